From an optimization exercise on the open Yosys and OpenROAD flow, aimed at small area, a short achievable clock period and few clock cycles; shortcuts taken in it are not production practice. At most, simulation tests tie the RTL to the original design; equivalence was not proved. Order is by start time. A run may have started before the one above it ended, and the first run may already hold edits. Some runs may be left out. An edit can pass the tests and still lose a function that they never use. Only the layout flow was run in runs 1 to 4, 6, 7 and 9; the RTL was not checked for function there. No activity file was given, so power comes from the tool's default toggle rates.

**flow/run.sh**
```bash
#!/bin/bash
# synth_recipe.tcl (not shown) runs the flow's synth.tcl, then flattens the netlist and writes it again
# the make line also repeats each setting of config.mk as NAME=value (left out here)
make -C /OpenROAD-flow-scripts/flow DESIGN_CONFIG=/design/flow/config.mk WORK_HOME=/design/flow/orfs CLKGATE_MAP_FILE= SYNTH_SCRIPT=/design/flow/synth_recipe.tcl finish
```
**flow/config.mk**
```make
export PLATFORM = sky130hd
export DESIGN_NAME = ARM_SingleCycle_CPU
export DESIGN_NICKNAME = ARM_SingleCycle_CPU
export VERILOG_FILES = /design/flow/design.v
export SDC_FILE = /design/flow/constraint.sdc
export NUM_CORES = 4
export LEC_CHECK = 0
export CAP_MARGIN = 20
export CORE_MARGIN = 2
export CORE_UTILIZATION = 40
export PLACE_DENSITY = 0.6
export SLEW_MARGIN = 20
```
**flow/constraint.sdc**
```tcl
create_clock -name core_clock -period 14.0 [get_ports {i_CLK}]
set_input_delay 2.8000 -clock core_clock [delete_from_list [all_inputs] [get_ports {i_CLK}]]
set_output_delay 2.8000 -clock core_clock [all_outputs]
set_load 0.01 [all_outputs]
```
**flow/design.v**
```verilog
module	ARM_SingleCycle_DataPath
	#(parameter	BusWidth = 32)
	(input logic	i_CLK, i_RESET,
	input logic[1:0]				i_Reg_Src, i_Imm_Src,
	input logic						i_PC_Src, i_ALU_Src, 
	input logic						i_Mem_ToReg,
	input logic						i_Reg_Write,
	input logic[1:0]				i_ALU_Control,
	output logic[3:0]				o_ALU_Flags,
	input logic[23:0]				i_Instr,
	output logic[(BusWidth - 1):0]	o_PC, o_ALU_Result,
	output logic[(BusWidth - 1):0]	o_Write_Data,
	input logic[(BusWidth - 1):0]	i_Read_Data);
	logic[(BusWidth - 1):0]			s_PC_in;
	logic[(BusWidth - 1):0]			s_PC;
	logic[(BusWidth - 1):0]			s_PC_Plus4, s_PC_Plus8;
	logic[3:0]						s_Reg1_Address, s_Reg2_Address;
	logic[(BusWidth - 1):0]			s_Reg1_Data, s_Reg2_Data;
	logic[(BusWidth - 1):0]			s_ExtendedData;
	logic[6:0]						s_Shamt;
	logic[(BusWidth - 1):0]			s_Shifted_Data;
	logic[(BusWidth - 1):0]			s_ALU_Src2;
	logic[(BusWidth - 1):0]			s_ALU_Result;
	logic[(BusWidth - 1):0]			s_Result;
	ARM_Mux2				PC_Source
		(s_PC_Plus4, s_Result,
		i_PC_Src,
		s_PC_in);
	ARM_ProgramCounter		ProgramCounter
		(i_CLK, i_RESET,
		s_PC_in,
		s_PC);
	assign o_PC = s_PC;
	ARM_Adder				NextInstruction_Adder
		(s_PC,  32'd4,
		s_PC_Plus4);
	ARM_Adder				PC_Plus8_Adder
		( 32'd4, s_PC_Plus4,
		s_PC_Plus8);
	ARM_Mux2	Reg1_Source
		(i_Instr[19:16], 4'd15,
		i_Reg_Src[0],
		s_Reg1_Address[3:0]);
	ARM_Mux2	Reg2_Source
		(i_Instr[3:0], i_Instr[15:12],
		i_Reg_Src[1],
		s_Reg2_Address[3:0]);
	ARM_RegisterFile		RegisterFile
		(i_CLK, i_RESET,
		i_Reg_Write,
		s_Reg1_Address, s_Reg2_Address,
		 i_Instr[15:12],
		s_PC_Plus8,
		s_Result,
		s_Reg1_Data, s_Reg2_Data);
	ARM_ExtensionUnit		ExtensionUnit
		(i_Instr[23:0],
		i_Imm_Src,
		s_ExtendedData);
	ARM_Mux2				ALU_Src2_Mux
		(s_Reg2_Data, s_ExtendedData,
		i_ALU_Src,
		s_ALU_Src2);
	ARM_ALU					ALU
		(s_Reg1_Data, s_ALU_Src2,
		i_ALU_Control,
		s_ALU_Result,
		o_ALU_Flags);
	assign o_ALU_Result = s_ALU_Result;
	assign o_Write_Data = s_Reg2_Data;
	ARM_Mux2				Result_Source
		(s_ALU_Result, i_Read_Data,
		i_Mem_ToReg,
		s_Result);
endmodule
module	ARM_ProgramCounter
	#(parameter	AddressBusWidth	= 32)
	(input logic							i_CLK, i_RESET,
	input logic[(AddressBusWidth - 1):0]	i_Address,
	output logic[(AddressBusWidth - 1):0]	o_Address);
	always_ff	@(posedge i_CLK, posedge i_RESET)
	begin
		if (i_RESET)		o_Address <= 'd0;
		else				o_Address <= i_Address;
	end
endmodule
module	ARM_Adder
	#(parameter BusWidth = 32)
	(input logic[(BusWidth - 1):0]	i_Adder_Src1, i_Adder_Src2,
	output logic[(BusWidth - 1):0]	o_Adder_Result);
	assign o_Adder_Result = i_Adder_Src1 + i_Adder_Src2;
endmodule
module	ARM_RegisterFile
	#(parameter	BusWidth			= 32,
				RegisterFileSize	= 15)
	(input logic					i_CLK, i_RESET,
	input logic						i_Write_Enable,
	input logic[3:0]				i_Address_ToRead1, i_Address_ToRead2,
	input logic[3:0]				i_Address_ToWrite,
	input logic[(BusWidth - 1):0]	i_R15,
	input logic[(BusWidth - 1):0]	i_Write_Data,
	output logic[(BusWidth - 1):0]	o_Read_Data1, o_Read_Data2);
	int								i;
	logic[(BusWidth - 1):0]			RegisterFile[(RegisterFileSize - 1):0];
	always_ff	@(posedge i_CLK, posedge i_RESET)
	begin
		if (i_RESET)
		begin
			for (i = 0; i < 15; i = i + 1)		RegisterFile[i] <= 32'd0;
		end
		else if (i_Write_Enable)				RegisterFile[i_Address_ToWrite] <= i_Write_Data;
	end
	assign o_Read_Data1 = (i_Address_ToRead1 == 4'd15) ?	i_R15 : RegisterFile[i_Address_ToRead1];
	assign o_Read_Data2 = (i_Address_ToRead2 == 4'd15) ?	i_R15 : RegisterFile[i_Address_ToRead2];
endmodule
module	ARM_ExtensionUnit
	#(parameter	BusWidth			= 32,
				ExtendableDataWidth	= 24)
	(input logic[(ExtendableDataWidth - 1):0]	i_Data,
	input logic[1:0]							i_ExtensionControl,
	output logic[(BusWidth - 1):0]				o_Extension);
	typedef enum logic[1:0] {IMM_DATA_PROCESSING, IMM_MEM, IMM_BRANCH}	ExtensionType;
	always_comb
	begin
		case (i_ExtensionControl)
			IMM_DATA_PROCESSING:	o_Extension = {24'b0, i_Data[7:0]};
			IMM_MEM:				o_Extension = {20'b0, i_Data[11:0]};
			IMM_BRANCH:				o_Extension = {{6{i_Data[23]}}, i_Data[23:0], 2'b00};
			default:	o_Extension = 32'bx;
		endcase
	end
endmodule
module ARM_Shift
	#(parameter	BusWidth	= 32)
	(input logic[(BusWidth - 1):0]	i_Data,
	input logic[6:0]				i_Shamt,
	output logic[(BusWidth - 1):0]	o_Shifted_Data);
	int		l_Shamt;
	typedef enum logic[1:0]	{LSL, LSR, ASR, ROR}	t_ShiftType;
	logic[1:0]						s_ShiftType;
	assign s_ShiftType = i_Shamt[1:0];
	always_comb
	begin
		case (s_ShiftType)
			LSL:	o_Shifted_Data = (i_Data << i_Shamt[6:2]);
			LSR:	o_Shifted_Data = (i_Data >> i_Shamt[6:2]);
			ASR:	o_Shifted_Data = (i_Data >>> i_Shamt[6:2]);
			ROR:
			begin
				case(i_Shamt[6:2])
					4'd0:	o_Shifted_Data = i_Data;
					4'd1:
					begin
						o_Shifted_Data[((BusWidth - 1) - 1):0] = i_Data >> 1;
						o_Shifted_Data[(BusWidth - 1)] = i_Data[0];
					end
					4'd2:
					begin
						o_Shifted_Data[((BusWidth - 1) - 2):0] = i_Data >> 2;
						o_Shifted_Data[(BusWidth - 1):((BusWidth - 1) - 1)] = i_Data[1:0];
					end
					4'd3:
					begin
						o_Shifted_Data[((BusWidth - 1) - 3):0] = i_Data >> 3;
						o_Shifted_Data[(BusWidth - 1):((BusWidth - 1) - 2)] = i_Data[2:0];
					end
					4'd4:
					begin
						o_Shifted_Data[((BusWidth - 1) - 4):0] = i_Data >> 4;
						o_Shifted_Data[(BusWidth - 1):((BusWidth - 1) - 3)] = i_Data[3:0];
					end
					4'd5:
					begin
						o_Shifted_Data[((BusWidth - 1) - 5):0] = i_Data >> 5;
						o_Shifted_Data[(BusWidth - 1):((BusWidth - 1) - 4)] = i_Data[4:0];
					end
					4'd6:
					begin
						o_Shifted_Data[((BusWidth - 1) - 6):0] = i_Data >> 6;
						o_Shifted_Data[(BusWidth - 1):((BusWidth - 1) - 5)] = i_Data[5:0];
					end
					4'd7:
					begin
						o_Shifted_Data[((BusWidth - 1) - 7):0] = i_Data >> 7;
						o_Shifted_Data[(BusWidth - 1):((BusWidth - 1) - 6)] = i_Data[6:0];
					end
					4'd8:
					begin
						o_Shifted_Data[((BusWidth - 1) - 8):0] = i_Data >> 8;
						o_Shifted_Data[(BusWidth - 1):((BusWidth - 1) - 7)] = i_Data[7:0];
					end
					4'd9:
					begin
						o_Shifted_Data[((BusWidth - 1) - 9):0] = i_Data >> 9;
						o_Shifted_Data[(BusWidth - 1):((BusWidth - 1) - 8)] = i_Data[8:0];
					end
					4'd10:
					begin
						o_Shifted_Data[((BusWidth - 1) - 10):0] = i_Data >> 10;
						o_Shifted_Data[(BusWidth - 1):((BusWidth - 1) - 9)] = i_Data[9:0];
					end
					4'd11:
					begin
						o_Shifted_Data[((BusWidth - 1) - 11):0] = i_Data >> 11;
						o_Shifted_Data[(BusWidth - 1):((BusWidth - 1) - 10)] = i_Data[10:0];
					end
					4'd12:
					begin
						o_Shifted_Data[((BusWidth - 1) - 12):0] = i_Data >> 12;
						o_Shifted_Data[(BusWidth - 1):((BusWidth - 1) - 11)] = i_Data[11:0];
					end
					4'd13:
					begin
						o_Shifted_Data[((BusWidth - 1) - 13):0] = i_Data >> 13;
						o_Shifted_Data[(BusWidth - 1):((BusWidth - 1) - 12)] = i_Data[12:0];
					end
					4'd14:
					begin
						o_Shifted_Data[((BusWidth - 1) - 14):0] = i_Data >> 14;
						o_Shifted_Data[(BusWidth - 1):((BusWidth - 1) - 13)] = i_Data[13:0];
					end
					4'd15:
					begin
						o_Shifted_Data[((BusWidth - 1) - 15):0] = i_Data >> 15;
						o_Shifted_Data[(BusWidth - 1):((BusWidth - 1) - 14)] = i_Data[14:0];
					end
				endcase
			end
		endcase
	end
endmodule
module	ARM_ALU
	#(parameter	BusWidth	= 32)
	(input logic[(BusWidth - 1):0]	i_ALU_Src1, i_ALU_Src2,
	input logic[1:0]				i_ALU_Control,
	output logic[(BusWidth - 1):0]	o_ALU_Result,
	output logic[3:0]				o_ALU_Flags);
	logic[(BusWidth - 1):0]			s_ALU_Result;
	logic							s_Flag_Negative, s_Flag_Zero;
	logic							s_Flag_Carry, s_Flag_Overflow;
	logic[BusWidth:0]				s_Sum_Ext;
	logic							s_Sum_Carry;
	assign s_Sum_Ext = {1'b0, i_ALU_Src1} + {1'b0, i_ALU_Src2};
	assign s_Sum_Carry = s_Sum_Ext[BusWidth];
	typedef enum logic[1:0] {ADD, SUB, AND, ORR}	ALU_Operation;
	always_comb
	begin
		case (i_ALU_Control[1:0])
			ADD:	s_ALU_Result = i_ALU_Src1 + i_ALU_Src2;
			SUB:	s_ALU_Result = i_ALU_Src1 - i_ALU_Src2;
			AND:	s_ALU_Result = i_ALU_Src1 & i_ALU_Src2;
			ORR:	s_ALU_Result = i_ALU_Src1 | i_ALU_Src2;
			default:	s_ALU_Result = 32'b0;
		endcase
	end
	always_comb
	begin
		s_Flag_Negative = (s_ALU_Result[BusWidth - 1] == 1'b1) ?	1'b1 : 1'b0;
		s_Flag_Zero = (s_ALU_Result == 0) ?							1'b1 : 1'b0;
		case (i_ALU_Control[1:0])
			ADD:
			begin
				s_Flag_Carry = s_Sum_Carry;
				s_Flag_Overflow =	((~i_ALU_Src1[BusWidth - 1] & ~i_ALU_Src2[BusWidth - 1] & s_ALU_Result[BusWidth - 1]) |
									(i_ALU_Src1[BusWidth - 1] & i_ALU_Src2[BusWidth - 1] & ~s_ALU_Result[BusWidth - 1]));
			end
			SUB:
			begin
				s_Flag_Carry = (i_ALU_Src1 >= i_ALU_Src2) ?					1'b1 : 1'b0;
				s_Flag_Overflow =	((i_ALU_Src1[BusWidth - 1] & ~i_ALU_Src2[BusWidth - 1] & ~s_ALU_Result[BusWidth - 1]) |
									(~i_ALU_Src1[BusWidth - 1] & i_ALU_Src2[BusWidth - 1] & s_ALU_Result[BusWidth - 1]));
			end
			default:
			begin
				s_Flag_Carry = 1'bx;
				s_Flag_Overflow = 1'bx;
			end
		endcase
	end
	assign o_ALU_Result =	s_ALU_Result;
	assign o_ALU_Flags =	{s_Flag_Negative, s_Flag_Zero,
							s_Flag_Carry, s_Flag_Overflow};
endmodule
module ARM_Mux2
	#(parameter	BusWidth	= 32)
	(input logic[(BusWidth - 1):0]	i_Mux_Src0, i_Mux_Src1,
	input logic						i_Mux_Src_Select,
	output logic[(BusWidth - 1):0]	o_Mux_out);
	assign o_Mux_out = (i_Mux_Src_Select) ?	i_Mux_Src1 : i_Mux_Src0;
endmodule
module ARM_SyngleCycle_Controller
	(input logic		i_CLK, i_RESET,
	input logic[3:0]	i_ALU_Flags,
	output logic[1:0]	o_Reg_Src, o_Imm_Src,
	output logic		o_PC_Src, o_ALU_Src,
	output logic		o_Mem_ToReg,
	output logic		o_Reg_Write, o_Mem_Write,
	output logic[1:0]	o_ALU_Control,
	input logic[15:0]	i_Instr);
	logic[3:0]			s_Cond;
	logic[1:0]			s_Flag_Write;
	logic				s_PC_Src;
	logic				s_Reg_Write, s_Mem_Write;
	logic				s_No_Write;
	logic[1:0]			s_Op;
	logic[5:0]			s_Funct;
	logic[3:0]			s_Rd;
	assign s_Cond	= i_Instr[15:12];
	assign s_Op		= i_Instr[11:10];
	assign s_Funct	= i_Instr[9:4];
	assign s_Rd		= i_Instr[3:0];
	ARM_SyngleCycle_Decoder				Decoder
		(s_Op,
		s_Funct,
		s_Rd,
		s_Flag_Write,
		s_PC_Src,
		s_Reg_Write, s_Mem_Write,
		s_No_Write,
		o_Mem_ToReg,
		o_ALU_Src,
		o_Reg_Src, o_Imm_Src,
		o_ALU_Control);
	ARM_SyngleCycle_ConditionalLogic	ConditionalLogic
		(i_CLK, i_RESET,
		s_Cond,
		i_ALU_Flags,
		s_Flag_Write,
		s_PC_Src,
		s_Reg_Write, s_Mem_Write,
		s_No_Write,
		o_PC_Src,
		o_Reg_Write, o_Mem_Write);
endmodule
module	ARM_SyngleCycle_Decoder
	(input logic[1:0]	i_Op,
	input logic[5:0]	i_Funct,
	input logic[3:0]	i_Rd,
	output logic[1:0]	o_Flag_Write,
	output logic		o_PC_Src,
	output logic		o_Reg_Write, o_Mem_Write,
	output logic		o_No_Write,
	output logic		o_Mem_ToReg,
	output logic		o_ALU_Src,
	output logic[1:0]	o_Reg_Src, o_Imm_Src,
	output logic[1:0]	o_ALU_Control);
	logic				s_ALU_Operation;
	logic				s_Branch;
	ARM_SyngleCycle_ALU_Decoder		ALU_Decoder
		(i_Funct[4:0],
		s_ALU_Operation,
		o_ALU_Control, o_Flag_Write,
		o_No_Write);
	ARM_SyngleCycle_Main_Decoder	Main_Decoder
		(i_Op, {i_Funct[5], i_Funct[0]},
		o_Reg_Src, o_Imm_Src,
		o_ALU_Src,
		o_Reg_Write, o_Mem_Write,
		o_Mem_ToReg,
		s_ALU_Operation,
		s_Branch);
	ARM_SyngleCycle_PC_Logic		PC_Logic
		(i_Rd,
		s_Branch, o_Reg_Write,
		o_PC_Src);
endmodule
module	ARM_SyngleCycle_ALU_Decoder
	(input logic[4:0]	i_Funct,
	input logic			i_ALU_Operation,
	output logic[1:0]	o_ALU_Control, o_Flag_Write,
	output logic		o_No_Write);
	typedef enum logic[3:0]	{ADD = 4'b0100,
							SUB = 4'b0010,
							AND = 4'b0000,
							ORR = 4'b1100,
							CMP = 4'b1010}	InstructionType;
	always_comb
	begin
		if (i_ALU_Operation)
		begin
			o_ALU_Control		= 2'bxx;
			o_No_Write			= 1'bx;
			o_Flag_Write		= 2'b00;
			case (i_Funct[4:1])
				ADD:
				begin
					o_ALU_Control		= 2'b00;
					o_No_Write			= 1'b0;
					if (i_Funct[0])		o_Flag_Write	= 2'b11;
				end
				SUB:
				begin
					o_ALU_Control		= 2'b01;
					o_No_Write			= 1'b0;
					if (i_Funct[0])		o_Flag_Write	= 2'b11;
				end
				AND:
				begin
					o_ALU_Control		= 2'b10;
					o_No_Write			= 1'b0;
					if (i_Funct[0])		o_Flag_Write	= 2'b10;
				end
				ORR:
				begin
					o_ALU_Control		= 2'b11;
					o_No_Write			= 1'b0;
					if (i_Funct[0])		o_Flag_Write	= 2'b10;
				end
				CMP:
				begin
					o_ALU_Control		= 2'b01;
					o_No_Write			= 1'b1;
					if (i_Funct[0])		o_Flag_Write	= 2'b11;
				end
				default:
				begin
					o_ALU_Control		= 2'bxx;
					o_No_Write			= 1'bx;
					o_Flag_Write		= 2'bxx;
				end
			endcase
		end
		else
		begin
			o_ALU_Control	= 2'b0;
			o_Flag_Write	= 2'b0;
			o_No_Write		= 1'b0;
		end
	end
endmodule
module	ARM_SyngleCycle_Main_Decoder
	(input logic[1:0]	i_Op, i_Funct,
	output logic[1:0]	o_Reg_Src, o_Imm_Src,
	output logic		o_ALU_Src,
	output logic		o_Reg_Write, o_Mem_Write,
	output logic		o_Mem_ToReg,
	output logic		o_ALU_Operation,
	output logic		o_Branch);
	typedef enum logic[1:0] {DATA_PROCESSING,
							MEM_CONTROL,
							BRANCH}	InstructionType;
	always_comb
	begin
		case (i_Op)
			DATA_PROCESSING:
			begin
				if (i_Funct[1])
				begin
					o_Branch		= 1'b0;
					o_Mem_ToReg		= 1'b0;
					o_Mem_Write		= 1'b0;
					o_ALU_Src		= 1'b1;
					o_Imm_Src		= 2'b00;
					o_Reg_Write		= 1'b1;
					o_Reg_Src		= 2'bx0;
					o_ALU_Operation	= 1'b1;
				end
				else
				begin
					o_Branch		= 1'b0;
					o_Mem_ToReg		= 1'b0;
					o_Mem_Write		= 1'b0;
					o_ALU_Src		= 1'b0;
					o_Imm_Src		= 2'bxx;
					o_Reg_Write		= 1'b1;
					o_Reg_Src		= 2'b00;
					o_ALU_Operation	= 1'b1;
				end
			end
			MEM_CONTROL:
			begin
				if (i_Funct[0])
				begin
					o_Branch		= 1'b0;
					o_Mem_ToReg		= 1'b1;
					o_Mem_Write		= 1'b0;
					o_ALU_Src		= 1'b1;
					o_Imm_Src		= 2'b01;
					o_Reg_Write		= 1'b1;
					o_Reg_Src		= 2'bx0;
					o_ALU_Operation	= 1'b0;
				end
				else
				begin
					o_Branch		= 1'b0;
					o_Mem_ToReg		= 1'bx;
					o_Mem_Write		= 1'b1;
					o_ALU_Src		= 1'b1;
					o_Imm_Src		= 2'b01;
					o_Reg_Write		= 1'b0;
					o_Reg_Src		= 2'b10;
					o_ALU_Operation	= 1'b0;
				end
			end
			BRANCH:
			begin
				o_Branch		= 1'b1;
				o_Mem_ToReg		= 1'b0;
				o_Mem_Write		= 1'b0;
				o_ALU_Src		= 1'b1;
				o_Imm_Src		= 2'b10;
				o_Reg_Write		= 1'b0;
				o_Reg_Src		= 2'bx1;
				o_ALU_Operation	= 1'b0;
			end
			default:
			begin
				o_Branch		= 1'bx;
				o_Mem_ToReg		= 1'bx;
				o_Mem_Write		= 1'bx;
				o_ALU_Src		= 1'bx;
				o_Imm_Src		= 2'bxx;
				o_Reg_Write		= 1'bx;
				o_Reg_Src		= 2'bxx;
				o_ALU_Operation	= 1'bx;
			end
		endcase
	end
endmodule
module	ARM_SyngleCycle_PC_Logic
	(input logic[3:0]	i_Rd,
	input logic			i_Branch, i_Reg_Write,
	output logic		o_PC_Src);
	assign o_PC_Src = (((i_Rd == 4'd15) & i_Reg_Write) | i_Branch) ?	1'b1 : 1'b0;
endmodule
module	ARM_SyngleCycle_ConditionalLogic
	(input logic		i_CLK, i_RESET,
	input logic[3:0]	i_Cond,
	input logic[3:0]	i_ALU_Flags,
	input logic[1:0]	i_Flag_Write,
	input logic			i_PC_Src,
	input logic			i_Reg_Write, i_Mem_Write,
	input logic			i_No_Write,
	output logic		o_PC_Src,
	output logic		o_Reg_Write, o_Mem_Write);
	logic[1:0]			s_Flags_NZ, s_Flags_CV;
	logic				s_Cond_Executed;
	logic[1:0]			s_Flag_Write;
	assign s_Flag_Write = (s_Cond_Executed) ?	i_Flag_Write : 2'b00;
	always_ff	@(posedge i_CLK, posedge i_RESET)
	begin
		if (i_RESET)
		begin
			s_Flags_NZ <= 2'b00;
			s_Flags_CV <= 2'b00;
		end
		else
		begin
			if (s_Flag_Write[1])	s_Flags_NZ <= i_ALU_Flags[3:2];
			if (s_Flag_Write[0])	s_Flags_CV <= i_ALU_Flags[1:0];
		end
	end
	ARM_SyngleCycle_ConditionCheck	ConditionCheck
		(i_Cond,
		s_Flags_NZ,
		s_Flags_CV,
		s_Cond_Executed);
	always_comb
	begin
		if (s_Cond_Executed)
		begin
			o_PC_Src = i_PC_Src;
			o_Mem_Write = i_Mem_Write;
			if (~i_No_Write)	o_Reg_Write = i_Reg_Write;
			else					o_Reg_Write = 1'b0;
		end
		else
		begin
			o_PC_Src = 1'b0;
			o_Mem_Write = 1'b0;
			o_Reg_Write = 1'b0;
		end
	end
endmodule
module	ARM_SyngleCycle_ConditionCheck
	(input logic[3:0]	i_Cond,
	input logic[1:0]	i_Flags_NZ,
	input logic[1:0]	i_Flags_CV,
	output logic		o_Cond_Executed);
	typedef enum logic[3:0]	{EQ, NE, CS, LO,
							MI, PL, VS, VC,
							HI,	LS, GE, LT,
							GT, LE, AL}	ConditionTyoe;
	always_comb
	begin
		case (i_Cond)
			EQ:	if (i_Flags_NZ[0])		o_Cond_Executed = 1'b1;
				else					o_Cond_Executed = 1'b0;
			NE:	if (i_Flags_NZ[0] == 0)	o_Cond_Executed = 1'b1;
				else					o_Cond_Executed = 1'b0;
			CS:	if (i_Flags_CV[1])		o_Cond_Executed = 1'b1;
				else					o_Cond_Executed = 1'b0;
			LO:	if (i_Flags_CV[1] == 0)	o_Cond_Executed = 1'b1;
				else					o_Cond_Executed = 1'b0;
			MI:	if (i_Flags_NZ[1])		o_Cond_Executed = 1'b1;
				else					o_Cond_Executed = 1'b0;
			PL:	if (i_Flags_NZ[1] == 0)	o_Cond_Executed = 1'b1;
				else					o_Cond_Executed = 1'b0;
			VS:	if (i_Flags_CV[0])		o_Cond_Executed = 1'b1;
				else					o_Cond_Executed = 1'b0;
			VC:	if (i_Flags_CV[0] == 0)	o_Cond_Executed = 1'b1;
				else					o_Cond_Executed = 1'b0;
			HI:	if ((i_Flags_NZ[0] == 0) & (i_Flags_CV[1]))	o_Cond_Executed = 1'b1;
				else										o_Cond_Executed = 1'b0;
			LS:	if ((i_Flags_NZ[0]) | (i_Flags_CV[1] == 0))	o_Cond_Executed = 1'b1;
				else										o_Cond_Executed = 1'b0;
			GE:	if (~((i_Flags_NZ[1]) ^ (i_Flags_CV[0])))	o_Cond_Executed = 1'b1;
				else										o_Cond_Executed = 1'b0;
			LT:	if (((i_Flags_NZ[1]) ^ (i_Flags_CV[0])))	o_Cond_Executed = 1'b1;
				else										o_Cond_Executed = 1'b0;
			GT:	if ((~i_Flags_NZ[0]) & (~((i_Flags_NZ[1]) ^ (i_Flags_CV[0]))))	o_Cond_Executed = 1'b1;
				else															o_Cond_Executed = 1'b0;
			LE:	if ((i_Flags_NZ[0]) | (((i_Flags_NZ[1]) ^ (i_Flags_CV[0]))))	o_Cond_Executed = 1'b1;
				else															o_Cond_Executed = 1'b0;
			AL:	o_Cond_Executed = 1'b1;
			default:	o_Cond_Executed = 1'bx;
		endcase
	end
endmodule
module ARM_SingleCycle_CPU
	#(parameter	BusWidth	= 32)
	(input logic		i_CLK, i_RESET,
	input logic[(BusWidth - 1):0]	i_Instr,
	output logic[(BusWidth - 1):0]	o_PC,
	output logic[(BusWidth - 1):0]	o_Data_Address,
	output logic					o_Mem_Write,
	output logic[(BusWidth - 1):0]	o_Write_Data,
	input logic[(BusWidth - 1):0]	i_Read_Data);
	logic[3:0]			s_ALU_Flags;
	logic[1:0]			s_Reg_Src, s_Imm_Src;
	logic				s_PC_Src, s_ALU_Src;
	logic[1:0]			s_ALU_Control;
	logic				s_Mem_ToReg;
	logic				s_Reg_Write; 
	ARM_SingleCycle_DataPath	Datapath
		(i_CLK, i_RESET,
		s_Reg_Src, s_Imm_Src,
		s_PC_Src, s_ALU_Src,
		s_Mem_ToReg,
		s_Reg_Write,
		s_ALU_Control,
		s_ALU_Flags,
		i_Instr[23:0],
		o_PC, o_Data_Address,
		o_Write_Data,
		i_Read_Data);
	ARM_SyngleCycle_Controller	Controller
		(i_CLK, i_RESET,
		s_ALU_Flags,
		s_Reg_Src, s_Imm_Src,
		s_PC_Src, s_ALU_Src,
		s_Mem_ToReg,
		s_Reg_Write, o_Mem_Write,
		s_ALU_Control,
		{i_Instr[31:20], i_Instr[15:12]});
endmodule
```
==> qor.csv, run 1 <==
metric,value,unit
antenna violations before repair,6,
largest net degree at the start of global routing,81,
DP HPWL,103000,um
CP Capture Type,output pin,
Detail Route Antenna Nets,0,
# nets final,4052,
final period utilization,95.3,%
WS Path Type,input pin to output pin,
hold-fix buffers at CTS,0,
effective utilization at floorplan,40.5,%
Wirelength per Cell,30.9,um
worst skew pair latency,0.66,ns
Yosys cell types,89,
Final setup viols,0,
DRT Pass-1 Iters,8,
Clock Path Buffers,3,
Leak,0.0160,uW
synth-to-layout area growth,15.4,%
vias in the first global route,31400,
CP Data Required Time,11.20,ns
YS warnings,14,
Max-cap violations,0,
clk_skew,0.0302,ns
internal reg-to-reg setup slack,5.50,ns
Final Routed Wirelength,153000,um
Slew HR,20.0,%
Synth async-reset ratio,100,%
Final min period,13.35,ns
I/O Buffers,162,
CP Max Fanout,18,
Die Span X,287,um
"Slew Viols, Final",0,
Main synth FF type,dfrtp_1,
die height,287,um
Syn Area/Cell,8.33,um^2
RSZ-0062 raised after global routing,no,
status,"complete, no violations",
synthesized area,0.0321,mm^2
post-route setup TNS,0,ns
Setup Buffers After CTS,0,
H-tree depth,2,
first-pass GRT wire length,221000,um
f_max,74.9,MHz
Root Buffer,clkbuf_16,
Worst Max-Slew Pin Slew,1.20,ns
TritonCTS Buffers,56,
"commonest non-fill, non-tap cell in the layout",nand2_1,
Hold WC Path Type,register to register,
drt drc,0,
layout cells sized above 1,8.01,%
Core Region,0.0793,mm^2
critical path arrival,10.55,ns
Iter 0 DRT Violations,5220,
"EDFF count, synth",0,
full die area,0.0826,mm^2
"Reg clk slew, reported paths",0.06,ns
final hold violation count,0,
most frequent cells in the layout,"nand2_1, o21ai_0, dfrtp_1",
grt total ovfl,0,
Mapped Cells,3857,
Area after DPL,0.0351,mm^2
gpl congestion,0.990,
pwr dens,194,mW/mm^2
vias per cell,6.65,
GR Util All Layers,36.3,%
VDD IR max,101,uV
# resized after CTS,0,
row count,103,
post-route design area,0.0371,mm^2
post-synthesis register bit count,516,
I/O Pins,163,
Critical Path Start Type,input pin,
via count,33000,
Layout fillers,7792,
sequential-to-total area share from yosys stat,40.2,%
CTS tree,built,
clock sinks,516,
==> registers in the layout, indices dropped and copies added, names as in the netlist <==
| name | count |
|---|---|
| Controller.ConditionalLogic.s_Flags_CV | 2 |
| Datapath.RegisterFile.RegisterFile | 480 |
| Controller.ConditionalLogic.s_Flags_NZ | 2 |
| Datapath.ProgramCounter.o_Address | 32 |
==> stage by stage <==
step           cells  utilization, %  hold WS (ns)  total power, uW  setup slack, ns
2_1_floorplan   3857               -         0.469             4180             3.55
3_3_place_gp    4869            44.3         0.489             5480             1.02
3_5_place_dp    4869            44.3         0.497             5500            0.998
4_1_cts         4970            46.8         0.511             7090            0.961
5_1_grt         4971            46.8         0.532             7550            0.340
6_report        4972            46.8         0.507             7190            0.653
==> metal layers <==
layer | vias up | share of wire [%] | global-route usage (%)
met5 | - | 0.0065 | 0.174
met4 | 2 | 6.2 | 18.4
met3 | 587 | 12 | 10.0
met2 | 2260 | 42 | 53.8
met1 | 16000 | 40 | 48.5
li1 | 14200 | - | -
==> worst max-delay path, cell delays in order <==
cell and delay [ns]:
clkdlybuf4s50_1 0.46, inv_1 0.12, ha_1 0.60, a31oi_1 0.49, nor2_4 0.88, buf_4 0.39
a222oi_1 0.12, and3_1 0.20, nand4_1 0.18, o221ai_1 0.22, o21a_1 0.26, ha_1 0.52
nand2_1 0.11, o21ai_0 0.66, o21ai_0 0.22, a21oi_1 0.43, a21o_1 0.18, a21oi_1 0.09
o311ai_0 0.53, a221oi_1 0.16, a21oi_1 0.31, clkdlybuf4s50_1 0.60
==> synthesized netlist by cell type (all sizes together) (31+ instances only) <==
| cell | instances | share of area (%) |
|---|---|---|
| a22oi | 304 | 7.1 |
| xnor2 | 41 | 1.1 |
| nand3 | 104 | 1.6 |
| o21ai | 559 | 8.7 |
| a21o | 58 | 1.4 |
| inv | 133 | 1.6 |
| mux2i | 52 | 1.6 |
| nor3 | 45 | 0.75 |
| a21oi | 179 | 2.8 |
| nand4 | 87 | 1.7 |
| dfrtp | 516 | 40 |
| clkbuf | 284 | 3.3 |
| o21a | 31 | 0.72 |
| buf | 35 | 0.51 |
| nand2 | 607 | 7.1 |
| nor2 | 184 | 2.1 |
| a222oi | 67 | 2.1 |
| o22ai | 43 | 0.84 |
| ha | 107 | 4.2 |
==> logic make-up (layout without fill, tap and decap cells) <==
group	count (synthesis)	in the layout	share of synthesized area [%]
adders and majority gates	109	109	4.29
and+or+nand+nor	1180	1180	16.6
buffers and inverters	452	515	5.38
xor gates and xnor gates	65	65	1.77
AOI/OAI and AO/OA	1482	1482	30.1
other	0	2	0
DFF	516	516	40.2
muxes	53	53	1.65
==> where the power goes <==
part / switching [uW] / internal [uW] / leakage (uW)
registers: 679 / 2110 / 0.00665
clock network: 662 / 926 / 0.000949
logic: 1790 / 1020 / 0.00840
==> worst paths after layout <==
| path | from | end | depth (start not counted) |
|---|---|---|---|
| min | Datapath.RegisterFile.RegisterFile[6][3]$_DFFE_PP0P_ | Datapath.RegisterFile.RegisterFile[6][3]$_DFFE_PP0P_ | 2 |
| max in group asynchronous | i_RESET | Datapath.RegisterFile.RegisterFile[10][28]$_DFFE_PP0P_ | 4 |
| max reg2reg | Datapath.ProgramCounter.o_Address[6]$_DFF_PP0_ | Datapath.RegisterFile.RegisterFile[10][25]$_DFFE_PP0P_ | 22 |
| min reg2reg | Datapath.RegisterFile.RegisterFile[6][3]$_DFFE_PP0P_ | Datapath.RegisterFile.RegisterFile[6][3]$_DFFE_PP0P_ | 2 |
| max | i_Instr[27] | o_Data_Address[30] | 22 |
| min in group asynchronous | i_RESET | Datapath.RegisterFile.RegisterFile[7][7]$_DFFE_PP0P_ | 2 |
==> area by class of cell <==
cell class	instances	area, um^2	share of cell area (%)
antenna	2	5.00	0.0135
clock buffer	79	1600	4.31
clock inverter	22	329	0.887
inverter	133	503	1.36
multi-input combinational	2889	17900	48.2
sequential	516	12900	34.8
tap	1050	1310	3.54
timing repair buffer	281	2540	6.86
==> run 2: changes to the inputs <==
==> flow/design.v (replaced) <==
module	ARM_RegisterFile
	(input logic		i_CLK, i_RESET,
	input logic			i_Write_Enable,
	input logic[3:0]	i_Address_ToWrite,
	input logic[31:0]	i_Write_Data,
	input logic[3:0]	i_Address_ToRead1,
	input logic			i_Read1_PC,
	input logic[3:0]	i_Address_ToRead2,
	input logic[31:0]	i_R15,
	output logic[31:0]	o_Read_Data1, o_Read_Data2);
	logic[31:0]			s_Regs[14:0];
	logic[14:0]			s_Valid;
	logic[14:0]			s_Write;
	logic[15:0]			s_Sel1, s_Sel2;
	always_comb
	begin
		for (int i = 0; i < 15; i++)
			s_Write[i] = i_Write_Enable & (i_Address_ToWrite == i);
	end
	always_ff	@(posedge i_CLK, posedge i_RESET)
	begin
		if (i_RESET)	s_Valid <= 15'd0;
		else			s_Valid <= s_Valid | s_Write;
	end
	always_ff	@(posedge i_CLK)
	begin
		for (int i = 0; i < 15; i++)
			if (s_Write[i])	s_Regs[i] <= i_Write_Data;
	end
	always_comb
	begin
		for (int i = 0; i < 15; i++)
		begin
			s_Sel1[i] = ~i_Read1_PC & (i_Address_ToRead1 == i) & s_Valid[i];
			s_Sel2[i] = (i_Address_ToRead2 == i) & s_Valid[i];
		end
		s_Sel1[15] = i_Read1_PC | (i_Address_ToRead1 == 4'd15);
		s_Sel2[15] = (i_Address_ToRead2 == 4'd15);
		o_Read_Data1 = {32{s_Sel1[15]}} & i_R15;
		o_Read_Data2 = {32{s_Sel2[15]}} & i_R15;
		for (int i = 0; i < 15; i++)
		begin
			o_Read_Data1 = o_Read_Data1 | ({32{s_Sel1[i]}} & s_Regs[i]);
			o_Read_Data2 = o_Read_Data2 | ({32{s_Sel2[i]}} & s_Regs[i]);
		end
	end
endmodule
module	ARM_ConditionCheck
	(input logic[3:0]	i_Cond,
	input logic			i_N, i_Z, i_C, i_V,
	output logic		o_Pass);
	logic		s_Base;
	always_comb
	begin
		case (i_Cond[3:1])
			3'b000:		s_Base = i_Z;
			3'b001:		s_Base = i_C;
			3'b010:		s_Base = i_N;
			3'b011:		s_Base = i_V;
			3'b100:		s_Base = i_C & ~i_Z;
			3'b101:		s_Base = i_N == i_V;
			3'b110:		s_Base = ~i_Z & (i_N == i_V);
			default:	s_Base = 1'b1;
		endcase
	end
	assign o_Pass = (i_Cond == 4'b1110) | (s_Base ^ i_Cond[0]);
endmodule
module ARM_SingleCycle_CPU
	#(parameter	BusWidth	= 32)
	(input logic		i_CLK, i_RESET,
	input logic[(BusWidth - 1):0]	i_Instr,
	output logic[(BusWidth - 1):0]	o_PC,
	output logic[(BusWidth - 1):0]	o_Data_Address,
	output logic					o_Mem_Write,
	output logic[(BusWidth - 1):0]	o_Write_Data,
	input logic[(BusWidth - 1):0]	i_Read_Data);
	logic[3:0]	s_Cond, s_Cmd, s_Rn, s_Rd, s_Rm;
	logic[1:0]	s_Op;
	logic		s_I, s_S;
	assign s_Cond	= i_Instr[31:28];
	assign s_Op		= i_Instr[27:26];
	assign s_I		= i_Instr[25];
	assign s_Cmd	= i_Instr[24:21];
	assign s_S		= i_Instr[20];
	assign s_Rn		= i_Instr[19:16];
	assign s_Rd		= i_Instr[15:12];
	assign s_Rm		= i_Instr[3:0];
	logic		s_DP, s_Mem, s_Branch, s_Load;
	assign s_DP		= ~s_Op[1] & ~s_Op[0];
	assign s_Mem	= ~s_Op[1] &  s_Op[0];
	assign s_Branch	=  s_Op[1];
	assign s_Load	= s_Mem & s_S;
	logic		s_Sub, s_Logic, s_Cmp;
	assign s_Sub	= s_DP & s_Cmd[1];
	assign s_Logic	= s_DP & ~s_Cmd[1] & (s_Cmd[3] == s_Cmd[2]);
	assign s_Cmp	= s_Cmd[3] & s_Cmd[1];
	logic[31:0]	s_PC;
	logic		s_N, s_Z, s_C, s_V;
	logic[31:0]	s_PC_Plus4, s_PC_Plus8;
	assign s_PC_Plus4 = s_PC + 32'd4;
	assign s_PC_Plus8 = s_PC + 32'd8;
	logic		s_Cond_Pass;
	ARM_ConditionCheck	ConditionCheck
		(s_Cond, s_N, s_Z, s_C, s_V, s_Cond_Pass);
	logic[31:0]	s_RD1, s_RD2, s_Result;
	logic		s_Reg_Write;
	logic[3:0]	s_RA2;
	assign s_RA2 = s_Op[0] ? s_Rd : s_Rm;
	ARM_RegisterFile	RegisterFile
		(i_CLK, i_RESET,
		s_Reg_Write, s_Rd, s_Result,
		s_Rn, s_Branch, s_RA2,
		s_PC_Plus8,
		s_RD1, s_RD2);
	logic[31:0]	s_B, s_B_X;
	always_comb
	begin
		case (s_Op)
			2'b00:		s_B = s_I ? {24'b0, i_Instr[7:0]} : s_RD2;
			2'b01:		s_B = {20'b0, i_Instr[11:0]};
			default:	s_B = {{6{i_Instr[23]}}, i_Instr[23:0], 2'b00};
		endcase
	end
	assign s_B_X = s_B ^ {32{s_Sub}};
	logic[32:0]	s_Sum;
	assign s_Sum = {1'b0, s_RD1} + {1'b0, s_B_X} + {32'b0, s_Sub};
	logic[31:0]	s_ALU;
	assign s_ALU = s_Logic ? (s_Cmd[3] ? (s_RD1 | s_B) : (s_RD1 & s_B)) : s_Sum[31:0];
	assign s_Result = s_Load ? i_Read_Data : s_ALU;
	logic		s_Flag_N, s_Flag_Z, s_Flag_C, s_Flag_V;
	assign s_Flag_N = s_ALU[31];
	assign s_Flag_Z = ~|s_ALU;
	assign s_Flag_C = s_Sum[32];
	assign s_Flag_V = (s_RD1[31] == s_B_X[31]) & (s_Sum[31] != s_RD1[31]);
	logic		s_Flag_Write;
	assign s_Flag_Write = s_Cond_Pass & s_DP & s_S;
	always_ff	@(posedge i_CLK, posedge i_RESET)
	begin
		if (i_RESET)
		begin
			s_N <= 1'b0;
			s_Z <= 1'b0;
			s_C <= 1'b0;
			s_V <= 1'b0;
		end
		else if (s_Flag_Write)
		begin
			s_N <= s_Flag_N;
			s_Z <= s_Flag_Z;
			if (~s_Logic)
			begin
				s_C <= s_Flag_C;
				s_V <= s_Flag_V;
			end
		end
	end
	logic		s_Writes_Rd, s_PC_Src;
	assign s_Writes_Rd	= (s_DP & ~s_Cmp) | s_Load;
	assign s_Reg_Write	= s_Cond_Pass & s_Writes_Rd;
	assign s_PC_Src		= s_Cond_Pass & (s_Branch | ((s_DP | s_Load) & (s_Rd == 4'd15)));
	always_ff	@(posedge i_CLK, posedge i_RESET)
	begin
		if (i_RESET)	s_PC <= 32'd0;
		else			s_PC <= s_PC_Src ? s_Result : s_PC_Plus4;
	end
	assign o_PC				= s_PC;
	assign o_Data_Address	= s_Sum[31:0];
	assign o_Mem_Write		= s_Cond_Pass & s_Mem & ~s_S;
	assign o_Write_Data		= s_RD2;
endmodule
==> run 2 against run 1 <==
Compared with the run above:
- critical path type unchanged
- largest cell class is now flip-flops and latches
- clock-buffer cell count is 17 lower
- flip-flop and latch count increased by 15
- combinational power is 27% lower
==> qor.csv, run 2 <==
metric,value,unit
full die area,0.0731,mm^2
grt total ovfl,0,
RR Startpoint,RegisterFile.s_Valid[2]$_DFF_PP0_,
synthesized area,0.0284,mm^2
post-synth top area cell,edfxtp_1,
"Reg clk slew, reported paths",0.06,ns
die height,270,um
RSZ-0062 raised after global routing,no,
Final Routed Wirelength,149000,um
worst setup margin,0.701,ns
Max-cap violations,0,
largest net degree at the start of global routing,54,
Buf/Inv on CP,3,
WS Path Type,input pin to output pin,
final period utilization,95.0,%
DP HPWL,101000,um
status,"complete, no violations",
final hold violation count,0,
Synth Area in Compound Gates,22.1,%
DR WL met3,22600,um
post-route design area,0.0334,mm^2
Main synth FF type,edfxtp_1,
"commonest non-fill, non-tap cell in the layout",edfxtp_1,
CTS tree,built,
Syn Area/Cell,11.7,um^2
critical path's top delay family,compound AO/OA/AOI/OAI gates,
"EDFF count, synth",480,
mux cell area share after synthesis,1.12,%
TritonCTS Buffers,55,
H-tree depth,2,
effective utilization at floorplan,40.4,%
top-count cell post-synth,edfxtp_1,
critical path startpoint,i_Instr[3],
Wirelength per Cell,41.7,um
f_max,75.2,MHz
# resized after CTS,0,
Detail Route Antenna Nets,0,
Commonest cells post-synth,"edfxtp_1, a22oi_1, nand2_1, clkbuf_1, nor2_1",
Slew HR,16.0,%
Hold Startpoint,s_C$_DFFE_PP0P_,
Final min period,13.30,ns
Setup WS pre-CTS,1.09,ns
WL met2,62500,um
Top reg by flops,RegisterFile.s_Regs,
top post-synthesis cells by area,"edfxtp_1, a22oi_1, dfrtp_1",
Hold WC Path Type,register to register,
row count,97,
pwr dens,172,mW/mm^2
vias in the first global route,24700,
Core Region,0.0701,mm^2
Root Buffer,clkbuf_16,
# nets final,2694,
critical path arrival,10.50,ns
via count,26100,
Mapped Cells,2431,
layout cells sized above 1,12.4,%
gpl congestion,1.04,
Setup Buffers After CTS,0,
GR Util All Layers,39.6,%
Iter 0 DRT Violations,4472,
CP Max Fanout,17,
max reg flops,480,
Area after DPL,0.0316,mm^2
area of the multi-input gates,0.0120,mm^2
Worst Max-Slew Pin Slew,1.26,ns
DRT Pass-1 Iters,9,
post-synthesis register bit count,531,
synth-to-layout area growth,17.8,%
I/O Pins,163,
Highest Signal Layer,met5,
Critical Path Start Type,input pin,
most frequent cells in the layout,"edfxtp_1, a22oi_1, nand2_1",
first-pass GRT wire length,201000,um
Yosys cell types,100,
Layout fillers,6362,
Die Span X,270,um
wl on met1,54700,um
drt drc,0,
"Slew Viols, Final",0,
CP Cell Sequence,clkdlybuf4s50_1 > nor3b_1 > o221a_1 > a222oi_1 > o2111ai_1 > or3_1 > a22oi_1 > xnor2_1 > ha_1 > and4_1 > nand2_1 > or2_2 > o41ai_1 > o21ai_0 > buf_4 > o211ai_1 > a211oi_1 > o21ai_0 > a21oi_1 > xnor2_1 > clkdlybuf4s50_1,
I/O Buffers,162,
vias per cell,7.28,
Synth async-reset ratio,9.60,%
CP Data Required Time,11.20,ns
Clock Path Buffers,3,
clk_skew,0.0566,ns
largest family of logic cells by synthesized area,compound AO/OA/AOI/OAI gates,
CP max-delay cell,o221a_1,
"slowest stage delay, CP",1.11,ns
Final setup viols,0,
antenna violations before repair,5,
hold-fix buffers at CTS,0,
YS warnings,4,
CP Capture Type,output pin,
post-route setup TNS,0,ns
biggest regs,"RegisterFile.s_Regs x480, s_PC x32, RegisterFile.s_Valid x15",
simple-gate share of the synthesized area,12.6,%
adder-cell share of the synthesized area,2.09,%
register area,0.0157,mm^2
share of the synthesized area in the top cell type,50.8,%
VDD IR max,108,uV
sequential-to-total area share from yosys stat,55.3,%
clock sinks,531,
Leak,0.0112,uW
worst skew pair latency,0.65,ns
Synth Area in XOR/XNOR,3.58,%
[run 2: cell types whose count changed after synthesis, moves of 67 or more]
cell,change
edfxtp_1,+480
dfrtp_1,-465
o21ai_0,-457
nand2_1,-423
clkbuf_1,-141
inv_1,-99
a21oi_1,-94
ha_1,-74
a22oi_1,-68
nor2_1,-67
[run 2: logic make-up (layout without fill, tap and decap cells)]
kind of cell | Yosys count | count (layout)
AOI/OAI and AO/OA | 822 | 822
xor gates and xnor gates | 116 | 116
adders and majority gates | 50 | 50
buffers and inverters | 218 | 428
DFF | 531 | 531
muxes | 28 | 28
other | 0 | 6
and+or+nand+nor | 666 | 666
[run 2: final cells by class]
| type | instances | share of cell area, % |
|---|---|---|
| diodes | 6 | 0.0449 |
| clock buffers | 62 | 4.20 |
| clock inverters | 42 | 1.10 |
| inverters | 34 | 0.382 |
| multi-input cells | 1682 | 35.9 |
| flip-flops and latches | 531 | 47.0 |
| well taps | 940 | 3.52 |
| repair buffers | 290 | 7.85 |
[run 2: tightest hold or removal path, delay by kind of cell, from the launching register on]
kind / cells / cell delay, ns
and+or+nand+nor: 1 / 0.05
DFF: 1 / 0.36
AOI/OAI and AO/OA: 1 / 0.06
[run 2: report_power, final]
part           switching [uW]  internal, uW
combinational            1350           686
sequential                213          2060
clock                     667           787
[run 2: worst paths after layout]
check                                                     to  slack (ns)  cells after the start
min reg2reg                                  s_C$_DFFE_PP0P_        0.51                      2
min                                          s_C$_DFFE_PP0P_        0.51                      2
max                                       o_Data_Address[30]        0.70                     21
min in group asynchronous                 s_PC[15]$_DFF_PP0_        2.74                      3
max in group asynchronous  RegisterFile.s_Valid[2]$_DFF_PP0_       10.61                      3
max reg2reg                                  s_Z$_DFFE_PP0P_        6.13                     24
[run 2: through the flow]
| step | instances | utilization, % | hold slack, ns | power (uW) |
|---|---|---|---|---|
| finish | 3587 | 47.6 | 0.514 | 5760 |
| global route | 3581 | 47.6 | 0.557 | 5900 |
| floorplan | 2431 | - | 0.467 | 3140 |
| CTS | 3581 | 47.6 | 0.521 | 5670 |
| detailed placement | 3477 | 45.1 | 0.507 | 4240 |
| global placement | 3476 | 45.0 | 0.507 | 4220 |
[run 2: per-layer routing]
layer | track usage, % | vias up
li1 | - | 10200
met1 | 51.1 | 12800
met2 | 58.0 | 2487
met3 | 14.6 | 554
met4 | 20.7 | 4
met5 | 0 | -
==> run 3: changes to the inputs <==
--- a/flow/config.mk
+++ b/flow/config.mk
@@ -9,4 +9,5 @@
 export CORE_MARGIN = 2
 export CORE_UTILIZATION = 40
 export PLACE_DENSITY = 0.6
+export SETUP_SLACK_MARGIN = 5
 export SLEW_MARGIN = 20
==> run 3 against run 2 <==
Compared with the run above:
- sequential share of layout area is 5.7 points lower
- design area is 14% higher
- flip-flop and latch count stayed put
- clock skew is 0.025 ns lower
- sequential power hardly changed
- combinational power is 23% higher
- global-route usage is 2.2 points higher
- power is 9.7% higher
- wire length is 5.8% higher
- worst hold slack better by 0.0072 ns
- critical path type unchanged
- still clean
- non-clock buffer count is 243 higher
==> qor.csv, run 3 <==
metric,value,unit
status,"complete, no violations",
# nets final,2943,
Net Sw Power,2400,uW
Syn Area/Cell,11.7,um^2
Slew HR,25.4,%
post-route setup TNS,0,ns
Synth async-reset ratio,9.60,%
critical path startpoint,i_Instr[26],
Clock power frac,24.9,%
hold worst-path end,s_C$_DFFE_PP0P_,
pwr dens,166,mW/mm^2
Comb power frac,39.3,%
layout cells sized above 1,29.5,%
DRT Pass-1 Iters,12,
synth-to-layout area growth,34.2,%
Core Region,0.0701,mm^2
Die Span X,270,um
worst setup margin,3.46,ns
reg2reg end,s_Z$_DFFE_PP0P_,
sequential-to-total area share from yosys stat,55.3,%
full die area,0.0731,mm^2
Main synth FF type,edfxtp_1,
share of the synthesized area in the top cell type,50.8,%
Hold Path Stages,2,
post-synth top area cell,edfxtp_1,
Clock Path Buffers,3,
"EDFF count, synth",480,
Leak,0.0134,uW
most frequent cells in the layout,"edfxtp_1, buf_4, a22oi_1",
Root Buffer,clkbuf_16,
Reg power frac,35.7,%
Net Sw Frac,38.0,%
first-pass GRT wire length,213000,um
top-count cell post-synth,edfxtp_1,
TritonCTS Buffers,55,
critical path's top delay family,compound AO/OA/AOI/OAI gates,
top post-synthesis cells by area,"edfxtp_1, a22oi_1, dfrtp_1",
via count,28500,
Critical Path Start Type,input pin,
Buf/Inv on CP,4,
Max-cap violations,0,
YS warnings,4,
Final setup viols,0,
CP Capture Type,output pin,
Wirelength per Cell,41.2,um
vias in the first global route,27100,
I/O Buffers,162,
VDD IR max,102,uV
I/O Pins,163,
drt drc,0,
f_max,94.9,MHz
"most used cell, CP",xnor2_2,
Setup WS pre-CTS,1.35,ns
"Reg clk slew, reported paths",0.06,ns
"Slew Viols, Final",0,
"slowest stage delay, CP",0.45,ns
H-tree depth,2,
RR Startpoint,s_PC[4]$_DFF_PP0_,
CP Data Required Time,11.20,ns
RSZ-0062 raised after global routing,yes,
vias per cell,7.41,
Detail Route Antenna Nets,0,
internal reg-to-reg setup slack,6.36,ns
largest net degree at the start of global routing,52,
Hold Startpoint,s_C$_DFFE_PP0P_,
Yosys cell types,100,
DP HPWL,95900,um
row count,97,
Iter 0 DRT Violations,5258,
Hold WC Path Type,register to register,
CP max-delay cell,o32ai_4,
biggest regs,"RegisterFile.s_Regs x480, s_PC x32, RegisterFile.s_Valid x15",
clk_skew,0.0314,ns
antenna violations before repair,16,
max reg flops,480,
effective utilization at floorplan,40.4,%
WS Path Type,input pin to output pin,
die height,270,um
final period utilization,75.3,%
synthesized area,0.0284,mm^2
CP Cell Sequence,buf_16 > buf_12 > and3b_2 > o221a_4 > a22o_1 > a221oi_2 > nand4_1 > a22oi_2 > xnor2_2 > ha_4 > nor2b_4 > o31a_1 > o32ai_4 > o41ai_4 > o21ai_2 > o211ai_1 > buf_4 > a211o_1 > a21oi_2 > xnor2_2 > buf_2,
final hold violation count,0,
CTS tree,built,
Worst Max-Slew Pin Slew,1.12,ns
CP Max Fanout,7,
clock sinks,531,
post-synthesis register bit count,531,
Final min period,10.54,ns
GR Util All Layers,41.8,%
Commonest cells post-synth,"edfxtp_1, a22oi_1, nand2_1, clkbuf_1, nor2_1",
Mapped Cells,2431,
worst skew pair latency,0.66,ns
hold-fix buffers at CTS,0,
grt total ovfl,0,
Top reg by flops,RegisterFile.s_Regs,
gpl congestion,1.04,
Final Routed Wirelength,158000,um
worst r2r path cells,24,
critical path arrival,7.74,ns
Internal,3920,uW
"commonest non-fill, non-tap cell in the layout",edfxtp_1,
run 3: power by group through the flow:
stage | Sequential (uW) | Clock [uW] | Combinational, uW
floorplan | 2190 | 0 | 999
global placement | 2270 | 0 | 1950
detailed placement | 2270 | 0 | 1970
CTS | 2240 | 1570 | 2220
global route | 2260 | 1640 | 2540
finish | 2260 | 1570 | 2490
run 3: metal layers:
layer  part of all wire [%]  track usage, %  routed length, um
met1                     34            49.8              53600
met2                     40            59.7              63900
met3                     16            19.4              25600
met4                    9.3            28.7              14700
met5                   0.19            1.84                301
run 3: cell families (layout without fill, tap and decap cells):
family | count (synthesis) | after routing | share of synthesized area (%)
AO/OA/AOI/OAI | 822 | 827 | 22.1
AND/OR/NAND/NOR | 666 | 667 | 12.6
flip-flops | 531 | 531 | 55.3
buffers and inverters | 218 | 671 | 3.14
XOR/XNOR | 116 | 116 | 3.58
adder cells (fa/ha/maj) | 50 | 50 | 2.09
multiplexers | 28 | 28 | 1.12
other | 0 | 12 | 0
run 3: timing repair:
action / CTS / global route
pin swaps: 131 / 89
gates resized for setup: 546 / 109
gates cloned: 15 / 1
buffers inserted: 194 / 47
setup endpoints to repair: 195 / 32
run 3: worst max path at each step:
stage                                     to  slack [ns]  cells past startpoint
after floorplan           o_Data_Address[30]        3.92                     25
after global placement    o_Data_Address[30]        1.34                     21
after detailed placement  o_Data_Address[30]        1.35                     21
after CTS                 o_Data_Address[30]        3.75                     24
after global routing      o_Data_Address[30]        3.51                     24
final                     o_Data_Address[28]        3.46                     21
run 3: layout make-up:
cell class | instances | area, um^2
Clock buffer | 73 | 1470
Multi-Input combinational cell | 1688 | 13900
Antenna cell | 12 | 30.0
Fill cell | 5916 | 32100
Inverter | 34 | 131
Clock inverter | 31 | 439
Tap cell | 940 | 1180
Sequential cell | 531 | 15700
Timing Repair Buffer | 533 | 5220
run 3: tightest hold or removal path, stage by stage (launching register included):
cell and delay (ns):
dfrtp_1 0.37, nand2_1 0.05, o21ai_0 0.06
run 3: stage by stage:
stage	power, uW	instances	hold slack, ns	util (%)	instance area, um^2
floorplan	3190	2431	0.467	-	28800
global placement	4220	3469	0.515	45.2	31700
detailed placement	4240	3469	0.515	45.2	31700
CTS	6040	3782	0.527	53.0	37200
global route	6440	3830	0.555	54.2	38000
finish	6320	3842	0.521	54.3	38100
==> run 4: changes to the inputs <==
--- a/flow/config.mk
+++ b/flow/config.mk
@@ -5,6 +5,7 @@
 export SDC_FILE = /design/flow/constraint.sdc
 export NUM_CORES = 4
 export LEC_CHECK = 0
+export ABC_CLOCK_PERIOD_IN_PS = 4000
 export CAP_MARGIN = 20
 export CORE_MARGIN = 2
 export CORE_UTILIZATION = 40
==> run 4 against run 3 <==
Compared with the run above:
- final cell count stayed put
- global-route usage stayed put
- largest cell class unchanged
- sequential power hardly changed
- fmax stayed put
- first-iteration DRC count stayed put
- clock power hardly changed
==> qor.csv, run 4 <==
metric,value,unit
status,"complete, no violations",
TritonCTS Buffers,55,
Worst Max-Slew Pin Slew,1.12,ns
Syn Area/Cell,11.7,um^2
Final min period,10.54,ns
Max-cap violations,0,
Final Routed Wirelength,158000,um
internal reg-to-reg setup slack,6.36,ns
Main synth FF type,edfxtp_1,
critical path arrival,7.74,ns
most frequent cells in the layout,"edfxtp_1, buf_4, a22oi_1",
grt total ovfl,0,
effective utilization at floorplan,40.4,%
top-count cell post-synth,edfxtp_1,
Buf/Inv on CP,4,
Comb power frac,39.3,%
I/O Pins,163,
vias in the first global route,27100,
Detail Route Antenna Nets,0,
Synth async-reset ratio,9.60,%
row count,97,
post-route setup TNS,0,ns
CP Data Required Time,11.20,ns
Net Sw Frac,38.0,%
drt drc,0,
via count,28500,
CP Capture Type,output pin,
vias per cell,7.41,
Core Region,0.0701,mm^2
die height,270,um
YS warnings,4,
post-synthesis register bit count,531,
CP Max Fanout,7,
full die area,0.0731,mm^2
Iter 0 DRT Violations,5258,
antenna violations before repair,16,
"commonest non-fill, non-tap cell in the layout",edfxtp_1,
"Slew Viols, Final",0,
DRT Pass-1 Iters,12,
"Reg clk slew, reported paths",0.06,ns
Slew HR,25.4,%
worst setup margin,3.46,ns
hold worst-path end,s_C$_DFFE_PP0P_,
first-pass GRT wire length,213000,um
"slowest stage delay, CP",0.45,ns
max reg flops,480,
Reg power frac,35.7,%
DP HPWL,95900,um
largest net degree at the start of global routing,52,
Top reg by flops,RegisterFile.s_Regs,
share of the synthesized area in the top cell type,50.8,%
final hold violation count,0,
biggest regs,"RegisterFile.s_Regs x480, s_PC x32, RegisterFile.s_Valid x15",
Setup WS pre-CTS,1.35,ns
Wirelength per Cell,41.2,um
Final setup viols,0,
CP max-delay cell,o32ai_4,
Clock power frac,24.9,%
RSZ-0062 raised after global routing,yes,
gpl congestion,1.04,
critical path's top delay family,compound AO/OA/AOI/OAI gates,
post-synth top area cell,edfxtp_1,
"EDFF count, synth",480,
Hold Path Stages,2,
reg2reg end,s_Z$_DFFE_PP0P_,
Inst Count DP,3469,
Net Sw Power,2400,uW
clk_skew,0.0314,ns
GR Util All Layers,41.8,%
Hold WC Path Type,register to register,
CTS tree,built,
Crit path depth,21,
Hold Startpoint,s_C$_DFFE_PP0P_,
Die Span X,270,um
worst r2r path cells,24,
layout cells sized above 1,29.5,%
Yosys cell types,100,
top post-synthesis cells by area,"edfxtp_1, a22oi_1, dfrtp_1",
WS Path Type,input pin to output pin,
hold-fix buffers at CTS,0,
# nets final,2943,
VDD IR max,102,uV
Root Buffer,clkbuf_16,
synthesized area,0.0284,mm^2
synth-to-layout area growth,34.2,%
H-tree depth,2,
CP Cell Sequence,buf_16 > buf_12 > and3b_2 > o221a_4 > a22o_1 > a221oi_2 > nand4_1 > a22oi_2 > xnor2_2 > ha_4 > nor2b_4 > o31a_1 > o32ai_4 > o41ai_4 > o21ai_2 > o211ai_1 > buf_4 > a211o_1 > a21oi_2 > xnor2_2 > buf_2,
fin cells,3842,
Internal,3920,uW
Clock Path Buffers,3,
worst skew pair latency,0.66,ns
Leak,0.0134,uW
sequential-to-total area share from yosys stat,55.3,%
Commonest cells post-synth,"edfxtp_1, a22oi_1, nand2_1, clkbuf_1, nor2_1",
pwr dens,166,mW/mm^2
final period utilization,75.3,%
"most used cell, CP",xnor2_2,
RR Startpoint,s_PC[4]$_DFF_PP0_,
f_max,94.9,MHz
Critical Path Start Type,input pin,
Mapped Cells,2431,
I/O Buffers,162,
clock sinks,531,
[run 4: repair_timing]
action,CTS,global route
gates resized for setup,546,109
buffers inserted,194,47
pin swaps,131,89
gates cloned,15,1
endpoints found under the setup margin,195,32
hold endpoints to repair,0,0
[run 4: worst min-delay path, delay by kind of cell (launching register included)]
family	cells	cell delay [ns]
simple gates	1	0.05
flops	1	0.37
compound gates	1	0.06
[run 4: final cells by class]
| cell class | instances | area, um^2 |
|---|---|---|
| tap | 940 | 1180 |
| timing repair buffer | 533 | 5220 |
| clock buffer | 73 | 1470 |
| inverter | 34 | 131 |
| antenna | 12 | 30.0 |
| sequential | 531 | 15700 |
| clock inverter | 31 | 439 |
| multi-input combinational | 1688 | 13900 |
| fill | 5916 | 32100 |
[run 4: metrics by stage]
stage	total power [uW]	cell area (um^2)	util, %	hold slack, ns
after global routing	6440	38000	54.2	0.555
after CTS	6040	37200	53.0	0.527
after global placement	4220	31700	45.2	0.515
final	6320	38100	54.3	0.521
after floorplan	3190	28800	-	0.467
after detailed placement	4240	31700	45.2	0.515
[run 4: metal layers]
layer | wire [um] | global-route usage, % | up-vias
met3 | 25600 | 19.4 | 900
met2 | 63900 | 59.7 | 2941
li1 | - | - | 10800
met4 | 14700 | 28.7 | 14
met1 | 53600 | 49.8 | 13800
met5 | 301 | 1.84 | -
[run 4: logic make-up after synthesis]
kind of cell | count (synthesis) | synth area share (%)
compound gates | 822 | 22.1
mux | 28 | 1.12
fa+ha+maj | 50 | 2.09
flops | 531 | 55.3
buf+inv | 218 | 3.14
xor+xnor | 116 | 3.58
simple gates | 666 | 12.6
[run 4: power by group through the flow]
stage,combinational (uW),clock (uW),sequential (uW)
final,2490,1570,2260
after detailed placement,1970,0,2270
after global placement,1950,0,2270
after global routing,2540,1640,2260
after CTS,2220,1570,2240
after floorplan,999,0,2190
[run 4: worst max-delay path by stage]
stage,startpoint,to,slack (ns)
finish,i_Instr[26],o_Data_Address[28],3.46
global placement,i_Instr[13],o_Data_Address[30],1.34
floorplan,i_Instr[26],o_Data_Address[30],3.92
global route,i_Instr[26],o_Data_Address[30],3.51
CTS,i_Instr[26],o_Data_Address[30],3.75
detailed placement,i_Instr[0],o_Data_Address[30],1.35
==> run 5: changes to the inputs <==
--- a/flow/design.v
+++ b/flow/design.v
@@ -117,11 +117,14 @@
 	begin
 		case (s_Op)
 			2'b00:		s_B = s_I ? {24'b0, i_Instr[7:0]} : s_RD2;
-			2'b01:		s_B = {20'b0, i_Instr[11:0]};
 			default:	s_B = {{6{i_Instr[23]}}, i_Instr[23:0], 2'b00};
 		endcase
 	end
 	assign s_B_X = s_B ^ {32{s_Sub}};
+	logic[12:0]	s_Addr_Lo;
+	logic[19:0]	s_Addr_Hi;
+	assign s_Addr_Lo = {1'b0, s_RD1[11:0]} + {1'b0, i_Instr[11:0]};
+	assign s_Addr_Hi = s_RD1[31:12] + {19'b0, s_Addr_Lo[12]};
 	logic[32:0]	s_Sum;
 	assign s_Sum = {1'b0, s_RD1} + {1'b0, s_B_X} + {32'b0, s_Sub};
 	logic[31:0]	s_ALU;
@@ -164,7 +167,7 @@
 		else			s_PC <= s_PC_Src ? s_Result : s_PC_Plus4;
 	end
 	assign o_PC				= s_PC;
-	assign o_Data_Address	= s_Sum[31:0];
+	assign o_Data_Address	= {s_Addr_Hi, s_Addr_Lo[11:0]};
 	assign o_Mem_Write		= s_Cond_Pass & s_Mem & ~s_S;
 	assign o_Write_Data		= s_RD2;
 endmodule
--- a/flow/config.mk
+++ b/flow/config.mk
@@ -5,7 +5,6 @@
 export SDC_FILE = /design/flow/constraint.sdc
 export NUM_CORES = 4
 export LEC_CHECK = 0
-export ABC_CLOCK_PERIOD_IN_PS = 4000
 export CAP_MARGIN = 20
 export CORE_MARGIN = 2
 export CORE_UTILIZATION = 40
==> run 5 against run 4 <==
Compared with the run above:
- critical path depth up 7
- clock power down about 10%
- synthesized area up 1.9%
- wire length down 11%
- global-route usage down 5.0 points
- design area down 6.7%
- fmax up 2.9%
- sequential power about the same
- first-iteration DRC count down 2.5%
- register-to-register slack better by 0.05 ns
- highest routed layer unchanged
==> qor.csv, run 5 <==
metric,value,unit
worst r2r path cells,24,
I/O Buffers,162,
top post-synthesis cells by area,"edfxtp_1, a22oi_1, dfrtp_1",
top-count cell post-synth,edfxtp_1,
Commonest cells post-synth,"edfxtp_1, nand2_1, a22oi_1, clkbuf_1, nor2_1",
internal reg-to-reg setup slack,6.41,ns
die height,273,um
post-synthesis register bit count,531,
Iter 0 DRT Violations,5128,
Die Span X,273,um
most frequent cells in the layout,"edfxtp_1, nand2_1, a22oi_1",
final hold violation count,0,
max reg flops,480,
hold_ws,0.528,ns
antenna violations before repair,5,
post-synth top area cell,edfxtp_1,
CP Max Fanout,6,
vias per cell,7.20,
Slew HR,20.4,%
Main synth FF type,edfxtp_1,
CTS tree,built,
f_max,97.7,MHz
full die area,0.0744,mm^2
VDD IR max,93.3,uV
Final Routed Wirelength,141000,um
gpl congestion,0.993,
Core Region,0.0715,mm^2
Yosys cell types,90,
Wirelength per Cell,37.4,um
GR Util All Layers,36.8,%
via count,27200,
"EDFF count, synth",480,
row count,98,
grt total ovfl,0,
layout cells sized above 1,19.8,%
worst skew pair latency,0.63,ns
first-pass GRT wire length,195000,um
YS warnings,4,
Leak,0.0126,uW
# nets final,2891,
"Reg clk slew, reported paths",0.07,ns
Top reg by flops,RegisterFile.s_Regs,
sequential-to-total area share from yosys stat,54.3,%
TritonCTS Buffers,53,
I/O Pins,163,
synth-to-layout area growth,23.0,%
"commonest non-fill, non-tap cell in the layout",edfxtp_1,
biggest regs,"RegisterFile.s_Regs x480, s_PC x32, RegisterFile.s_Valid x15",
Hold WC Path Type,register to register,
Mapped Cells,2548,
Final min period,10.24,ns
drt drc,0,
critical path startpoint,i_Instr[18],
Max-cap violations,0,
Root Buffer,clkbuf_16,
Clock Path Buffers,3,
pwr dens,170,mW/mm^2
Worst setup endpoint,o_Data_Address[27],
largest net degree at the start of global routing,55,
effective utilization at floorplan,40.4,%
H-tree depth,2,
Detail Route Antenna Nets,0,
WS Path Type,input pin to output pin,
"Slew Viols, Final",0,
clock sinks,531,
final period utilization,73.1,%
total power,6040,uW
post-route setup TNS,0,ns
clk_skew,0.0165,ns
Hold Startpoint,s_C$_DFFE_PP0P_,
vias in the first global route,25800,
critical path arrival,7.44,ns
Final setup viols,0,
Critical Path Start Type,input pin,
Layout fillers,6228,
status,"complete, no violations",
reg2reg end,s_Z$_DFFE_PP0P_,
Synth async-reset ratio,9.60,%
RR Startpoint,s_PC[3]$_DFF_PP0_,
CP Data Required Time,11.20,ns
DRT Pass-1 Iters,11,
DP HPWL,89200,um
synthesized area,0.0289,mm^2
CP Capture Type,output pin,
share of the synthesized area in the top cell type,49.9,%
Syn Area/Cell,11.3,um^2
Worst Max-Slew Pin Slew,1.19,ns
RSZ-0062 raised after global routing,yes,
==> run 5: cell count changes after synthesis, moves of 12 or more <==
| cell | delta |
|---|---|
| a222oi_1 | +27 |
| a22oi_1 | -27 |
| and2_1 | +14 |
| and4_1 | -22 |
| clkbuf_1 | +14 |
| ha_1 | +14 |
| nand2_1 | +41 |
| nand3_1 | +18 |
| nor2_1 | +30 |
| nor3_1 | +15 |
| or2_2 | +12 |
| xor2_1 | +21 |
==> run 5: layout make-up <==
cell class	instances	area, um^2	share of cell area, %
Antenna cell	1	2.50	0.00704
Clock buffer	68	1430	4.03
Clock inverter	31	260	0.732
Inverter	31	119	0.334
Multi-Input combinational cell	1796	13400	37.7
Sequential cell	531	15700	44.2
Tap cell	950	1190	3.34
Timing Repair Buffer	363	3440	9.68
==> run 5: kinds of logic after synthesis <==
kind of cell	count (synthesis)	share of synthesized area, %
mux	38	1.49
simple gates	753	13.4
flops	531	54.3
buf+inv	221	2.96
xor+xnor	137	4.15
fa+ha+maj	61	2.59
compound gates	807	21.1
==> run 5: timing repair <==
action                     in CTS  in global routing
cloned                          3                  2
hold buffers                    0                  0
setup endpoints to repair     372                257
pin swaps                      50                 43
gates resized for setup       272                 91
buffers inserted               69                 34
==> run 5: critical path: stages <==
cell and delay, ns:
buf_12 0.12, nor2b_4 0.13, and4_1 0.19, a2111o_1 0.45
nor4_4 0.32, nand2_2 0.16, ha_4 0.21, fa_2 0.37
a21oi_4 0.19, nor2_4 0.06, nor2_2 0.16, o21bai_1 0.11
a21oi_2 0.17, o21bai_1 0.11, a21oi_2 0.21, o21bai_1 0.12
a21oi_2 0.16, nor2b_1 0.07, o21ai_1 0.15, nand2b_1 0.11
ha_4 0.18, and2_4 0.14, and2_4 0.17, nand2_4 0.08
nor3b_4 0.06, buf_4 0.15, xnor2_2 0.12, buf_2 0.17
==> run 5: how the worst min path moves through the flow <==
stage / slack [ns] / cells after the start / end
floorplan: 0.46 / 1 / RegisterFile.s_Valid[8]$_DFF_PP0_
global placement: 0.51 / 2 / s_C$_DFFE_PP0P_
finish: 0.53 / 2 / s_C$_DFFE_PP0P_
global route: 0.56 / 2 / s_Z$_DFFE_PP0P_
detailed placement: 0.51 / 2 / s_C$_DFFE_PP0P_
CTS: 0.53 / 2 / s_C$_DFFE_PP0P_
==> run 5: metrics by stage <==
| step | area (um^2) | setup WS (ns) | std cells | utilization (%) |
|---|---|---|---|---|
| 6_report | 35500 | 3.76 | 3771 | 49.7 |
| 5_1_grt | 35500 | 3.50 | 3770 | 49.7 |
| 4_1_cts | 34800 | 3.95 | 3732 | 48.7 |
| 3_5_place_dp | 32000 | 1.64 | 3561 | 44.8 |
| 3_3_place_gp | 32000 | 1.73 | 3561 | 44.8 |
| 2_1_floorplan | 29200 | 4.35 | 2548 | - |
==> run 5: power by group <==
group / switching [uW] / total [uW] / internal (uW)
registers: 197 / 2290 / 2090
logic: 1500 / 2340 / 845
clock network: 638 / 1410 / 767
==> run 5: per-layer routing <==
metal	vias to the layer above	GRT usage [%]	wire length [um]
met5	-	0	34
met4	6	20.7	10700
met3	730	13.3	21400
met1	13100	46.2	49800
li1	10700	-	-
met2	2689	54.9	59100
Testbench counts for the RTL of run 5, summed over its fixed seeds: cycles 76,800.
==> run 6: changes to the inputs <==
--- a/flow/design.v
+++ b/flow/design.v
@@ -44,6 +44,64 @@
 			o_Read_Data2 = o_Read_Data2 | ({32{s_Sel2[i]}} & s_Regs[i]);
 		end
 	end
+endmodule
+module	ARM_PrefixAdder
+	#(parameter	Width	= 32)
+	(input logic[(Width - 1):0]		i_A, i_B,
+	input logic						i_Cin,
+	output logic[(Width - 1):0]		o_Sum,
+	output logic					o_Cout);
+	localparam	Levels = $clog2(Width + 1);
+	logic[Width:0]		s_G[Levels:0];
+	logic[Width:0]		s_P[Levels:0];
+	logic[(Width - 1):0]	s_X;
+	assign s_X = i_A ^ i_B;
+	assign s_G[0] = {i_A & i_B, i_Cin};
+	assign s_P[0] = {s_X, 1'b0};
+	genvar	l, k;
+	generate
+		for (l = 0; l < Levels; l++)
+		begin : level
+			for (k = 0; k <= Width; k++)
+			begin : bit_k
+				if (k >= (1 << l))
+				begin
+					assign s_G[l + 1][k] = s_G[l][k] | (s_P[l][k] & s_G[l][k - (1 << l)]);
+					assign s_P[l + 1][k] = s_P[l][k] & s_P[l][k - (1 << l)];
+				end
+				else
+				begin
+					assign s_G[l + 1][k] = s_G[l][k];
+					assign s_P[l + 1][k] = s_P[l][k];
+				end
+			end
+		end
+	endgenerate
+	assign o_Sum	= s_X ^ s_G[Levels][(Width - 1):0];
+	assign o_Cout	= s_G[Levels][Width];
+endmodule
+module	ARM_PrefixIncrementer
+	#(parameter	Width	= 20)
+	(input logic[(Width - 1):0]		i_A,
+	input logic						i_Inc,
+	output logic[(Width - 1):0]		o_Sum);
+	localparam	Levels = $clog2(Width);
+	logic[(Width - 1):0]	s_P[Levels:0];
+	assign s_P[0] = {i_A[(Width - 2):0], 1'b1};
+	genvar	l, k;
+	generate
+		for (l = 0; l < Levels; l++)
+		begin : level
+			for (k = 0; k < Width; k++)
+			begin : bit_k
+				if (k >= (1 << l))
+					assign s_P[l + 1][k] = s_P[l][k] & s_P[l][k - (1 << l)];
+				else
+					assign s_P[l + 1][k] = s_P[l][k];
+			end
+		end
+	endgenerate
+	assign o_Sum = i_A ^ ({Width{i_Inc}} & s_P[Levels]);
 endmodule
 module	ARM_ConditionCheck
 	(input logic[3:0]	i_Cond,
@@ -121,19 +179,29 @@
 		endcase
 	end
 	assign s_B_X = s_B ^ {32{s_Sub}};
-	logic[12:0]	s_Addr_Lo;
+	logic[11:0]	s_Addr_Lo;
+	logic		s_Addr_C;
 	logic[19:0]	s_Addr_Hi;
-	assign s_Addr_Lo = {1'b0, s_RD1[11:0]} + {1'b0, i_Instr[11:0]};
-	assign s_Addr_Hi = s_RD1[31:12] + {19'b0, s_Addr_Lo[12]};
-	logic[32:0]	s_Sum;
-	assign s_Sum = {1'b0, s_RD1} + {1'b0, s_B_X} + {32'b0, s_Sub};
+	ARM_PrefixAdder	#(12)	Address_Adder
+		(s_RD1[11:0], i_Instr[11:0], 1'b0,
+		s_Addr_Lo, s_Addr_C);
+	ARM_PrefixIncrementer	#(20)	Address_Incrementer
+		(s_RD1[31:12], s_Addr_C,
+		s_Addr_Hi);
+	logic[31:0]	s_Sum;
+	logic		s_Carry;
+	ARM_PrefixAdder	#(32)	ALU_Adder
+		(s_RD1, s_B_X, s_Sub,
+		s_Sum, s_Carry);
 	logic[31:0]	s_ALU;
-	assign s_ALU = s_Logic ? (s_Cmd[3] ? (s_RD1 | s_B) : (s_RD1 & s_B)) : s_Sum[31:0];
+	assign s_ALU = s_Logic ? (s_Cmd[3] ? (s_RD1 | s_B) : (s_RD1 & s_B)) : s_Sum;
 	assign s_Result = s_Load ? i_Read_Data : s_ALU;
 	logic		s_Flag_N, s_Flag_Z, s_Flag_C, s_Flag_V;
 	assign s_Flag_N = s_ALU[31];
-	assign s_Flag_Z = ~|s_ALU;
-	assign s_Flag_C = s_Sum[32];
+	logic[31:0]	s_Zero_Bits;
+	assign s_Zero_Bits = (s_RD1 ^ s_B_X) ^ {s_RD1[30:0] | s_B_X[30:0], s_Sub};
+	assign s_Flag_Z = s_Logic ? ~|(s_Cmd[3] ? (s_RD1 | s_B) : (s_RD1 & s_B)) : ~|s_Zero_Bits;
+	assign s_Flag_C = s_Carry;
 	assign s_Flag_V = (s_RD1[31] == s_B_X[31]) & (s_Sum[31] != s_RD1[31]);
 	logic		s_Flag_Write;
 	assign s_Flag_Write = s_Cond_Pass & s_DP & s_S;
@@ -167,7 +235,7 @@
 		else			s_PC <= s_PC_Src ? s_Result : s_PC_Plus4;
 	end
 	assign o_PC				= s_PC;
-	assign o_Data_Address	= {s_Addr_Hi, s_Addr_Lo[11:0]};
+	assign o_Data_Address	= {s_Addr_Hi, s_Addr_Lo};
 	assign o_Mem_Write		= s_Cond_Pass & s_Mem & ~s_S;
 	assign o_Write_Data		= s_RD2;
 endmodule
--- a/flow/config.mk
+++ b/flow/config.mk
@@ -8,6 +8,8 @@
 export CAP_MARGIN = 20
 export CORE_MARGIN = 2
 export CORE_UTILIZATION = 40
+export CTS_BUF_LIST = sky130_fd_sc_hd__clkbuf_8
 export PLACE_DENSITY = 0.6
 export SETUP_SLACK_MARGIN = 5
 export SLEW_MARGIN = 20
+export SYNTH_HIERARCHICAL = 1
==> run 6 against run 5 <==
Compared with the run above:
- the layout now fails its checks (max-capacitance violations, max-slew violations)
- synthesized cell count increased by 31%
- sequential share of layout area is 4.0 points lower
- first-iteration DRC count up 7.0%
- non-clock buffer count increased by 32
- power is 7.8% higher
- via count increased by 15%
- clock-buffer cell count is 29 higher
- core utilization fell by 1.1 points
- wire length rose by 8.1%
- global-route usage fell by 1.7 points
- worst setup slack better by 0.63 ns
- final cell count grew 25%
- largest cell class unchanged
==> qor.csv, run 6 <==
metric,value,unit
status,"complete, but fails checks",
Layout Check Fails,"max-capacitance violations, max-slew violations",
antenna violations before repair,5,
hold_ws,0.504,ns
H-tree depth,3,
sequential-to-total area share from yosys stat,48.4,%
hold-fix buffers at CTS,0,
drt drc,0,
Syn Area/Cell,9.70,um^2
critical path arrival,6.81,ns
DRT Pass-1 Iters,9,
RR Startpoint,s_PC[5]$_DFF_PP0_,
CTS tree,built,
Root Buffer,clkbuf_8,
Commonest cells post-synth,"edfxtp_1, inv_1, nand3_1, nor3_1, clkbuf_1",
Yosys cell types,102,
Clock Path Buffers,3,
"commonest non-fill, non-tap cell in the layout",edfxtp_1,
largest net degree at the start of global routing,60,
grt total ovfl,0,
CP max-delay cell,or4_4,
TritonCTS Buffers,90,
Buf/Inv on CP,7,
WS Path Type,input pin to output pin,
clk_skew,0.0373,ns
share of the synthesized area in the top cell type,44.4,%
Worst Max-Slew Pin Slew,1.64,ns
DP HPWL,94600,um
Critical Path Start Type,input pin,
Slew HR,-9.31,%
Hold Startpoint,RegisterFile.s_Valid[4]$_DFF_PP0_,
critical path's top delay family,compound AO/OA/AOI/OAI gates,
final core occ,48.6,%
final period utilization,68.6,%
Net Sw Power,2630,uW
biggest regs,"RegisterFile.s_Regs x480, s_PC x32, RegisterFile.s_Valid x15",
post-synthesis register bit count,531,
Reg power frac,34.3,%
critical path startpoint,i_Instr[18],
Max-cap violations,2,
Internal,3880,uW
worst skew pair latency,0.73,ns
vias in the first global route,28900,
CP Max Fanout,7,
vias per cell,6.64,
Hold WC Path Type,register to register,
first-pass GRT wire length,208000,um
layout cells sized above 1,15.7,%
GR Util All Layers,35.1,%
Final min period,9.61,ns
Comb power frac,43.2,%
CP Data Required Time,11.20,ns
fin cells,4709,
Net Sw Frac,40.4,%
Final Routed Wirelength,153000,um
"slowest stage delay, CP",0.59,ns
Main synth FF type,edfxtp_1,
Core Region,0.0804,mm^2
Synth async-reset ratio,9.60,%
VDD IR max,71.9,uV
Detail Route Antenna Nets,0,
# nets final,3720,
Clock power frac,22.4,%
synthesized area,0.0324,mm^2
most frequent cells in the layout,"edfxtp_1, inv_1, nand3_1",
Wirelength per Cell,32.4,um
f_max,104,MHz
row count,104,
top-count cell post-synth,edfxtp_1,
via count,31300,
I/O Pins,163,
pwr dens,167,mW/mm^2
CP Capture Type,output pin,
clock sinks,531,
Final setup viols,0,
post-route setup TNS,0,ns
effective utilization at floorplan,40.3,%
top post-synthesis cells by area,"edfxtp_1, nand3_1, inv_1",
Iter 0 DRT Violations,5488,
Leak,0.0152,uW
full die area,0.0834,mm^2
post-synth top area cell,edfxtp_1,
"EDFF count, synth",480,
die height,289,um
final hold violation count,0,
Inst Count DP,4419,
YS warnings,18,
RSZ-0062 raised after global routing,yes,
"Reg clk slew, reported paths",0.06,ns
total power,6510,uW
Mapped Cells,3343,
Top reg by flops,RegisterFile.s_Regs,
max reg flops,480,
"Slew Viols, Final",44,
Die Span X,289,um
CP Cell Sequence,buf_12 > nor3b_4 > bufbuf_16 > buf_4 > a32oi_1 > nand3_1 > or4_4 > ha_4 > a21o_1 > nor2b_1 > o31a_1 > o21ai_2 > o21ai_2 > a221o_2 > nand4_4 > nor4_4 > buf_6 > buf_4 > buf_6 > xor2_1 > buf_2,
I/O Buffers,162,
gpl congestion,0.962,
synth-to-layout area growth,20.5,%
[run 6: metrics by stage]
stage          worst slack, ns  instance area (um^2)
2_1_floorplan             5.01                 32600
3_3_place_gp              2.46                 35500
3_5_place_dp              2.42                 35500
4_1_cts                   4.35                 38500
5_1_grt                   4.29                 39100
6_report                  4.39                 39100
[run 6: cell type report]
type	count	area, um^2
Antenna cell	4	10.0
Clock buffer	97	1340
Clock inverter	67	490
Fill cell	7540	41300
Inverter	425	1600
Multi-Input combinational cell	2130	14800
Sequential cell	531	15700
Tap cell	1060	1330
Timing Repair Buffer	395	3830
[run 6: power groups by stage]
stage / clock network (uW) / registers, uW / logic [uW]
after floorplan: 0 / 2230 / 1410
after global placement: 0 / 2260 / 2570
after detailed placement: 0 / 2260 / 2580
after CTS: 1450 / 2230 / 2660
after global routing: 1520 / 2250 / 2900
final: 1460 / 2230 / 2810
[run 6: metal layers]
layer,up-vias,GRT usage (%),part of all wire (%)
met2,2762,50.2,41
met4,4,22.7,8.3
li1,12900,-,-
met5,-,0,0.015
met3,734,11.3,15
met1,14900,45.6,36
[run 6: kinds of logic (layout without fill, tap and decap cells)]
kind of cell | after synthesis | in the layout | synth area share (%)
AO/OA/AOI/OAI | 512 | 512 | 12.2
XOR/XNOR | 174 | 174 | 4.70
adder cells (fa/ha/maj) | 110 | 110 | 4.07
buffers and inverters | 685 | 984 | 8.29
flip-flops | 531 | 531 | 48.4
multiplexers | 35 | 35 | 1.15
other | 1 | 6 | 0.0116
AND/OR/NAND/NOR | 1295 | 1297 | 21.2
[run 6: Yosys stat by module, one instance, submodules excluded, a selection]
module / area [um^2] / cells inside / flip-flops and latches
ARM_SingleCycle_CPU: 5600 / 783 / 36
ARM_RegisterFile: 23800 / 2158 / 495
ARM_ConditionCheck: 85.1 / 11 / 0
[run 6: timing repair]
item	in CTS	in global routing
gates resized for setup	211	89
gates cloned	10	4
pin swaps	52	36
setup buffers	83	25
setup endpoints to repair	220	112
[run 6: final timing paths]
path                       slack [ns]  cells after the start                           endpoint
setup / recovery                 4.39                     21                 o_Data_Address[23]
hold / removal                   0.50                      1  RegisterFile.s_Valid[4]$_DFF_PP0_
setup reg to reg                 6.90                     22                 s_PC[31]$_DFF_PP0_
hold reg to reg                  0.50                      1  RegisterFile.s_Valid[4]$_DFF_PP0_
max in group asynchronous       10.70                      2                 s_PC[20]$_DFF_PP0_
min in group asynchronous        2.71                      2                    s_Z$_DFFE_PP0P_
[run 6: worst register-to-register path, delay by kind of cell, from the launching register on]
| family | cells | cell delay [ns] |
|---|---|---|
| AND/OR/NAND/NOR | 10 | 3.42 |
| AO/OA/AOI/OAI | 7 | 1.38 |
| adder cells (fa/ha/maj) | 1 | 0.59 |
| XOR/XNOR | 2 | 0.55 |
| flip-flops | 1 | 0.50 |
| multiplexers | 1 | 0.25 |
| buffers and inverters | 1 | 0.23 |
==> run 7: changes to the inputs <==
--- a/flow/config.mk
+++ b/flow/config.mk
@@ -12,4 +12,3 @@
 export PLACE_DENSITY = 0.6
 export SETUP_SLACK_MARGIN = 5
 export SLEW_MARGIN = 20
-export SYNTH_HIERARCHICAL = 1
==> run 7 against run 6 <==
Compared with the run above:
- largest power group unchanged
- wire length rose by 15%
- clock-buffer cell count fell by 4
- sequential share of layout area up 1.2 points
- now clean on timing, DRC and antenna
- worst setup slack got worse by 0.13 ns
- combinational power is 3% higher
- critical endpoint is now o_Data_Address[22]
- highest routed layer unchanged
==> qor.csv, run 7 <==
metric,value,unit
status,"complete, no violations",
max reg flops,480,
Clock Path Buffers,3,
mux cell area share after synthesis,1.13,%
I/O Buffers,162,
total power,6600,uW
I/O Pins,163,
"Slew Viols, Final",0,
Die Span X,281,um
Critical Path Start Type,input pin,
# nets final,3218,
clock sinks,531,
die height,281,um
Iter 0 DRT Violations,5447,
post-synthesis register bit count,531,
pwr dens,174,mW/mm^2
antenna violations before repair,18,
top-count cell post-synth,edfxtp_1,
Commonest cells post-synth,"edfxtp_1, a22oi_1, nand2_1, clkbuf_1, nor2_1",
"Reg clk slew, reported paths",0.07,ns
row count,101,
YS warnings,12,
Area after DPL,0.0342,mm^2
internal reg-to-reg setup slack,5.61,ns
post-synth top area cell,edfxtp_1,
RR Startpoint,s_PC[3]$_DFF_PP0_,
via count,30100,
worst r2r path cells,22,
CP max-delay cell,a2111oi_2,
Max-cap violations,0,
Wirelength per Cell,42.1,um
GR Util All Layers,43.6,%
Main synth FF type,edfxtp_1,
CP Max Fanout,10,
largest family of logic cells by synthesized area,compound AO/OA/AOI/OAI gates,
effective utilization at floorplan,40.5,%
Final setup viols,0,
post-route design area,0.0379,mm^2
Synth Area in XOR/XNOR,4.61,%
Top reg by flops,RegisterFile.s_Regs,
Slew HR,20.3,%
full die area,0.0792,mm^2
reg2reg end,RegisterFile.s_Regs[7][30]$_DFFE_PP_,
CTS tree,built,
synth-to-layout area growth,23.3,%
share of the synthesized area in the top cell type,46.8,%
Synth async-reset ratio,9.60,%
Hold Path Stages,2,
hold worst-path end,s_V$_DFFE_PP0P_,
RSZ-0062 raised after global routing,yes,
most frequent cells in the layout,"edfxtp_1, a22oi_1, buf_4",
vias in the first global route,28800,
worst skew pair latency,0.74,ns
Mapped Cells,2780,
"EDFF count, synth",480,
layout cells sized above 1,21.2,%
H-tree depth,3,
Worst Max-Slew Pin Slew,1.19,ns
final hold violation count,0,
Root Buffer,clkbuf_8,
sequential-to-total area share from yosys stat,51.0,%
"commonest non-fill, non-tap cell in the layout",edfxtp_1,
Final Routed Wirelength,176000,um
simple-gate share of the synthesized area,13.5,%
WS Path Type,input pin to output pin,
grt total ovfl,0,
synthesized area,0.0308,mm^2
critical path arrival,6.94,ns
Hold Startpoint,s_V$_DFFE_PP0P_,
f_max,103,MHz
Hold WC Path Type,register to register,
DP HPWL,118000,um
Detail Route Antenna Nets,0,
adder-cell share of the synthesized area,4.02,%
Layout fillers,6828,
clk_skew,0.0408,ns
top post-synthesis cells by area,"edfxtp_1, a22oi_1, dfrtp_1",
Inst Count DP,3903,
Yosys cell types,102,
Synth Area in Compound Gates,21.8,%
gpl congestion,1.06,
CP Cell Sequence,buf_12 > nor3b_4 > buf_6 > and2_4 > buf_12 > buf_4 > a22oi_1 > nand4_1 > a2111oi_2 > buf_4 > inv_2 > ha_4 > or2_2 > a21oi_1 > nand4bb_4 > nor4_4 > buf_4 > buf_4 > buf_6 > buf_6 > buf_6 > nand3_2 > xnor2_1 > buf_2,
final period utilization,69.6,%
Core Region,0.0761,mm^2
drt drc,0,
DRT Pass-1 Iters,10,
Syn Area/Cell,11.1,um^2
"slowest stage delay, CP",0.41,ns
Leak,0.0135,uW
CP Data Required Time,11.20,ns
first-pass GRT wire length,236000,um
Final min period,9.74,ns
post-route setup TNS,0,ns
fin cells,4182,
CP Capture Type,output pin,
biggest regs,"RegisterFile.s_Regs x480, s_PC x32, RegisterFile.s_Valid x15",
TritonCTS Buffers,88,
vias per cell,7.20,
largest net degree at the start of global routing,57,
VDD IR max,82.1,uV
[run 7: cell count changes in the layout (fill, tap and decap cells not counted), sizes merged, moves of 37 or more]
cell | before | now
nor3 | 277 | 44
nand3 | 415 | 53
a2111oi | 98 | 18
a22oi | 0 | 205
a222oi | 0 | 44
a22o | 1 | 67
inv | 452 | 108
nand2 | 130 | 167
a21oi | 71 | 124
nand4 | 142 | 57
o21ai | 70 | 114
[run 7: final cells by class]
class | count | area [um^2] | area share (%)
diodes | 8 | 20.0 | 0.0528
clock inverters | 68 | 464 | 1.22
inverters | 86 | 323 | 0.851
multi-input cells | 1953 | 15100 | 39.7
clock buffers | 93 | 1280 | 3.37
repair buffers | 413 | 3800 | 10.0
flip-flops and latches | 531 | 15700 | 41.3
well taps | 1030 | 1290 | 3.40
[run 7: how the worst max path moves through the flow]
stage	startpoint	endpoint	slack, ns	cells past startpoint
after floorplan	i_Instr[19]	o_Data_Address[31]	4.70	23
after CTS	i_Instr[19]	o_Data_Address[31]	4.17	24
final	i_Instr[18]	o_Data_Address[22]	4.26	24
after detailed placement	i_Instr[16]	o_Data_Address[29]	2.24	21
after global placement	i_Instr[16]	o_Data_Address[29]	2.28	21
after global routing	i_Instr[19]	o_Data_Address[31]	4.17	26
[run 7: logic make-up (layout without fill, tap and decap cells)]
kind of cell | Yosys count | count (layout)
multiplexers | 31 | 31
flip-flops | 531 | 531
XOR/XNOR | 162 | 162
buffers and inverters | 297 | 660
adder cells (fa/ha/maj) | 103 | 103
AO/OA/AOI/OAI | 901 | 901
AND/OR/NAND/NOR | 755 | 756
other | 0 | 8
[run 7: through the flow]
step / setup WS, ns / utilization, % / hold WS [ns]
final: 4.26 / 49.9 / 0.550
after floorplan: 4.70 / - / 0.460
after CTS: 4.17 / 49.3 / 0.550
after detailed placement: 2.24 / 45.0 / 0.531
after global placement: 2.28 / 44.9 / 0.504
after global routing: 4.17 / 49.9 / 0.615
[run 7: metal layers]
metal  up-vias  wire (um)  part of all wire (%)  global-route usage, %
met4        16      17000                   9.7                   33.3
met1     14700      60000                    34                   51.6
met2      2903      72800                    41                   63.7
met3       879      26100                    15                   17.3
li1      11700          -                     -                      -
met5         -        205                  0.12                      0
[run 7: what timing repair did]
item                                    in CTS  in global routing
hold buffers                                 0                  0
pin swaps                                   57                 39
endpoints found under the setup margin     466                248
gates cloned                                 4                  0
setup buffers                               87                 19
resized for setup                          332                 70
hold endpoints to repair                     0                  0
[run 7: power breakdown]
group          leakage (uW)  switching (uW)  internal (uW)  total, uW
clock              0.000983             687            730       1420
sequential          0.00493             201           2090       2290
combinational       0.00757            1910            981       2890
[run 7: critical path, delay by kind of cell]
family	cells	cell delay [ns]
compound gates	3	0.95
buf+inv	12	1.72
fa+ha+maj	1	0.23
xor+xnor	1	0.11
simple gates	7	1.08
==> run 8: changes to the inputs <==
==> flow/design.v: back to that of run 5 <==
==> run 8 against run 7 <==
Compared with the run above:
- design area is 7.5% lower
- via count shrank 10%
- sequential power about the same
- synthesized area shrank 6.1%
- clock skew decreased by 0.013 ns
- register-to-register slack better by 0.50 ns
- power down 10%
- critical path depth up 4
- global-route usage is 6.8 points lower
- worst hold slack got worse by 0.020 ns
- first-iteration DRC count shrank 4.2%
- largest cell class unchanged
- highest routed layer unchanged
==> qor.csv, run 8 <==
metric,value,unit
first-pass GRT wire length,194000,um
grt total ovfl,0,
Main synth FF type,edfxtp_1,
Root Buffer,clkbuf_8,
max reg flops,480,
pwr dens,169,mW/mm^2
"Reg clk slew, reported paths",0.06,ns
post-route setup TNS,0,ns
Clock Path Buffers,3,
Slew HR,21.4,%
die height,273,um
Die Span X,273,um
Iter 0 DRT Violations,5217,
"Slew Viols, Final",0,
Buf/Inv on CP,3,
Final min period,10.21,ns
H-tree depth,3,
synth-to-layout area growth,21.5,%
Final Routed Wirelength,140000,um
Top reg by flops,RegisterFile.s_Regs,
final hold violation count,0,
GR Util All Layers,36.8,%
DRT Pass-1 Iters,15,
Syn Area/Cell,11.3,um^2
row count,98,
layout cells sized above 1,19.8,%
CTS tree,built,
total power,5940,uW
"most used cell, CP",a21oi_2,
VDD IR max,92.5,uV
"commonest non-fill, non-tap cell in the layout",edfxtp_1,
WS Path Type,input pin to output pin,
critical path arrival,7.41,ns
Area after DPL,0.0320,mm^2
post-synthesis register bit count,531,
synthesized area,0.0289,mm^2
Hold WC Path Type,register to register,
drt drc,0,
share of the synthesized area in the top cell type,49.9,%
post-route design area,0.0351,mm^2
gpl congestion,0.993,
TritonCTS Buffers,86,
Synth async-reset ratio,9.60,%
effective utilization at floorplan,40.4,%
Core Region,0.0715,mm^2
I/O Pins,163,
"slowest stage delay, CP",0.41,ns
Yosys cell types,90,
Commonest cells post-synth,"edfxtp_1, nand2_1, a22oi_1, clkbuf_1, nor2_1",
full die area,0.0744,mm^2
biggest regs,"RegisterFile.s_Regs x480, s_PC x32, RegisterFile.s_Valid x15",
Layout fillers,6295,
clock sinks,531,
vias per cell,7.13,
post-synth top area cell,edfxtp_1,
internal reg-to-reg setup slack,6.11,ns
Hold Startpoint,s_C$_DFFE_PP0P_,
top-count cell post-synth,edfxtp_1,
CP Capture Type,output pin,
vias in the first global route,25900,
CP Data Required Time,11.20,ns
status,"complete, no violations",
Max-cap violations,0,
"EDFF count, synth",480,
hold_ws,0.530,ns
top post-synthesis cells by area,"edfxtp_1, a22oi_1, dfrtp_1",
reg2reg end,s_Z$_DFFE_PP0P_,
worst r2r path cells,24,
RR Startpoint,s_PC[3]$_DFF_PP0_,
clk_skew,0.0279,ns
Detail Route Antenna Nets,0,
Crit path depth,28,
Leak,0.0125,uW
CP max-delay cell,a2111o_1,
Worst Max-Slew Pin Slew,1.17,ns
f_max,97.9,MHz
hold worst-path end,s_C$_DFFE_PP0P_,
worst skew pair latency,0.72,ns
via count,27100,
RSZ-0062 raised after global routing,yes,
# nets final,2892,
Hold Path Stages,2,
Mapped Cells,2548,
largest net degree at the start of global routing,55,
Final setup viols,0,
critical path's top delay family,simple AND/OR/NAND/NOR gates,
I/O Buffers,162,
final period utilization,72.9,%
Critical Path Start Type,input pin,
Wirelength per Cell,36.9,um
DP HPWL,89200,um
sequential-to-total area share from yosys stat,54.3,%
most frequent cells in the layout,"edfxtp_1, nand2_1, a22oi_1",
antenna violations before repair,7,
CP Max Fanout,8,
YS warnings,4,
[run 8: logic make-up after synthesis]
group                      count (synthesis)  synth area share (%)
and+or+nand+nor                          753                  13.4
buffers and inverters                    221                  2.96
DFF                                      531                  54.3
adders and majority gates                 61                  2.59
xor gates and xnor gates                 137                  4.15
muxes                                     38                  1.49
AOI/OAI and AO/OA                        807                  21.1
[run 8: routing by layer]
| layer | part of all wire [%] | up-vias | GRT usage, % |
|---|---|---|---|
| li1 | - | 10700 | - |
| met1 | 35 | 13000 | 45.7 |
| met2 | 42 | 2657 | 54.5 |
| met3 | 16 | 713 | 14.2 |
| met4 | 7.3 | 6 | 21.3 |
| met5 | 0.020 | - | 0 |
[run 8: how the worst max path moves through the flow]
stage,start,to,slack [ns]
3_3_place_gp,i_Instr[27],o_Data_Address[30],1.73
5_1_grt,i_Instr[16],o_Data_Address[31],3.42
2_1_floorplan,i_Instr[16],o_Data_Address[29],4.35
3_5_place_dp,i_Instr[27],o_Data_Address[30],1.64
6_report,i_Instr[16],o_Data_Address[27],3.79
4_1_cts,i_Instr[19],o_Data_Address[27],3.92
[run 8: what timing repair did]
action / in CTS / in global routing
pin swaps: 44 / 39
hold buffers: 0 / 0
resized for setup: 285 / 59
cloned: 3 / 0
buffers inserted: 48 / 25
endpoints found under the setup margin: 340 / 210
[run 8: through the flow]
step                util [%]  worst slack, ns  cells
global placement        44.8             1.73   3561
CTS                     48.5             3.92   3768
global route            49.1             3.42   3798
detailed placement      44.8             1.64   3561
finish                  49.1             3.79   3800
floorplan                  -             4.35   2548
[run 8: final cells by class]
| type | instances | area (um^2) | area share [%] |
|---|---|---|---|
| Sequential cell | 531 | 15700 | 44.7 |
| Clock buffer | 92 | 1270 | 3.61 |
| Inverter | 31 | 116 | 0.332 |
| Tap cell | 950 | 1190 | 3.39 |
| Multi-Input combinational cell | 1796 | 13300 | 37.8 |
| Clock inverter | 64 | 442 | 1.26 |
| Timing Repair Buffer | 331 | 3120 | 8.89 |
| Antenna cell | 5 | 12.5 | 0.0356 |
[run 8: worst reg2reg max path: stages (launching register included)]
cell	delay, ns
dfrtp_1	0.76
ha_1	0.41
and4_1	0.35
nand2_1	0.12
nor2_1	0.16
xor2_1	0.54
a222oi_1	0.24
and4_1	0.19
nand2_1	0.37
nand2_1	0.17
xor2_1	0.17
o21ai_0	0.20
ha_1	0.34
a21oi_1	0.23
o21ai_0	0.10
a32oi_1	0.34
nand3_1	0.26
xnor2_2	0.35
o22ai_1	0.16
or3b_2	0.50
nor4b_2	0.45
or4b_1	0.49
nor4b_2	0.48
nand4b_1	0.21
o41ai_2	0.22
[run 8: power breakdown]
group | total (uW) | internal (uW) | switching [uW]
clock | 1370 | 707 | 663
combinational | 2280 | 805 | 1480
sequential | 2290 | 2090 | 195
total | 5940 | 3600 | 2330
Testbench counts for the RTL of run 8, summed over its fixed seeds: cycles 76,800.
==> run 9: changes to the inputs <==
--- a/flow/design.v
+++ b/flow/design.v
@@ -117,14 +117,11 @@
 	begin
 		case (s_Op)
 			2'b00:		s_B = s_I ? {24'b0, i_Instr[7:0]} : s_RD2;
+			2'b01:		s_B = {20'b0, i_Instr[11:0]};
 			default:	s_B = {{6{i_Instr[23]}}, i_Instr[23:0], 2'b00};
 		endcase
 	end
 	assign s_B_X = s_B ^ {32{s_Sub}};
-	logic[12:0]	s_Addr_Lo;
-	logic[19:0]	s_Addr_Hi;
-	assign s_Addr_Lo = {1'b0, s_RD1[11:0]} + {1'b0, i_Instr[11:0]};
-	assign s_Addr_Hi = s_RD1[31:12] + {19'b0, s_Addr_Lo[12]};
 	logic[32:0]	s_Sum;
 	assign s_Sum = {1'b0, s_RD1} + {1'b0, s_B_X} + {32'b0, s_Sub};
 	logic[31:0]	s_ALU;
@@ -167,7 +164,7 @@
 		else			s_PC <= s_PC_Src ? s_Result : s_PC_Plus4;
 	end
 	assign o_PC				= s_PC;
-	assign o_Data_Address	= {s_Addr_Hi, s_Addr_Lo[11:0]};
+	assign o_Data_Address	= s_Sum[31:0];
 	assign o_Mem_Write		= s_Cond_Pass & s_Mem & ~s_S;
 	assign o_Write_Data		= s_RD2;
 endmodule
--- a/flow/config.mk
+++ b/flow/config.mk
@@ -5,6 +5,7 @@
 export SDC_FILE = /design/flow/constraint.sdc
 export NUM_CORES = 4
 export LEC_CHECK = 0
+export ABC_AREA = 1
 export CAP_MARGIN = 20
 export CORE_MARGIN = 2
 export CORE_UTILIZATION = 40
==> run 9 against run 8 <==
Compared with the run above:
- combinational power up 18%
- critical path type unchanged
- final cell count increased by 29%
- critical path depth fell by 4
- largest power group is now combinational logic
- clock skew is 0.036 ns higher
- clock power about the same
- synthesized cell count up 33%
==> qor.csv, run 9 <==
metric,value,unit
Die Span X,277,um
hold-fix buffers at CTS,0,
layout cells sized above 1,25.5,%
post-route setup TNS,0,ns
row count,99,
total power,6290,uW
post-synthesis register bit count,531,
RSZ-0062 raised after global routing,yes,
# nets final,3981,
I/O Pins,163,
most frequent cells in the layout,"nand2_1, edfxtp_1, inv_1",
Layout fillers,6514,
share of the synthesized area in the top cell type,48.5,%
drt drc,0,
CP Max Fanout,8,
TritonCTS Buffers,88,
pwr dens,159,mW/mm^2
die height,277,um
"Slew Viols, Final",0,
Leak,0.0159,uW
vias per cell,6.19,
f_max,104,MHz
DRT Pass-1 Iters,7,
register area,0.0157,mm^2
area of the multi-input gates,0.0143,mm^2
final hold violation count,0,
Critical Path Start Type,input pin,
post-route design area,0.0396,mm^2
full die area,0.0765,mm^2
Clock Path Buffers,3,
Top reg by flops,RegisterFile.s_Regs,
DP HPWL,98000,um
Mapped Cells,3377,
Core Region,0.0732,mm^2
Commonest cells post-synth,"nand2_1, edfxtp_1, inv_1, nor2_1",
Slew HR,18.5,%
max reg flops,480,
grt total ovfl,0,
Hold WC Path Type,register to register,
Syn Area/Cell,8.80,um^2
H-tree depth,3,
sequential-to-total area share from yosys stat,52.8,%
critical path arrival,6.78,ns
VDD IR max,71.2,uV
Worst Max-Slew Pin Slew,1.22,ns
Iter 0 DRT Violations,5167,
status,"complete, no violations",
gpl congestion,1.06,
CP Capture Type,output pin,
"EDFF count, synth",480,
"Reg clk slew, reported paths",0.06,ns
Final min period,9.58,ns
worst setup margin,4.42,ns
antenna violations before repair,5,
clk_skew,0.0635,ns
I/O Buffers,162,
Yosys cell types,72,
top post-synthesis cells by area,"edfxtp_1, nand2_1, inv_1",
final core occ,54.0,%
"commonest non-fill, non-tap cell in the layout",nand2_1,
effective utilization at floorplan,40.6,%
Max-cap violations,0,
top-count cell post-synth,nand2_1,
Main synth FF type,edfxtp_1,
clock sinks,531,
YS warnings,4,
Final Routed Wirelength,156000,um
final period utilization,68.5,%
biggest regs,"RegisterFile.s_Regs x480, s_PC x32, RegisterFile.s_Valid x15",
Wirelength per Cell,31.8,um
post-synth top area cell,edfxtp_1,
vias in the first global route,27900,
GR Util All Layers,39.5,%
WS Path Type,input pin to output pin,
worst skew pair latency,0.73,ns
first-pass GRT wire length,212000,um
Final setup viols,0,
CTS tree,built,
Synth async-reset ratio,9.60,%
synthesized area,0.0297,mm^2
synth-to-layout area growth,33.2,%
Setup WS pre-CTS,2.12,ns
CP Data Required Time,11.20,ns
Root Buffer,clkbuf_8,
Area after DPL,0.0327,mm^2
Detail Route Antenna Nets,0,
largest net degree at the start of global routing,63,
via count,30400,
## run 9: changes by cell type in the layout (fill, tap and decap cells not counted), sizes merged, moves of 49 or more
cell	change
o21ai	+89
xnor2	-49
buf	+200
nor2	+156
nand3	+111
a222oi	-90
a22oi	-205
inv	+348
a22o	-53
nand2	+813
o22ai	+77
## run 9: cell families after synthesis
| group | share of synthesized area (%) |
|---|---|
| simple gates | 24.1 |
| xor+xnor | 2.82 |
| flops | 52.8 |
| buf+inv | 7.02 |
| fa+ha+maj | 1.46 |
| compound gates | 11.8 |
## run 9: worst paths after layout
path                              startpoint                                 to  slack (ns)  cells past startpoint
max                              i_Instr[17]                 o_Data_Address[28]        4.42                     24
min                          s_Z$_DFFE_PP0P_                    s_Z$_DFFE_PP0P_        0.54                      2
max reg2reg                s_PC[3]$_DFF_PP0_                 s_PC[30]$_DFF_PP0_        6.59                     41
min reg2reg                  s_Z$_DFFE_PP0P_                    s_Z$_DFFE_PP0P_        0.54                      2
max in group asynchronous            i_RESET  RegisterFile.s_Valid[6]$_DFF_PP0_       10.71                      3
min in group asynchronous            i_RESET                    s_Z$_DFFE_PP0P_        2.61                      3
## run 9: area by class of cell
type / instances / area share, %
Antenna cell: 5 / 0.0316
Tap cell: 959 / 3.03
Multi-Input combinational cell: 2346 / 36.2
Sequential cell: 531 / 39.7
Inverter: 386 / 4.44
Timing Repair inverter: 3 / 0.0696
Clock inverter: 59 / 1.01
Clock buffer: 92 / 3.20
Timing Repair Buffer: 525 / 12.4
## run 9: worst max-delay path, stage by stage
cell	delay (ns)
buf_2	0.17
inv_4	0.10
nand2_2	0.11
inv_1	0.12
nand3_4	0.17
buf_4	0.14
buf_4	0.28
o22ai_1	0.12
nor4_1	0.59
nand2_1	0.27
ha_4	0.38
inv_1	0.10
o31ai_2	0.24
buf_4	0.17
nand3_2	0.08
nand3_2	0.09
inv_2	0.04
o21ai_2	0.13
inv_2	0.05
buf_6	0.12
o21ai_4	0.15
xor2_2	0.17
inv_1	0.05
buf_2	0.13
## run 9: per-layer routing
metal,GRT usage (%),wire [um]
met1,49.9,55200
met5,0,122
met3,13.9,24300
met2,56.5,62800
met4,27.4,13600
## run 9: stage by stage
step / hold WS, ns / cells
2_1_floorplan: 0.440 / 3377
3_3_place_gp: 0.487 / 4461
3_5_place_dp: 0.484 / 4461
4_1_cts: 0.528 / 4824
5_1_grt: 0.599 / 4903
6_report: 0.537 / 4906
## run 9: repair_timing
item	4_1_cts	5_1_grt
gates cloned	6	2
setup buffers	206	75
pin swaps	130	129
gates resized for setup	622	232
endpoints found under the setup margin	70	31
## run 9: power breakdown
group	internal, uW	total, uW	leakage [uW]	switching (uW)
clock network	699	1360	0.000947	662
logic	989	2690	0.0101	1700
registers	2080	2240	0.00489	162
==> run 10: changes to the inputs <==
--- a/flow/design.v
+++ b/flow/design.v
@@ -117,11 +117,14 @@
 	begin
 		case (s_Op)
 			2'b00:		s_B = s_I ? {24'b0, i_Instr[7:0]} : s_RD2;
-			2'b01:		s_B = {20'b0, i_Instr[11:0]};
 			default:	s_B = {{6{i_Instr[23]}}, i_Instr[23:0], 2'b00};
 		endcase
 	end
 	assign s_B_X = s_B ^ {32{s_Sub}};
+	logic[12:0]	s_Addr_Lo;
+	logic[19:0]	s_Addr_Hi;
+	assign s_Addr_Lo = {1'b0, s_RD1[11:0]} + {1'b0, i_Instr[11:0]};
+	assign s_Addr_Hi = s_RD1[31:12] + {19'b0, s_Addr_Lo[12]};
 	logic[32:0]	s_Sum;
 	assign s_Sum = {1'b0, s_RD1} + {1'b0, s_B_X} + {32'b0, s_Sub};
 	logic[31:0]	s_ALU;
@@ -164,7 +167,7 @@
 		else			s_PC <= s_PC_Src ? s_Result : s_PC_Plus4;
 	end
 	assign o_PC				= s_PC;
-	assign o_Data_Address	= s_Sum[31:0];
+	assign o_Data_Address	= {s_Addr_Hi, s_Addr_Lo[11:0]};
 	assign o_Mem_Write		= s_Cond_Pass & s_Mem & ~s_S;
 	assign o_Write_Data		= s_RD2;
 endmodule
==> flow/flow/run.sh (new file) <==
#!/bin/bash
set -euo pipefail
export BUFFER_PORTS_ARGS="-buffer_cell sky130_fd_sc_hd__buf_1"
bash standard.sh > standard_flow.log 2>&1
==> flow/standard.sh (new file) <==
#!/bin/bash
# synth_recipe.tcl (not shown) runs the flow's synth.tcl, then flattens the netlist and writes it again
# the make line also repeats each setting of config.mk as NAME=value (left out here)
make -C /OpenROAD-flow-scripts/flow DESIGN_CONFIG=/design/flow/config.mk WORK_HOME=/design/flow/orfs CLKGATE_MAP_FILE= SYNTH_SCRIPT=/design/flow/synth_recipe.tcl "${@:-finish}"
--- a/flow/config.mk
+++ b/flow/config.mk
@@ -5,7 +5,6 @@
 export SDC_FILE = /design/flow/constraint.sdc
 export NUM_CORES = 4
 export LEC_CHECK = 0
-export ABC_AREA = 1
 export CAP_MARGIN = 20
 export CORE_MARGIN = 2
 export CORE_UTILIZATION = 40
removed: flow/run.sh
==> run 10 against run 9 <==
Compared with the run above:
- still clean
- sequential power about the same
- synthesized cell count shrank 25%
- combinational power decreased by 7%
- fmax is 8.8% lower
- clock power barely moved
- clock-buffer cell count down 2
- synthesized area fell by 2.7%
- critical path depth rose by 30
- largest power group unchanged
==> qor.csv, run 10 <==
metric,value,unit
biggest regs,"RegisterFile.s_Regs x480, s_PC x32, RegisterFile.s_Valid x15",
grt total ovfl,0,
Final setup viols,0,
via count,27800,
Clock Path Buffers,3,
Die Span X,273,um
Syn Area/Cell,11.3,um^2
Iter 0 DRT Violations,5186,
top post-synthesis cells by area,"edfxtp_1, a22oi_1, dfrtp_1",
first-pass GRT wire length,198000,um
area of the multi-input gates,0.0135,mm^2
sequential-to-total area share from yosys stat,54.3,%
Final min period,10.51,ns
Yosys cell types,90,
vias in the first global route,26500,
full die area,0.0744,mm^2
# nets final,2963,
final hold violation count,0,
met2 Use GR,55.0,%
"EDFF count, synth",480,
simple-gate share of the synthesized area,13.4,%
clock sinks,531,
share of the synthesized area in the top cell type,49.9,%
final period utilization,75.1,%
reg2reg end,s_Z$_DFFE_PP0P_,
"Reg clk slew, reported paths",0.06,ns
antenna violations before repair,9,
Worst Max-Slew Pin Slew,1.24,ns
Hold Startpoint,s_C$_DFFE_PP0P_,
row count,98,
Core Region,0.0715,mm^2
RSZ-0062 raised after global routing,yes,
"Slew Viols, Final",0,
H-tree depth,3,
Main synth FF type,edfxtp_1,
Root Buffer,clkbuf_8,
Commonest cells post-synth,"edfxtp_1, nand2_1, a22oi_1, clkbuf_1, nor2_1",
GR Util All Layers,37.6,%
TritonCTS Buffers,86,
post-route setup TNS,0,ns
f_max,95.2,MHz
Slew HR,16.4,%
synthesized area,0.0289,mm^2
DP HPWL,88900,um
Layout fillers,6320,
YS warnings,4,
Synth Area in Compound Gates,21.1,%
fin cells,3869,
total power,6140,uW
gpl congestion,0.979,
"commonest non-fill, non-tap cell in the layout",edfxtp_1,
adder-cell share of the synthesized area,2.59,%
die height,273,um
Top reg by flops,RegisterFile.s_Regs,
post-synth top area cell,edfxtp_1,
largest family of logic cells by synthesized area,compound AO/OA/AOI/OAI gates,
Mapped Cells,2548,
Synth async-reset ratio,9.60,%
Detail Route Antenna Nets,0,
DRT Pass-1 Iters,14,
Final Routed Wirelength,145000,um
status,"complete, no violations",
worst skew pair latency,0.72,ns
critical path arrival,11.12,ns
worst r2r path cells,51,
mux cell area share after synthesis,1.49,%
GR peak layer,met2,
VDD IR max,85.6,uV
hold worst-path end,s_C$_DFFE_PP0P_,
WS Path Type,input pin to register,
Max-cap violations,0,
Synth Area in XOR/XNOR,4.15,%
I/O Buffers,162,
"slowest stage delay, CP",0.55,ns
max reg flops,480,
layout cells sized above 1,22.6,%
top-count cell post-synth,edfxtp_1,
hold-fix buffers at CTS,0,
met1 GRT Util,46.2,%
post-synthesis register bit count,531,
drt drc,0,
CP max-delay cell,or4b_4,
CP Max Fanout,6,
Leak,0.0126,uW
RR Startpoint,RegisterFile.s_Valid[13]$_DFF_PP0_,
most frequent cells in the layout,"edfxtp_1, nand2_1, a22oi_1",
I/O Pins,163,
pwr dens,174,mW/mm^2
CP Capture Type,register,
internal reg-to-reg setup slack,5.29,ns
Critical Path Start Type,input pin,
Inst Count DP,3560,
synth-to-layout area growth,22.0,%
clk_skew,0.0484,ns
effective utilization at floorplan,40.4,%
met3 Track Usage GR,14.2,%
register area,0.0157,mm^2
"most used cell, CP",buf_6,
Wirelength per Cell,37.5,um
CTS tree,built,
Hold WC Path Type,register to register,
Hold Path Stages,2,
CP Data Required Time,14.61,ns
largest net degree at the start of global routing,54,
vias per cell,7.18,
-- run 10: cell types whose count changed after synthesis, sizes merged, moves of 53 or more --
cell / previous run / this run
a22o: 9 / 62
nand3: 193 / 82
a222oi: 0 / 90
o22ai: 90 / 13
inv: 383 / 31
nand2: 1038 / 225
a22oi: 4 / 209
clkbuf: 43 / 157
nor2: 303 / 147
o21ai: 206 / 117
-- run 10: worst max-delay path: cells and delay by family --
kind            cells  cell delay [ns]
compound gates      7             1.56
xor+xnor            1             0.14
fa+ha+maj           1             0.24
buf+inv            31             3.50
simple gates       14             2.84
-- run 10: layout make-up --
cell class | count | share of cell area, %
antenna | 7 | 0.0497
clock buffer | 90 | 3.51
clock inverter | 62 | 1.26
inverter | 31 | 0.330
multi-input combinational | 1798 | 38.3
sequential | 531 | 44.5
tap | 950 | 3.37
timing repair buffer | 400 | 8.68
-- run 10: cells by family after synthesis --
| logic type | Yosys count |
|---|---|
| compound gates | 807 |
| xor+xnor | 137 |
| fa+ha+maj | 61 |
| buf+inv | 221 |
| flops | 531 |
| mux | 38 |
| simple gates | 753 |
-- run 10: metrics by stage --
step                      setup slack [ns]  util [%]  hold slack (ns)  area (um^2)
after floorplan                       4.35         -            0.460        29200
after global placement                2.42      43.3            0.508        31000
after detailed placement              2.38      43.3            0.510        31000
after CTS                             3.75      48.2            0.534        34400
after global routing                  3.26      49.3            0.583        35300
final                                 3.49      49.3            0.531        35300
-- run 10: report_power, final --
part	total (uW)	internal (uW)	leakage [uW]	switching [uW]
clock network	1370	708	0.000902	666
registers	2270	2090	0.00494	181
logic	2500	886	0.00675	1610
total	6140	3680	0.0126	2460
-- run 10: what timing repair did --
item	4_1_cts	5_1_grt
cloned	5	5
endpoints found under the setup margin	104	335
buffers inserted	110	30
pin swaps	59	58
resized for setup	204	104
-- run 10: worst max-delay path by stage --
stage,from,end,slack [ns],depth (start not counted)
5_1_grt,i_Instr[27],o_Data_Address[21],3.26,31
3_3_place_gp,i_Instr[16],o_Data_Address[30],2.42,26
2_1_floorplan,i_Instr[16],o_Data_Address[29],4.35,27
3_5_place_dp,i_Instr[16],o_Data_Address[30],2.38,26
6_report,i_Instr[27],s_Z$_DFFE_PP0P_,3.49,54
4_1_cts,i_Instr[27],o_Data_Address[29],3.75,26
-- run 10: metal layers --
| metal | vias to the layer above | part of all wire, % |
|---|---|---|
| met2 | 2792 | 41 |
| li1 | 10800 | - |
| met1 | 13400 | 34 |
| met5 | - | 0.019 |
| met4 | 4 | 8.2 |
| met3 | 787 | 16 |
Testbench counts for the RTL of run 10, summed over its fixed seeds: cycles 76,800.
==> run 11: changes to the inputs <==
==> flow/run.sh (new file) <==
#!/bin/bash
# synth_recipe.tcl (not shown) runs the flow's synth.tcl, then flattens the netlist and writes it again
# the make line also repeats each setting of config.mk as NAME=value (left out here)
make -C /OpenROAD-flow-scripts/flow DESIGN_CONFIG=/design/flow/config.mk WORK_HOME=/design/flow/orfs CLKGATE_MAP_FILE= SYNTH_SCRIPT=/design/flow/synth_recipe.tcl finish
--- a/flow/config.mk
+++ b/flow/config.mk
@@ -10,5 +10,5 @@
 export CORE_UTILIZATION = 40
 export CTS_BUF_LIST = sky130_fd_sc_hd__clkbuf_8
 export PLACE_DENSITY = 0.6
-export SETUP_SLACK_MARGIN = 5
+export SETUP_SLACK_MARGIN = 4
 export SLEW_MARGIN = 20
removed: flow/flow/run.sh
removed: flow/standard.sh
==> run 11 against run 10 <==
Compared with the run above:
- sequential power about the same
- clock-buffer cell count is 1 higher
- core utilization shrank 0.67 points
- combinational power shrank 8.0%
- power decreased by 3.3%
- first-iteration DRC count rose by 8.2%
- sequential share of layout area increased by 0.61 points
- register-to-register slack gained 0.76 ns
- critical path type is now input pin to output pin
- global-route usage decreased by 0.72 points
- clock power barely moved
==> qor.csv, run 11 <==
metric,value,unit
Synth async-reset ratio,9.60,%
die height,273,um
share of the synthesized area in the top cell type,49.9,%
grt total ovfl,0,
Yosys cell types,90,
post-synth top area cell,edfxtp_1,
first-pass GRT wire length,194000,um
row count,98,
sequential-to-total area share from yosys stat,54.3,%
WS Path Type,input pin to output pin,
RSZ-0062 raised after global routing,yes,
antenna violations before repair,3,
# nets final,2882,
top-count cell post-synth,edfxtp_1,
max reg flops,480,
"Reg clk slew, reported paths",0.06,ns
drt drc,0,
Final min period,10.08,ns
CTS tree,built,
final period utilization,72.0,%
"commonest non-fill, non-tap cell in the layout",edfxtp_1,
critical path's top delay family,simple AND/OR/NAND/NOR gates,
status,"complete, no violations",
clk_skew,0.0578,ns
"slowest stage delay, CP",0.45,ns
Max-cap violations,0,
TritonCTS Buffers,89,
effective utilization at floorplan,40.4,%
Core Region,0.0715,mm^2
worst r2r path cells,24,
Buf/Inv on CP,3,
gpl congestion,1.01,
Main synth FF type,edfxtp_1,
YS warnings,4,
Layout fillers,6373,
Inst Count DP,3558,
f_max,99.2,MHz
largest net degree at the start of global routing,54,
Slew HR,12.1,%
top post-synthesis cells by area,"edfxtp_1, a22oi_1, dfrtp_1",
final hold violation count,0,
H-tree depth,3,
"most used cell, CP",a21oi_2,
Syn Area/Cell,11.3,um^2
full die area,0.0744,mm^2
DRT Pass-1 Iters,13,
Worst Max-Slew Pin Slew,1.31,ns
CP Capture Type,output pin,
VDD IR max,83.0,uV
pwr dens,171,mW/mm^2
post-synthesis register bit count,531,
Detail Route Antenna Nets,0,
Critical Path Start Type,input pin,
Final Routed Wirelength,142000,um
fin cells,3795,
clock sinks,531,
CP Data Required Time,11.20,ns
Final setup viols,0,
Clock Path Buffers,3,
Crit path depth,28,
via count,27100,
post-route setup TNS,0,ns
GR Util All Layers,36.9,%
Commonest cells post-synth,"edfxtp_1, nand2_1, a22oi_1, clkbuf_1, nor2_1",
biggest regs,"RegisterFile.s_Regs x480, s_PC x32, RegisterFile.s_Valid x15",
I/O Pins,163,
Root Buffer,clkbuf_8,
CP Max Fanout,13,
most frequent cells in the layout,"edfxtp_1, nand2_1, a22oi_1",
vias in the first global route,25500,
worst skew pair latency,0.75,ns
Hold WC Path Type,register to register,
vias per cell,7.13,
DP HPWL,91400,um
Top reg by flops,RegisterFile.s_Regs,
Die Span X,273,um
synthesized area,0.0289,mm^2
"Slew Viols, Final",0,
Iter 0 DRT Violations,5611,
Hold Path Stages,2,
"EDFF count, synth",480,
Mapped Cells,2548,
synth-to-layout area growth,20.4,%
Wirelength per Cell,37.3,um
hold-fix buffers at CTS,0,
critical path arrival,7.28,ns
CP max-delay cell,a2111o_1,
layout cells sized above 1,17.9,%
Leak,0.0124,uW
I/O Buffers,162,
[run 11: path summary, 6_finish.rpt]
check | from | endpoint | slack, ns
worst max-delay path | i_Instr[18] | o_Data_Address[27] | 3.92
worst min-delay path | s_Z$_DFFE_PP0P_ | s_Z$_DFFE_PP0P_ | 0.53
worst max register to register | s_PC[3]$_DFF_PP0_ | s_Z$_DFFE_PP0P_ | 6.05
worst min register to register | s_Z$_DFFE_PP0P_ | s_Z$_DFFE_PP0P_ | 0.53
max in group asynchronous | i_RESET | RegisterFile.s_Valid[3]$_DFF_PP0_ | 10.75
min in group asynchronous | i_RESET | s_Z$_DFFE_PP0P_ | 2.59
[run 11: routing by layer]
layer	share of wire, %	GRT usage, %	vias to the layer above
li1	-	-	10700
met1	35	46.6	13000
met2	42	53.7	2694
met3	16	14.5	670
met4	6.9	20.9	4
met5	0.083	0	-
[run 11: metrics by stage]
stage          utilization [%]  total power [uW]  worst slack, ns  cell area (um^2)  hold WS [ns]
2_1_floorplan                -              3330             4.00             28900         0.460
3_3_place_gp              44.5              4370             1.83             31800         0.510
3_5_place_dp              44.5              4380             1.75             31800         0.509
4_1_cts                   47.9              5790             3.90             34200         0.530
5_1_grt                   48.7              6110             3.76             34800         0.561
6_report                  48.7              5940             3.92             34800         0.525
[run 11: logic make-up (layout without fill, tap and decap cells)]
logic type                 count (synthesis)  in the layout  synth area share, %
AOI/OAI and AO/OA                        807            807                 21.1
xor gates and xnor gates                 137            137                 4.15
adders and majority gates                 61             61                 2.59
buffers and inverters                    221            513                 2.96
DFF                                      531            531                 54.3
muxes                                     38             38                 1.49
other                                      0              5                    0
and+or+nand+nor                          753            753                 13.4
[run 11: area by class of cell]
type | count | area, um^2 | area share (%)
Clock buffer | 91 | 1250 | 3.60
Multi-Input combinational cell | 1796 | 13100 | 37.6
Clock inverter | 73 | 467 | 1.34
Antenna cell | 5 | 12.5 | 0.0360
Inverter | 31 | 116 | 0.334
Sequential cell | 531 | 15700 | 45.1
Tap cell | 950 | 1190 | 3.42
Timing Repair Buffer | 318 | 2970 | 8.54
[run 11: worst register-to-register path, stage by stage (launching register included)]
cell	delay, ns
dfrtp_1	0.70
ha_1	0.43
and4_1	0.36
nand2_1	0.12
nor2_1	0.15
xor2_1	0.51
a222oi_1	0.22
and4_1	0.18
nand2_1	0.36
nand2_1	0.16
xor2_1	0.16
o21ai_0	0.18
ha_1	0.36
a21oi_1	0.34
o21ai_0	0.13
a32oi_1	0.39
nand3_1	0.27
xnor2_2	0.34
o22ai_1	0.16
or3b_2	0.50
nor4b_2	0.38
or4b_1	0.50
nor4b_2	0.49
nand4b_1	0.24
o41ai_2	0.23
[run 11: repair_timing]
action                                  in CTS  in global routing
gates cloned                                 3                  2
buffers inserted                            29                 34
resized for setup                          212                 78
endpoints found under the setup margin      44                 40
pin swaps                                   31                 41
[run 11: report_power, final]
part           internal (uW)  total (uW)  switching, uW
Combinational            801        2300           1500
Sequential              2090        2280            183
Clock                    689        1370            678
==> run 12: changes to the inputs <==
--- a/flow/config.mk
+++ b/flow/config.mk
@@ -10,5 +10,5 @@
 export CORE_UTILIZATION = 40
 export CTS_BUF_LIST = sky130_fd_sc_hd__clkbuf_8
 export PLACE_DENSITY = 0.6
-export SETUP_SLACK_MARGIN = 4
+export SETUP_SLACK_MARGIN = 3
 export SLEW_MARGIN = 20
==> run 12 against run 11 <==
Compared with the run above:
- global-route usage fell by 0.50 points
- clock-buffer cell count fell by 1
- wire length fell by 1.6%
- fmax fell by 8.7%
- non-clock buffer count fell by 56
- critical endpoint unchanged
==> qor.csv, run 12 <==
metric,value,unit
status,"complete, no violations",
critical path arrival,8.24,ns
row count,98,
GR Util All Layers,36.4,%
vias per cell,7.11,
DRT Pass-1 Iters,10,
grt total ovfl,0,
"Reg clk slew, reported paths",0.05,ns
Hold Startpoint,s_C$_DFFE_PP0P_,
Detail Route Antenna Nets,0,
Synth async-reset ratio,9.60,%
I/O Buffers,162,
total power,5860,uW
sequential-to-total area share from yosys stat,54.3,%
CP Data Required Time,11.20,ns
final hold violation count,0,
Leak,0.0119,uW
via count,26600,
share of the synthesized area in the top cell type,49.9,%
drt drc,0,
Highest Signal Layer,met5,
Max-cap violations,0,
die height,273,um
Clock Path Buffers,3,
f_max,90.5,MHz
Critical Path Start Type,input pin,
CP Capture Type,output pin,
Root Buffer,clkbuf_8,
"EDFF count, synth",480,
CP max-delay cell,clkdlybuf4s50_1,
Layout fillers,6416,
YS warnings,4,
Yosys cell types,90,
critical path's top delay family,simple AND/OR/NAND/NOR gates,
max reg flops,480,
I/O Pins,163,
VDD IR max,80.9,uV
RR Startpoint,RegisterFile.s_Valid[3]$_DFF_PP0_,
Commonest cells post-synth,"edfxtp_1, nand2_1, a22oi_1, clkbuf_1, nor2_1",
clock sinks,531,
top post-synthesis cells by area,"edfxtp_1, a22oi_1, dfrtp_1",
Syn Area/Cell,11.3,um^2
synthesized area,0.0289,mm^2
biggest regs,"RegisterFile.s_Regs x480, s_PC x32, RegisterFile.s_Valid x15",
pwr dens,173,mW/mm^2
Hold WC Path Type,register to register,
Area after DPL,0.0318,mm^2
Wirelength per Cell,37.3,um
DP HPWL,90400,um
RSZ-0062 raised after global routing,yes,
Worst Max-Slew Pin Slew,1.20,ns
largest net degree at the start of global routing,53,
effective utilization at floorplan,40.4,%
clk_skew,0.0388,ns
Final setup viols,0,
TritonCTS Buffers,89,
WS Path Type,input pin to output pin,
"slowest stage delay, CP",0.56,ns
Buf/Inv on CP,4,
antenna violations before repair,3,
post-synth top area cell,edfxtp_1,
Final min period,11.04,ns
CTS tree,built,
Iter 0 DRT Violations,5210,
wl on met1,49300,um
Slew HR,20.1,%
post-route setup TNS,0,ns
hold-fix buffers at CTS,0,
CP Max Fanout,31,
H-tree depth,3,
# nets final,2826,
worst skew pair latency,0.74,ns
post-route design area,0.0338,mm^2
Inst Count DP,3560,
final core occ,47.3,%
vias in the first global route,25300,
Final Routed Wirelength,140000,um
"commonest non-fill, non-tap cell in the layout",edfxtp_1,
WL met2,58800,um
fin cells,3739,
synth-to-layout area growth,16.9,%
Mapped Cells,2548,
gpl congestion,1.01,
critical path startpoint,i_Instr[27],
"Slew Viols, Final",0,
DR WL met3,21600,um
post-synthesis register bit count,531,
Main synth FF type,edfxtp_1,
first-pass GRT wire length,191000,um
most frequent cells in the layout,"edfxtp_1, nand2_1, a22oi_1",
Die Span X,273,um
final period utilization,78.9,%
Core Region,0.0715,mm^2
top-count cell post-synth,edfxtp_1,
layout cells sized above 1,12.7,%
full die area,0.0744,mm^2
Top reg by flops,RegisterFile.s_Regs,
## run 12: kinds of logic after synthesis
group                    count (synthesis)  share of synthesized area, %
AO/OA/AOI/OAI                          807                          21.1
AND/OR/NAND/NOR                        753                          13.4
flip-flops                             531                          54.3
buffers and inverters                  221                          2.96
XOR/XNOR                               137                          4.15
adder cells (fa/ha/maj)                 61                          2.59
multiplexers                            38                          1.49
## run 12: layout make-up
class,instances,area (um^2),share of cell area (%)
Sequential cell,531,15700,46.4
Multi-Input combinational cell,1796,12600,37.4
Timing Repair Buffer,262,2390,7.09
Clock buffer,90,1240,3.67
Tap cell,950,1190,3.52
Clock inverter,75,512,1.51
Inverter,31,116,0.344
Antenna cell,4,10.0,0.0296
## run 12: per-layer routing
metal  up-vias  global-route usage (%)
met5         -                       0
met4         2                    21.7
met3       629                    13.9
met2      2574                    53.5
met1     12800                    45.4
li1      10600                       -
## run 12: worst register-to-register path, cell delays in order (launching register included)
cell	delay, ns
dfrtp_1	0.41
buf_4	0.30
nor4bb_1	0.59
o22a_1	0.75
buf_4	0.46
a22oi_1	0.14
nand4_1	0.36
o41a_1	0.33
xnor2_1	0.16
o21ai_0	0.11
ha_1	0.45
a2111o_1	0.42
o2111ai_1	0.51
nand3_1	0.25
xnor2_1	0.42
o22ai_1	0.18
or3b_2	0.49
nor4b_1	0.62
or4b_1	0.52
nor4b_2	0.46
nand4b_1	0.25
o41ai_2	0.23
## run 12: what timing repair did
action | in CTS | in global routing
endpoints found under the setup margin | 23 | 13
hold endpoints to repair | 0 | 0
buffers inserted | 7 | 2
pin swaps | 6 | 2
resized for setup | 57 | 20
## run 12: stage by stage
| stage | setup WS (ns) | hold slack [ns] |
|---|---|---|
| final | 2.96 | 0.528 |
| after global routing | 2.72 | 0.561 |
| after CTS | 3.02 | 0.525 |
| after detailed placement | 1.53 | 0.503 |
| after global placement | 1.69 | 0.494 |
| after floorplan | 3.91 | 0.460 |
## run 12: worst paths after layout
kind | slack, ns | endpoint | depth (start not counted)
max in group asynchronous | 10.80 | RegisterFile.s_Valid[12]$_DFF_PP0_ | 3
worst max register to register | 5.51 | s_Z$_DFFE_PP0P_ | 21
worst min-delay path | 0.53 | s_C$_DFFE_PP0P_ | 2
worst max-delay path | 2.96 | o_Data_Address[27] | 28
min in group asynchronous | 2.58 | s_Z$_DFFE_PP0P_ | 3
worst min register to register | 0.53 | s_C$_DFFE_PP0P_ | 2
## run 12: power by group
part / internal, uW / switching (uW)
combinational: 744 / 1440
clock: 717 / 675
sequential: 2090 / 191
total: 3550 / 2300
==> run 13: changes to the inputs <==
--- a/flow/design.v
+++ b/flow/design.v
@@ -1,49 +1,48 @@
-module	ARM_RegisterFile
-	(input logic		i_CLK, i_RESET,
-	input logic			i_Write_Enable,
-	input logic[3:0]	i_Address_ToWrite,
-	input logic[31:0]	i_Write_Data,
-	input logic[3:0]	i_Address_ToRead1,
-	input logic			i_Read1_PC,
-	input logic[3:0]	i_Address_ToRead2,
-	input logic[31:0]	i_R15,
-	output logic[31:0]	o_Read_Data1, o_Read_Data2);
-	logic[31:0]			s_Regs[14:0];
-	logic[14:0]			s_Valid;
-	logic[14:0]			s_Write;
-	logic[15:0]			s_Sel1, s_Sel2;
-	always_comb
-	begin
-		for (int i = 0; i < 15; i++)
-			s_Write[i] = i_Write_Enable & (i_Address_ToWrite == i);
-	end
-	always_ff	@(posedge i_CLK, posedge i_RESET)
-	begin
-		if (i_RESET)	s_Valid <= 15'd0;
-		else			s_Valid <= s_Valid | s_Write;
-	end
-	always_ff	@(posedge i_CLK)
-	begin
-		for (int i = 0; i < 15; i++)
-			if (s_Write[i])	s_Regs[i] <= i_Write_Data;
-	end
-	always_comb
-	begin
-		for (int i = 0; i < 15; i++)
-		begin
-			s_Sel1[i] = ~i_Read1_PC & (i_Address_ToRead1 == i) & s_Valid[i];
-			s_Sel2[i] = (i_Address_ToRead2 == i) & s_Valid[i];
-		end
-		s_Sel1[15] = i_Read1_PC | (i_Address_ToRead1 == 4'd15);
-		s_Sel2[15] = (i_Address_ToRead2 == 4'd15);
-		o_Read_Data1 = {32{s_Sel1[15]}} & i_R15;
-		o_Read_Data2 = {32{s_Sel2[15]}} & i_R15;
-		for (int i = 0; i < 15; i++)
-		begin
-			o_Read_Data1 = o_Read_Data1 | ({32{s_Sel1[i]}} & s_Regs[i]);
-			o_Read_Data2 = o_Read_Data2 | ({32{s_Sel2[i]}} & s_Regs[i]);
-		end
-	end
+module	ARM_AddressAdder
+	(input logic[31:0]	i_Base,
+	input logic[11:0]	i_Offset,
+	output logic[31:0]	o_Address);
+	logic[11:0]		s_G[4:0];
+	logic[11:0]		s_P[4:0];
+	logic[11:0]		s_X;
+	logic[11:0]		s_C;
+	logic[19:0]		s_Ones[5:0];
+	assign s_X		= i_Base[11:0] ^ i_Offset;
+	assign s_G[0]	= i_Base[11:0] & i_Offset;
+	assign s_P[0]	= s_X;
+	genvar	l, k;
+	generate
+		for (l = 0; l < 4; l++)
+		begin : carry_level
+			for (k = 0; k < 12; k++)
+			begin : bit_k
+				if (k >= (1 << l))
+				begin
+					assign s_G[l + 1][k] = s_G[l][k] | (s_P[l][k] & s_G[l][k - (1 << l)]);
+					assign s_P[l + 1][k] = s_P[l][k] & s_P[l][k - (1 << l)];
+				end
+				else
+				begin
+					assign s_G[l + 1][k] = s_G[l][k];
+					assign s_P[l + 1][k] = s_P[l][k];
+				end
+			end
+		end
+		assign s_Ones[0] = {i_Base[30:12], 1'b1};
+		for (l = 0; l < 5; l++)
+		begin : ones_level
+			for (k = 0; k < 20; k++)
+			begin : bit_k
+				if (k >= (1 << l))
+					assign s_Ones[l + 1][k] = s_Ones[l][k] & s_Ones[l][k - (1 << l)];
+				else
+					assign s_Ones[l + 1][k] = s_Ones[l][k];
+			end
+		end
+	endgenerate
+	assign s_C = {s_G[4][10:0], 1'b0};
+	assign o_Address[11:0]	= s_X ^ s_C;
+	assign o_Address[31:12]	= i_Base[31:12] ^ ({20{s_G[4][11]}} & s_Ones[5]);
 endmodule
 module	ARM_ConditionCheck
 	(input logic[3:0]	i_Cond,
@@ -106,12 +105,42 @@
 	logic		s_Reg_Write;
 	logic[3:0]	s_RA2;
 	assign s_RA2 = s_Op[0] ? s_Rd : s_Rm;
-	ARM_RegisterFile	RegisterFile
-		(i_CLK, i_RESET,
-		s_Reg_Write, s_Rd, s_Result,
-		s_Rn, s_Branch, s_RA2,
-		s_PC_Plus8,
-		s_RD1, s_RD2);
+	logic[31:0]	s_Regs[14:0];
+	logic[14:0]	s_Valid;
+	logic[14:0]	s_Write;
+	logic[15:0]	s_Sel1, s_Sel2;
+	always_comb
+	begin
+		for (int i = 0; i < 15; i++)
+			s_Write[i] = s_Reg_Write & (s_Rd == i);
+	end
+	always_ff	@(posedge i_CLK, posedge i_RESET)
+	begin
+		if (i_RESET)	s_Valid <= 15'd0;
+		else			s_Valid <= s_Valid | s_Write;
+	end
+	always_ff	@(posedge i_CLK)
+	begin
+		for (int i = 0; i < 15; i++)
+			if (s_Write[i])	s_Regs[i] <= s_Result;
+	end
+	always_comb
+	begin
+		for (int i = 0; i < 15; i++)
+		begin
+			s_Sel1[i] = ~s_Branch & (s_Rn == i) & s_Valid[i];
+			s_Sel2[i] = (s_RA2 == i) & s_Valid[i];
+		end
+		s_Sel1[15] = s_Branch | (s_Rn == 4'd15);
+		s_Sel2[15] = (s_RA2 == 4'd15);
+		s_RD1 = {32{s_Sel1[15]}} & s_PC_Plus8;
+		s_RD2 = {32{s_Sel2[15]}} & s_PC_Plus8;
+		for (int i = 0; i < 15; i++)
+		begin
+			s_RD1 = s_RD1 | ({32{s_Sel1[i]}} & s_Regs[i]);
+			s_RD2 = s_RD2 | ({32{s_Sel2[i]}} & s_Regs[i]);
+		end
+	end
 	logic[31:0]	s_B, s_B_X;
 	always_comb
 	begin
@@ -121,19 +150,19 @@
 		endcase
 	end
 	assign s_B_X = s_B ^ {32{s_Sub}};
-	logic[12:0]	s_Addr_Lo;
-	logic[19:0]	s_Addr_Hi;
-	assign s_Addr_Lo = {1'b0, s_RD1[11:0]} + {1'b0, i_Instr[11:0]};
-	assign s_Addr_Hi = s_RD1[31:12] + {19'b0, s_Addr_Lo[12]};
-	logic[32:0]	s_Sum;
-	assign s_Sum = {1'b0, s_RD1} + {1'b0, s_B_X} + {32'b0, s_Sub};
+	ARM_AddressAdder	AddressAdder
+		(s_RD1, i_Instr[11:0],
+		o_Data_Address);
+	logic[31:0]	s_Sum;
+	logic		s_Carry;
+	assign {s_Carry, s_Sum} = {1'b0, s_RD1} + {1'b0, s_B_X} + {32'b0, s_Sub};
 	logic[31:0]	s_ALU;
-	assign s_ALU = s_Logic ? (s_Cmd[3] ? (s_RD1 | s_B) : (s_RD1 & s_B)) : s_Sum[31:0];
+	assign s_ALU = s_Logic ? (s_Cmd[3] ? (s_RD1 | s_B) : (s_RD1 & s_B)) : s_Sum;
 	assign s_Result = s_Load ? i_Read_Data : s_ALU;
 	logic		s_Flag_N, s_Flag_Z, s_Flag_C, s_Flag_V;
 	assign s_Flag_N = s_ALU[31];
 	assign s_Flag_Z = ~|s_ALU;
-	assign s_Flag_C = s_Sum[32];
+	assign s_Flag_C = s_Carry;
 	assign s_Flag_V = (s_RD1[31] == s_B_X[31]) & (s_Sum[31] != s_RD1[31]);
 	logic		s_Flag_Write;
 	assign s_Flag_Write = s_Cond_Pass & s_DP & s_S;
@@ -167,7 +196,6 @@
 		else			s_PC <= s_PC_Src ? s_Result : s_PC_Plus4;
 	end
 	assign o_PC				= s_PC;
-	assign o_Data_Address	= {s_Addr_Hi, s_Addr_Lo[11:0]};
 	assign o_Mem_Write		= s_Cond_Pass & s_Mem & ~s_S;
 	assign o_Write_Data		= s_RD2;
 endmodule
--- a/flow/config.mk
+++ b/flow/config.mk
@@ -10,5 +10,6 @@
 export CORE_UTILIZATION = 40
 export CTS_BUF_LIST = sky130_fd_sc_hd__clkbuf_8
 export PLACE_DENSITY = 0.6
-export SETUP_SLACK_MARGIN = 3
+export SETUP_SLACK_MARGIN = 4
 export SLEW_MARGIN = 20
+export SYNTH_HIERARCHICAL = 1
==> run 13 against run 12 <==
Compared with the run above:
- critical path depth down 12
- fmax increased by 10%
- sequential share of layout area down 2.3 points
- clock skew is 0.025 ns higher
- design area up 5.1%
- final cell count rose by 5.1%
- critical path type unchanged
- largest cell class unchanged
- highest routed layer unchanged
==> qor.csv, run 13 <==
metric,value,unit
Crit path depth,16,
Yosys cell types,110,
RR Startpoint,s_Valid[0]$_DFF_PP0_,
critical path arrival,7.22,ns
Area after DPL,0.0331,mm^2
total power,6310,uW
CTS tree,built,
"Reg clk slew, reported paths",0.06,ns
VDD IR max,102,uV
die height,277,um
largest net degree at the start of global routing,65,
Main synth FF type,edfxtp_1,
post-route design area,0.0355,mm^2
Slew HR,22.3,%
internal reg-to-reg setup slack,6.34,ns
Synth async-reset ratio,9.60,%
post-synth top area cell,edfxtp_1,
Leak,0.0125,uW
WS Path Type,input pin to output pin,
CP Capture Type,output pin,
clock sinks,531,
DRT Pass-1 Iters,13,
Clock Path Buffers,3,
synth-to-layout area growth,18.7,%
Worst setup endpoint,o_Data_Address[15],
Buf/Inv on CP,5,
reg2reg end,s_PC[25]$_DFF_PP0_,
RSZ-0062 raised after global routing,yes,
I/O Buffers,162,
gpl congestion,1.02,
final hold violation count,0,
share of the synthesized area in the top cell type,48.2,%
CP Max Fanout,19,
Wirelength per Cell,42.4,um
GR Util All Layers,42.1,%
layout cells sized above 1,15.7,%
pwr dens,178,mW/mm^2
clk_skew,0.0640,ns
Syn Area/Cell,11.2,um^2
sequential-to-total area share from yosys stat,52.5,%
post-synthesis register bit count,531,
Layout fillers,6775,
Final min period,10.02,ns
Hold WC Path Type,register to register,
Core Region,0.0742,mm^2
final core occ,47.9,%
area of the multi-input gates,0.0138,mm^2
critical path's top delay family,buffers and inverters,
drt drc,0,
biggest regs,"s_Regs x480, s_PC x32, s_Valid x15",
DP HPWL,112000,um
Die Span X,277,um
Commonest cells post-synth,"edfxtp_1, a22oi_1, nand2_1, nor2_1, clkbuf_1",
vias in the first global route,27600,
post-route setup TNS,0,ns
top post-synthesis cells by area,"edfxtp_1, a22oi_1, dfrtp_1",
YS warnings,13,
TritonCTS Buffers,91,
via count,28900,
I/O Pins,163,
status,"complete, no violations",
Top reg by flops,s_Regs,
Critical Path Start Type,input pin,
"EDFF count, synth",480,
antenna violations before repair,11,
effective utilization at floorplan,40.3,%
CP max-delay cell,clkdlybuf4s50_1,
full die area,0.0770,mm^2
"commonest non-fill, non-tap cell in the layout",edfxtp_1,
Detail Route Antenna Nets,0,
first-pass GRT wire length,225000,um
Final setup viols,0,
Iter 0 DRT Violations,5686,
vias per cell,7.36,
CP Cell Sequence,clkdlybuf4s50_1 > buf_12 > nor2b_2 > and3_1 > buf_4 > a222oi_1 > nand2_2 > fa_2 > a211oi_4 > nor2_4 > o31ai_4 > a31oi_4 > buf_12 > nand4_1 > xnor2_1 > clkdlybuf4s50_1,
Root Buffer,clkbuf_8,
Max-cap violations,0,
grt total ovfl,0,
# nets final,2994,
"Slew Viols, Final",0,
Mapped Cells,2668,
Final Routed Wirelength,167000,um
most frequent cells in the layout,"edfxtp_1, a22oi_1, nand2_1",
"slowest stage delay, CP",0.56,ns
CP Data Required Time,11.20,ns
Worst Max-Slew Pin Slew,1.16,ns
worst skew pair latency,0.76,ns
top-count cell post-synth,edfxtp_1,
final period utilization,71.6,%
register area,0.0157,mm^2
critical path startpoint,i_Instr[19],
H-tree depth,3,
synthesized area,0.0299,mm^2
f_max,99.8,MHz
max reg flops,480,
worst r2r path cells,21,
row count,100,
==> run 13: changes by cell type in the layout (fill, tap and decap cells not counted), sizes merged, moves of 13 or more <==
cell / before / now
buf: 105 / 155
a21oi: 82 / 122
a222oi: 90 / 53
nand2: 225 / 188
and3: 33 / 57
a32oi: 19 / 42
a2111oi: 4 / 21
o211ai: 11 / 27
dlymetal6s2s: 11 / 25
a32o: 12 / 25
clkdlybuf4s50: 143 / 130
nor2: 147 / 160
==> run 13: logic make-up after synthesis <==
kind of cell,count (synthesis),synth area share [%]
adders and majority gates,64,2.60
buffers and inverters,218,3.01
AOI/OAI and AO/OA,934,23.4
and+or+nand+nor,761,13.5
xor gates and xnor gates,125,3.66
muxes,35,1.31
DFF,531,52.5
==> run 13: per-layer routing <==
metal	vias up	track usage (%)	wire length, um
met2	2696	61.3	69400
met4	4	25.1	11600
met1	14300	53.2	61500
li1	11300	-	-
met5	-	0	22
met3	707	15.7	24100
==> run 13: timing repair <==
| action | CTS | global route |
|---|---|---|
| buffers inserted | 7 | 12 |
| setup endpoints to repair | 48 | 125 |
| pin swaps | 7 | 9 |
| hold buffers | 0 | 0 |
| cloned | 0 | 0 |
| resized for setup | 74 | 64 |
==> run 13: worst min-delay path by stage <==
stage                               from                    to  slack [ns]  depth (start not counted)
global route             s_N$_DFFE_PP0P_       s_N$_DFFE_PP0P_        0.60                          1
CTS                      s_N$_DFFE_PP0P_       s_N$_DFFE_PP0P_        0.57                          1
global placement         s_V$_DFFE_PP0P_       s_V$_DFFE_PP0P_        0.52                          2
finish                   s_N$_DFFE_PP0P_       s_N$_DFFE_PP0P_        0.56                          1
detailed placement       s_N$_DFFE_PP0P_       s_N$_DFFE_PP0P_        0.55                          1
floorplan           s_Valid[6]$_DFF_PP0_  s_Valid[6]$_DFF_PP0_        0.48                          1
==> run 13: cell type report <==
| type | instances | share of cell area [%] |
|---|---|---|
| clock inverters | 73 | 1.28 |
| repair buffers | 315 | 8.24 |
| clock buffers | 94 | 3.64 |
| multi-input cells | 1919 | 39.0 |
| diodes | 6 | 0.0423 |
| flip-flops and latches | 531 | 44.2 |
| inverters | 22 | 0.233 |
| well taps | 969 | 3.41 |
==> run 13: modules after synthesis, one instance, submodules excluded <==
module	cells inside	area (um^2)
ARM_SingleCycle_CPU	2540	28900
ARM_ConditionCheck	11	85.1
ARM_AddressAdder	117	900
==> run 13: where the power goes <==
part           internal (uW)  switching [uW]
combinational            865            1770
sequential              2090             186
clock                    691             711
==> run 13: per-stage QoR <==
step	setup WS (ns)	hold WS, ns	instances
floorplan	4.67	0.476	2668
global placement	2.33	0.516	3736
detailed placement	2.26	0.553	3736
CTS	3.93	0.566	3910
global route	3.92	0.595	3925
finish	3.98	0.565	3929
Testbench counts for the RTL of run 13, summed over its fixed seeds: cycles 76,800.
==> run 14: changes to the inputs <==
--- a/flow/config.mk
+++ b/flow/config.mk
@@ -10,6 +10,6 @@
 export CORE_UTILIZATION = 40
 export CTS_BUF_LIST = sky130_fd_sc_hd__clkbuf_8
 export PLACE_DENSITY = 0.6
-export SETUP_SLACK_MARGIN = 4
+export SETUP_SLACK_MARGIN = 5
 export SLEW_MARGIN = 20
 export SYNTH_HIERARCHICAL = 1
==> run 14 against run 13 <==
Compared with the run above:
- clock skew fell by 0.015 ns
- still clean
- worst setup slack improved by 0.82 ns
- fmax rose by 8.9%
- core utilization rose by 1.9 points
- die area did not move
- flip-flop and latch count did not move
- largest power group unchanged
- critical path type unchanged
- wire length fell by 0.69%
- first-iteration DRC count rose by 8.8%
- critical path depth rose by 3
==> qor.csv, run 14 <==
metric,value,unit
worst r2r path cells,20,
synthesized area,0.0299,mm^2
status,"complete, no violations",
internal reg-to-reg setup slack,6.96,ns
biggest regs,"s_Regs x480, s_PC x32, s_Valid x15",
Max-cap violations,0,
pwr dens,175,mW/mm^2
area of the multi-input gates,0.0144,mm^2
grt total ovfl,0,
I/O Buffers,162,
top-count cell post-synth,edfxtp_1,
final hold violation count,0,
Main synth FF type,edfxtp_1,
TritonCTS Buffers,91,
GR Util All Layers,41.4,%
most frequent cells in the layout,"edfxtp_1, a22oi_1, nand2_1",
Final min period,9.20,ns
Syn Area/Cell,11.2,um^2
"EDFF count, synth",480,
via count,29500,
"Reg clk slew, reported paths",0.06,ns
final period utilization,65.7,%
CP Data Required Time,11.20,ns
VDD IR max,72.8,uV
gpl congestion,1.04,
post-route setup TNS,0,ns
largest net degree at the start of global routing,65,
max reg flops,480,
DP HPWL,104000,um
Mapped Cells,2668,
total power,6470,uW
vias per cell,7.38,
Commonest cells post-synth,"edfxtp_1, a22oi_1, nand2_1, nor2_1, clkbuf_1",
die height,277,um
row count,100,
YS warnings,13,
I/O Pins,163,
clock sinks,531,
CP Cell Sequence,buf_12 > nor2b_1 > and3_4 > buf_8 > a221oi_2 > nand3_1 > a211oi_2 > nand2_4 > fa_2 > a211oi_4 > nor2_4 > o31ai_4 > a31oi_4 > buf_12 > buf_8 > clkbuf_16 > nand3_2 > xnor2_1 > buf_2,
sequential-to-total area share from yosys stat,52.5,%
first-pass GRT wire length,222000,um
fin cells,3998,
clk_skew,0.0495,ns
Leak,0.0129,uW
critical path arrival,6.40,ns
post-synthesis register bit count,531,
hold worst-path end,s_V$_DFFE_PP0P_,
Final setup viols,0,
Yosys cell types,110,
drt drc,0,
# nets final,3066,
RR Startpoint,s_PC[5]$_DFF_PP0_,
Synth async-reset ratio,9.60,%
"slowest stage delay, CP",0.46,ns
H-tree depth,3,
Inst Count DP,3729,
post-synth top area cell,edfxtp_1,
Wirelength per Cell,41.4,um
f_max,109,MHz
share of the synthesized area in the top cell type,48.2,%
Hold WC Path Type,register to register,
Critical Path Start Type,input pin,
Core Region,0.0742,mm^2
CP Capture Type,output pin,
CTS tree,built,
top post-synthesis cells by area,"edfxtp_1, a22oi_1, dfrtp_1",
RSZ-0062 raised after global routing,yes,
register area,0.0157,mm^2
"commonest non-fill, non-tap cell in the layout",edfxtp_1,
Clock Path Buffers,3,
DRT Pass-1 Iters,10,
Iter 0 DRT Violations,6184,
worst skew pair latency,0.76,ns
reg2reg end,s_PC[25]$_DFF_PP0_,
layout cells sized above 1,21.4,%
CP Max Fanout,19,
Final Routed Wirelength,165000,um
WS Path Type,input pin to output pin,
effective utilization at floorplan,40.3,%
vias in the first global route,27700,
Die Span X,277,um
Layout fillers,6562,
antenna violations before repair,10,
Root Buffer,clkbuf_8,
"Slew Viols, Final",0,
Hold Path Stages,2,
Top reg by flops,s_Regs,
CP max-delay cell,fa_2,
hold-fix buffers at CTS,0,
Hold Startpoint,s_V$_DFFE_PP0P_,
Detail Route Antenna Nets,0,
synth-to-layout area growth,23.5,%
Worst Max-Slew Pin Slew,1.21,ns
Slew HR,19.0,%
full die area,0.0770,mm^2
==> run 14: cell counts after synthesis <==
No cell type changed its count.
==> run 14: kinds of logic (layout without fill, tap and decap cells) <==
| group | Yosys count | after routing | share of synthesized area [%] |
|---|---|---|---|
| AOI/OAI and AO/OA | 934 | 934 | 23.4 |
| and+or+nand+nor | 761 | 761 | 13.5 |
| DFF | 531 | 531 | 52.5 |
| buffers and inverters | 218 | 571 | 3.01 |
| xor gates and xnor gates | 125 | 125 | 3.66 |
| adders and majority gates | 64 | 64 | 2.60 |
| muxes | 35 | 35 | 1.31 |
| other | 0 | 8 | 0 |
==> run 14: layer usage <==
metal	GRT usage [%]	share of wire, %	up-vias	wire length (um)
met4	26.1	7.7	16	12800
met3	17.9	16	784	26000
met5	0.563	0.13	-	218
met2	60.3	41	2980	68500
li1	-	-	11400	-
met1	50.0	35	14400	57900
==> run 14: per-stage QoR <==
stage	setup slack (ns)	hold WS, ns	instance area (um^2)	util [%]
after floorplan	5.00	0.476	30100	-
after global placement	2.16	0.530	33100	44.6
after detailed placement	2.07	0.549	33100	44.6
after CTS	4.82	0.565	36200	48.8
after global routing	4.73	0.590	36900	49.7
final	4.80	0.562	36900	49.8
==> run 14: how the worst max path moves through the flow <==
stage           startpoint  cells past startpoint  slack, ns                  to
2_1_floorplan  i_Instr[17]                     18       5.00  o_Data_Address[13]
3_3_place_gp   i_Instr[17]                     16       2.16  o_Data_Address[13]
3_5_place_dp   i_Instr[17]                     16       2.07  o_Data_Address[26]
4_1_cts        i_Instr[27]                     16       4.82  o_Data_Address[26]
5_1_grt        i_Instr[27]                     18       4.73  o_Data_Address[22]
6_report       i_Instr[18]                     19       4.80  o_Data_Address[18]
==> run 14: Yosys stat by module (local to each module, per instance) <==
module	cells inside	cell area, um^2	flip-flops and latches
ARM_SingleCycle_CPU	2540	28900	531
ARM_ConditionCheck	11	85.1	0
ARM_AddressAdder	117	900	0
==> run 14: repair_timing <==
item / CTS / global route
gates cloned: 5 / 4
endpoints found under the hold margin: 0 / 0
pin swaps: 38 / 43
resized for setup: 310 / 99
buffers inserted: 66 / 24
endpoints found under the setup margin: 371 / 159
==> run 14: power breakdown <==
group / internal (uW) / switching [uW]
Combinational: 937 / 1810
Sequential: 2090 / 171
Clock: 769 / 696
==> run 14: area by class of cell <==
| cell class | instances | share of cell area [%] |
|---|---|---|
| clock inverters | 70 | 1.52 |
| flip-flops and latches | 531 | 42.5 |
| multi-input cells | 1919 | 38.9 |
| clock buffers | 92 | 3.43 |
| well taps | 969 | 3.28 |
| repair buffers | 387 | 10.1 |
| inverters | 22 | 0.224 |
| diodes | 8 | 0.0542 |
==> run 14: worst max-delay path: cells and delay by family <==
kind	cells	cell delay (ns)
xor gates and xnor gates	1	0.11
and+or+nand+nor	6	0.86
buffers and inverters	6	0.91
adders and majority gates	1	0.46
AOI/OAI and AO/OA	5	1.22
==> run 15: changes to the inputs <==
==> flow/flow/run.sh (new file) <==
#!/bin/bash
# The standard layout with two changes to the timing repair: the port
# buffers start as buf_2 (repair resizes them as needed) and the repair aims
# for 6 ns of setup slack at the 14 ns clock.
set -euo pipefail
export BUFFER_PORTS_ARGS="-buffer_cell sky130_fd_sc_hd__buf_2"
export SETUP_SLACK_MARGIN=6
bash standard.sh > standard_flow.log 2>&1
==> flow/standard.sh (new file) <==
#!/bin/bash
# synth_recipe.tcl (not shown) runs the flow's synth.tcl, then flattens the netlist and writes it again
# the make line also repeats each setting of config.mk as NAME=value (left out here)
make -C /OpenROAD-flow-scripts/flow DESIGN_CONFIG=/design/flow/config.mk WORK_HOME=/design/flow/orfs CLKGATE_MAP_FILE= SYNTH_SCRIPT=/design/flow/synth_recipe.tcl "${@:-finish}"
--- a/flow/config.mk
+++ b/flow/config.mk
@@ -5,11 +5,11 @@
 export SDC_FILE = /design/flow/constraint.sdc
 export NUM_CORES = 4
 export LEC_CHECK = 0
+export ABC_AREA = 1
 export CAP_MARGIN = 20
 export CORE_MARGIN = 2
 export CORE_UTILIZATION = 40
 export CTS_BUF_LIST = sky130_fd_sc_hd__clkbuf_8
 export PLACE_DENSITY = 0.6
-export SETUP_SLACK_MARGIN = 5
 export SLEW_MARGIN = 20
 export SYNTH_HIERARCHICAL = 1
removed: flow/run.sh
==> run 15 against run 14 <==
Compared with the run above:
- final cell count increased by 30%
- core utilization rose by 0.73 points
- highest routed layer unchanged
- synthesized cell count increased by 38%
- clock power down 8%
==> qor.csv, run 15 <==
metric,value,unit
die height,281,um
"EDFF count, synth",480,
internal reg-to-reg setup slack,7.72,ns
Worst Max-Slew Pin Slew,0.971,ns
Die Span X,281,um
Clock Path Buffers,3,
Commonest cells post-synth,"nand2_1, edfxtp_1, inv_1, nor2_1, nand3_1",
I/O Buffers,162,
GR Util All Layers,38.9,%
Leak,0.0161,uW
CP Data Required Time,11.20,ns
full die area,0.0791,mm^2
DRT Pass-1 Iters,9,
vias per cell,6.10,
# nets final,4201,
worst skew pair latency,0.74,ns
Synth async-reset ratio,9.60,%
VDD IR max,82.2,uV
"Slew Viols, Final",0,
CP Capture Type,output pin,
row count,101,
synthesized area,0.0308,mm^2
most frequent cells in the layout,"nand2_1, edfxtp_1, inv_1",
reg2reg end,s_Z$_DFFE_PP0P_,
clock sinks,531,
final hold violation count,0,
Detail Route Antenna Nets,0,
Inst Count DP,4837,
I/O Pins,163,
Top reg by flops,s_Regs,
RR Startpoint,s_PC[3]$_DFF_PP0_,
TritonCTS Buffers,88,
Core Region,0.0761,mm^2
CTS tree,built,
sequential-to-total area share from yosys stat,51.0,%
first-pass GRT wire length,215000,um
Hold WC Path Type,register to register,
Setup WS pre-CTS,4.04,ns
RSZ-0062 raised after global routing,yes,
top-count cell post-synth,nand2_1,
pwr dens,151,mW/mm^2
status,"complete, no violations",
share of the synthesized area in the top cell type,46.9,%
WS Path Type,input pin to output pin,
DP HPWL,98700,um
fin cells,5193,
worst setup margin,5.52,ns
clk_skew,0.0605,ns
top post-synthesis cells by area,"edfxtp_1, nand2_1, inv_1",
Critical Path Start Type,input pin,
worst r2r path cells,31,
Yosys cell types,66,
antenna violations before repair,7,
max reg flops,480,
Max-cap violations,0,
critical path startpoint,i_Instr[18],
CP Max Fanout,6,
post-route setup TNS,0,ns
post-synthesis register bit count,531,
YS warnings,13,
biggest regs,"s_Regs x480, s_PC x32, s_Valid x15",
post-synth top area cell,edfxtp_1,
Mapped Cells,3671,
drt drc,0,
final period utilization,60.6,%
vias in the first global route,29500,
largest net degree at the start of global routing,57,
H-tree depth,3,
Root Buffer,clkbuf_8,
Worst setup endpoint,o_Data_Address[13],
critical path arrival,5.68,ns
Iter 0 DRT Violations,5379,
layout cells sized above 1,20.8,%
synth-to-layout area growth,24.9,%
Slew HR,35.1,%
Wirelength per Cell,30.2,um
Final setup viols,0,
gpl congestion,1.04,
Final min period,8.48,ns
"commonest non-fill, non-tap cell in the layout",nand2_1,
grt total ovfl,0,
effective utilization at floorplan,40.4,%
"Reg clk slew, reported paths",0.06,ns
Syn Area/Cell,8.38,um^2
f_max,118,MHz
Main synth FF type,edfxtp_1,
Final Routed Wirelength,157000,um
via count,31700,
run 15: cell count changes after synthesis, moves of 50 or more:
cell,delta
nand2_1,+977
inv_1,+344
nand3_1,+184
o21ai_0,+57
a22o_1,-50
and3_1,-56
nor2_1,+161
a222oi_1,-53
a22oi_1,-203
clkbuf_1,-110
run 15: cells by family after synthesis:
group	Yosys count	share of synthesized area, %
AOI/OAI and AO/OA	544	10.9
xor gates and xnor gates	73	2.08
adders and majority gates	49	2.04
buffers and inverters	510	6.82
DFF	531	51.0
and+or+nand+nor	1964	27.2
run 15: modules after synthesis, one instance, submodules excluded:
module | copies in the design | flip-flops and latches | cells
ARM_ConditionCheck | 1 | 0 | 31
ARM_SingleCycle_CPU | 1 | 531 | 3378
ARM_AddressAdder | 1 | 0 | 262
run 15: worst min path at each step:
stage / start / to / depth (start not counted)
2_1_floorplan: s_Valid[3]$_DFF_PP0_ / s_Valid[3]$_DFF_PP0_ / 2
3_3_place_gp: s_Valid[10]$_DFF_PP0_ / s_Valid[10]$_DFF_PP0_ / 2
3_5_place_dp: s_V$_DFFE_PP0P_ / s_V$_DFFE_PP0P_ / 2
4_1_cts: s_V$_DFFE_PP0P_ / s_V$_DFFE_PP0P_ / 2
5_1_grt: s_V$_DFFE_PP0P_ / s_V$_DFFE_PP0P_ / 2
6_report: s_V$_DFFE_PP0P_ / s_V$_DFFE_PP0P_ / 2
run 15: metal layers:
layer | part of all wire [%] | vias up | track usage, %
met5 | 0.055 | - | 0.611
li1 | - | 13400 | -
met3 | 15 | 733 | 13.3
met2 | 41 | 2643 | 56.1
met1 | 35 | 15000 | 47.9
met4 | 9.1 | 8 | 29.7
run 15: per-stage QoR:
| step | utilization, % | power [uW] | hold WS (ns) | instance area, um^2 |
|---|---|---|---|---|
| 2_1_floorplan | - | 3180 | 0.440 | 30800 |
| 3_3_place_gp | 43.6 | 4070 | 0.497 | 33100 |
| 3_5_place_dp | 43.6 | 4070 | 0.498 | 33100 |
| 4_1_cts | 49.7 | 5620 | 0.512 | 37800 |
| 5_1_grt | 50.5 | 5970 | 0.551 | 38400 |
| 6_report | 50.5 | 5790 | 0.508 | 38400 |
run 15: timing repair:
item,4_1_cts,5_1_grt
gates cloned,14,1
hold endpoints to repair,0,0
hold buffers,0,0
endpoints found under the setup margin,186,104
buffers inserted,145,30
pin swaps,82,53
resized for setup,349,81
run 15: final cells by class:
type | count | area (um^2)
Antenna cell | 4 | 10.0
Clock buffer | 90 | 1240
Clock inverter | 72 | 419
Fill cell | 7214 | 37700
Inverter | 398 | 1790
Multi-Input combinational cell | 2633 | 14300
Sequential cell | 531 | 15700
Tap cell | 1030 | 1290
Timing Repair Buffer | 433 | 3660
Timing Repair inverter | 2 | 28.8
run 15: power by group:
part,switching [uW],leakage (uW),internal (uW)
registers,134,0.00489,2030
clock network,673,0.000920,674
logic,1570,0.0103,703
run 15: critical path, cell delays in order:
cell and delay, ns:
buf_12 0.13, clkinv_8 0.05, nor3_4 0.04, buf_6 0.13
nand2_8 0.15, buf_12 0.17, o22ai_4 0.09, a221oi_2 0.25
nand2_1 0.15, nor2_4 0.25, inv_4 0.08, ha_4 0.25
nand2_2 0.08, nand2_2 0.05, nand2_2 0.07, nand2_4 0.06
nand2_4 0.07, nand3_4 0.08, buf_12 0.16, buf_6 0.12
ha_4 0.15, xor2_2 0.12, buf_2 0.14
==> run 16: changes to the inputs <==
==> flow/run.sh (new file) <==
#!/bin/bash
# synth_recipe.tcl (not shown) runs the flow's synth.tcl, then flattens the netlist and writes it again
# the make line also repeats each setting of config.mk as NAME=value (left out here)
make -C /OpenROAD-flow-scripts/flow DESIGN_CONFIG=/design/flow/config.mk WORK_HOME=/design/flow/orfs CLKGATE_MAP_FILE= SYNTH_SCRIPT=/design/flow/synth_recipe.tcl finish
--- a/flow/config.mk
+++ b/flow/config.mk
@@ -11,5 +11,6 @@
 export CORE_UTILIZATION = 40
 export CTS_BUF_LIST = sky130_fd_sc_hd__clkbuf_8
 export PLACE_DENSITY = 0.6
+export SETUP_SLACK_MARGIN = 5
 export SLEW_MARGIN = 20
 export SYNTH_HIERARCHICAL = 1
removed: flow/flow/run.sh
removed: flow/standard.sh
==> run 16 against run 15 <==
Compared with the run above:
- still clean
- sequential power is essentially flat
- combinational power shrank 4%
- wire length shrank 3.8%
- die area is the same
- sequential share of layout area grew 1.3 points
- power shrank 0.88%
- worst setup slack lost 0.54 ns
- synthesized cell count is the same
- fmax shrank 6.0%
- worst hold slack gained 0.0088 ns
- non-clock buffer count shrank 100
- highest routed layer unchanged
==> qor.csv, run 16 <==
metric,value,unit
most frequent cells in the layout,"nand2_1, edfxtp_1, inv_1",
DP HPWL,99000,um
critical path's top delay family,buffers and inverters,
TritonCTS Buffers,88,
Final min period,9.02,ns
CP max-delay cell,clkdlybuf4s50_1,
first-pass GRT wire length,207000,um
Clock Path Buffers,3,
top post-synthesis cells by area,"edfxtp_1, nand2_1, inv_1",
Layout fillers,7344,
CP Capture Type,output pin,
vias in the first global route,28600,
pwr dens,154,mW/mm^2
final hold violation count,0,
Detail Route Antenna Nets,0,
Commonest cells post-synth,"nand2_1, edfxtp_1, inv_1, nor2_1, nand3_1",
Synth async-reset ratio,9.60,%
top-count cell post-synth,nand2_1,
area of the multi-input gates,0.0137,mm^2
"most used cell, CP",nand2_1,
Final setup viols,0,
effective utilization at floorplan,40.4,%
biggest regs,"s_Regs x480, s_PC x32, s_Valid x15",
Critical Path Start Type,input pin,
clock sinks,531,
die height,281,um
hold-fix buffers at CTS,0,
largest net degree at the start of global routing,57,
GR Util All Layers,37.2,%
Core Region,0.0761,mm^2
"slowest stage delay, CP",0.65,ns
f_max,111,MHz
WS Path Type,input pin to output pin,
Yosys cell types,66,
sequential-to-total area share from yosys stat,51.0,%
CTS tree,built,
"Slew Viols, Final",0,
Final Routed Wirelength,151000,um
# nets final,4098,
synthesized area,0.0308,mm^2
VDD IR max,67.2,uV
Hold WC Path Type,register to register,
Slew HR,21.4,%
RSZ-0062 raised after global routing,no,
CP Data Required Time,11.20,ns
grt total ovfl,0,
Die Span X,281,um
Root Buffer,clkbuf_8,
Buf/Inv on CP,4,
final core occ,48.9,%
synth-to-layout area growth,21.0,%
Syn Area/Cell,8.38,um^2
"commonest non-fill, non-tap cell in the layout",nand2_1,
antenna violations before repair,11,
Main synth FF type,edfxtp_1,
row count,101,
"EDFF count, synth",480,
full die area,0.0791,mm^2
clk_skew,0.0473,ns
via count,30800,
gpl congestion,1.01,
Worst Max-Slew Pin Slew,1.17,ns
register area,0.0157,mm^2
layout cells sized above 1,13.0,%
final period utilization,64.4,%
worst skew pair latency,0.72,ns
Leak,0.0153,uW
max reg flops,480,
"Reg clk slew, reported paths",0.05,ns
CP Max Fanout,17,
YS warnings,13,
Iter 0 DRT Violations,5408,
post-synth top area cell,edfxtp_1,
CP Cell Sequence,clkdlybuf4s50_1 > inv_1 > nand2_1 > nand2_1 > nand2_2 > nor2_2 > nand2_4 > inv_6 > nand2_1 > nand4_1 > nor2_1 > nand3_1 > clkdlybuf4s50_1,
H-tree depth,3,
share of the synthesized area in the top cell type,46.9,%
I/O Buffers,162,
drt drc,0,
critical path arrival,6.22,ns
post-synthesis register bit count,531,
Top reg by flops,s_Regs,
I/O Pins,163,
Wirelength per Cell,29.6,um
vias per cell,6.05,
Mapped Cells,3671,
DRT Pass-1 Iters,7,
Max-cap violations,0,
status,"complete, no violations",
post-route setup TNS,0,ns
[run 16: cell counts after synthesis]
No cell type changed its count.
[run 16: per-layer routing]
| metal | track usage [%] | share of wire, % | wire length (um) | up-vias |
|---|---|---|---|---|
| li1 | - | - | - | 13200 |
| met1 | 46.6 | 35 | 53000 | 14400 |
| met2 | 55.4 | 42 | 63300 | 2621 |
| met3 | 11.8 | 15 | 23000 | 645 |
| met4 | 24.4 | 7.5 | 11400 | 10 |
| met5 | 0 | 0.046 | 69 | - |
[run 16: cell type report]
cell class,count,area share [%]
clock inverters,68,1.18
inverters,398,4.49
multi-input cells,2632,36.9
diodes,4,0.0269
repair buffers,333,8.42
well taps,1030,3.46
clock buffers,91,3.37
flip-flops and latches,531,42.2
[run 16: worst paths after layout]
path                       slack [ns]  cells after the start         startpoint           endpoint
max reg2reg                      7.44                     28  s_PC[3]$_DFF_PP0_    s_Z$_DFFE_PP0P_
min in group asynchronous        2.30                      2            i_RESET    s_N$_DFFE_PP0P_
min                              0.52                      2    s_V$_DFFE_PP0P_    s_V$_DFFE_PP0P_
max                              4.98                     13        i_Instr[12]   o_Write_Data[28]
max in group asynchronous       10.76                      3            i_RESET  s_PC[3]$_DFF_PP0_
min reg2reg                      0.52                      2    s_V$_DFFE_PP0P_    s_V$_DFFE_PP0P_
[run 16: cell families after synthesis]
group,synth area share (%)
XOR/XNOR,2.08
buffers and inverters,6.82
flip-flops,51.0
AO/OA/AOI/OAI,10.9
AND/OR/NAND/NOR,27.2
adder cells (fa/ha/maj),2.04
[run 16: repair_timing]
item	in CTS	in global routing
buffers inserted	64	25
pin swaps	29	13
cloned	4	1
resized for setup	190	75
endpoints found under the setup margin	139	96
[run 16: Yosys stat by module (local to each module, per instance)]
module               cells  area [um^2]  copies in the design
ARM_SingleCycle_CPU   3378        29300                     1
ARM_AddressAdder       262         1290                     1
ARM_ConditionCheck      31          129                     1
[run 16: per-stage QoR]
step	power, uW	hold slack (ns)	cells	setup WS [ns]	area, um^2
2_1_floorplan	3180	0.440	3671	5.80	30800
3_3_place_gp	4180	0.503	4830	2.82	33800
3_5_place_dp	4170	0.506	4830	2.73	33800
4_1_cts	5610	0.518	5057	4.90	36800
5_1_grt	5930	0.563	5085	4.99	37200
6_report	5740	0.517	5087	4.98	37200
[run 16: tightest hold or removal path, delay by kind of cell (launching register included)]
family / cells / cell delay (ns)
AO/OA/AOI/OAI: 1 / 0.05
flip-flops: 1 / 0.36
AND/OR/NAND/NOR: 1 / 0.06
[run 16: where the power goes]
part / total [uW] / internal [uW] / switching (uW) / leakage, uW
clock network: 1370 / 700 / 670 / 0.000978
registers: 2190 / 2030 / 158 / 0.00489
logic: 2180 / 700 / 1480 / 0.00947
==> run 17: changes to the inputs <==
==> flow/flow/run.sh (new file) <==
#!/bin/bash
# The standard layout with two changes to the timing repair: the port
# buffers start as buf_2 (repair resizes them as needed) and the repair aims
# for 6 ns of setup slack at the 14 ns clock.
set -euo pipefail
export BUFFER_PORTS_ARGS="-buffer_cell sky130_fd_sc_hd__buf_2"
export SETUP_SLACK_MARGIN=6
bash standard.sh > standard_flow.log 2>&1
==> flow/standard.sh (new file) <==
#!/bin/bash
# synth_recipe.tcl (not shown) runs the flow's synth.tcl, then flattens the netlist and writes it again
# the make line also repeats each setting of config.mk as NAME=value (left out here)
make -C /OpenROAD-flow-scripts/flow DESIGN_CONFIG=/design/flow/config.mk WORK_HOME=/design/flow/orfs CLKGATE_MAP_FILE= SYNTH_SCRIPT=/design/flow/synth_recipe.tcl "${@:-finish}"
--- a/flow/config.mk
+++ b/flow/config.mk
@@ -11,6 +11,6 @@
 export CORE_UTILIZATION = 40
 export CTS_BUF_LIST = sky130_fd_sc_hd__clkbuf_8
 export PLACE_DENSITY = 0.6
-export SETUP_SLACK_MARGIN = 5
 export SLEW_MARGIN = 20
 export SYNTH_HIERARCHICAL = 1
+export TNS_END_PERCENT = 20
removed: flow/run.sh
==> run 17 against run 16 <==
Compared with the run above:
- synthesized area is the same
- combinational power is 4% higher
- global-route usage grew 1.7 points
- final cell count increased by 2.0%
- die area stayed put
- sequential share of layout area decreased by 1.3 points
- largest cell class unchanged
- synthesized cell count did not move
- clock power about the same
==> qor.csv, run 17 <==
metric,value,unit
f_max,119,MHz
pwr dens,151,mW/mm^2
share of the synthesized area in the top cell type,46.9,%
final hold violation count,0,
DRT Pass-1 Iters,7,
post-route design area,0.0384,mm^2
most frequent cells in the layout,"nand2_1, edfxtp_1, inv_1",
biggest regs,"s_Regs x480, s_PC x32, s_Valid x15",
vias per cell,6.14,
"EDFF count, synth",480,
grt total ovfl,0,
Comb power frac,39.3,%
Layout fillers,7225,
WS Path Type,input pin to output pin,
Wirelength per Cell,30.3,um
row count,101,
YS warnings,13,
CP Data Required Time,11.20,ns
synth-to-layout area growth,24.8,%
mux cell area share after synthesis,0,%
drt drc,0,
max reg flops,480,
clock sinks,531,
largest net degree at the start of global routing,57,
post-synth top area cell,edfxtp_1,
Core Region,0.0761,mm^2
die height,281,um
largest family of logic cells by synthesized area,simple AND/OR/NAND/NOR gates,
Final Routed Wirelength,157000,um
antenna violations before repair,8,
"Slew Viols, Final",0,
vias in the first global route,29600,
critical path arrival,5.63,ns
Synth Area in XOR/XNOR,2.08,%
RSZ-0062 raised after global routing,yes,
"commonest non-fill, non-tap cell in the layout",nand2_1,
CP max-delay cell,nor3_2,
# nets final,4199,
Internal,3410,uW
Net Sw Frac,41.1,%
Root Buffer,clkbuf_8,
Max-cap violations,0,
DP HPWL,98700,um
Synth Area in Compound Gates,10.9,%
adder-cell share of the synthesized area,2.04,%
register area,0.0157,mm^2
"Reg clk slew, reported paths",0.06,ns
hold_ws,0.508,ns
Die Span X,281,um
"slowest stage delay, CP",0.66,ns
I/O Pins,163,
synthesized area,0.0308,mm^2
Worst Max-Slew Pin Slew,0.994,ns
I/O Buffers,162,
final period utilization,60.2,%
Clock power frac,23.3,%
gpl congestion,1.04,
effective utilization at floorplan,40.4,%
worst skew pair latency,0.75,ns
CTS tree,built,
top post-synthesis cells by area,"edfxtp_1, nand2_1, inv_1",
first-pass GRT wire length,215000,um
GR Util All Layers,38.9,%
TritonCTS Buffers,88,
hold-fix buffers at CTS,0,
Leak,0.0161,uW
Reg power frac,37.4,%
Net Sw Power,2380,uW
Slew HR,33.5,%
Final min period,8.43,ns
"most used cell, CP",nand2_1,
Final setup viols,0,
Mapped Cells,3671,
status,"complete, no violations",
Critical Path Start Type,input pin,
Clock Path Buffers,3,
post-synthesis register bit count,531,
layout cells sized above 1,20.7,%
H-tree depth,3,
sequential-to-total area share from yosys stat,51.0,%
CP Capture Type,output pin,
Top reg by flops,s_Regs,
post-route setup TNS,0,ns
Hold WC Path Type,register to register,
clk_skew,0.0510,ns
Iter 0 DRT Violations,5375,
Detail Route Antenna Nets,0,
VDD IR max,81.3,uV
Area after DPL,0.0331,mm^2
Commonest cells post-synth,"nand2_1, edfxtp_1, inv_1, nor2_1, nand3_1",
top-count cell post-synth,nand2_1,
simple-gate share of the synthesized area,27.2,%
Syn Area/Cell,8.38,um^2
Main synth FF type,edfxtp_1,
CP Max Fanout,15,
area of the multi-input gates,0.0143,mm^2
Yosys cell types,66,
full die area,0.0791,mm^2
Synth async-reset ratio,9.60,%
via count,31900,
CP Cell Sequence,buf_8 > inv_8 > nor2_4 > nand2_2 > nor2_4 > buf_4 > bufbuf_16 > nand2_1 > nand4_1 > nor3_2 > nand2_4 > nand2_1 > nor2_1 > nand2_1 > nor2_1 > nand2_1 > nand2_1 > nand2_1 > buf_2,
-- run 17: cell families (layout without fill, tap and decap cells) --
| family | after synthesis | in the layout |
|---|---|---|
| and+or+nand+nor | 1964 | 1967 |
| AOI/OAI and AO/OA | 544 | 544 |
| DFF | 531 | 531 |
| buffers and inverters | 510 | 993 |
| xor gates and xnor gates | 73 | 73 |
| adders and majority gates | 49 | 49 |
| other | 0 | 4 |
-- run 17: critical path: cells and delay by family --
| kind | cells | cell delay (ns) |
|---|---|---|
| simple gates | 14 | 1.98 |
| buf+inv | 5 | 0.81 |
-- run 17: per-layer routing --
metal,up-vias,part of all wire [%],global-route usage [%]
met5,-,0.099,0.488
met4,10,8.8,29.8
met1,15000,35,47.4
met2,2735,41,56.2
li1,13400,-,-
met3,739,15,13.8
-- run 17: Yosys stat by module, one instance, submodules excluded --
module               cells inside  times used  flops+latches
ARM_AddressAdder              262           1              0
ARM_ConditionCheck             31           1              0
ARM_SingleCycle_CPU          3378           1            531
-- run 17: path summary, 6_finish.rpt --
kind	depth (start not counted)	end	start	slack, ns
max in group asynchronous	3	s_Valid[11]$_DFF_PP0_	i_RESET	11.09
min in group asynchronous	3	s_PC[23]$_DFF_PP0_	i_RESET	2.26
max	19	o_Data_Address[27]	i_Instr[16]	5.57
max reg2reg	26	s_Regs[11][29]$_DFFE_PP_	s_PC[3]$_DFF_PP0_	7.97
min	2	s_V$_DFFE_PP0P_	s_V$_DFFE_PP0P_	0.51
min reg2reg	2	s_V$_DFFE_PP0P_	s_V$_DFFE_PP0P_	0.51
-- run 17: through the flow --
stage / total power (uW) / std cells / worst slack, ns / utilization (%)
final: 5780 / 5191 / 5.57 / 50.4
after global routing: 5960 / 5189 / 5.49 / 50.4
after CTS: 5620 / 5154 / 5.66 / 49.7
after detailed placement: 4070 / 4837 / 4.04 / 43.6
after global placement: 4070 / 4837 / 4.10 / 43.6
after floorplan: 3180 / 3671 / 6.02 / -
-- run 17: cell type report --
class                      count  area share, %
timing repair buffer         430           9.33
sequential                   531           40.9
timing repair inverter         3         0.0815
clock buffer                  90           3.23
multi-input combinational   2633           37.3
clock inverter                72           1.09
antenna                        4         0.0261
inverter                     398           4.72
tap                         1030           3.36
-- run 17: repair_timing --
item / 4_1_cts / 5_1_grt
pin swaps: 80 / 47
resized for setup: 337 / 82
setup endpoints to repair: 186 / 215
setup buffers: 141 / 31
hold endpoints to repair: 0 / 0
cloned: 14 / 2
-- run 17: power groups by stage --
stage          logic (uW)  clock network (uW)  registers [uW]
6_report             2270                1340            2160
5_1_grt              2390                1410            2170
4_1_cts              2120                1340            2160
3_5_place_dp         1880                   0            2190
3_3_place_gp         1880                   0            2190
2_1_floorplan        1030                   0            2160
==> run 18: changes to the inputs <==
--- a/flow/config.mk
+++ b/flow/config.mk
@@ -10,7 +10,8 @@
 export CORE_MARGIN = 2
 export CORE_UTILIZATION = 40
 export CTS_BUF_LIST = sky130_fd_sc_hd__clkbuf_8
+export CTS_CLUSTER_DIAMETER = 60
+export CTS_CLUSTER_SIZE = 16
 export PLACE_DENSITY = 0.6
 export SLEW_MARGIN = 20
 export SYNTH_HIERARCHICAL = 1
-export TNS_END_PERCENT = 20
==> run 18 against run 17 <==
Compared with the run above:
- critical path type unchanged
- sequential share of layout area is 0.52 points higher
- design area shrank 1.3%
- clock-buffer cell count fell by 43
- first-iteration DRC count decreased by 8.0%
- flip-flop and latch count unchanged
==> qor.csv, run 18 <==
metric,value,unit
status,"complete, no violations",
critical path's top delay family,buffers and inverters,
CP max-delay cell,nor3_4,
Core Region,0.0761,mm^2
Wirelength per Cell,30.5,um
RSZ-0062 raised after global routing,yes,
Root Buffer,clkbuf_8,
WS Path Type,input pin to output pin,
Final setup viols,0,
antenna violations before repair,6,
"slowest stage delay, CP",0.27,ns
Slew HR,30.9,%
Max-cap violations,0,
grt total ovfl,0,
vias per cell,6.11,
post-route setup TNS,0,ns
DP HPWL,98700,um
largest net degree at the start of global routing,57,
worst skew pair latency,0.74,ns
CP Max Fanout,6,
row count,101,
Hold WC Path Type,register to register,
pwr dens,143,mW/mm^2
GR Util All Layers,38.7,%
first-pass GRT wire length,214000,um
sequential-to-total area share from yosys stat,51.0,%
Buf/Inv on CP,10,
CP Data Required Time,11.20,ns
Main synth FF type,edfxtp_1,
Mapped Cells,3671,
share of the synthesized area in the top cell type,46.9,%
TritonCTS Buffers,46,
full die area,0.0791,mm^2
hold-fix buffers at CTS,0,
post-synth top area cell,edfxtp_1,
biggest regs,"s_Regs x480, s_PC x32, s_Valid x15",
Top reg by flops,s_Regs,
"commonest non-fill, non-tap cell in the layout",nand2_1,
max reg flops,480,
Critical Path Start Type,input pin,
gpl congestion,1.04,
Layout fillers,7223,
YS warnings,13,
"EDFF count, synth",480,
"Slew Viols, Final",0,
CTS tree,built,
Final Routed Wirelength,156000,um
top-count cell post-synth,nand2_1,
I/O Pins,163,
Commonest cells post-synth,"nand2_1, edfxtp_1, inv_1, nor2_1, nand3_1",
"Reg clk slew, reported paths",0.07,ns
Synth async-reset ratio,9.60,%
H-tree depth,2,
Leak,0.0158,uW
total power,5420,uW
clock sinks,531,
Clock Path Buffers,3,
Iter 0 DRT Violations,4945,
clk_skew,0.0745,ns
final hold violation count,0,
"most used cell, CP",nand2_1,
critical path arrival,5.72,ns
CP Capture Type,output pin,
most frequent cells in the layout,"nand2_1, edfxtp_1, inv_1",
via count,31300,
f_max,117,MHz
Die Span X,281,um
CP Cell Sequence,buf_12 > buf_8 > nor3_4 > nand2_2 > buf_12 > buf_4 > inv_6 > nand2_1 > nand4_1 > nor2_1 > nand2_1 > buf_6 > ha_4 > nand2_4 > inv_4 > a21oi_4 > nand3_4 > buf_12 > clkbuf_16 > nand2_1 > nand2_1 > nand2_1 > buf_2,
layout cells sized above 1,20.8,%
VDD IR max,71.3,uV
DRT Pass-1 Iters,6,
synth-to-layout area growth,23.2,%
Yosys cell types,66,
post-synthesis register bit count,531,
top post-synthesis cells by area,"edfxtp_1, nand2_1, inv_1",
Final min period,8.52,ns
Syn Area/Cell,8.38,um^2
effective utilization at floorplan,40.4,%
vias in the first global route,29000,
I/O Buffers,162,
Detail Route Antenna Nets,0,
drt drc,0,
Worst Max-Slew Pin Slew,1.03,ns
final period utilization,60.9,%
synthesized area,0.0308,mm^2
die height,281,um
# nets final,4178,
run 18: cell counts after synthesis:
No cell type changed its count.
run 18: kinds of logic after synthesis:
logic type / count (synthesis) / share of synthesized area (%)
xor+xnor: 73 / 2.08
flops: 531 / 51.0
simple gates: 1964 / 27.2
fa+ha+maj: 49 / 2.04
compound gates: 544 / 10.9
buf+inv: 510 / 6.82
run 18: repair_timing:
item	CTS	global route
endpoints found under the setup margin	187	130
setup buffers	165	27
gates resized for setup	351	101
pin swaps	85	48
cloned	16	1
endpoints found under the hold margin	0	0
run 18: tightest hold or removal path: cells and delay by family (launching register included):
kind	cells	cell delay, ns
AO/OA/AOI/OAI	1	0.06
flip-flops	1	0.36
AND/OR/NAND/NOR	1	0.06
run 18: worst paths after layout:
path | start | end | slack (ns) | cells after the start
max | i_Instr[27] | o_Data_Address[22] | 5.48 | 23
min | s_V$_DFFE_PP0P_ | s_V$_DFFE_PP0P_ | 0.51 | 2
max reg2reg | s_PC[3]$_DFF_PP0_ | s_Z$_DFFE_PP0P_ | 7.74 | 31
min reg2reg | s_V$_DFFE_PP0P_ | s_V$_DFFE_PP0P_ | 0.51 | 2
max in group asynchronous | i_RESET | s_Valid[0]$_DFF_PP0_ | 11.09 | 3
min in group asynchronous | i_RESET | s_PC[23]$_DFF_PP0_ | 2.30 | 3
run 18: final cells by class:
cell class,count,area [um^2],area share (%)
multi-input combinational,2634,14400,38.0
clock inverter,23,219,0.578
inverter,398,1760,4.64
clock buffer,47,647,1.71
antenna,3,7.51,0.0198
tap,1030,1290,3.40
timing repair buffer,451,3880,10.2
timing repair inverter,2,17.5,0.0462
sequential,531,15700,41.4
run 18: report_power, final:
group          switching, uW  internal [uW]
logic                   1590            728
clock network            597            348
registers                133           2030
total                   2320           3100
run 18: modules after synthesis (local to each module, per instance):
module / copies in the design / cells
ARM_ConditionCheck: 1 / 31
ARM_SingleCycle_CPU: 1 / 3378
ARM_AddressAdder: 1 / 262
run 18: metal layers:
metal  vias to the layer above  track usage, %  share of wire [%]
met3                       682            13.7                 15
met2                      2580            56.4                 41
li1                      13300               -                  -
met1                     14800            47.1                 35
met5                         -               0              0.016
met4                         4            29.0                9.1
run 18: through the flow:
step / cell area (um^2) / hold slack, ns / instances / worst slack (ns) / utilization [%]
global placement: 33100 / 0.497 / 4837 / 4.10 / 43.6
finish: 37900 / 0.511 / 5119 / 5.48 / 49.8
CTS: 37200 / 0.515 / 5088 / 5.62 / 48.9
floorplan: 30800 / 0.440 / 3671 / 6.02 / -
detailed placement: 33100 / 0.498 / 4837 / 4.04 / 43.6
global route: 37900 / 0.553 / 5117 / 5.40 / 49.8
==> run 19: changes to the inputs <==
--- a/flow/config.mk
+++ b/flow/config.mk
@@ -10,8 +10,7 @@
 export CORE_MARGIN = 2
 export CORE_UTILIZATION = 40
 export CTS_BUF_LIST = sky130_fd_sc_hd__clkbuf_8
-export CTS_CLUSTER_DIAMETER = 60
-export CTS_CLUSTER_SIZE = 16
-export PLACE_DENSITY = 0.6
+export PLACE_DENSITY = 0.75
 export SLEW_MARGIN = 20
 export SYNTH_HIERARCHICAL = 1
+export TNS_END_PERCENT = 20
==> run 19 against run 18 <==
Compared with the run above:
- combinational power is 5% lower
- global-route usage is 2.2 points lower
- core utilization is 0.60 points lower
- design area is 1.2% lower
- sequential power hardly changed
- largest power group unchanged
==> qor.csv, run 19 <==
metric,value,unit
Root Buffer,clkbuf_8,
Hold WC Path Type,register to register,
Critical Path Start Type,input pin,
Syn Area/Cell,8.38,um^2
Final setup viols,0,
biggest regs,"s_Regs x480, s_PC x32, s_Valid x15",
Buf/Inv on CP,8,
YS warnings,13,
pwr dens,152,mW/mm^2
Detail Route Antenna Nets,0,
critical path startpoint,i_Instr[16],
"Slew Viols, Final",0,
Top reg by flops,s_Regs,
largest family of logic cells by synthesized area,simple AND/OR/NAND/NOR gates,
first-pass GRT wire length,205000,um
Iter 0 DRT Violations,6175,
Inst Count DP,4822,
Final Routed Wirelength,148000,um
Max-cap violations,0,
Worst Max-Slew Pin Slew,1.15,ns
Yosys cell types,66,
simple-gate share of the synthesized area,27.2,%
Synth Area in XOR/XNOR,2.08,%
"commonest non-fill, non-tap cell in the layout",nand2_1,
H-tree depth,3,
TritonCTS Buffers,85,
CP Max Fanout,7,
Synth Area in Compound Gates,10.9,%
Synth async-reset ratio,9.60,%
RSZ-0062 raised after global routing,yes,
share of the synthesized area in the top cell type,46.9,%
CP Capture Type,output pin,
drt drc,0,
vias in the first global route,29800,
DRT Pass-1 Iters,10,
I/O Pins,163,
RR Startpoint,s_PC[3]$_DFF_PP0_,
layout cells sized above 1,19.5,%
internal reg-to-reg setup slack,7.69,ns
fin cells,5128,
final period utilization,61.5,%
Die Span X,281,um
CP max-delay cell,ha_4,
Mapped Cells,3671,
worst r2r path cells,28,
worst setup margin,5.39,ns
worst skew pair latency,0.76,ns
Commonest cells post-synth,"nand2_1, edfxtp_1, inv_1, nor2_1, nand3_1",
DP HPWL,92900,um
"EDFF count, synth",480,
clock sinks,531,
max reg flops,480,
Crit path depth,24,
synthesized area,0.0308,mm^2
Final min period,8.61,ns
die height,281,um
sequential-to-total area share from yosys stat,51.0,%
full die area,0.0791,mm^2
post-synthesis register bit count,531,
via count,32300,
CP Cell Sequence,buf_12 > clkinv_8 > nand2_8 > nor2_4 > nand2_4 > clkinvlp_4 > buf_12 > a221oi_2 > nand2_1 > nor2_4 > inv_2 > ha_4 > nand2_2 > nand2_2 > nand2_2 > nand2_2 > nand2_4 > nand3_4 > buf_12 > buf_12 > nand2_2 > nand2_1 > nand2_1 > buf_2,
GR Util All Layers,36.5,%
post-synth top area cell,edfxtp_1,
"most used cell, CP",nand2_2,
Worst setup endpoint,o_Data_Address[30],
gpl congestion,1.02,
antenna violations before repair,10,
WS Path Type,input pin to output pin,
Setup WS pre-CTS,3.65,ns
grt total ovfl,0,
"Reg clk slew, reported paths",0.05,ns
f_max,116,MHz
VDD IR max,79.0,uV
Clock Path Buffers,3,
most frequent cells in the layout,"nand2_1, edfxtp_1, inv_1",
"slowest stage delay, CP",0.29,ns
# nets final,4141,
post-route setup TNS,0,ns
top post-synthesis cells by area,"edfxtp_1, nand2_1, inv_1",
largest net degree at the start of global routing,57,
row count,101,
Slew HR,22.7,%
final hold violation count,0,
Main synth FF type,edfxtp_1,
top-count cell post-synth,nand2_1,
hold_ws,0.504,ns
synth-to-layout area growth,21.7,%
Layout fillers,7052,
clk_skew,0.0795,ns
effective utilization at floorplan,40.4,%
critical path's top delay family,simple AND/OR/NAND/NOR gates,
CTS tree,built,
vias per cell,6.31,
mux cell area share after synthesis,0,%
Wirelength per Cell,28.8,um
status,"complete, no violations",
adder-cell share of the synthesized area,2.04,%
Leak,0.0157,uW
critical path arrival,5.81,ns
reg2reg end,s_Z$_DFFE_PP0P_,
CP Data Required Time,11.20,ns
I/O Buffers,162,
Core Region,0.0761,mm^2
-- run 19: cell counts after synthesis --
Identical to the previous run, type by type.
-- run 19: logic make-up after synthesis --
logic type	Yosys count
buf+inv	510
simple gates	1964
fa+ha+maj	49
xor+xnor	73
compound gates	544
flops	531
-- run 19: Yosys stat by module (local to each module, per instance) --
module / flip-flops and latches / cells / cell area [um^2] / copies in the design
ARM_SingleCycle_CPU: 531 / 3378 / 29300 / 1
ARM_ConditionCheck: 0 / 31 / 129 / 1
ARM_AddressAdder: 0 / 262 / 1290 / 1
-- run 19: worst min-delay path by stage --
stage                     cells past startpoint                    to  slack [ns]                  from
final                                         2       s_Z$_DFFE_PP0P_        0.50       s_Z$_DFFE_PP0P_
after global routing                          2       s_V$_DFFE_PP0P_        0.53       s_V$_DFFE_PP0P_
after CTS                                     2       s_Z$_DFFE_PP0P_        0.51       s_Z$_DFFE_PP0P_
after detailed placement                      2       s_Z$_DFFE_PP0P_        0.49       s_Z$_DFFE_PP0P_
after global placement                        2  s_Valid[7]$_DFF_PP0_        0.48  s_Valid[7]$_DFF_PP0_
after floorplan                               2  s_Valid[3]$_DFF_PP0_        0.44  s_Valid[3]$_DFF_PP0_
-- run 19: final cells by class --
class	instances	area [um^2]	area share (%)
flip-flops and latches	531	15700	41.9
repair inverters	1	8.76	0.0234
diodes	6	15.0	0.0401
repair buffers	376	3000	8.02
well taps	1030	1290	3.44
inverters	398	1730	4.62
clock inverters	66	403	1.08
multi-input cells	2634	14100	37.7
clock buffers	86	1180	3.16
-- run 19: power by group --
group	switching [uW]	total (uW)	internal (uW)
registers	146	2180	2030
logic	1540	2210	668
clock network	664	1300	635
total	2350	5690	3340
-- run 19: metrics by stage --
stage	power [uW]	util (%)	cell area, um^2
3_5_place_dp	4010	43.4	33000
6_report	5690	49.2	37400
5_1_grt	5830	49.2	37400
4_1_cts	5460	48.6	36900
2_1_floorplan	3180	-	30800
3_3_place_gp	4000	43.4	33000
-- run 19: repair_timing --
action                                  4_1_cts  5_1_grt
hold buffers                                  0        0
endpoints found under the setup margin      266      188
pin swaps                                    63       36
gates resized for setup                     268       77
setup buffers                               116       18
gates cloned                                 12        2
-- run 19: worst register-to-register path, delay by kind of cell (launching register included) --
| kind | cells | cell delay [ns] |
|---|---|---|
| adders and majority gates | 2 | 0.71 |
| DFF | 1 | 0.60 |
| and+or+nand+nor | 19 | 3.14 |
| buffers and inverters | 1 | 0.18 |
| xor gates and xnor gates | 1 | 0.34 |
| AOI/OAI and AO/OA | 5 | 1.32 |
-- run 19: routing by layer --
| metal | GRT usage, % | up-vias | share of wire (%) |
|---|---|---|---|
| met5 | 2.26 | - | 0.19 |
| met4 | 27.6 | 8 | 10 |
| met3 | 19.0 | 1018 | 19 |
| met2 | 51.2 | 3314 | 39 |
| met1 | 41.8 | 14700 | 32 |
| li1 | - | 13300 | - |
==> run 20: changes to the inputs <==
==> flow/flow/run.sh (replaced) <==
#!/bin/bash
# The standard layout with two changes to the timing repair: the port
# buffers start as buf_2 (repair resizes them as needed) and the repair aims
# for 7 ns of setup slack at the 14 ns clock.
set -euo pipefail
export BUFFER_PORTS_ARGS="-buffer_cell sky130_fd_sc_hd__buf_2"
export SETUP_SLACK_MARGIN=7
bash standard.sh > standard_flow.log 2>&1
--- a/flow/config.mk
+++ b/flow/config.mk
@@ -10,7 +10,7 @@
 export CORE_MARGIN = 2
 export CORE_UTILIZATION = 40
 export CTS_BUF_LIST = sky130_fd_sc_hd__clkbuf_8
-export PLACE_DENSITY = 0.75
+export PLACE_DENSITY = 0.6
 export SLEW_MARGIN = 20
 export SYNTH_HIERARCHICAL = 1
 export TNS_END_PERCENT = 20
==> run 20 against run 19 <==
Compared with the run above:
- clock power rose by 9%
- first-iteration DRC count fell by 3.3%
- sequential power barely moved
- wire length rose by 14%
- still clean
- worst hold slack gained 0.023 ns
- power is 7.4% higher
- combinational power is 14% higher
- via count is 3.4% higher
==> qor.csv, run 20 <==
metric,value,unit
"Reg clk slew, reported paths",0.05,ns
register area,0.0157,mm^2
Final Routed Wirelength,168000,um
share of the synthesized area in the top cell type,46.9,%
status,"complete, no violations",
layout cells sized above 1,28.8,%
Yosys cell types,66,
Critical Path Start Type,input pin,
row count,101,
DRT Pass-1 Iters,9,
"EDFF count, synth",480,
sequential-to-total area share from yosys stat,51.0,%
Final min period,8.58,ns
Hold WC Path Type,register to register,
Synth async-reset ratio,9.60,%
H-tree depth,3,
Max-cap violations,0,
DP HPWL,99100,um
hold_ws,0.527,ns
Core Region,0.0761,mm^2
Worst Max-Slew Pin Slew,1.05,ns
post-route setup TNS,0,ns
Syn Area/Cell,8.38,um^2
synth-to-layout area growth,38.3,%
post-synthesis register bit count,531,
YS warnings,13,
CP Capture Type,output pin,
top-count cell post-synth,nand2_1,
most frequent cells in the layout,"nand2_1, edfxtp_1, inv_1",
top post-synthesis cells by area,"edfxtp_1, nand2_1, inv_1",
grt total ovfl,0,
drt drc,0,
Main synth FF type,edfxtp_1,
I/O Buffers,162,
WS Path Type,input pin to output pin,
max reg flops,480,
GR Util All Layers,40.8,%
area of the multi-input gates,0.0158,mm^2
"commonest non-fill, non-tap cell in the layout",nand2_1,
Slew HR,29.9,%
Root Buffer,clkbuf_8,
clock sinks,531,
via count,33400,
"Slew Viols, Final",0,
I/O Pins,163,
RSZ-0062 raised after global routing,yes,
CP Data Required Time,11.20,ns
vias per cell,6.23,
antenna violations before repair,8,
CP Max Fanout,5,
full die area,0.0791,mm^2
final hold violation count,0,
first-pass GRT wire length,225000,um
Top reg by flops,s_Regs,
Wirelength per Cell,31.3,um
clk_skew,0.0703,ns
Final setup viols,0,
synthesized area,0.0308,mm^2
critical path arrival,5.78,ns
gpl congestion,1.01,
VDD IR max,70.8,uV
Mapped Cells,3671,
Inst Count DP,4828,
fin cells,5370,
CTS tree,built,
vias in the first global route,30800,
post-synth top area cell,edfxtp_1,
# nets final,4379,
biggest regs,"s_Regs x480, s_PC x32, s_Valid x15",
final period utilization,61.3,%
die height,281,um
Layout fillers,6589,
pwr dens,144,mW/mm^2
Clock Path Buffers,3,
TritonCTS Buffers,91,
effective utilization at floorplan,40.4,%
largest net degree at the start of global routing,57,
Die Span X,281,um
worst skew pair latency,0.76,ns
Iter 0 DRT Violations,5971,
Commonest cells post-synth,"nand2_1, edfxtp_1, inv_1, nor2_1, nand3_1",
Leak,0.0178,uW
f_max,117,MHz
Detail Route Antenna Nets,0,
## run 20: cell type report
cell class,count,area share [%]
multi-input cells,2635,37.2
repair buffers,599,13.8
flip-flops and latches,531,36.9
well taps,1030,3.03
diodes,7,0.0412
clock buffers,93,3.01
repair inverters,9,0.262
clock inverters,68,1.10
inverters,398,4.66
## run 20: per-module statistics from Yosys, one instance, submodules excluded
| module | copies in the design | cells inside | cell area, um^2 | flip-flops and latches |
|---|---|---|---|---|
| ARM_AddressAdder | 1 | 262 | 1290 | 0 |
| ARM_SingleCycle_CPU | 1 | 3378 | 29300 | 531 |
| ARM_ConditionCheck | 1 | 31 | 129 | 0 |
## run 20: final timing paths
path,startpoint,to,slack (ns),cells past startpoint
setup / recovery,i_Instr[19],o_Data_Address[14],5.42,23
hold / removal,s_V$_DFFE_PP0P_,s_V$_DFFE_PP0P_,0.53,2
setup reg to reg,s_PC[8]$_DFF_PP0_,s_Regs[5][31]$_DFFE_PP_,8.19,21
hold reg to reg,s_V$_DFFE_PP0P_,s_V$_DFFE_PP0P_,0.53,2
max in group asynchronous,i_RESET,s_PC[3]$_DFF_PP0_,11.13,3
min in group asynchronous,i_RESET,s_Z$_DFFE_PP0P_,2.27,3
## run 20: worst max-delay path: stages
cell      delay (ns)
buf_6           0.13
inv_6           0.09
nor3_4          0.05
buf_4           0.16
nand2_8         0.16
o22ai_1         0.15
a221oi_4        0.24
nand2_2         0.12
nor2_4          0.31
inv_2           0.11
ha_4            0.27
nand2_2         0.06
nand2_2         0.06
nand2_2         0.08
nand2_4         0.06
nand2_4         0.09
nand3_4         0.20
buf_6           0.21
buf_16          0.13
nand2_2         0.05
nand2_1         0.05
nand2_1         0.06
buf_2           0.13
## run 20: metrics by stage
step | util, % | total power [uW] | setup WS, ns | cell area (um^2)
after floorplan | - | 3200 | 6.13 | 31000
after global placement | 43.7 | 4090 | 4.00 | 33200
after detailed placement | 43.7 | 4090 | 3.99 | 33200
after CTS | 53.6 | 5870 | 5.56 | 40700
after global routing | 55.9 | 6260 | 5.38 | 42500
final | 55.9 | 6110 | 5.42 | 42500
## run 20: cells by family after synthesis
logic type      count (synthesis)  share of synthesized area (%)
fa+ha+maj                      49                           2.04
xor+xnor                       73                           2.08
simple gates                 1964                           27.2
compound gates                544                           10.9
buf+inv                       510                           6.82
flops                         531                           51.0
## run 20: layer usage
metal	track usage, %	share of wire [%]	vias up
li1	-	-	13700
met1	47.9	33	15600
met2	58.6	40	3133
met3	16.6	16	1008
met4	33.1	11	8
met5	1.77	0.10	-
## run 20: what timing repair did
action / 4_1_cts / 5_1_grt
hold buffers: 0 / 0
resized for setup: 728 / 233
endpoints found under the setup margin: 518 / 281
gates cloned: 21 / 6
pin swaps: 162 / 158
setup buffers: 278 / 68
## run 20: report_power, final
group | internal [uW] | switching, uW | total, uW
sequential | 2030 | 125 | 2160
combinational | 836 | 1690 | 2530
clock | 717 | 704 | 1420
==> run 21: changes to the inputs <==
==> flow/flow/run.sh (replaced) <==
#!/bin/bash
# The standard layout with two changes to the timing repair: the port
# buffers start as buf_2 (repair resizes them as needed) and the repair aims
# for 6 ns of setup slack at the 14 ns clock.
set -euo pipefail
export BUFFER_PORTS_ARGS="-buffer_cell sky130_fd_sc_hd__buf_2"
export SETUP_SLACK_MARGIN=6
bash standard.sh > standard_flow.log 2>&1
--- a/flow/config.mk
+++ b/flow/config.mk
@@ -5,7 +5,6 @@
 export SDC_FILE = /design/flow/constraint.sdc
 export NUM_CORES = 4
 export LEC_CHECK = 0
-export ABC_AREA = 1
 export CAP_MARGIN = 20
 export CORE_MARGIN = 2
 export CORE_UTILIZATION = 40
==> run 21 against run 20 <==
Compared with the run above:
- worst hold slack gained 0.028 ns
- flip-flop and latch count is the same
- worst setup slack lost 0.68 ns
- still clean on timing, DRC and antenna
- register-to-register slack lost 1.0 ns
- core utilization shrank 5.7 points
- fmax shrank 7.4%
- clock skew shrank 0.024 ns
==> qor.csv, run 21 <==
metric,value,unit
sequential-to-total area share from yosys stat,52.5,%
gpl congestion,1.04,
hold-fix buffers at CTS,0,
top post-synthesis cells by area,"edfxtp_1, a22oi_1, dfrtp_1",
RSZ-0062 raised after global routing,yes,
DP HPWL,102000,um
drt drc,0,
CP Max Fanout,17,
hold worst-path end,s_V$_DFFE_PP0P_,
Die Span X,277,um
vias in the first global route,28100,
Critical Path Start Type,input pin,
via count,29900,
CTS tree,built,
synthesized area,0.0299,mm^2
post-route setup TNS,0,ns
Hold Startpoint,s_V$_DFFE_PP0P_,
Final Routed Wirelength,165000,um
Core Region,0.0742,mm^2
most frequent cells in the layout,"edfxtp_1, a22oi_1, buf_4",
first-pass GRT wire length,220000,um
Final min period,9.26,ns
Syn Area/Cell,11.2,um^2
CP Data Required Time,11.20,ns
final period utilization,66.2,%
# nets final,3097,
Layout fillers,6566,
Top reg by flops,s_Regs,
largest net degree at the start of global routing,64,
effective utilization at floorplan,40.3,%
Root Buffer,clkbuf_8,
internal reg-to-reg setup slack,7.16,ns
Yosys cell types,110,
DRT Pass-1 Iters,10,
TritonCTS Buffers,89,
"Reg clk slew, reported paths",0.05,ns
Slew HR,20.3,%
post-synthesis register bit count,531,
CP max-delay cell,fa_2,
hold_ws,0.555,ns
f_max,108,MHz
full die area,0.0770,mm^2
antenna violations before repair,7,
Max-cap violations,0,
Hold Path Stages,2,
Synth async-reset ratio,9.60,%
GR Util All Layers,40.8,%
I/O Buffers,162,
synth-to-layout area growth,24.7,%
Commonest cells post-synth,"edfxtp_1, a22oi_1, nand2_1, nor2_1, clkbuf_1",
critical path arrival,6.46,ns
clk_skew,0.0464,ns
pwr dens,175,mW/mm^2
YS warnings,13,
Setup WS pre-CTS,3.39,ns
final hold violation count,0,
layout cells sized above 1,29.1,%
VDD IR max,69.4,uV
"Slew Viols, Final",0,
Mapped Cells,2668,
worst r2r path cells,20,
max reg flops,480,
"slowest stage delay, CP",0.47,ns
Final setup viols,0,
Wirelength per Cell,41.0,um
grt total ovfl,0,
WS Path Type,input pin to output pin,
row count,100,
RR Startpoint,s_PC[8]$_DFF_PP0_,
Iter 0 DRT Violations,6171,
clock sinks,531,
vias per cell,7.43,
total power,6510,uW
Clock Path Buffers,3,
worst setup margin,4.74,ns
top-count cell post-synth,edfxtp_1,
"most used cell, CP",buf_12,
Detail Route Antenna Nets,0,
post-synth top area cell,edfxtp_1,
CP Capture Type,output pin,
reg2reg end,s_PC[25]$_DFF_PP0_,
Main synth FF type,edfxtp_1,
final core occ,50.3,%
critical path's top delay family,compound AO/OA/AOI/OAI gates,
status,"complete, no violations",
share of the synthesized area in the top cell type,48.2,%
CP Cell Sequence,buf_12 > and2_4 > and3_4 > buf_6 > a22oi_1 > nand2_1 > a211oi_2 > nand2_4 > fa_2 > a211oi_4 > nor2_4 > o31ai_4 > a31oi_4 > buf_12 > buf_16 > ha_4 > xor2_2 > buf_2,
die height,277,um
Leak,0.0133,uW
"commonest non-fill, non-tap cell in the layout",edfxtp_1,
I/O Pins,163,
Hold WC Path Type,register to register,
Worst Max-Slew Pin Slew,1.20,ns
Buf/Inv on CP,5,
H-tree depth,3,
worst skew pair latency,0.74,ns
"EDFF count, synth",480,
biggest regs,"s_Regs x480, s_PC x32, s_Valid x15",
run 21: worst max path at each step:
| stage | end | cells after the start | start |
|---|---|---|---|
| after floorplan | o_Data_Address[13] | 19 | i_Instr[18] |
| after global placement | o_Data_Address[26] | 16 | i_Instr[17] |
| after detailed placement | o_Data_Address[26] | 16 | i_Instr[17] |
| after CTS | o_Data_Address[31] | 20 | i_Instr[17] |
| after global routing | o_Data_Address[28] | 16 | i_Instr[18] |
| final | o_Data_Address[13] | 18 | i_Instr[19] |
run 21: area by class of cell:
type | instances | area [um^2] | share of cell area [%]
flip-flops and latches | 531 | 15700 | 42.1
clock buffers | 92 | 1270 | 3.40
diodes | 4 | 10.0 | 0.0268
repair buffers | 416 | 3480 | 9.32
multi-input cells | 1923 | 15000 | 40.2
well taps | 969 | 1210 | 3.25
inverters | 22 | 82.6 | 0.221
clock inverters | 70 | 548 | 1.47
run 21: logic make-up after synthesis:
family          Yosys count  synth area share (%)
flops                   531                  52.5
buf+inv                 218                  3.01
fa+ha+maj                64                  2.60
mux                      35                  1.31
simple gates            761                  13.5
compound gates          934                  23.4
xor+xnor                125                  3.66
run 21: stage by stage:
stage / cell area (um^2) / cells
4_1_cts: 35800 / 3954
3_5_place_dp: 32300 / 3709
3_3_place_gp: 32300 / 3709
2_1_floorplan: 30300 / 2668
5_1_grt: 37300 / 4024
6_report: 37300 / 4027
run 21: timing repair:
item | in CTS | in global routing
resized for setup | 222 | 177
endpoints found under the setup margin | 437 | 319
setup buffers | 76 | 63
cloned | 7 | 6
pin swaps | 48 | 91
run 21: where the power goes:
group          total, uW  switching [uW]  internal [uW]
combinational       2790            1860            925
sequential          2270             183           2090
clock               1460             692            766
run 21: per-layer routing:
| metal | up-vias | routed length (um) | global-route usage [%] |
|---|---|---|---|
| met5 | - | 2 | 0.313 |
| met1 | 14500 | 55900 | 49.2 |
| met2 | 3087 | 67600 | 58.8 |
| met4 | 2 | 14100 | 27.6 |
| li1 | 11500 | - | - |
| met3 | 870 | 27400 | 17.5 |
run 21: worst min-delay path, stage by stage (launching register included):
cell	delay [ns]
dfrtp_1	0.39
nand2_1	0.07
o31ai_1	0.06
run 21: Yosys stat by module, one instance, submodules excluded:
module	times used	flops+latches
ARM_AddressAdder	1	0
ARM_ConditionCheck	1	0
ARM_SingleCycle_CPU	1	531
==> run 22: changes to the inputs <==
--- a/flow/config.mk
+++ b/flow/config.mk
@@ -5,11 +5,14 @@
 export SDC_FILE = /design/flow/constraint.sdc
 export NUM_CORES = 4
 export LEC_CHECK = 0
+export ABC_AREA = 1
 export CAP_MARGIN = 20
 export CORE_MARGIN = 2
 export CORE_UTILIZATION = 40
 export CTS_BUF_LIST = sky130_fd_sc_hd__clkbuf_8
-export PLACE_DENSITY = 0.6
+export CTS_CLUSTER_DIAMETER = 50
+export CTS_CLUSTER_SIZE = 14
+export PLACE_DENSITY = 0.75
 export SLEW_MARGIN = 20
 export SYNTH_HIERARCHICAL = 1
 export TNS_END_PERCENT = 20
==> run 22 against run 21 <==
Compared with the run above:
- register-to-register slack improved by 0.60 ns
- via count increased by 7.0%
- combinational power decreased by about 20%
- non-clock buffer count decreased by 36
- die area increased by 2.8%
- global-route usage decreased by 3.9 points
- critical path depth decreased by 2
- first-iteration DRC count increased by 2.8%
- power decreased by 17%
- flip-flop and latch count unchanged
- final cell count increased by 26%
- critical endpoint is now o_Data_Address[20]
==> qor.csv, run 22 <==
metric,value,unit
status,"complete, no violations",
Final min period,8.61,ns
Hold WC Path Type,register to register,
critical path startpoint,i_Instr[27],
largest family of logic cells by synthesized area,simple AND/OR/NAND/NOR gates,
die height,281,um
DRT Pass-1 Iters,10,
Iter 0 DRT Violations,6344,
WS Path Type,input pin to output pin,
critical path arrival,5.81,ns
Hold Startpoint,s_Z$_DFFE_PP0P_,
I/O Pins,163,
final period utilization,61.5,%
"commonest non-fill, non-tap cell in the layout",nand2_1,
mux cell area share after synthesis,0,%
post-route setup TNS,0,ns
clk_skew,0.0659,ns
Synth Area in XOR/XNOR,2.08,%
synth-to-layout area growth,20.8,%
Final setup viols,0,
drt drc,0,
post-synth top area cell,edfxtp_1,
Max-cap violations,0,
"EDFF count, synth",480,
layout cells sized above 1,19.0,%
Critical Path Start Type,input pin,
most frequent cells in the layout,"nand2_1, edfxtp_1, inv_1",
Synth async-reset ratio,9.60,%
Mapped Cells,3671,
Layout fillers,7067,
Worst Max-Slew Pin Slew,1.20,ns
pwr dens,146,mW/mm^2
synthesized area,0.0308,mm^2
"Slew Viols, Final",0,
H-tree depth,2,
CTS tree,built,
GR Util All Layers,36.9,%
vias in the first global route,29600,
I/O Buffers,162,
grt total ovfl,0,
Inst Count DP,4822,
adder-cell share of the synthesized area,2.04,%
"Reg clk slew, reported paths",0.07,ns
first-pass GRT wire length,207000,um
Root Buffer,clkbuf_8,
clock sinks,531,
biggest regs,"s_Regs x480, s_PC x32, s_Valid x15",
Synth Area in Compound Gates,10.9,%
Clock Path Buffers,3,
antenna violations before repair,13,
f_max,116,MHz
share of the synthesized area in the top cell type,46.9,%
CP Capture Type,output pin,
TritonCTS Buffers,51,
largest net degree at the start of global routing,57,
sequential-to-total area share from yosys stat,51.0,%
vias per cell,6.31,
final hold violation count,0,
VDD IR max,73.4,uV
RSZ-0062 raised after global routing,yes,
simple-gate share of the synthesized area,27.2,%
Main synth FF type,edfxtp_1,
Yosys cell types,66,
fin cells,5066,
full die area,0.0791,mm^2
Wirelength per Cell,29.4,um
Top reg by flops,s_Regs,
max reg flops,480,
post-synthesis register bit count,531,
register area,0.0157,mm^2
gpl congestion,1.02,
via count,32000,
# nets final,4110,
Leak,0.0155,uW
CP Max Fanout,14,
RR Startpoint,s_PC[3]$_DFF_PP0_,
Die Span X,281,um
row count,101,
effective utilization at floorplan,40.4,%
YS warnings,13,
Slew HR,19.3,%
DP HPWL,92900,um
Commonest cells post-synth,"nand2_1, edfxtp_1, inv_1, nor2_1, nand3_1",
Detail Route Antenna Nets,0,
worst skew pair latency,0.79,ns
top post-synthesis cells by area,"edfxtp_1, nand2_1, inv_1",
area of the multi-input gates,0.0142,mm^2
Core Region,0.0761,mm^2
CP Data Required Time,11.20,ns
Final Routed Wirelength,149000,um
top-count cell post-synth,nand2_1,
Syn Area/Cell,8.38,um^2
==> run 22: cell count changes in the layout (fill, tap and decap cells not counted), sizes merged, moves of 46 or more <==
cell,delta
a222oi,-53
a22o,-50
a22oi,-203
and3,-58
clkbuf,-46
inv,+349
nand2,+1008
nand3,+196
nor2,+178
o21ai,+76
xnor2,-47
==> run 22: through the flow <==
| stage | setup WS [ns] | hold WS, ns | util (%) | total power [uW] | cell area [um^2] |
|---|---|---|---|---|---|
| final | 5.39 | 0.512 | 48.9 | 5420 | 37200 |
| after global placement | 3.85 | 0.485 | 43.4 | 4000 | 33000 |
| after detailed placement | 3.65 | 0.495 | 43.4 | 4010 | 33000 |
| after global routing | 5.37 | 0.537 | 48.8 | 5550 | 37100 |
| after floorplan | 6.02 | 0.440 | - | 3180 | 30800 |
| after CTS | 5.60 | 0.514 | 48.3 | 5200 | 36700 |
==> run 22: worst paths after layout <==
| path | slack [ns] | cells after the start | endpoint |
|---|---|---|---|
| max reg2reg | 7.76 | 24 | s_Regs[9][29]$_DFFE_PP_ |
| min in group asynchronous | 2.24 | 3 | s_PC[31]$_DFF_PP0_ |
| min | 0.51 | 2 | s_Z$_DFFE_PP0P_ |
| max in group asynchronous | 11.18 | 3 | s_Valid[8]$_DFF_PP0_ |
| min reg2reg | 0.51 | 2 | s_Z$_DFFE_PP0P_ |
| max | 5.39 | 16 | o_Data_Address[20] |
==> run 22: cell type report <==
type / instances / share of cell area (%)
diodes: 13 / 0.0875
multi-input cells: 2634 / 38.3
clock inverters: 29 / 0.842
well taps: 1030 / 3.47
clock buffers: 51 / 1.89
flip-flops and latches: 531 / 42.2
repair buffers: 380 / 8.45
inverters: 398 / 4.78
==> run 22: kinds of logic after synthesis <==
kind of cell | count (synthesis)
buffers and inverters | 510
adder cells (fa/ha/maj) | 49
AND/OR/NAND/NOR | 1964
XOR/XNOR | 73
flip-flops | 531
AO/OA/AOI/OAI | 544
==> run 22: worst max-delay path, cell delays in order <==
cell and delay (ns):
buf_12 0.13, inv_12 0.06, nand3_4 0.10, nor2_4 0.06, buf_4 0.17, bufbuf_16 0.32, nand2_1 0.09, nand2_1 0.05
a2111oi_0 0.62, nand3_2 0.46, nand4_1 0.42, nor2_1 0.16, nand2_4 0.09, nand2_2 0.05, nand2_1 0.08, buf_2 0.12
==> run 22: what timing repair did <==
action | CTS | global route
hold buffers | 0 | 0
pin swaps | 80 | 29
setup endpoints to repair | 261 | 132
setup buffers | 127 | 11
resized for setup | 329 | 58
cloned | 12 | 1
==> run 22: per-layer routing <==
| metal | share of wire (%) | global-route usage [%] |
|---|---|---|
| met2 | 39 | 51.0 |
| met1 | 32 | 42.1 |
| met5 | 0.17 | 0.794 |
| met3 | 19 | 20.0 |
| met4 | 10 | 28.9 |
==> run 22: power breakdown <==
part           leakage, uW  total [uW]  internal, uW  switching [uW]
clock network     0.000526        1030           427             602
logic               0.0101        2220           672            1540
registers          0.00489        2170          2030             143
==> run 22: per-module statistics from Yosys (local to each module, per instance) <==
module | cells | times used
ARM_AddressAdder | 262 | 1
ARM_ConditionCheck | 31 | 1
ARM_SingleCycle_CPU | 3378 | 1
==> run 23: changes to the inputs <==
==> flow/flow/run.sh (replaced) <==
#!/bin/bash
# The standard layout with two changes to the timing repair: the port
# buffers start as buf_2 (repair resizes them as needed) and the repair aims
# for 5.5 ns of setup slack at the 14 ns clock.
set -euo pipefail
export BUFFER_PORTS_ARGS="-buffer_cell sky130_fd_sc_hd__buf_2"
export SETUP_SLACK_MARGIN=5.5
bash standard.sh > standard_flow.log 2>&1
--- a/flow/config.mk
+++ b/flow/config.mk
@@ -8,11 +8,11 @@
 export ABC_AREA = 1
 export CAP_MARGIN = 20
 export CORE_MARGIN = 2
-export CORE_UTILIZATION = 40
+export CORE_UTILIZATION = 60
 export CTS_BUF_LIST = sky130_fd_sc_hd__clkbuf_8
 export CTS_CLUSTER_DIAMETER = 50
 export CTS_CLUSTER_SIZE = 14
-export PLACE_DENSITY = 0.75
+export PLACE_DENSITY = 0.8
 export SLEW_MARGIN = 20
 export SYNTH_HIERARCHICAL = 1
 export TNS_END_PERCENT = 20
==> run 23 against run 22 <==
Compared with the run above:
- sequential share of layout area increased by 1.8 points
- worst hold slack got worse by 0.0055 ns
- clock skew decreased by 0.0078 ns
- non-clock buffer count is 41 lower
- final cell count down 8.0%
- synthesized cell count unchanged
- still clean
- worst setup slack worse by 0.16 ns
- fmax decreased by 1.9%
- clock-buffer cell count unchanged
- wire length decreased by 4.1%
- critical endpoint is now o_Data_Address[13]
- critical path depth rose by 5
- global-route usage increased by 16 points
==> qor.csv, run 23 <==
metric,value,unit
CP Cell Sequence,buf_4 > nand2_2 > nor2_4 > nand3_4 > buf_12 > inv_12 > nand2_1 > nand3_1 > a211oi_1 > nand3_2 > buf_4 > ha_4 > nand2_2 > inv_1 > nand2_1 > nand2_2 > nand2_4 > nand3_4 > ha_4 > xor2_1 > buf_2,
pwr dens,147,mW/mm^2
first-pass GRT wire length,198000,um
sequential-to-total area share from yosys stat,51.0,%
Wirelength per Cell,30.6,um
DP HPWL,91100,um
CP max-delay cell,a211oi_1,
RR Startpoint,s_PC[3]$_DFF_PP0_,
clock sinks,531,
I/O Pins,163,
Critical Path Start Type,input pin,
reg2reg end,s_Z$_DFFE_PP0P_,
Worst Max-Slew Pin Slew,1.24,ns
worst r2r path cells,34,
CTS tree,built,
top post-synthesis cells by area,"edfxtp_1, nand2_1, inv_1",
Hold Path Stages,2,
critical path arrival,5.97,ns
post-synth top area cell,edfxtp_1,
TritonCTS Buffers,51,
layout cells sized above 1,16.5,%
biggest regs,"s_Regs x480, s_PC x32, s_Valid x15",
drt drc,0,
Commonest cells post-synth,"nand2_1, edfxtp_1, inv_1, nor2_1, nand3_1",
full die area,0.0531,mm^2
# nets final,4067,
"EDFF count, synth",480,
final hold violation count,0,
Layout fillers,3911,
effective utilization at floorplan,61.1,%
WS Path Type,input pin to output pin,
"most used cell, CP",nand2_2,
Main synth FF type,edfxtp_1,
grt total ovfl,0,
final period utilization,62.6,%
via count,31900,
CP Capture Type,output pin,
row count,82,
Clock Path Buffers,3,
synth-to-layout area growth,15.8,%
status,"complete, no violations",
Detail Route Antenna Nets,0,
Final setup viols,0,
RSZ-0062 raised after global routing,yes,
Hold Startpoint,s_Z$_DFFE_PP0P_,
Final min period,8.77,ns
"Slew Viols, Final",0,
post-synthesis register bit count,531,
"Reg clk slew, reported paths",0.07,ns
top-count cell post-synth,nand2_1,
Area after DPL,0.0325,mm^2
Yosys cell types,66,
post-route design area,0.0356,mm^2
DRT Pass-1 Iters,15,
antenna violations before repair,9,
synthesized area,0.0308,mm^2
CP Data Required Time,11.20,ns
Max-cap violations,0,
post-route setup TNS,0,ns
die height,230,um
hold worst-path end,s_Z$_DFFE_PP0P_,
Core Region,0.0504,mm^2
Leak,0.0149,uW
Root Buffer,clkbuf_8,
Final Routed Wirelength,143000,um
f_max,114,MHz
worst skew pair latency,0.77,ns
VDD IR max,113,uV
max reg flops,480,
H-tree depth,2,
"slowest stage delay, CP",0.51,ns
most frequent cells in the layout,"nand2_1, edfxtp_1, inv_1",
Top reg by flops,s_Regs,
hold_ws,0.507,ns
clk_skew,0.0581,ns
Slew HR,16.4,%
Hold WC Path Type,register to register,
Synth async-reset ratio,9.60,%
vias in the first global route,29300,
Setup WS pre-CTS,3.80,ns
Die Span X,230,um
worst setup margin,5.23,ns
I/O Buffers,162,
largest net degree at the start of global routing,57,
vias per cell,6.84,
CP Max Fanout,19,
gpl congestion,1.03,
YS warnings,13,
register area,0.0157,mm^2
share of the synthesized area in the top cell type,46.9,%
Syn Area/Cell,8.38,um^2
"commonest non-fill, non-tap cell in the layout",nand2_1,
final core occ,70.7,%
area of the multi-input gates,0.0138,mm^2
hold-fix buffers at CTS,0,
internal reg-to-reg setup slack,7.35,ns
Mapped Cells,3671,
Iter 0 DRT Violations,6874,
GR Util All Layers,52.6,%
## run 23: cell counts after synthesis
No cell type changed its count.
## run 23: cell families (layout without fill, tap and decap cells)
family | Yosys count | count (layout) | share of synthesized area, %
flops | 531 | 531 | 51.0
buf+inv | 510 | 816 | 6.82
simple gates | 1964 | 1966 | 27.2
xor+xnor | 73 | 73 | 2.08
fa+ha+maj | 49 | 49 | 2.04
compound gates | 544 | 544 | 10.9
other cells | 0 | 10 | 0
## run 23: per-module statistics from Yosys, one instance, submodules excluded
module               cells inside  copies in the design
ARM_AddressAdder              262                     1
ARM_ConditionCheck             31                     1
ARM_SingleCycle_CPU          3378                     1
## run 23: worst max path at each step
stage / start / end / depth (start not counted)
final: i_Instr[19] / o_Data_Address[13] / 21
after global placement: i_Instr[17] / o_Data_Address[13] / 19
after global routing: i_Instr[19] / o_Data_Address[15] / 23
after CTS: i_Instr[26] / o_Write_Data[26] / 15
after detailed placement: i_Instr[17] / o_Data_Address[13] / 19
after floorplan: i_Instr[17] / o_Data_Address[13] / 17
## run 23: per-layer routing
metal  track usage [%]  wire, um  vias to the layer above  part of all wire, %
li1                  -         -                    13100                    -
met1              62.9     45300                    14300                   32
met2              72.6     56000                     3511                   39
met3              27.6     27900                     1038                   20
met4              36.5     13300                       12                  9.3
met5             0.551       227                        -                 0.16
## run 23: layout make-up
class	count	area share, %
Antenna cell	10	0.0702
Clock inverter	28	0.702
Clock buffer	51	1.97
Tap cell	672	2.36
Sequential cell	531	44.0
Timing Repair Buffer	339	7.40
Inverter	398	4.73
Multi-Input combinational cell	2632	38.7
## run 23: power breakdown
part           switching (uW)  internal [uW]
combinational            1490            611
sequential                129           2030
clock                     592            389
## run 23: stage by stage
| step | instances | power, uW |
|---|---|---|
| after floorplan | 3671 | 3180 |
| after global placement | 4462 | 3980 |
| after detailed placement | 4462 | 3990 |
| after CTS | 4620 | 5030 |
| after global routing | 4652 | 5360 |
| final | 4661 | 5240 |
## run 23: what timing repair did
| item | 4_1_cts | 5_1_grt |
|---|---|---|
| resized for setup | 173 | 73 |
| endpoints found under the setup margin | 71 | 106 |
| setup buffers | 73 | 29 |
| gates cloned | 6 | 2 |
| pin swaps | 36 | 40 |
## run 23: critical path: cells and delay by family
kind	cells	cell delay (ns)
compound gates	1	0.51
buf+inv	6	0.85
simple gates	11	1.12
xor+xnor	1	0.15
fa+ha+maj	2	0.49
==> run 24: changes to the inputs <==
==> flow/flow/run.sh (replaced) <==
#!/bin/bash
# The standard layout with two changes to the timing repair: the port
# buffers start as buf_2 (repair resizes them as needed) and the repair aims
# for 5 ns of setup slack at the 14 ns clock.
set -euo pipefail
export BUFFER_PORTS_ARGS="-buffer_cell sky130_fd_sc_hd__buf_2"
export SETUP_SLACK_MARGIN=5
bash standard.sh > standard_flow.log 2>&1
--- a/flow/config.mk
+++ b/flow/config.mk
@@ -8,11 +8,11 @@
 export ABC_AREA = 1
 export CAP_MARGIN = 20
 export CORE_MARGIN = 2
-export CORE_UTILIZATION = 60
+export CORE_UTILIZATION = 40
 export CTS_BUF_LIST = sky130_fd_sc_hd__clkbuf_8
 export CTS_CLUSTER_DIAMETER = 50
 export CTS_CLUSTER_SIZE = 14
-export PLACE_DENSITY = 0.8
+export PLACE_DENSITY = 0.75
 export SLEW_MARGIN = 20
 export SYNTH_HIERARCHICAL = 1
 export TNS_END_PERCENT = 20
==> run 24 against run 23 <==
Compared with the run above:
- combinational power decreased by 6%
- wire length increased by 1.5%
- register-to-register slack improved by 0.06 ns
- first-iteration DRC count fell by 14%
- sequential share of layout area rose by 1.1 points
- synthesized area unchanged
- non-clock buffer count shrank 72
- critical path type unchanged
- largest cell class unchanged
- highest routed layer unchanged
==> qor.csv, run 24 <==
metric,value,unit
Leak,0.0145,uW
layout cells sized above 1,13.3,%
I/O Buffers,162,
I/O Pins,163,
post-route setup TNS,0,ns
DP HPWL,95400,um
Hold WC Path Type,register to register,
CP Max Fanout,14,
sequential-to-total area share from yosys stat,51.0,%
hold-fix buffers at CTS,0,
Inst Count DP,4821,
pwr dens,149,mW/mm^2
first-pass GRT wire length,199000,um
worst setup margin,4.89,ns
Die Span X,281,um
Clock Path Buffers,3,
GR Util All Layers,35.6,%
via count,30600,
final hold violation count,0,
CP Capture Type,output pin,
Critical Path Start Type,input pin,
drt drc,0,
critical path arrival,6.31,ns
Slew HR,21.1,%
Mapped Cells,3671,
f_max,110,MHz
Iter 0 DRT Violations,5933,
vias per cell,6.18,
RSZ-0062 raised after global routing,no,
share of the synthesized area in the top cell type,46.9,%
Setup WS pre-CTS,3.77,ns
largest net degree at the start of global routing,57,
DRT Pass-1 Iters,10,
H-tree depth,2,
Syn Area/Cell,8.38,um^2
largest family of logic cells by synthesized area,simple AND/OR/NAND/NOR gates,
post-synthesis register bit count,531,
Final setup viols,0,
mux cell area share after synthesis,0,%
Final min period,9.11,ns
top-count cell post-synth,nand2_1,
Top reg by flops,s_Regs,
final period utilization,65.1,%
grt total ovfl,0,
effective utilization at floorplan,40.4,%
adder-cell share of the synthesized area,2.04,%
fin cells,4953,
Detail Route Antenna Nets,0,
CTS tree,built,
clock sinks,531,
worst skew pair latency,0.75,ns
Final Routed Wirelength,145000,um
gpl congestion,1.04,
Commonest cells post-synth,"nand2_1, edfxtp_1, inv_1, nor2_1, nand3_1",
# nets final,3995,
synth-to-layout area growth,13.0,%
top post-synthesis cells by area,"edfxtp_1, nand2_1, inv_1",
post-synth top area cell,edfxtp_1,
full die area,0.0791,mm^2
Synth async-reset ratio,9.60,%
Root Buffer,clkbuf_8,
Synth Area in Compound Gates,10.9,%
clk_skew,0.0641,ns
synthesized area,0.0308,mm^2
Core Region,0.0761,mm^2
die height,281,um
YS warnings,13,
row count,101,
TritonCTS Buffers,52,
Yosys cell types,66,
"EDFF count, synth",480,
most frequent cells in the layout,"nand2_1, edfxtp_1, inv_1",
max reg flops,480,
Main synth FF type,edfxtp_1,
WS Path Type,input pin to output pin,
status,"complete, no violations",
total power,5160,uW
"Reg clk slew, reported paths",0.07,ns
Synth Area in XOR/XNOR,2.08,%
"Slew Viols, Final",0,
"commonest non-fill, non-tap cell in the layout",nand2_1,
antenna violations before repair,15,
CP Data Required Time,11.20,ns
Max-cap violations,0,
vias in the first global route,28500,
simple-gate share of the synthesized area,27.2,%
biggest regs,"s_Regs x480, s_PC x32, s_Valid x15",
VDD IR max,82.8,uV
Worst Max-Slew Pin Slew,1.18,ns
Wirelength per Cell,29.3,um
==> run 24: cell types whose count changed in the layout (fill, tap and decap cells not counted), sizes merged <==
| cell | previous run | this run |
|---|---|---|
| diode | 10 | 3 |
| clkinvlp | 11 | 3 |
| buf | 333 | 265 |
| clkbuf | 52 | 56 |
| inv | 399 | 414 |
| bufbuf | 5 | 0 |
| nand3 | 269 | 268 |
| clkinv | 14 | 18 |
==> run 24: repair_timing <==
action | in CTS | in global routing
gates resized for setup | 53 | 47
cloned | 1 | 1
endpoints found under the setup margin | 32 | 38
setup buffers | 15 | 19
pin swaps | 4 | 12
==> run 24: per-layer routing <==
| layer | share of wire (%) | GRT usage, % | vias up |
|---|---|---|---|
| met2 | 40 | 51.2 | 2951 |
| li1 | - | - | 12900 |
| met4 | 9.4 | 26.7 | 25 |
| met1 | 32 | 42.3 | 13900 |
| met3 | 18 | 15.1 | 827 |
| met5 | 0.19 | 0.794 | - |
==> run 24: report_power, final <==
part | total (uW) | internal [uW] | switching (uW)
clock network | 1010 | 414 | 600
registers | 2180 | 2030 | 148
logic | 1970 | 535 | 1440
==> run 24: area by class of cell <==
type	instances	area, um^2
diodes	3	7.51
clock buffers	54	743
clock inverters	39	304
fillers	7437	41300
inverters	398	1600
multi-input cells	2631	13400
flip-flops and latches	531	15700
well taps	1030	1290
repair buffers	267	1720
==> run 24: per-module statistics from Yosys, one instance, submodules excluded <==
module | area [um^2] | cells | flops+latches | copies in the design
ARM_AddressAdder | 1290 | 262 | 0 | 1
ARM_ConditionCheck | 129 | 31 | 0 | 1
ARM_SingleCycle_CPU | 29300 | 3378 | 531 | 1
==> run 24: cell families after synthesis <==
| logic type | after synthesis |
|---|---|
| simple gates | 1964 |
| xor+xnor | 73 |
| flops | 531 |
| compound gates | 544 |
| fa+ha+maj | 49 |
| buf+inv | 510 |
==> run 24: metrics by stage <==
step	hold WS (ns)	instance area [um^2]	util [%]
floorplan	0.440	30800	-
global placement	0.492	33000	43.3
detailed placement	0.498	33000	43.4
CTS	0.516	34400	45.2
global route	0.563	34800	45.7
finish	0.513	34800	45.7
==> run 24: worst paths after layout <==
kind	from	endpoint	slack, ns	depth (start not counted)
setup / recovery	i_Instr[13]	o_Write_Data[21]	4.89	13
hold reg to reg	s_Z$_DFFE_PP0P_	s_Z$_DFFE_PP0P_	0.51	2
setup reg to reg	s_PC[3]$_DFF_PP0_	s_Regs[0][30]$_DFFE_PP_	7.41	28
min in group asynchronous	i_RESET	s_PC[31]$_DFF_PP0_	2.31	3
hold / removal	s_Z$_DFFE_PP0P_	s_Z$_DFFE_PP0P_	0.51	2
max in group asynchronous	i_RESET	s_Valid[8]$_DFF_PP0_	11.06	3
==> run 24: worst max-delay path: stages <==
cell and delay (ns):
buf_2 0.13, inv_1 0.30, nand2_1 0.09, nand2_1 0.12, nand2_2 0.10, nor2_2 0.51
nand2_2 0.36, inv_1 0.47, buf_4 0.44, a32o_1 0.21, a211oi_1 0.06, nand3_1 0.46
buf_2 0.24
==> run 25: changes to the inputs <==
==> flow/flow/run.sh (replaced) <==
#!/bin/bash
# The standard layout with two changes to the timing repair: the port
# buffers start as buf_2 (repair resizes them as needed) and the repair aims
# for 5.5 ns of setup slack at the 14 ns clock.
set -euo pipefail
export BUFFER_PORTS_ARGS="-buffer_cell sky130_fd_sc_hd__buf_2"
export SETUP_SLACK_MARGIN=5.5
bash standard.sh > standard_flow.log 2>&1
==> run 25 against run 24 <==
Compared with the run above:
- still clean
- synthesized cell count stayed put
- combinational power is 6% higher
- die area stayed put
- wire length is 2.9% higher
- sequential power hardly changed
- register-to-register slack better by 0.34 ns
- final cell count is 1.8% higher
- largest power group unchanged
==> qor.csv, run 25 <==
metric,value,unit
VDD IR max,85.3,uV
critical path's top delay family,simple AND/OR/NAND/NOR gates,
top-count cell post-synth,nand2_1,
Buf/Inv on CP,4,
post-synth top area cell,edfxtp_1,
Top reg by flops,s_Regs,
WS Path Type,input pin to output pin,
Iter 0 DRT Violations,6379,
post-synthesis register bit count,531,
antenna violations before repair,11,
Main synth FF type,edfxtp_1,
full die area,0.0791,mm^2
status,"complete, no violations",
Die Span X,281,um
Detail Route Antenna Nets,0,
"most used cell, CP",nand2_1,
worst setup margin,5.31,ns
"commonest non-fill, non-tap cell in the layout",nand2_1,
DRT Pass-1 Iters,10,
I/O Pins,163,
clock sinks,531,
layout cells sized above 1,17.0,%
biggest regs,"s_Regs x480, s_PC x32, s_Valid x15",
Commonest cells post-synth,"nand2_1, edfxtp_1, inv_1, nor2_1, nand3_1",
CP Max Fanout,19,
f_max,115,MHz
CTS tree,built,
final period utilization,62.1,%
"slowest stage delay, CP",0.73,ns
Leak,0.0151,uW
GR Util All Layers,36.4,%
max reg flops,480,
hold_ws,0.511,ns
register area,0.0157,mm^2
CP Data Required Time,11.20,ns
gpl congestion,1.04,
largest net degree at the start of global routing,57,
row count,101,
CP Cell Sequence,buf_2 > inv_1 > nand2_1 > nand2_1 > nand2_4 > nor2_4 > nand2_4 > inv_2 > nand2_1 > o21ai_0 > nor2_1 > nand2_1 > nor2_1 > nand2_1 > buf_2,
"EDFF count, synth",480,
Root Buffer,clkbuf_8,
Wirelength per Cell,29.6,um
"Reg clk slew, reported paths",0.07,ns
Final Routed Wirelength,149000,um
Critical Path Start Type,input pin,
DP HPWL,95400,um
Final setup viols,0,
Worst Max-Slew Pin Slew,1.28,ns
Clock Path Buffers,3,
sequential-to-total area share from yosys stat,51.0,%
Setup WS pre-CTS,3.77,ns
# nets final,4083,
critical path arrival,5.89,ns
"Slew Viols, Final",0,
clk_skew,0.0685,ns
Final min period,8.69,ns
drt drc,0,
YS warnings,13,
post-route setup TNS,0,ns
met3 Track Usage GR,16.5,%
effective utilization at floorplan,40.4,%
CP Capture Type,output pin,
Mapped Cells,3671,
synthesized area,0.0308,mm^2
RSZ-0062 raised after global routing,yes,
first-pass GRT wire length,203000,um
Syn Area/Cell,8.38,um^2
Hold WC Path Type,register to register,
area of the multi-input gates,0.0138,mm^2
GR peak layer,met2,
vias per cell,6.29,
most frequent cells in the layout,"nand2_1, edfxtp_1, inv_1",
CP max-delay cell,inv_2,
I/O Buffers,162,
Yosys cell types,66,
Layout fillers,7225,
met2 Use GR,51.4,%
Max-cap violations,0,
Slew HR,14.2,%
final hold violation count,0,
met1 GRT Util,42.5,%
synth-to-layout area growth,18.1,%
Synth async-reset ratio,9.60,%
vias in the first global route,29100,
top post-synthesis cells by area,"edfxtp_1, nand2_1, inv_1",
Core Region,0.0761,mm^2
pwr dens,145,mW/mm^2
via count,31700,
H-tree depth,2,
grt total ovfl,0,
share of the synthesized area in the top cell type,46.9,%
die height,281,um
worst skew pair latency,0.75,ns
TritonCTS Buffers,52,
run 25: layer usage:
metal	routed length (um)	part of all wire, %
met2	57900	39
met3	27200	18
met4	16100	11
met1	47800	32
met5	198	0.13
run 25: power by group:
group          switching [uW]  internal [uW]
clock                     602            414
combinational            1480            609
sequential                153           2030
total                    2230           3050
run 25: kinds of logic after synthesis:
kind of cell | Yosys count | synth area share (%)
AOI/OAI and AO/OA | 544 | 10.9
xor gates and xnor gates | 73 | 2.08
adders and majority gates | 49 | 2.04
buffers and inverters | 510 | 6.82
DFF | 531 | 51.0
and+or+nand+nor | 1964 | 27.2
run 25: stage by stage:
step,utilization (%),cell area (um^2),instances,total power (uW)
after global placement,43.3,33000,4821,3990
after floorplan,-,30800,3671,3180
after global routing,47.7,36300,5039,5420
final,47.8,36300,5044,5280
after detailed placement,43.4,33000,4821,4000
after CTS,46.7,35500,4999,5090
run 25: per-module statistics from Yosys (local to each module, per instance):
module	cells inside	times used	area [um^2]
ARM_AddressAdder	262	1	1290
ARM_ConditionCheck	31	1	129
ARM_SingleCycle_CPU	3378	1	29300
run 25: final timing paths:
kind / from / to / slack, ns / depth (start not counted)
max: i_Instr[15] / o_Write_Data[26] / 5.31 / 15
min: s_Z$_DFFE_PP0P_ / s_Z$_DFFE_PP0P_ / 0.51 / 2
max reg2reg: s_PC[9]$_DFF_PP0_ / s_Regs[11][29]$_DFFE_PP_ / 7.75 / 24
min reg2reg: s_Z$_DFFE_PP0P_ / s_Z$_DFFE_PP0P_ / 0.51 / 2
max in group asynchronous: i_RESET / s_Valid[3]$_DFF_PP0_ / 11.08 / 3
min in group asynchronous: i_RESET / s_PC[22]$_DFF_PP0_ / 2.31 / 3
run 25: what timing repair did:
item,4_1_cts,5_1_grt
endpoints found under the setup margin,92,210
pin swaps,37,30
endpoints found under the hold margin,0,0
hold buffers,0,0
gates cloned,5,4
gates resized for setup,145,126
setup buffers,80,35
run 25: worst min-delay path: stages (launching register included):
cell     delay [ns]
dfrtp_1        0.36
nand2_1        0.06
nand2_1        0.05
run 25: area by class of cell:
cell class / instances / share of cell area, %
flip-flops and latches: 531 / 43.2
repair buffers: 353 / 7.50
clock buffers: 54 / 2.05
repair inverters: 1 / 0.0310
clock inverters: 39 / 0.837
inverters: 398 / 4.70
diodes: 6 / 0.0413
multi-input cells: 2632 / 38.1
well taps: 1030 / 3.55
==> run 26: changes to the inputs <==
==> flow/flow/run.sh (replaced) <==
#!/bin/bash
# The standard layout with two changes to the timing repair: the port
# buffers start as buf_2 (repair resizes them as needed) and the repair aims
# for 5.25 ns of setup slack at the 14 ns clock.
set -euo pipefail
export BUFFER_PORTS_ARGS="-buffer_cell sky130_fd_sc_hd__buf_2"
export SETUP_SLACK_MARGIN=5.25
bash standard.sh > standard_flow.log 2>&1
--- a/flow/config.mk
+++ b/flow/config.mk
@@ -10,8 +10,8 @@
 export CORE_MARGIN = 2
 export CORE_UTILIZATION = 40
 export CTS_BUF_LIST = sky130_fd_sc_hd__clkbuf_8
-export CTS_CLUSTER_DIAMETER = 50
-export CTS_CLUSTER_SIZE = 14
+export CTS_CLUSTER_DIAMETER = 55
+export CTS_CLUSTER_SIZE = 16
 export PLACE_DENSITY = 0.75
 export SLEW_MARGIN = 20
 export SYNTH_HIERARCHICAL = 1
==> run 26 against run 25 <==
Compared with the run above:
- still clean on timing, DRC and antenna
- power decreased by 3.2%
- sequential share of layout area increased by 1.3 points
- design area decreased by 3.0%
- fmax decreased by 2.0%
- combinational power decreased by 4%
- register-to-register slack about the same
- clock-buffer cell count decreased by 10
- critical endpoint is now o_Data_Address[31]
==> qor.csv, run 26 <==
metric,value,unit
status,"complete, no violations",
Leak,0.0146,uW
Hold WC Path Type,register to register,
top post-synthesis cells by area,"edfxtp_1, nand2_1, inv_1",
synth-to-layout area growth,14.6,%
effective utilization at floorplan,40.4,%
Synth Area in XOR/XNOR,2.08,%
CTS tree,built,
final period utilization,63.3,%
Slew HR,18.9,%
H-tree depth,2,
f_max,113,MHz
hold-fix buffers at CTS,0,
largest family of logic cells by synthesized area,simple AND/OR/NAND/NOR gates,
area of the multi-input gates,0.0136,mm^2
top-count cell post-synth,nand2_1,
"EDFF count, synth",480,
simple-gate share of the synthesized area,27.2,%
Mapped Cells,3671,
largest net degree at the start of global routing,57,
CP Capture Type,output pin,
CP Max Fanout,27,
Critical Path Start Type,input pin,
Iter 0 DRT Violations,5908,
post-route setup TNS,0,ns
clk_skew,0.0577,ns
vias per cell,6.26,
critical path arrival,6.06,ns
Clock Path Buffers,3,
via count,31200,
Core Region,0.0761,mm^2
max reg flops,480,
Wirelength per Cell,29.5,um
die height,281,um
antenna violations before repair,11,
YS warnings,13,
layout cells sized above 1,14.6,%
Detail Route Antenna Nets,0,
Yosys cell types,66,
Main synth FF type,edfxtp_1,
# nets final,4025,
GR Util All Layers,35.9,%
worst skew pair latency,0.71,ns
"Reg clk slew, reported paths",0.07,ns
Area after DPL,0.0330,mm^2
mux cell area share after synthesis,0,%
share of the synthesized area in the top cell type,46.9,%
synthesized area,0.0308,mm^2
Synth async-reset ratio,9.60,%
Final Routed Wirelength,147000,um
biggest regs,"s_Regs x480, s_PC x32, s_Valid x15",
Root Buffer,clkbuf_8,
register area,0.0157,mm^2
DP HPWL,95400,um
Syn Area/Cell,8.38,um^2
full die area,0.0791,mm^2
VDD IR max,66.9,uV
pwr dens,145,mW/mm^2
CP Data Required Time,11.20,ns
Final setup viols,0,
post-synthesis register bit count,531,
grt total ovfl,0,
"Slew Viols, Final",0,
Worst Max-Slew Pin Slew,1.21,ns
Top reg by flops,s_Regs,
Final min period,8.86,ns
final core occ,46.3,%
Layout fillers,7359,
Commonest cells post-synth,"nand2_1, edfxtp_1, inv_1, nor2_1, nand3_1",
WS Path Type,input pin to output pin,
TritonCTS Buffers,44,
first-pass GRT wire length,201000,um
row count,101,
gpl congestion,1.04,
DRT Pass-1 Iters,10,
I/O Pins,163,
RSZ-0062 raised after global routing,yes,
adder-cell share of the synthesized area,2.04,%
vias in the first global route,28700,
final hold violation count,0,
I/O Buffers,162,
post-synth top area cell,edfxtp_1,
most frequent cells in the layout,"nand2_1, edfxtp_1, inv_1",
Max-cap violations,0,
drt drc,0,
"commonest non-fill, non-tap cell in the layout",nand2_1,
Die Span X,281,um
post-route design area,0.0352,mm^2
Synth Area in Compound Gates,10.9,%
clock sinks,531,
sequential-to-total area share from yosys stat,51.0,%
run 26: changes by cell type in the layout (fill, tap and decap cells not counted), moves of 6 or more:
cell,change
buf_4,-35
clkbuf_8,-10
nor2_1,+10
nand2_1,+8
nor2_2,-8
buf_12,-6
buf_6,-6
ha_4,-6
run 26: worst paths after layout:
check	from	end	slack, ns	depth (start not counted)
min in group asynchronous	i_RESET	s_PC[11]$_DFF_PP0_	2.33	3
max in group asynchronous	i_RESET	s_Valid[13]$_DFF_PP0_	11.03	3
worst max-delay path	i_Instr[19]	o_Data_Address[31]	5.14	17
worst max register to register	s_Valid[14]$_DFF_PP0_	s_Z$_DFFE_PP0P_	7.75	28
worst min register to register	s_Z$_DFFE_PP0P_	s_Z$_DFFE_PP0P_	0.52	2
worst min-delay path	s_Z$_DFFE_PP0P_	s_Z$_DFFE_PP0P_	0.52	2
run 26: layout make-up:
cell class                 instances  area share [%]
clock buffer                      44            1.72
inverter                         398            4.63
clock inverter                    29           0.763
tap                             1030            3.66
multi-input combinational       2631            38.5
antenna                            9          0.0639
timing repair buffer             305            6.14
sequential                       531            44.5
run 26: timing repair:
action	CTS	global route
setup buffers	42	28
setup endpoints to repair	57	99
cloned	1	3
pin swaps	13	17
resized for setup	88	74
run 26: logic make-up after synthesis:
group | count (synthesis)
simple gates | 1964
compound gates | 544
flops | 531
buf+inv | 510
xor+xnor | 73
fa+ha+maj | 49
run 26: report_power, final:
part | total [uW] | internal, uW | switching [uW] | leakage, uW
Sequential | 2180 | 2030 | 151 | 0.00489
Combinational | 2010 | 565 | 1450 | 0.00924
Clock | 924 | 363 | 560 | 0.000487
run 26: critical path, cell delays in order:
cell	delay, ns
buf_2	0.15
inv_1	0.16
nand3_2	0.13
nor2_2	0.17
buf_8	0.37
clkinvlp_4	0.37
o221ai_1	0.22
a2111oi_0	0.09
nand3_1	0.55
nand2_1	0.16
nor2_1	0.16
nand3_1	0.10
nor3_1	0.24
nand2_1	0.08
nand2_1	0.06
nand2_1	0.05
buf_2	0.13
run 26: Yosys stat by module, one instance, submodules excluded:
module               times used  flops+latches  cell area [um^2]
ARM_AddressAdder              1              0              1290
ARM_ConditionCheck            1              0               129
ARM_SingleCycle_CPU           1            531             29300
run 26: per-layer routing:
| layer | wire length, um | GRT usage [%] | part of all wire (%) |
|---|---|---|---|
| met3 | 27000 | 15.7 | 18 |
| met5 | 167 | 0 | 0.11 |
| met4 | 14700 | 27.7 | 10 |
| met2 | 57900 | 51.2 | 39 |
| met1 | 47000 | 42.4 | 32 |
run 26: metrics by stage:
| stage | hold slack, ns | setup slack (ns) | power [uW] | instances |
|---|---|---|---|---|
| floorplan | 0.440 | 5.80 | 3180 | 3671 |
| global placement | 0.492 | 3.86 | 3990 | 4821 |
| detailed placement | 0.498 | 3.77 | 4000 | 4821 |
| CTS | 0.518 | 5.23 | 4950 | 4937 |
| global route | 0.565 | 5.06 | 5260 | 4969 |
| finish | 0.517 | 5.14 | 5120 | 4977 |
==> run 27: changes to the inputs <==
--- a/flow/config.mk
+++ b/flow/config.mk
@@ -12,6 +12,7 @@
 export CTS_BUF_LIST = sky130_fd_sc_hd__clkbuf_8
 export CTS_CLUSTER_DIAMETER = 55
 export CTS_CLUSTER_SIZE = 16
+export GPL_ROUTABILITY_DRIVEN = 0
 export PLACE_DENSITY = 0.75
 export SLEW_MARGIN = 20
 export SYNTH_HIERARCHICAL = 1
==> run 27 against run 26 <==
Compared with the run above:
- still clean
- clock power grew 2%
- sequential power about the same
- non-clock buffer count shrank 18
- combinational power about the same
- worst setup slack got worse by 0.19 ns
- fmax down 2.1%
==> qor.csv, run 27 <==
metric,value,unit
post-synth top area cell,edfxtp_1,
H-tree depth,2,
CP Cell Sequence,buf_2 > inv_1 > nand2_1 > nand2_1 > nand2_2 > nor2_2 > nand2_2 > clkinvlp_4 > buf_4 > nand2_1 > o21ai_0 > a21oi_1 > nand3_1 > nor2_1 > nand2_1 > buf_2,
top-count cell post-synth,nand2_1,
critical path arrival,6.25,ns
largest net degree at the start of global routing,57,
synth-to-layout area growth,13.7,%
Slew HR,17.3,%
post-synthesis register bit count,531,
row count,101,
worst setup margin,4.95,ns
"most used cell, CP",nand2_1,
Yosys cell types,66,
CP Max Fanout,12,
synthesized area,0.0308,mm^2
full die area,0.0791,mm^2
sequential-to-total area share from yosys stat,51.0,%
first-pass GRT wire length,198000,um
vias in the first global route,29300,
Worst Max-Slew Pin Slew,1.23,ns
Mapped Cells,3671,
pwr dens,146,mW/mm^2
Hold Startpoint,s_Z$_DFFE_PP0P_,
drt drc,0,
RR Startpoint,s_Valid[7]$_DFF_PP0_,
"Reg clk slew, reported paths",0.07,ns
total power,5120,uW
RSZ-0062 raised after global routing,yes,
critical path startpoint,i_Instr[13],
# nets final,4006,
Area after DPL,0.0330,mm^2
final hold violation count,0,
Top reg by flops,s_Regs,
Commonest cells post-synth,"nand2_1, edfxtp_1, inv_1, nor2_1, nand3_1",
CP Data Required Time,11.20,ns
Critical Path Start Type,input pin,
Final setup viols,0,
Hold WC Path Type,register to register,
I/O Pins,163,
internal reg-to-reg setup slack,7.45,ns
Setup WS pre-CTS,3.97,ns
clock sinks,531,
"Slew Viols, Final",0,
biggest regs,"s_Regs x480, s_PC x32, s_Valid x15",
Iter 0 DRT Violations,6976,
clk_skew,0.0596,ns
effective utilization at floorplan,40.4,%
max reg flops,480,
TritonCTS Buffers,42,
reg2reg end,s_Z$_DFFE_PP0P_,
hold_ws,0.522,ns
Worst setup endpoint,o_Write_Data[24],
Syn Area/Cell,8.38,um^2
antenna violations before repair,6,
worst r2r path cells,35,
"EDFF count, synth",480,
Main synth FF type,edfxtp_1,
"commonest non-fill, non-tap cell in the layout",nand2_1,
CP max-delay cell,nor2_2,
Wirelength per Cell,28.9,um
post-route design area,0.0350,mm^2
Detail Route Antenna Nets,0,
Final Routed Wirelength,143000,um
worst skew pair latency,0.71,ns
I/O Buffers,162,
WS Path Type,input pin to output pin,
DP HPWL,91400,um
YS warnings,13,
f_max,110,MHz
CP Capture Type,output pin,
Die Span X,281,um
Core Region,0.0761,mm^2
vias per cell,6.46,
"slowest stage delay, CP",0.43,ns
most frequent cells in the layout,"nand2_1, edfxtp_1, inv_1",
Clock Path Buffers,3,
hold-fix buffers at CTS,0,
DRT Pass-1 Iters,13,
Final min period,9.05,ns
via count,32000,
Synth async-reset ratio,9.60,%
die height,281,um
layout cells sized above 1,13.8,%
Max-cap violations,0,
VDD IR max,73.0,uV
CTS tree,built,
top post-synthesis cells by area,"edfxtp_1, nand2_1, inv_1",
Root Buffer,clkbuf_8,
final period utilization,64.7,%
Leak,0.0145,uW
status,"complete, no violations",
grt total ovfl,0,
post-route setup TNS,0,ns
GR Util All Layers,35.1,%
share of the synthesized area in the top cell type,46.9,%
## run 27: worst min path at each step
stage,slack [ns],end,cells past startpoint
floorplan,0.44,s_Valid[3]$_DFF_PP0_,2
finish,0.52,s_Z$_DFFE_PP0P_,2
global placement,0.49,s_V$_DFFE_PP0P_,2
CTS,0.52,s_Z$_DFFE_PP0P_,2
detailed placement,0.50,s_Z$_DFFE_PP0P_,2
global route,0.55,s_Z$_DFFE_PP0P_,2
## run 27: power breakdown
part	total, uW	switching [uW]	internal (uW)
clock network	941	550	391
logic	2000	1440	554
registers	2180	155	2030
## run 27: kinds of logic after synthesis
group,share of synthesized area [%]
simple gates,27.2
compound gates,10.9
flops,51.0
buf+inv,6.82
xor+xnor,2.08
fa+ha+maj,2.04
## run 27: worst max-delay path, delay by kind of cell
family	cells	cell delay [ns]
simple gates	9	1.66
buf+inv	5	1.56
compound gates	2	0.17
## run 27: cell type report
type                    count  area, um^2
clock inverters            29         278
well taps                1030        1290
diodes                      7        17.5
flip-flops and latches    531       15700
repair buffers            287        1960
fillers                  7230       41100
inverters                 398        1630
clock buffers              44         606
multi-input cells        2632       13500
## run 27: per-layer routing
layer  GRT usage (%)  wire (um)
met5            2.20        252
met4            28.8      15800
met3            19.3      28700
met2            48.4      55100
met1            39.5      43600
## run 27: timing repair
| action | in CTS | in global routing |
|---|---|---|
| pin swaps | 13 | 10 |
| endpoints found under the setup margin | 39 | 155 |
| setup buffers | 36 | 14 |
| resized for setup | 93 | 40 |
| cloned | 3 | 2 |
## run 27: through the flow
step / utilization, % / instances
2_1_floorplan: - / 3671
3_3_place_gp: 43.3 / 4822
3_5_place_dp: 43.3 / 4822
4_1_cts: 45.5 / 4934
5_1_grt: 46.0 / 4952
6_report: 46.0 / 4958
## run 27: Yosys stat by module, one instance, submodules excluded
module | times used | flip-flops and latches | cells | cell area, um^2
ARM_AddressAdder | 1 | 0 | 262 | 1290
ARM_ConditionCheck | 1 | 0 | 31 | 129
ARM_SingleCycle_CPU | 1 | 531 | 3378 | 29300

static timing again, ports no longer ideal:
The results above use ideal ports. As a check the final layouts listed here were re-extracted and re-timed, cells and wires unchanged. Step 1, drivers: a clkbuf_16 drives i_CLK and a buf_2 each remaining input, both assumed. Step 2 adds t to the input delays and takes it off the output delays; t is the mean of the earliest and latest rising clock arrival at the registers after step 1. Input paths then give back, and output paths get back, about the clock's delay inside the block. a / b / c = ideal ports / drivers / drivers and shift; a / b = the first two.
run	shift t [ns]	setup WS [ns]	cell pins on the clock port's net
run 1	0.704	0.653 / 0.626 / 0.626	1
run 2	0.681	0.701 / 0.677 / 0.677	1
run 3	0.718	3.462 / 3.236 / 3.236	1
run 4	0.718	3.462 / 3.236 / 3.236	1
run 5	0.681	3.763 / 3.644 / 3.644	1
run 6	0.783	4.390 / 4.176 / 4.176	1
run 7	0.786	4.259 / 4.210 / 4.081	1
run 8	0.767	3.789 / 3.683 / 3.315	1
run 9	0.761	4.417 / 4.380 / 4.380	1
run 10	0.753	3.491 / 3.474 / 2.771	1
run 11	0.786	3.920 / 3.767 / 3.355	1
run 12	0.779	2.956 / 2.919 / 2.273	1
run 13	0.796	3.982 / 3.961 / 3.573	1
run 14	0.805	4.803 / 4.743 / 4.373	1
run 15	0.774	5.522 / 5.450 / 5.450	1
run 16	0.759	4.984 / 4.955 / 4.444	1
run 17	0.776	5.572 / 5.475 / 5.443	1
run 18	0.765	5.475 / 5.400 / 5.400	1
run 19	0.787	5.390 / 5.276 / 5.131	1
run 20	0.790	5.418 / 5.350 / 5.350	1
run 21	0.768	4.735 / 4.675 / 4.675	1
run 22	0.825	5.393 / 5.296 / 5.042	1
run 23	0.796	5.230 / 5.164 / 4.695	1
run 24	0.774	4.893 / 4.861 / 4.376	1
run 25	0.786	5.313 / 5.282 / 4.728	1
run 26	0.748	5.140 / 5.087 / 4.696	1
run 27	0.750	4.947 / 4.911 / 4.351	1
The setup slack of run 10, which loses most, moves by -0.017 ns with the drivers and by -0.720 ns with both steps.
